Source: an optimization exercise on an open RTL-to-GDS flow (aim: small area, a short achievable clock period and few clock cycles per item). Production flows keep margins and buffers that such runs may drop.
At most, simulation tests tie the RTL to the original design; equivalence was not proved.
Runs are listed by start time; runs that overlapped did not see each other's results, and the first one shown may already differ from the original design.
Not every run is shown, and edits may drop behaviour that the tests do not exercise.
For run 4, only the layout was checked, not whether the RTL still works.

<file path="design/flow/design.v">
module EC_TOP(
           clk, rst_n, in_valid,
           in_Px, in_Py, in_Qx, in_Qy, in_prime, in_a,
           out_valid, out_Rx, out_Ry
       );
input clk, rst_n, in_valid;
input [6-1:0] in_Px, in_Py, in_Qx, in_Qy, in_prime, in_a;
output reg out_valid;
output reg [6-1:0] out_Rx, out_Ry;
wire [6-1:0] inv_out;
reg [5:0] IP_out;
reg [1:0] count;
reg [6-1:0] IN_1,IN_Px,IN_Py,IN_Qx,IN_Qy,IN_a,IN_prime,m_out,IN_2;
reg [5:0] ox,oy;
reg [12:0] mod3_in;
reg [11:0] mod1_in;
reg [11:0] mod2_in;
reg [5:0] mod1_out,mod2_out,mod3_out;
always @(posedge clk or negedge rst_n)
begin
    if(!rst_n)
    begin
        count<=0;
    end
    else
    begin
        if(count==0)
        begin
            if(in_valid)
                count<=count+1;
            else
                count<=count;
        end
        else
        begin
            if(out_valid)
                count<=0;
            else
                count<=count+1;
        end
    end
end
always @(posedge clk  )
begin
    begin
        if(in_valid)begin
            IN_Px<=in_Px;
            IN_Py<=in_Py;
            IN_Qx<=in_Qx;
            IN_Qy<=in_Qy;
            IN_a<=in_a;
            IN_prime<=in_prime;
        end
        else begin
            IN_Px<=IN_Px;
            IN_Py<=IN_Py;
            IN_Qx<=IN_Qx;
            IN_Qy<=IN_Qy;
            IN_a<=IN_a;
            IN_prime<=IN_prime;
        end
    end
end
always @(posedge clk  )
begin
    begin
        if(count==1)
            IP_out<=inv_out;
        else
            IP_out<=IP_out;
    end
end
always @(posedge clk  )
begin
    begin
        if(in_valid)begin
            IN_2<=mod1_out;
        end
        else
            IN_2<=IN_2;
    end
end
always @(posedge clk  )begin
    begin
        if(count==1)
            m_out<=mod3_out;
        else
            m_out<=m_out;
    end
end
always @(*) begin
    if(count==0)
    begin
        if(in_Px!=in_Qx||in_Py!=in_Qy)
            mod1_in=in_prime+in_Qx-in_Px;
        else
            mod1_in=2*in_Py;
    end
    else if (count==1) begin
        mod1_in=mod2_out*IN_Px;
    end
    else if (count==2)
        mod1_in=IP_out*m_out;
    else if (count==3)
        mod1_in=IP_out*m_out;
    else
        mod1_in=0;
end
always @(*) begin
    if(count==1)
        mod2_in=3*IN_Px;
    else if (count==2)
        mod2_in=IN_prime+IN_prime-IN_Px-IN_Qx;
    else if (count==3)
        mod2_in=IN_prime+IN_Px-ox;
    else
        mod2_in=0;
end
always @(*) begin
    if(count==1)begin
        if(IN_Px!=IN_Qx||IN_Py!=IN_Qy)
            mod3_in=IN_prime+IN_Qy-IN_Py;
        else
            mod3_in=mod1_out+IN_a;
    end
    else if (count==2)
        mod3_in=mod1_out*mod1_out+mod2_out;
    else if (count==3)
        mod3_in=mod1_out*mod2_out+IN_prime-IN_Py;
    else
        mod3_in=0;
end
always @(*) begin
    if(count==0)
        mod1_out=mod1_in%in_prime;
    else
        mod1_out=mod1_in%IN_prime;
end
always @(*) begin
    mod2_out=mod2_in%IN_prime;
end
always @(*) begin
    mod3_out=mod3_in%IN_prime;
end
always @(posedge clk  )
begin
    begin
        if(count==2)
            ox<=mod3_out;
        else
            ox<=ox;
    end
end
always @(posedge clk or negedge rst_n)
begin
    if(!rst_n)
    begin
        out_Rx<=0;
        out_Ry<=0;
        out_valid<=0;
    end
    else
    begin
        if(count==3)
        begin
            out_valid<=1;
            out_Rx<=ox;
            out_Ry<=mod3_out;
        end
        else
        begin
            out_valid<=0;
            out_Rx<=0;
            out_Ry<=0;
        end
    end
end
INV_IP #(.IP_WIDTH(6)) I_INV_IP (.IN_1(IN_prime),.IN_2(IN_2),.OUT_INV(inv_out));
endmodule
module INV_IP #(parameter IP_WIDTH = 6) (
    IN_1, IN_2,
    OUT_INV
);
input  [IP_WIDTH-1:0] IN_1, IN_2;
output [IP_WIDTH-1:0] OUT_INV;
wire signed [IP_WIDTH:0] lv_out;
wire [IP_WIDTH-1:0] big_in,small_in;
assign big_in=(IN_1>IN_2)? IN_1 : IN_2;
assign small_in=(IN_1>IN_2)? IN_2 : IN_1;
wire [5:0] a1, b1;
wire [4:0] q1, r1;
wire signed [5:0] t1_1, t2_1, t3_1;
assign a1=big_in;
assign b1=small_in;
assign q1=a1/b1;
assign r1=a1%b1;
assign t1_1=0;
assign t2_1=1;
assign t3_1=t1_1-t2_1*q1;
wire [5:0] a2;
wire [4:0] b2;
wire [4:0] q2, r2;
wire signed [5:0] t1_2, t2_2, t3_2;
assign a2=b1;
assign b2=(r1==0) ? 1 : r1;
assign q2=a2/b2;
assign r2=a2%b2;
assign t1_2=t2_1;
assign t2_2=(r1==0) ? t2_1 : t3_1;
assign t3_2=t1_2-t2_2*q2;
wire [4:0] a3, b3;
wire [3:0] q3, r3;
wire signed [5:0] t1_3, t2_3, t3_3;
assign a3=b2;
assign b3=(r2==0) ? 1 : r2;
assign q3=a3/b3;
assign r3=a3%b3;
assign t1_3=t2_2;
assign t2_3=(r2==0) ? t2_2 : t3_2;
assign t3_3=t1_3-t2_3*q3;
wire [4:0] a4;
wire [3:0] b4;
wire [3:0] q4;
wire [2:0] r4;
wire signed [5:0] t1_4, t2_4, t3_4;
assign a4=b3;
assign b4=(r3==0) ? 1 : r3;
assign q4=a4/b4;
assign r4=a4%b4;
assign t1_4=t2_3;
assign t2_4=(r3==0) ? t2_3 : t3_3;
assign t3_4=t1_4-t2_4*q4;
wire [3:0] a5;
wire [2:0] b5;
wire [2:0] q5;
wire [1:0] r5;
wire signed [5:0] t1_5, t2_5, t3_5;
assign a5=b4;
assign b5=(r4==0) ? 1 : r4;
assign q5=a5/b5;
assign r5=a5%b5;
assign t1_5=t2_4;
assign t2_5=(r4==0) ? t2_4 : t3_4;
assign t3_5=t1_5-t2_5*q5;
wire [2:0] a6;
wire [1:0] b6;
wire [1:0] q6;
wire r6;
wire signed [5:0] t1_6, t2_6, t3_6;
assign a6=b5;
assign b6=(r5==0) ? 1 : r5;
assign q6=a6/b6;
assign r6=a6%b6;
assign t1_6=t2_5;
assign t2_6=(r5==0) ? t2_5 : t3_5;
assign t3_6=t1_6-t2_6*q6;
wire [1:0] a7;
wire b7;
wire q7;
wire r7;
wire signed [5:0] t1_7, t2_7, t3_7;
assign a7=b6;
assign b7=(r6==0) ? 1 : r6;
assign q7=a7/b7;
assign r7=a7%b7;
assign t1_7=t2_6;
assign t2_7=(r6==0) ? t2_6 : t3_6;
assign t3_7=t1_7-t2_7*q7;
assign lv_out=t2_7;
assign OUT_INV =(lv_out[IP_WIDTH]) ? lv_out+big_in: lv_out;
endmodule
</file>
<file path="design/flow/run.sh">
#!/bin/bash
# synth_recipe.tcl (not shown) runs the flow's synth.tcl, then flattens the netlist and writes it again
# the make line also repeats each setting of config.mk as NAME=value (left out here)
make -C /OpenROAD-flow-scripts/flow DESIGN_CONFIG=/design/flow/config.mk WORK_HOME=/design/flow/orfs CLKGATE_MAP_FILE= SYNTH_SCRIPT=/design/flow/synth_recipe.tcl finish
</file>
<file path="design/flow/config.mk">
export PLATFORM = sky130hd
export DESIGN_NAME = EC_TOP
export DESIGN_NICKNAME = EC_TOP
export VERILOG_FILES = /design/flow/design.v
export SDC_FILE = /design/flow/constraint.sdc
export NUM_CORES = 4
export LEC_CHECK = 0
export CAP_MARGIN = 20
export CORE_MARGIN = 2
export CORE_UTILIZATION = 40
export SLEW_MARGIN = 20
</file>
<file path="design/flow/constraint.sdc">
create_clock -name core_clock -period 90.0 [get_ports {clk}]
set_input_delay 18.0000 -clock core_clock [delete_from_list [all_inputs] [get_ports {clk}]]
set_output_delay 18.0000 -clock core_clock [all_outputs]
set_load 0.01 [all_outputs]
</file>
==> results of run 1 <==
-- flip-flops by register name, summed over array words and instances (netlist names) --
register,cells
out_valid,1
IN_2,6
IN_Py,6
IN_Qy,6
IN_a,6
count,2
IN_Qx,6
IN_prime,6
IN_Px,6
out_Ry,6
IP_out,6
ox,6
m_out,6
out_Rx,6
-- stage by stage --
stage,hold WS (ns),utilization,setup WS [ns],instances
final,0.532,0.433,8.32,4597
after global routing,0.556,0.433,0.842,4597
after CTS,0.517,0.433,8.84,4597
after detailed placement,0.505,0.429,9.11,4581
after global placement,0.512,0.429,11.19,4581
after floorplan,0.464,-,18.69,3620
-- cells by family (layout without fill, tap and decap cells) --
kind of cell | count (synthesis) | count (layout) | synth area share
simple gates | 1178 | 1178 | 0.206
buf+inv | 455 | 492 | 0.0623
fa+ha+maj | 612 | 612 | 0.305
mux | 127 | 127 | 0.0492
xor+xnor | 209 | 209 | 0.0647
flops | 75 | 75 | 0.0766
compound gates | 964 | 964 | 0.237
-- critical path, delay by kind of cell (launching register included) --
kind | cells | cell delay (ns)
multiplexers | 12 | 4.87
AND/OR/NAND/NOR | 102 | 20.23
flip-flops | 1 | 0.67
AO/OA/AOI/OAI | 173 | 38.12
adder cells (fa/ha/maj) | 47 | 15.52
buffers and inverters | 19 | 1.75
XOR/XNOR | 1 | 0.19
-- cells in the mapped netlist (27+ instances only) --
cell type and number:
a211oi_1 29, clkbuf_1 46, ha_1 478, o21a_1 129, edfxtp_1 60, xnor2_1 130
mux2_2 53, nor2b_1 52, inv_1 379, a21oi_1 206, a21o_1 90, o21ai_0 182
nand2_1 314, xor2_1 78, or3_1 33, nand2b_1 57, fa_1 134, nand3_1 51
nor3_1 128, and2_1 94, nor2_1 292, mux2i_1 64, a31oi_1 27, o31ai_1 28
-- worst paths after layout --
| path | to | slack, ns | cells after the start |
|---|---|---|---|
| worst max-delay path | out_Ry[3] | 8.32 | 354 |
| worst min-delay path | count[1] | 0.53 | 1 |
| worst max register to register | out_Ry[3] | 8.32 | 354 |
| worst min register to register | count[1] | 0.53 | 1 |
| max in group asynchronous | count[0] | 71.78 | 2 |
| min in group asynchronous | out_Ry[1] | 17.97 | 2 |
-- area by class of cell --
class                      count  area share
tap                          940      0.0387
clock inverter                 7     0.00255
sequential                    75      0.0717
timing repair buffer          90      0.0263
multi-input combinational   3090       0.806
inverter                     386      0.0477
clock buffer                   9     0.00741
-- routing by layer --
| metal | up-vias | wire, um | GRT usage | part of all wire |
|---|---|---|---|---|
| met5 | - | 0 | 0 | 0 |
| met1 | 12300 | 39200 | 0.308 | 0.46 |
| met4 | 0 | 2420 | 0.0707 | 0.029 |
| met3 | 121 | 3280 | 0.0138 | 0.039 |
| met2 | 595 | 39500 | 0.390 | 0.47 |
| li1 | 13100 | - | - | - |
==> impl_results.md, run 1 <==
- Core Rows: 97
- Post-route cell area: between 30000 and 40000 um^2
- ANT cells: 0
- Synth area leader: ha_1
- Outcome: no timing/DRC/antenna violations
- Most frequent cells in the layout: 477 x ha_1, 379 x inv_1, 314 x nand2_1
- First-pass GRT wire length: about 140000 um
- Max transition margin: 0.288
- Worst Max-Slew Pin Slew: 1.06 ns
- Critical path class: flip-flop to flip-flop
- CTS Buffer Depth: 2
- Nets: 4303
- Largest net degree at the start of global routing: 57
- Starting Density: 0.405
- RSZ-0062 raised after global routing: no
- Final setup viols: 0
- CP Capture Type: flip-flop
- Die height: 271 um
- Layout area overhead: 6.90%
- Reg area: 2180 um^2
- Vias in the first global route: 25300
- Crit-path most repeated cell: o21a_1
- Die Wd: ~270 um
- Final Skew: 0.0140 ns
- Minimum clock period: 81.68 ns
- Fillers: 7263
- Async SR Flop Fraction: 0.200
- Synth top area share: 0.210
- Clock transition at path regs: 0.08 ns
- Synth Net Count: 4271
- HP Start: out_valid
- Cell variety after synth: between 100 and 150
- CTS H-tree lvls: 3
- IO Count: 52
- Maximum Capacitance Violations: 0
- Total Routing Usage GR: 0.228
- Startpoint types: flip-flop
- Syn_area_per_cell: 7.85 um^2
- Initial antenna violation count: 3
- Crit path max-delay cell type: mux2i_1
- Area of the multi-input gates: 24500 um^2
- Post-synth EDFFs: 60
- Fraction of layout cells with a size suffix above 1: 0.0588
- DRT antenna net count: 0
- Worst EP arrival: 81.95 ns
- Postcts setup bufs: 0
- Top_reg_cell synth: edfxtp_1
- DP Wirelength: 68600 um
- Number of I/O port buffers: 51
- Critical Path RT: 90.27 ns
- Synth Cell Area: 28400 um^2
- Fmax: 0.0122 GHz
- Source-to-sink clock delay at the later pin of the worst-skew pair: approximately 0.4 ns
- Worst r2r src: IN_Px[1]
- Critical Path Fanout Max: 18
- Grt ovf: 0
- Register area share after synthesis: 0.0766
- Total clock sinks: 75
- DP Area: 30100 um^2
- Final-report hold violation count: 0
- Clk root buf: clkbuf_16
- Max Transition Viols Final: 0
- Largest cells by area after synthesis: ha_1 21%, fa_1 9.4%, edfxtp_1 6.3%
- Worst hold path type: flip-flop to flip-flop
- Synth Instances: 3620
- Most common cell after layout, fill and taps aside: ha_1
- Vias per cell: roughly 5.7
- Pre-Repair DR Iteration Count: 5
- Sum Neg Setup Slack: 0 ns
- Wire per inst: 18.4 um
- CTS Buf Count: 9
- TritonCTS clock tree: done
- Final WL: 84400 um
- Placer Congestion: 0.957
- Core area: around 70000 um^2
- Register bit total from synthesis: 75
- Final period utilization: 0.908
- Yosys warnings: 1
- Iter 0 DRT Violations: 1555
- Post-CTS sizing: 0
- Critical path's largest stage delay: 0.90 ns
- Via Count: 26100
- Crit path launch: IN_Px[1]
- Area of the die: 73200 um^2
- DR DRC count: 0
- Post-CTS Hold Buffers: 0
Testbench counts, summed over its fixed seeds: cycles 12,800, items 3,200.
Power of run 1 is not shown: default switching activity piles up to over one toggle a cycle in this logic, so the estimate is an artifact.
==> run 2: too many edits to list; what changed since run 1 <==
design/flow/design.v: 271 -> 18110 lines; modules unchanged: 0
  EC_TOP: edited, 179 -> 50 lines
  EC_COMB: new, 18060 lines, shown in part
  removed: INV_IP
==> module EC_TOP as of run 2 <==
module EC_TOP(
    clk, rst_n, in_valid,
    in_Px, in_Py, in_Qx, in_Qy, in_prime, in_a,
    out_valid, out_Rx, out_Ry
);
input clk, rst_n, in_valid;
input [5:0] in_Px, in_Py, in_Qx, in_Qy, in_prime, in_a;
output reg out_valid;
output reg [5:0] out_Rx, out_Ry;
reg v1, v2;
always @(posedge clk or negedge rst_n) begin
    if (!rst_n) begin
        v1 <= 1'b0;
        v2 <= 1'b0;
    end else begin
        v1 <= in_valid;
        v2 <= v1;
    end
end
reg [5:0] p, Px, Py, Qx, Qy, a;
always @(posedge clk) begin
    if (in_valid) begin
        p  <= in_prime;
        Px <= in_Px;
        Py <= in_Py;
        Qx <= in_Qx;
        Qy <= in_Qy;
        a  <= in_a;
    end
end
reg  [5:0] s;
wire [5:0] y, rx;
always @(posedge clk)
    s <= y;
EC_COMB u_comb (
    .p(p), .Px(Px), .Py(Py), .Qx(Qx), .Qy(Qy), .a(a), .s(s),
    .ph(v2), .y(y), .rx(rx)
);
always @(posedge clk or negedge rst_n) begin
    if (!rst_n) begin
        out_valid <= 1'b0;
        out_Rx    <= 6'd0;
        out_Ry    <= 6'd0;
    end else begin
        out_valid <= v2;
        out_Rx    <= v2 ? rx : 6'd0;
        out_Ry    <= v2 ? y  : 6'd0;
    end
end
endmodule
==> module EC_COMB as of run 2, first 109 of 18060 lines <==
module EC_COMB(p, Px, Py, Qx, Qy, a, s, ph, y, rx);
  input [5:0] p;
  wire [5:0] p;
  input [5:0] Px;
  wire [5:0] Px;
  input [5:0] Py;
  wire [5:0] Py;
  input [5:0] Qx;
  wire [5:0] Qx;
  input [5:0] Qy;
  wire [5:0] Qy;
  input [5:0] a;
  wire [5:0] a;
  input [5:0] s;
  wire [5:0] s;
  input ph;
  wire ph;
  output [5:0] y;
  wire [5:0] y;
  output [5:0] rx;
  wire [5:0] rx;
  wire _00000_;
  wire _00001_;
  wire _00002_;
  wire _00003_;
  wire _00004_;
  wire _00005_;
  wire _00006_;
  wire _00007_;
  wire _00008_;
  wire _00009_;
  wire _00010_;
  wire _00011_;
  wire _00012_;
  wire _00013_;
  wire _00014_;
  wire _00015_;
  wire _00016_;
  wire _00017_;
  wire _00018_;
  wire _00019_;
  wire _00020_;
  wire _00021_;
  wire _00022_;
  wire _00023_;
  wire _00024_;
  wire _00025_;
  wire _00026_;
  wire _00027_;
  wire _00028_;
  wire _00029_;
  wire _00030_;
  wire _00031_;
  wire _00032_;
  wire _00033_;
  wire _00034_;
  wire _00035_;
  wire _00036_;
  wire _00037_;
  wire _00038_;
  wire _00039_;
  wire _00040_;
  wire _00041_;
  wire _00042_;
  wire _00043_;
  wire _00044_;
  wire _00045_;
  wire _00046_;
  wire _00047_;
  wire _00048_;
  wire _00049_;
  wire _00050_;
  wire _00051_;
  wire _00052_;
  wire _00053_;
  wire _00054_;
  wire _00055_;
  wire _00056_;
  wire _00057_;
  wire _00058_;
  wire _00059_;
  wire _00060_;
  wire _00061_;
  wire _00062_;
  wire _00063_;
  wire _00064_;
  wire _00065_;
  wire _00066_;
  wire _00067_;
  wire _00068_;
  wire _00069_;
  wire _00070_;
  wire _00071_;
  wire _00072_;
  wire _00073_;
  wire _00074_;
  wire _00075_;
  wire _00076_;
  wire _00077_;
  wire _00078_;
  wire _00079_;
  wire _00080_;
  wire _00081_;
  wire _00082_;
  wire _00083_;
  wire _00084_;
  wire _00085_;
  wire _00086_;
  wire _00087_;
--- a/design/flow/config.mk
+++ b/design/flow/config.mk
@@ -5,6 +5,7 @@
 export SDC_FILE = /design/flow/constraint.sdc
 export NUM_CORES = 4
 export LEC_CHECK = 0
+export ABC_AREA = 1
 export CAP_MARGIN = 20
 export CORE_MARGIN = 2
 export CORE_UTILIZATION = 40
==> impl_results.md, run 2 <==
- Outcome: no timing/DRC/antenna violations
- Synth top area share: 0.136 (-0.0746)
- Total Routing Usage GR: 0.323 (+0.0950)
- Synth Area in Adders: 0.218 (-0.0867)
- Largest cells by area after synthesis: nand2_1 14%, ha_1 12%, inv_1 11%
- Critical path class: flip-flop to flip-flop
- Most frequent cell after synthesis: nand2_1
- Source-to-sink clock delay at the later pin of the worst-skew pair: 0.36 ns (-0.04 ns)
- Largest net degree at the start of global routing: 38 (-33%)
- Non-filler cells, final: 2990 (-35%)
- Fraction of layout cells with a size suffix above 1: 0.0678 (+0.00898)
- Core Rows: 71 (-27%)
- Max Transition Viols Final: 0 (unchanged)
- Crit path max-delay cell type: nand4_1
- Final WL: 62500 um (-26%)
- Cell variety after synth: 69 (-46%)
- CP top delay family: adder cells
- Initial antenna violation count: 0 (-3)
- Register area share after synthesis: 0.105 (+0.0281)
- Top_reg_cell synth: edfxtp_1
- Via Count: 16700 (-36%)
- Starting Density: 0.403 (-0.00246)
- Syn_area_per_cell: 6.20 um^2 (-21%)
- Clk root buf: clkbuf_16
- Async SR Flop Fraction: 0.263 (+0.0632)
- Post-CTS Hold Buffers: 0 (unchanged)
- Synth Area in Compound Gates: 0.140 (-0.0972)
- TritonCTS clock tree: done
- DR DRC count: 0 (unchanged)
- Post-synthesis xor/xnor area fraction: 0.0343 (-0.0304)
- Critical Path Fanout Max: 26 (+8)
- Die Wd: 198 um (-27%)
- Post-CTS sizing: 0 (unchanged)
- Pre-Repair DR Iteration Count: 6 (+1)
- CTS H-tree lvls: 3 (unchanged)
- DRT antenna net count: 0 (unchanged)
- Post-Synth Simple-Gate Area: 0.370 (+0.164)
- Nets: 2731 (-37%)
- Critical path's largest stage delay: 0.65 ns (-0.25 ns)
- Grt ovf: 0 (unchanged)
- RSZ-0062 raised after global routing: no
- CTS Buf Count: 9 (unchanged)
- Crit-path most repeated cell: inv_1
- First-pass GRT wire length: 96200 um (-29%)
- Iter 0 DRT Violations: 1649 (+6.0%)
- Synth Net Count: 2685 (-37%)
- Max transition margin: 0.310 (+0.0223)
- Largest family of logic cells by synthesized area: simple AND/OR/NAND/NOR gates
- Post-synth EDFFs: 36 (-40%)
- Synth cell count leaders: 545 x nand2_1, 437 x inv_1, 314 x nor2_1, 175 x nand3_1, 145 x ha_1
- Fillers: 3990 (-45%)
- Mux contribution to synthesized area: 0.000665 (-0.0485)
- Total clock sinks: 57 (-24%)
- Worst hold path type: flip-flop to flip-flop
- Vias in the first global route: 16800 (-34%)
- Minimum clock period: 27.85 ns (-53.83 ns)
- Vias per cell: 5.60 (-1.5%)
- Clock transition at path regs: 0.05 ns (-0.03 ns)
- Number of I/O port buffers: 51 (unchanged)
- Area of the die: 39200 um^2 (-46%)
- Post-placement cell count: 2974 (-35%)
- Critical Path RT: 90.21 ns (-0.06 ns)
- Startpoint types: flip-flop
- Wire per inst: 20.9 um (+14%)
- Layout area overhead: 9.10%
- Fmax: 0.0359 GHz (+190%)
- Synth area leader: nand2_1
- Final setup viols: 0 (unchanged)
- Fin Hold WS: 0.349 ns (-0.183 ns)
- Final-report hold violation count: 0 (unchanged)
- IO Count: 52 (unchanged)
- Core area: 37400 um^2 (-47%)
- Register bit total from synthesis: 57 (-24%)
- Die height: 198 um (-27%)
- CTS Buffer Depth: 2 (unchanged)
- Placer Congestion: 1.03 (+7.4%)
- Most frequent cells in the layout: 545 x nand2_1, 437 x inv_1, 313 x nor2_1
- Synth Cell Area: 15100 um^2 (-47%)
- CP Capture Type: flip-flop
- CP Buf/Inv Count: 35 (+16)
- Postcts setup bufs: 0 (unchanged)
- Yosys warnings: 1 (unchanged)
- ANT cells: 0 (unchanged)
- Final period utilization: 0.309 (-0.598)
- Most common cell after layout, fill and taps aside: nand2_1
- DP Wirelength: 49700 um (-28%)
- Worst Max-Slew Pin Slew: 1.02 ns (-0.0331 ns)
- Worst EP arrival: 28.06 ns (-53.89 ns)
- Final Skew: 0.0167 ns (+0.00271 ns)
- Synth Instances: 2428 (-33%)
- Sum Neg Setup Slack: 0 ns (unchanged)
- Maximum Capacitance Violations: 0 (unchanged)
==> run 2: cell count changes in the layout (fill, tap and decap cells not counted), moves of 92 or more <==
cell,previous run,this run
a21oi_1,206,89
o21a_1,129,4
xnor2_1,130,12
nand2_1,314,545
and2_1,94,2
ha_1,477,145
nand3_1,51,175
==> run 2: layer usage <==
| layer | wire length (um) | part of all wire | GRT usage | vias to the layer above |
|---|---|---|---|---|
| met3 | 4350 | 0.070 | 0.0455 | 269 |
| met1 | 25600 | 0.41 | 0.399 | 7787 |
| met5 | 0 | 0 | 0 | - |
| li1 | - | - | - | 7919 |
| met4 | 3990 | 0.064 | 0.188 | 0 |
| met2 | 28500 | 0.46 | 0.539 | 773 |
==> run 2: final timing paths <==
kind                             from        end  slack (ns)  depth (start not counted)
min in group asynchronous       rst_n  out_Rx[2]       18.17                          1
max in group asynchronous       rst_n  out_Ry[5]       71.23                          1
worst min register to register     v1         v2        0.35                          0
worst max register to register   p[0]  out_Ry[4]       62.15                        159
worst max-delay path             p[0]  out_Ry[4]       62.15                        159
worst min-delay path               v1         v2        0.35                          0
==> run 2: logic make-up after synthesis <==
kind of cell | count (synthesis)
compound gates | 350
xor+xnor | 56
fa+ha+maj | 219
buf+inv | 497
flops | 57
mux | 1
simple gates | 1248
==> run 2: worst reg2reg max path: cells and delay by family, from the launching register on <==
| family | cells | cell delay (ns) |
|---|---|---|
| AO/OA/AOI/OAI | 15 | 2.39 |
| adder cells (fa/ha/maj) | 41 | 12.45 |
| flip-flops | 1 | 0.37 |
| XOR/XNOR | 6 | 1.13 |
| AND/OR/NAND/NOR | 62 | 7.88 |
| buffers and inverters | 35 | 3.49 |
==> run 2: per-stage QoR <==
stage | worst slack [ns] | instance area [um^2] | util
finish | 62.15 | 16400 | 0.439
global placement | 62.99 | 16100 | 0.431
detailed placement | 62.43 | 16100 | 0.431
floorplan | 65.71 | 15100 | -
global route | 60.04 | 16400 | 0.439
CTS | 62.36 | 16400 | 0.439
==> run 2: cell type report <==
type                    instances  area [um^2]  area share
clock buffers                  11          233      0.0142
clock inverters                 5         80.1     0.00487
inverters                     453         1700       0.104
multi-input cells            1874        11500       0.699
flip-flops and latches         57         1580      0.0960
well taps                     511          639      0.0389
repair buffers                 79          716      0.0436
Testbench counts for the RTL of run 2, summed over its fixed seeds: cycles 9,600, items 3,200.
Power of run 2 is left out for the same reason.
==> run 3: changes to the inputs <==
--- a/design/flow/config.mk
+++ b/design/flow/config.mk
@@ -5,7 +5,6 @@
 export SDC_FILE = /design/flow/constraint.sdc
 export NUM_CORES = 4
 export LEC_CHECK = 0
-export ABC_AREA = 1
 export CAP_MARGIN = 20
 export CORE_MARGIN = 2
 export CORE_UTILIZATION = 40
==> impl_results.md, run 3 <==
- Die Wd: 211 um (+6.4%)
- Critical Path Fanout Max: 57 (+120%)
- Max Transition Viols Final: 0 (unchanged)
- Hold endpoint: v2
- Grt ovf: 0 (unchanged)
- Hold depth: 0 (unchanged)
- Wire per inst: 24.8 um (+19%)
- Number of I/O port buffers: 51 (unchanged)
- Yosys warnings: 1 (unchanged)
- Startpoint types: flip-flop
- Most frequent cell after synthesis: nor2_1
- Die height: 211 um (+6.4%)
- Synth Net Count: 2596 (-3.3%)
- Critical Path RT: 90.22 ns (about the same)
- Total clock sinks: 57 (unchanged)
- Worst reg2reg path endpoint: s[3]
- Syn_area_per_cell: 7.30 um^2 (+18%)
- Register area share after synthesis: 0.0923 (-0.0124)
- Iter 0 DRT Violations: 2703 (+64%)
- Met3 wire len: 7010 um (+61%)
- Clock transition at path regs: 0.05 ns (about the same)
- Synth Cell Area: 17100 um^2 (+13%)
- CP Capture Type: flip-flop
- Final WL: 70900 um (+13%)
- Final Skew: 0.0167 ns (-0.00000950 ns)
- CTS Buffer Depth: 2 (unchanged)
- Clk root buf: clkbuf_16
- Sum Neg Setup Slack: 0 ns (unchanged)
- Starting Density: 0.406 (+0.00371)
- Crit-path most repeated cell: fa_1
- Worst hold path type: flip-flop to flip-flop
- Critical path's largest stage delay: 0.74 ns (+0.09 ns)
- Final setup viols: 0 (unchanged)
- Metal-1 WL: 29000 um (+13%)
- Final period utilization: 0.383 (+0.0739)
- Minimum clock period: 34.50 ns (+6.65 ns)
- Synth area leader: ha_1
- Source-to-sink clock delay at the later pin of the worst-skew pair: 0.34 ns (-0.02 ns)
- HP Start: v1
- Crit path max-delay cell type: o311ai_0
- Worst R2R Setup Slack: 55.50 ns (-6.65 ns)
- CTS Buf Count: 9 (unchanged)
- Fillers: 4306 (+7.9%)
- Core area: 42000 um^2 (+12%)
- Most frequent cells in the layout: 240 x nor2_1, 226 x nand2_1, 173 x inv_1
- Top_reg_cell synth: edfxtp_1
- Most common cell after layout, fill and taps aside: nor2_1
- Vias per cell: 6.70 (+20%)
- Register bit total from synthesis: 57 (unchanged)
- Final-report hold violation count: 0 (unchanged)
- Maximum Capacitance Violations: 0 (unchanged)
- Worst Max-Slew Pin Slew: 1.05 ns (+0.0266 ns)
- Postcts setup bufs: 0 (unchanged)
- Synth Instances: 2339 (-3.7%)
- Via Count: 19100 (+14%)
- Core Rows: 75 (+5.6%)
- First-pass GRT wire length: 109000 um (+14%)
- Met2 WL post-DR: 31500 um (+10%)
- Synth cell count leaders: 241 x nor2_1, 226 x nand2_1, 173 x inv_1, 145 x ha_1, 116 x o21ai_0
- Fmax: 0.0290 GHz (-19%)
- Total Routing Usage GR: 0.315 (-0.00805)
- IO Count: 52 (unchanged)
- Pre-Repair DR Iteration Count: 9 (+3)
- Nets: 2568 (-6.0%)
- Synth top area share: 0.106 (-0.0297)
- RSZ-0062 raised after global routing: no
- DRT antenna net count: 0 (unchanged)
- Post-synth EDFFs: 36 (unchanged)
- Post-CTS sizing: 0 (unchanged)
- Initial antenna violation count: 0 (unchanged)
- Worst reg-to-reg path cell count: 142 (-11%)
- Post-CTS Hold Buffers: 0 (unchanged)
- Worst r2r src: p[1]
- Largest cells by area after synthesis: ha_1 11%, fa_1 8.6%, edfxtp_1 6.3%
- Async SR Flop Fraction: 0.263 (unchanged)
- Critical path class: flip-flop to flip-flop
- CTS H-tree lvls: 3 (unchanged)
- Fraction of layout cells with a size suffix above 1: 0.0708 (+0.00304)
- Placer Congestion: 1.03 (about the same)
- TritonCTS clock tree: done
- Max layer used: met4
- Worst EP arrival: 34.72 ns (+6.66 ns)
- Layout area overhead: 7.29%
- DP Wirelength: 52700 um (+6.0%)
- Largest net degree at the start of global routing: 58 (+53%)
- DR DRC count: 0 (unchanged)
- Max transition margin: 0.295 (-0.0159)
- Cell variety after synth: 117 (+70%)
- Vias in the first global route: 18600 (+11%)
- ANT cells: 0 (unchanged)
- Outcome: no timing/DRC/antenna violations
- Area of the die: 44400 um^2 (+13%)
## run 3: cell types whose count changed after synthesis, moves of 28 or more
| cell | previous run | this run |
|---|---|---|
| buf_2 | 6 | 36 |
| clkbuf_1 | 14 | 58 |
| inv_1 | 437 | 173 |
| mux2i_1 | 1 | 44 |
| nand2_1 | 545 | 226 |
| nand2b_1 | 0 | 29 |
| nand3_1 | 175 | 83 |
| nor2_1 | 314 | 241 |
| nor3_1 | 43 | 112 |
| nor4_1 | 15 | 43 |
| xnor2_1 | 12 | 78 |
## run 3: final cells by class
| class | instances | area, um^2 | share of cell area |
|---|---|---|---|
| Clock buffer | 13 | 293 | 0.0160 |
| Clock inverter | 3 | 42.5 | 0.00232 |
| Inverter | 177 | 664 | 0.0363 |
| Multi-Input combinational cell | 1969 | 14200 | 0.776 |
| Sequential cell | 57 | 1580 | 0.0860 |
| Tap cell | 539 | 674 | 0.0368 |
| Timing Repair Buffer | 97 | 851 | 0.0464 |
## run 3: worst max-delay path by stage
stage	endpoint	startpoint	slack, ns
finish	s[3]	p[1]	55.50
global route	s[3]	p[0]	53.14
CTS	s[3]	p[1]	55.85
detailed placement	s[3]	p[1]	55.90
global placement	out_Ry[1]	p[1]	56.67
floorplan	s[3]	p[1]	58.98
## run 3: cell families (layout without fill, tap and decap cells)
kind of cell | count (synthesis) | count (layout) | share of synthesized area
flip-flops | 57 | 57 | 0.0923
AO/OA/AOI/OAI | 612 | 612 | 0.256
buffers and inverters | 313 | 290 | 0.0767
adder cells (fa/ha/maj) | 239 | 239 | 0.204
multiplexers | 69 | 69 | 0.0428
XOR/XNOR | 115 | 115 | 0.0602
AND/OR/NAND/NOR | 934 | 934 | 0.267
## run 3: critical path, delay by kind of cell (launching register included)
kind                     cells  cell delay (ns)
flip-flops                   1             0.36
AO/OA/AOI/OAI               36             8.57
adder cells (fa/ha/maj)     41            13.21
XOR/XNOR                     5             1.27
multiplexers                 6             2.11
AND/OR/NAND/NOR             33             6.75
buffers and inverters       21             2.06
## run 3: per-stage QoR
| step | cell area (um^2) | setup WS, ns | hold WS, ns | cells | util |
|---|---|---|---|---|---|
| floorplan | 17100 | 58.98 | 0.331 | 2339 | - |
| global placement | 18000 | 56.67 | 0.337 | 2839 | 0.428 |
| detailed placement | 18000 | 55.90 | 0.339 | 2839 | 0.428 |
| CTS | 18300 | 55.85 | 0.351 | 2855 | 0.436 |
| global route | 18300 | 53.14 | 0.363 | 2855 | 0.436 |
| finish | 18300 | 55.50 | 0.348 | 2855 | 0.436 |
## run 3: per-layer routing
| metal | global-route usage | vias up |
|---|---|---|
| met2 | 0.505 | 1203 |
| met1 | 0.414 | 9126 |
| li1 | - | 8552 |
| met4 | 0.136 | 0 |
| met5 | 0 | - |
| met3 | 0.0590 | 247 |
Power of run 3 is left out for the same reason.
## Run 4: large edit since run 3, in outline
design/flow/design.v: 18110 -> 16511 lines; modules unchanged: 0
  EC_TOP: edited, 50 -> 54 lines
  EC_COMB: edited, 18060 -> 16457 lines, shown in part
==> module EC_TOP, changes in run 4 <==
@@ -28,13 +28,17 @@
         a  <= in_a;
     end
 end
-reg  [5:0] s;
+reg  [5:0] sv;
+reg        sflip;
 wire [5:0] y, rx;
-always @(posedge clk)
-    s <= y;
+wire       flip;
+always @(posedge clk) begin
+    sv    <= y;
+    sflip <= flip;
+end
 EC_COMB u_comb (
-    .p(p), .Px(Px), .Py(Py), .Qx(Qx), .Qy(Qy), .a(a), .s(s),
-    .ph(v2), .y(y), .rx(rx)
+    .p(p), .Px(Px), .Py(Py), .Qx(Qx), .Qy(Qy), .a(a), .sv(sv),
+    .ph(v2), .sflip(sflip), .y(y), .rx(rx), .flip(flip)
 );
 always @(posedge clk or negedge rst_n) begin
     if (!rst_n) begin
==> module EC_COMB, changes in run 4, first 99 of 21631 lines <==
@@ -1,4 +1,4 @@
-module EC_COMB(p, Px, Py, Qx, Qy, a, s, ph, y, rx);
+module EC_COMB(p, Px, Py, Qx, Qy, a, sv, ph, sflip, y, rx, flip);
   input [5:0] p;
   wire [5:0] p;
   input [5:0] Px;
@@ -11,14 +11,18 @@
   wire [5:0] Qy;
   input [5:0] a;
   wire [5:0] a;
-  input [5:0] s;
-  wire [5:0] s;
+  input [5:0] sv;
+  wire [5:0] sv;
   input ph;
   wire ph;
+  input sflip;
+  wire sflip;
   output [5:0] y;
   wire [5:0] y;
   output [5:0] rx;
   wire [5:0] rx;
+  output flip;
+  wire flip;
   wire _00000_;
   wire _00001_;
   wire _00002_;
@@ -6265,11796 +6269,10189 @@
   wire _06243_;
   wire _06244_;
   wire _06245_;
-  wire _06246_;
-  wire _06247_;
-  wire _06248_;
-  wire _06249_;
-  wire _06250_;
-  wire _06251_;
-  wire _06252_;
-  wire _06253_;
-  wire _06254_;
-  wire _06255_;
-  wire _06256_;
-  wire _06257_;
-  wire _06258_;
-  wire _06259_;
-  wire _06260_;
-  wire _06261_;
-  wire _06262_;
-  wire _06263_;
-  wire _06264_;
-  wire _06265_;
-  wire _06266_;
-  wire _06267_;
-  wire _06268_;
-  wire _06269_;
-  wire _06270_;
-  wire _06271_;
-  wire _06272_;
-  wire _06273_;
-  wire _06274_;
-  wire _06275_;
-  wire _06276_;
-  wire _06277_;
-  wire _06278_;
-  wire _06279_;
-  wire _06280_;
-  wire _06281_;
-  wire _06282_;
-  wire _06283_;
-  wire _06284_;
-  wire _06285_;
-  wire _06286_;
-  wire _06287_;
-  wire _06288_;
-  wire _06289_;
-  wire _06290_;
-  wire _06291_;
-  wire _06292_;
-  wire _06293_;
-  wire _06294_;
-  wire _06295_;
-  wire _06296_;
-  wire _06297_;
-  wire _06298_;
-  wire _06299_;
-  wire _06300_;
-  wire _06301_;
-  wire _06302_;
-  wire _06303_;
-  wire _06304_;
-  wire _06305_;
-  wire _06306_;
-  wire _06307_;
-  wire _06308_;
-  wire _06309_;
-  wire _06310_;
-  wire _06311_;
-  wire _06312_;
-  wire _06313_;
removed: design/flow/run.sh
==> design/flow/flow/run.sh (new file) <==
#!/bin/bash
# Layout flow: the standard synthesis, then the combinational logic between the
# registers is re-mapped with a stronger ABC script (every register instance, its name
# and its cell type are kept as the standard synthesis made them), then the standard
# layout steps from floorplan to finish.
set -euo pipefail
HERE=$(pwd)
RES=$HERE/orfs/results/${FLOW_PLATFORM}/EC_TOP/base
LIB=$FLOW_HOME/platforms/${FLOW_PLATFORM}/lib/sky130_fd_sc_hd__tt_025C_1v80.lib
YOSYS=$FLOW_HOME/../tools/install/yosys/bin/yosys
[ -x "$YOSYS" ] || YOSYS=yosys

# 1. standard synthesis
bash standard.sh synth > std_synth.log 2>&1
cp $RES/1_2_yosys.v std_synth.v

# 2. re-map the combinational logic
DU=""
for c in $(cat flow/dont_use.txt); do DU="$DU -dont_use $c"; done
cat > resynth.ys <<EOT
read_liberty -ignore_miss_func $LIB
read_verilog std_synth.v
hierarchy -top $FLOW_TOP
setattr -mod -set keep_hierarchy 1 sky130_fd_sc_hd__*df* sky130_fd_sc_hd__*dl*
flatten
opt_clean -purge
tee -o resynth_before.txt stat -liberty $LIB
abc -script $HERE/flow/resynth.abc -liberty $LIB $DU
opt_clean -purge
hilomap -singleton -hicell sky130_fd_sc_hd__conb_1 HI -locell sky130_fd_sc_hd__conb_1 LO
splitnets
opt_clean -purge
select $FLOW_TOP
tee -o resynth_after.txt stat -liberty $LIB
write_verilog -noattr -nohex -nodec -selected resynth.v
EOT
$YOSYS -l resynth.log -q resynth.ys > /dev/null 2>&1
cp resynth.v $RES/1_2_yosys.v
rm -f $RES/1_synth.odb $RES/1_synth.sdc

# 3. standard layout from the new netlist
bash standard.sh > std_layout.log 2>&1
==> design/flow/flow/dont_use.txt (new file) <==
sky130_fd_sc_hd__probe_p_8 sky130_fd_sc_hd__probec_p_8 sky130_fd_sc_hd__lpflow_bleeder_1 sky130_fd_sc_hd__lpflow_clkbufkapwr_1 sky130_fd_sc_hd__lpflow_clkbufkapwr_16 sky130_fd_sc_hd__lpflow_clkbufkapwr_2 sky130_fd_sc_hd__lpflow_clkbufkapwr_4 sky130_fd_sc_hd__lpflow_clkbufkapwr_8 sky130_fd_sc_hd__lpflow_clkinvkapwr_1 sky130_fd_sc_hd__lpflow_clkinvkapwr_16 sky130_fd_sc_hd__lpflow_clkinvkapwr_2 sky130_fd_sc_hd__lpflow_clkinvkapwr_4 sky130_fd_sc_hd__lpflow_clkinvkapwr_8 sky130_fd_sc_hd__lpflow_decapkapwr_12 sky130_fd_sc_hd__lpflow_decapkapwr_3 sky130_fd_sc_hd__lpflow_decapkapwr_4 sky130_fd_sc_hd__lpflow_decapkapwr_6 sky130_fd_sc_hd__lpflow_decapkapwr_8 sky130_fd_sc_hd__lpflow_inputiso0n_1 sky130_fd_sc_hd__lpflow_inputiso0p_1 sky130_fd_sc_hd__lpflow_inputiso1n_1 sky130_fd_sc_hd__lpflow_inputiso1p_1 sky130_fd_sc_hd__lpflow_inputisolatch_1 sky130_fd_sc_hd__lpflow_isobufsrc_1 sky130_fd_sc_hd__lpflow_isobufsrc_16 sky130_fd_sc_hd__lpflow_isobufsrc_2 sky130_fd_sc_hd__lpflow_isobufsrc_4 sky130_fd_sc_hd__lpflow_isobufsrc_8 sky130_fd_sc_hd__lpflow_isobufsrckapwr_16 sky130_fd_sc_hd__lpflow_lsbuf_lh_hl_isowell_tap_1 sky130_fd_sc_hd__lpflow_lsbuf_lh_hl_isowell_tap_2 sky130_fd_sc_hd__lpflow_lsbuf_lh_hl_isowell_tap_4 sky130_fd_sc_hd__lpflow_lsbuf_lh_isowell_4 sky130_fd_sc_hd__lpflow_lsbuf_lh_isowell_tap_1 sky130_fd_sc_hd__lpflow_lsbuf_lh_isowell_tap_2 sky130_fd_sc_hd__lpflow_lsbuf_lh_isowell_tap_4
==> design/flow/flow/resynth.abc (new file) <==
strash
dc2
balance; rewrite; refactor; balance; rewrite; rewrite -z; balance; refactor -z; rewrite -z; balance
dch -f
&get -n
&dch -f
&nf
&put
strash
dc2
balance; rewrite; refactor; balance; rewrite; rewrite -z; balance; refactor -z; rewrite -z; balance
&get -n
&deepsyn -T 20
&put
dch -f
map -a
map -D 14000
topo
==> design/flow/standard.sh (new file) <==
#!/bin/bash
# synth_recipe.tcl (not shown) runs the flow's synth.tcl, then flattens the netlist and writes it again
# the make line also repeats each setting of config.mk as NAME=value (left out here)
make -C /OpenROAD-flow-scripts/flow DESIGN_CONFIG=/design/flow/config.mk WORK_HOME=/design/flow/orfs CLKGATE_MAP_FILE= SYNTH_SCRIPT=/design/flow/synth_recipe.tcl "${@:-finish}"
--- a/design/flow/config.mk
+++ b/design/flow/config.mk
@@ -5,6 +5,7 @@
 export SDC_FILE = /design/flow/constraint.sdc
 export NUM_CORES = 4
 export LEC_CHECK = 0
+export ABC_AREA = 1
 export CAP_MARGIN = 20
 export CORE_MARGIN = 2
 export CORE_UTILIZATION = 40
==> impl_results.md, run 4 <==
- Outcome: no timing/DRC/antenna violations
- Non-filler cells, final: 2565 (-10%)
- Critical path class: flip-flop to flip-flop
- CTS Buffer Depth: 2 (unchanged)
- DP Worst Slack: 65.72 ns (+9.82 ns)
- Most common cell after layout, fill and taps aside: nand2_1
- Critical path's largest stage delay: 0.91 ns (+0.17 ns)
- IO Count: 52 (unchanged)
- Worst hold path type: flip-flop to flip-flop
- Vias in the first global route: 14400 (-22%)
- Worst EP arrival: 25.42 ns (-9.30 ns)
- Post-CTS Hold Buffers: 0 (unchanged)
- DRT antenna net count: 0 (unchanged)
- Clk root buf: clkbuf_16
- Total clock sinks: 58 (+1.8%)
- Minimum clock period: 25.20 ns (-9.31 ns)
- Final-report hold violation count: 0 (unchanged)
- Max transition margin: 0.232 (-0.0630)
- Syn_area_per_cell: 5.66 um^2 (-22%)
- First-pass GRT wire length: 81300 um (-26%)
- Synth Instances: 2089 (-11%)
- Synth Cell Area: 11800 um^2 (-31%)
- RSZ-0062 raised after global routing: no
- Number of I/O port buffers: 51 (unchanged)
- Post-placement cell count: 2549 (-10%)
- Yosys warnings: 1 (unchanged)
- Starting Density: 0.409 (+0.00267)
- CP Capture Type: flip-flop
- Total Routing Usage GR: 0.335 (+0.0198)
- Fraction of layout cells with a size suffix above 1: 0.0454 (-0.0254)
- Nets: 2215 (-14%)
- DR DRC count: 0 (unchanged)
- Maximum Capacitance Violations: 0 (unchanged)
- Layout area overhead: 12.3%
- Initial antenna violation count: 0 (unchanged)
- Most frequent cells in the layout: 418 x nand2_1, 372 x nor2_1, 287 x clkinv_1
- Iter 0 DRT Violations: 2454 (-9.2%)
- Vias per cell: 6.22 (-7.1%)
- Postcts setup bufs: 0 (unchanged)
- Crit-path most repeated cell: nand2_1
- Placer Congestion: 1.06 (+3.2%)
- Die Wd: 176 um (-16%)
- Largest net degree at the start of global routing: 38 (-34%)
- Wire per inst: 20.7 um (-17%)
- Final WL: 53000 um (-25%)
- CTS Buf Count: 9 (unchanged)
- Setup WS post-layout: 64.80 ns (+9.31 ns)
- Sum Neg Setup Slack: 0 ns (unchanged)
- Critical Path RT: 90.23 ns (about the same)
- Worst Max-Slew Pin Slew: 1.15 ns (+0.0996 ns)
- Grt ovf: 0 (unchanged)
- Die height: 176 um (-16%)
- Pre-Repair DR Iteration Count: 9 (unchanged)
- Synth Net Count: 2128 (-18%)
- Clock transition at path regs: 0.05 ns (about the same)
- Core Rows: 62 (-17%)
- Core area: 28900 um^2 (-31%)
- Max Transition Viols Final: 0 (unchanged)
- Source-to-sink clock delay at the later pin of the worst-skew pair: 0.34 ns (about the same)
- CTS H-tree lvls: 3 (unchanged)
- Startpoint types: flip-flop
- DP Wirelength: 41600 um (-21%)
- Final period utilization: 0.280 (-0.103)
- Via Count: 16000 (-17%)
- Post-CTS sizing: 0 (unchanged)
- ANT cells: 0 (unchanged)
- TritonCTS clock tree: done
- Fmax: 0.0397 GHz (+37%)
- Final Skew: 0.0137 ns (-0.00292 ns)
- Crit path max-delay cell type: clkinv_1
- Area of the die: 31000 um^2 (-30%)
- Critical Path Fanout Max: 26 (-54%)
- Final setup viols: 0 (unchanged)
[run 4: routing by layer]
metal	global-route usage	routed length, um	vias to the layer above
met5	0.0160	59	-
met4	0.126	2330	2
met3	0.0788	6480	207
met2	0.492	21000	1095
met1	0.473	23100	7139
li1	-	-	7517
[run 4: worst paths after layout]
check / from / endpoint / slack (ns) / cells past startpoint
max reg2reg: v2 / out_Ry[3] / 64.80 / 115
min: v1 / v2 / 0.36 / 0
min in group asynchronous: rst_n / out_Rx[0] / 18.12 / 1
min reg2reg: v1 / v2 / 0.36 / 0
max: v2 / out_Ry[3] / 64.80 / 115
max in group asynchronous: rst_n / out_Rx[5] / 71.40 / 1
[run 4: worst max-delay path: cells and delay by family (launching register included)]
family / cells / cell delay (ns)
simple gates: 56 / 10.06
fa+ha+maj: 1 / 0.40
compound gates: 49 / 11.49
xor+xnor: 5 / 1.09
buf+inv: 4 / 1.25
flops: 1 / 0.78
[run 4: cell type report]
cell class / instances / area, um^2
Inverter: 287 / 1080
Clock inverter: 5 / 27.5
Tap cell: 384 / 480
Multi-Input combinational cell: 1744 / 9170
Timing Repair Buffer: 76 / 698
Fill cell: 3091 / 15600
Clock buffer: 11 / 243
Sequential cell: 58 / 1600
[run 4: per-stage QoR]
| step | utilization | instance area, um^2 | hold WS, ns |
|---|---|---|---|
| finish | 0.459 | 13300 | 0.356 |
| CTS | 0.459 | 13300 | 0.356 |
| floorplan | - | 11800 | 0.331 |
| global route | 0.459 | 13300 | 0.367 |
| detailed placement | 0.450 | 13000 | 0.344 |
| global placement | 0.450 | 13000 | 0.334 |
Power of run 4 is left out for the same reason.
## Run 5: large edit since run 4, in outline
design/flow/design.v: 16511 -> 15843 lines; modules unchanged: 0
  EC_TOP: edited, 54 -> 50 lines
  EC_COMB: edited, 16457 -> 15793 lines, shown in part
==> module EC_TOP as of run 5 <==
module EC_TOP(
    clk, rst_n, in_valid,
    in_Px, in_Py, in_Qx, in_Qy, in_prime, in_a,
    out_valid, out_Rx, out_Ry
);
input clk, rst_n, in_valid;
input [5:0] in_Px, in_Py, in_Qx, in_Qy, in_prime, in_a;
output reg out_valid;
output reg [5:0] out_Rx, out_Ry;
reg v1, v2;
always @(posedge clk or negedge rst_n) begin
    if (!rst_n) begin
        v1 <= 1'b0;
        v2 <= 1'b0;
    end else begin
        v1 <= in_valid;
        v2 <= v1;
    end
end
reg [5:0] p, Px, Py, Qx, aq;
reg       dbl;
wire      in_dbl = (in_Px == in_Qx);
always @(posedge clk) begin
    if (in_valid) begin
        p   <= in_prime;
        Px  <= in_Px;
        Py  <= in_Py;
        Qx  <= in_Qx;
        aq  <= in_dbl ? in_a : in_Qy;
        dbl <= in_dbl;
    end
end
reg  [5:0] sv;
reg        sflip;
wire [5:0] y, rx;
wire       flip;
always @(posedge clk) begin
    sv    <= y;
    sflip <= flip;
end
EC_COMB u_comb (
    .p(p), .Px(Px), .Py(Py), .Qx(Qx), .aq(aq), .sv(sv),
    .ph(v2), .sflip(sflip), .dbl(dbl), .y(y), .rx(rx), .flip(flip)
);
always @(posedge clk) begin
    out_valid <= v2;
    out_Rx    <= v2 ? rx : 6'd0;
    out_Ry    <= v2 ? y  : 6'd0;
end
endmodule
==> module EC_COMB, changes in run 5, first 98 of 19785 lines <==
@@ -1,4 +1,4 @@
-module EC_COMB(p, Px, Py, Qx, Qy, a, sv, ph, sflip, y, rx, flip);
+module EC_COMB(p, Px, Py, Qx, aq, sv, ph, sflip, dbl, y, rx, flip);
   input [5:0] p;
   wire [5:0] p;
   input [5:0] Px;
@@ -7,16 +7,16 @@
   wire [5:0] Py;
   input [5:0] Qx;
   wire [5:0] Qx;
-  input [5:0] Qy;
-  wire [5:0] Qy;
-  input [5:0] a;
-  wire [5:0] a;
+  input [5:0] aq;
+  wire [5:0] aq;
   input [5:0] sv;
   wire [5:0] sv;
   input ph;
   wire ph;
   input sflip;
   wire sflip;
+  input dbl;
+  wire dbl;
   output [5:0] y;
   wire [5:0] y;
   output [5:0] rx;
@@ -6033,10425 +6033,9761 @@
   wire _06007_;
   wire _06008_;
   wire _06009_;
-  wire _06010_;
-  wire _06011_;
-  wire _06012_;
-  wire _06013_;
-  wire _06014_;
-  wire _06015_;
-  wire _06016_;
-  wire _06017_;
-  wire _06018_;
-  wire _06019_;
-  wire _06020_;
-  wire _06021_;
-  wire _06022_;
-  wire _06023_;
-  wire _06024_;
-  wire _06025_;
-  wire _06026_;
-  wire _06027_;
-  wire _06028_;
-  wire _06029_;
-  wire _06030_;
-  wire _06031_;
-  wire _06032_;
-  wire _06033_;
-  wire _06034_;
-  wire _06035_;
-  wire _06036_;
-  wire _06037_;
-  wire _06038_;
-  wire _06039_;
-  wire _06040_;
-  wire _06041_;
-  wire _06042_;
-  wire _06043_;
-  wire _06044_;
-  wire _06045_;
-  wire _06046_;
-  wire _06047_;
-  wire _06048_;
-  wire _06049_;
-  wire _06050_;
-  wire _06051_;
-  wire _06052_;
-  wire _06053_;
-  wire _06054_;
-  wire _06055_;
-  wire _06056_;
-  wire _06057_;
-  wire _06058_;
-  wire _06059_;
-  wire _06060_;
-  wire _06061_;
-  wire _06062_;
-  wire _06063_;
-  wire _06064_;
-  wire _06065_;
-  wire _06066_;
-  wire _06067_;
-  wire _06068_;
-  wire _06069_;
-  wire _06070_;
-  wire _06071_;
-  wire _06072_;
-  wire _06073_;
-  wire _06074_;
-  wire _06075_;
-  wire _06076_;
--- a/design/flow/flow/run.sh
+++ b/design/flow/flow/run.sh
@@ -39,4 +39,6 @@
 rm -f $RES/1_synth.odb $RES/1_synth.sdc
 
 # 3. standard layout from the new netlist
-bash standard.sh > std_layout.log 2>&1
+# the setup margin makes the resizer shorten every register-to-register path
+# whose slack is under the margin (so paths longer than 90 - margin ns)
+SETUP_SLACK_MARGIN=70 bash standard.sh > std_layout.log 2>&1
--- a/design/flow/config.mk
+++ b/design/flow/config.mk
@@ -5,7 +5,6 @@
 export SDC_FILE = /design/flow/constraint.sdc
 export NUM_CORES = 4
 export LEC_CHECK = 0
-export ABC_AREA = 1
 export CAP_MARGIN = 20
 export CORE_MARGIN = 2
 export CORE_UTILIZATION = 40
==> impl_results.md, run 5 <==
- Outcome: no timing/DRC/antenna violations
- Core Rows: 62 (unchanged)
- Syn_area_per_cell: 5.64 um^2 (-0.35%)
- CTS Buffer Depth: 2 (unchanged)
- Critical Path RT: 90.05 ns (-0.18 ns)
- Fin Hold WS: 0.377 ns (+0.0207 ns)
- Final WL: 58100 um (+9.6%)
- Vias per cell: 6.47 (+4.0%)
- Critical path's largest stage delay: 0.44 ns (-0.47 ns)
- Total Routing Usage GR: 0.348 (+0.0133)
- CTS H-tree lvls: 2 (-1)
- Minimum clock period: 19.81 ns (-5.38 ns)
- Synth Cell Area: 11600 um^2 (-1.7%)
- Grt ovf: 0 (unchanged)
- Fillers: 2747 (-11%)
- RSZ-0062 raised after global routing: no
- Nets: 2310 (+4.3%)
- Worst hold path type: flip-flop to flip-flop
- Critical path class: primary input to flip-flop
- Clk root buf: clkbuf_16
- Max transition margin: 0.290 (+0.0589)
- Critical Path Fanout Max: 7 (-73%)
- Worst r2r src: v2
- Worst Max-Slew Pin Slew: 1.04 ns (-0.112 ns)
- Placer Congestion: 1.15 (+7.9%)
- CP top delay family: simple AND/OR/NAND/NOR gates
- DP Wirelength: 40700 um (-2.1%)
- Sum Neg Setup Slack: 0 ns (unchanged)
- Most frequent cells in the layout: 344 x nand2_1, 266 x nor2_1, 229 x clkinv_1
- CTS Buf Count: 5 (-4)
- End point of the critical path: aq[4]
- Fraction of layout cells with a size suffix above 1: 0.252 (+0.206)
- Worst reg-to-reg path cell count: 122 (+6.1%)
- Cells along the critical path: clkdlybuf4s50_1 > or2_2 > nand2_1 > o221ai_1 > nor4_4 > mux2_2
- Final period utilization: 0.220 (-0.0598)
- Die height: 175 um (-0.85%)
- Synth Instances: 2060 (-1.4%)
- Pre-Repair DR Iteration Count: 10 (+1)
- WP depth: 6 (-95%)
- Worst EP arrival: 19.86 ns (-5.56 ns)
- Area of the die: 30500 um^2 (-1.7%)
- Crit path launch: in_Qx[1]
- Final Skew: 0.0129 ns (-0.000829 ns)
- Total clock sinks: 53 (-8.6%)
- Clock transition at path regs: 0.07 ns (+0.02 ns)
- Max Transition Viols Final: 0 (unchanged)
- Yosys warnings: 1 (unchanged)
- DRT antenna net count: 0 (unchanged)
- Initial antenna violation count: 0 (unchanged)
- Starting Density: 0.405 (-0.00383)
- IO Count: 52 (unchanged)
- First-pass GRT wire length: 84300 um (+3.6%)
- Fmax: 0.0505 GHz (+27%)
- Final-report hold violation count: 0 (unchanged)
- Die Wd: 175 um (-0.85%)
- Via Count: 17200 (+7.7%)
- Startpoint types: primary input
- Number of I/O port buffers: 51 (unchanged)
- Layout area overhead: 37.7%
- Iter 0 DRT Violations: 2774 (+13%)
- Wire per inst: 21.9 um (+5.9%)
- Vias in the first global route: 14900 (+3.4%)
- Largest net degree at the start of global routing: 35 (-7.9%)
- Synth Net Count: 2099 (-1.4%)
- Post-CTS Hold Buffers: 0 (unchanged)
- Most common cell after layout, fill and taps aside: nand2_1
- DR DRC count: 0 (unchanged)
- Core area: 28700 um^2 (-0.80%)
- Worst R2R Setup Slack: 70.57 ns (+5.77 ns)
- Crit path max-delay cell type: clkdlybuf4s50_1
- ANT cells: 0 (unchanged)
- Maximum Capacitance Violations: 0 (unchanged)
- Worst reg2reg path endpoint: out_Ry[1]
- TritonCTS clock tree: done
- CP Capture Type: flip-flop
- Final setup viols: 0 (unchanged)
- CP Buf/Inv Count: 1 (-3)
- Source-to-sink clock delay at the later pin of the worst-skew pair: 0.30 ns (-0.04 ns)
-- run 5: through the flow --
| step | cells | setup WS, ns | utilization | area [um^2] |
|---|---|---|---|---|
| 4_1_cts | 2561 | 69.97 | 0.480 | 13800 |
| 3_3_place_gp | 2519 | 67.00 | 0.447 | 12800 |
| 6_report | 2656 | 70.19 | 0.558 | 16000 |
| 2_1_floorplan | 2060 | 70.09 | - | 11600 |
| 3_5_place_dp | 2519 | 66.03 | 0.447 | 12800 |
| 5_1_grt | 2656 | 69.49 | 0.558 | 16000 |
-- run 5: cell type report --
type	count	area (um^2)	area share
multi-input cells	1746	11100	0.695
clock buffers	5	125	0.00781
inverters	264	1110	0.0692
repair buffers	201	1750	0.109
well taps	384	480	0.0300
clock inverters	3	43.8	0.00274
flip-flops and latches	53	1380	0.0864
-- run 5: repair_timing --
item                                    in CTS  in global routing
cloned                                       0                  4
pin swaps                                   21                131
endpoints found under the setup margin      18                 12
setup buffers                               34                 91
hold endpoints to repair                     0                  0
resized for setup                          147                365
-- run 5: how the worst min path moves through the flow --
stage,start,end,slack (ns),cells after the start
3_5_place_dp,v1,v2,0.36,0
4_1_cts,v1,v2,0.37,0
3_3_place_gp,v1,v2,0.37,0
5_1_grt,v1,v2,0.37,0
2_1_floorplan,v1,v2,0.33,0
6_report,v1,v2,0.38,0
-- run 5: metal layers --
metal  routed length [um]  track usage  part of all wire  vias up
li1                     -            -                 -     7740
met3                 6840       0.0527              0.12      303
met4                 2940        0.128             0.051        0
met2                25600        0.557              0.44     1352
met1                22700        0.474              0.39     7799
met5                    0            0                 0        -
Testbench counts for the RTL of run 5, summed over its fixed seeds: cycles 9,600, items 3,200.
Power of run 5 is left out for the same reason.
==> run 6: changes to the inputs <==
--- a/design/flow/flow/run.sh
+++ b/design/flow/flow/run.sh
@@ -41,4 +41,4 @@
 # 3. standard layout from the new netlist
 # the setup margin makes the resizer shorten every register-to-register path
 # whose slack is under the margin (so paths longer than 90 - margin ns)
-SETUP_SLACK_MARGIN=70 bash standard.sh > std_layout.log 2>&1
+SETUP_SLACK_MARGIN=68 bash standard.sh > std_layout.log 2>&1
--- a/design/flow/flow/resynth.abc
+++ b/design/flow/flow/resynth.abc
@@ -14,5 +14,5 @@
 &put
 dch -f
 map -a
-map -D 14000
+map -a
 topo
==> impl_results.md, run 6 <==
- Outcome: no timing/DRC/antenna violations
- Max transition margin: 0.375 (+0.0848)
- Most frequent cells in the layout: 306 x nand2_1, 270 x nor2_1, 215 x clkinv_1
- Critical path's largest stage delay: 0.77 ns (+0.33 ns)
- Vias in the first global route: 14000 (-6.1%)
- First-pass GRT wire length: 80300 um (-4.7%)
- Max Transition Viols Final: 0 (unchanged)
- Crit path max-delay cell type: nor2_1
- Worst R2R Setup Slack: 68.87 ns (-1.70 ns)
- DP Wirelength: 38800 um (-4.7%)
- Synth Cell Area: 10900 um^2 (-6.5%)
- Final period utilization: 0.235 (+0.0146)
- Worst hold path type: flip-flop to flip-flop
- Final-report hold violation count: 0 (unchanged)
- RSZ-0062 raised after global routing: yes
- TritonCTS clock tree: done
- Syn_area_per_cell: 5.69 um^2 (+0.79%)
- DR DRC count: 0 (unchanged)
- Number of I/O port buffers: 51 (unchanged)
- Fin Hold WS: 0.350 ns (-0.0270 ns)
- Most common cell after layout, fill and taps aside: nand2_1
- Critical path class: flip-flop to flip-flop
- Total clock sinks: 53 (unchanged)
- Die height: 169 um (-3.2%)
- Layout area overhead: 32.4%
- Maximum Capacitance Violations: 0 (unchanged)
- IO Count: 52 (unchanged)
- Iter 0 DRT Violations: 2122 (-24%)
- Synth Instances: 1912 (-7.2%)
- Grt ovf: 0 (unchanged)
- Clk root buf: clkbuf_16
- Final setup viols: 0 (unchanged)
- Worst Max-Slew Pin Slew: 0.935 ns (-0.103 ns)
- Die Wd: 169 um (-3.2%)
- Post-CTS Hold Buffers: 0 (unchanged)
- Placer Congestion: 1.03 (-10%)
- Nets: 2139 (-7.4%)
- CTS H-tree lvls: 2 (unchanged)
- Clock transition at path regs: 0.08 ns (about the same)
- Worst EP arrival: 21.33 ns (+1.47 ns)
- Pre-Repair DR Iteration Count: 6 (-4)
- CTS Buffer Depth: 2 (unchanged)
- Crit-path most repeated cell: nand2_2
- Fraction of layout cells with a size suffix above 1: 0.229 (-0.0228)
- Total Routing Usage GR: 0.360 (+0.0115)
- ANT cells: 0 (unchanged)
- Fmax: 0.0473 GHz (-6.2%)
- Startpoint types: flip-flop
- Core area: 26800 um^2 (-6.6%)
- Final WL: 53600 um (-7.7%)
- Starting Density: 0.406 (+0.000738)
- Yosys warnings: 1 (unchanged)
- Source-to-sink clock delay at the later pin of the worst-skew pair: 0.30 ns (about the same)
- Critical Path Fanout Max: 27 (+20)
- Largest net degree at the start of global routing: 35 (unchanged)
- Wire per inst: 21.9 um (+0.34%)
- CTS Buf Count: 5 (unchanged)
- Minimum clock period: 21.13 ns (+1.32 ns)
- Via Count: 15300 (-11%)
- Sum Neg Setup Slack: 0 ns (unchanged)
- Critical Path RT: 90.20 ns (+0.15 ns)
- Area of the die: 28500 um^2 (-6.3%)
- Synth Net Count: 1951 (-7.1%)
- Initial antenna violation count: 1 (+1)
- DRT antenna net count: 0 (unchanged)
- Core Rows: 60 (-3.2%)
- Final Skew: 0.0122 ns (-0.000687 ns)
- CP Capture Type: flip-flop
- Vias per cell: 6.29 (-2.9%)
[run 6: worst paths after layout]
| path | startpoint | to | depth (start not counted) |
|---|---|---|---|
| setup reg to reg | p[3] | out_Ry[1] | 147 |
| hold reg to reg | v1 | v2 | 0 |
| setup / recovery | p[3] | out_Ry[1] | 147 |
| min in group asynchronous | rst_n | v1 | 1 |
| max in group asynchronous | rst_n | v2 | 1 |
| hold / removal | v1 | v2 | 0 |
[run 6: per-layer routing]
metal	routed length, um	vias up	global-route usage
li1	-	7024	-
met1	21700	7043	0.482
met2	23800	1059	0.576
met3	5900	220	0.0706
met4	2190	2	0.127
met5	11	-	0
[run 6: cell type report]
| type | count | area (um^2) |
|---|---|---|
| multi-input cells | 1580 | 9700 |
| repair buffers | 179 | 1540 |
| inverters | 280 | 1190 |
| repair inverters | 1 | 6.26 |
| well taps | 341 | 427 |
| flip-flops and latches | 53 | 1390 |
| clock inverters | 2 | 15.0 |
| fillers | 2695 | 12400 |
| clock buffers | 6 | 139 |
[run 6: critical path: cells and delay by family, from the launching register on]
kind                     cells  cell delay [ns]
AO/OA/AOI/OAI               34             5.49
XOR/XNOR                    15             2.94
flip-flops                   1             0.35
AND/OR/NAND/NOR             77             8.92
adder cells (fa/ha/maj)      2             0.57
buffers and inverters       19             2.70
[run 6: timing repair]
item,4_1_cts,5_1_grt
pin swaps,27,81
buffers inserted,40,59
setup endpoints to repair,12,12
endpoints found under the hold margin,0,0
cloned,1,1
gates resized for setup,159,268
[run 6: metrics by stage]
step / instance area, um^2 / setup WS [ns] / util / cells
2_1_floorplan: 10900 / 68.04 / - / 1912
3_3_place_gp: 12100 / 64.39 / 0.450 / 2333
3_5_place_dp: 12100 / 63.91 / 0.450 / 2333
4_1_cts: 13000 / 68.02 / 0.486 / 2382
5_1_grt: 14400 / 67.49 / 0.537 / 2442
6_report: 14400 / 68.87 / 0.537 / 2442
Power of run 6 is left out for the same reason.
==> run 7: changes to the inputs <==
--- a/design/flow/flow/resynth.abc
+++ b/design/flow/flow/resynth.abc
@@ -14,5 +14,5 @@
 &put
 dch -f
 map -a
-map -a
+map -D 11000
 topo
==> impl_results.md, run 7 <==
- Syn_area_per_cell: 5.72 um^2 (+0.59%)
- Most frequent cells in the layout: 470 x nand2_1, 254 x nor2_1, 225 x clkinv_1
- Largest net degree at the start of global routing: 55 (+57%)
- Area of the die: 33400 um^2 (+17%)
- Critical Path Fanout Max: 38 (+41%)
- Synth Net Count: 2275 (+17%)
- Critical path's largest stage delay: 0.49 ns (-0.28 ns)
- Grt ovf: 0 (unchanged)
- Fraction of layout cells with a size suffix above 1: 0.113 (-0.116)
- Total clock sinks: 53 (unchanged)
- Final setup viols: 0 (unchanged)
- Most common cell after layout, fill and taps aside: nand2_1
- Source-to-sink clock delay at the later pin of the worst-skew pair: 0.31 ns (about the same)
- Maximum Capacitance Violations: 0 (unchanged)
- DR DRC count: 0 (unchanged)
- Worst Max-Slew Pin Slew: 0.889 ns (-0.0458 ns)
- Fillers: 3329 (+24%)
- Wire per inst: 23.6 um (+7.6%)
- CTS H-tree lvls: 2 (unchanged)
- DP Wirelength: 49200 um (+27%)
- Vias in the first global route: 16600 (+18%)
- Synth Instances: 2236 (+17%)
- Clock transition at path regs: 0.08 ns (about the same)
- Placer Congestion: 1.15 (+12%)
- Clk root buf: clkbuf_16
- Number of I/O port buffers: 51 (unchanged)
- Via Count: 18600 (+21%)
- First-pass GRT wire length: 97400 um (+21%)
- Pre-Repair DR Iteration Count: 9 (+3)
- Minimum clock period: 20.28 ns (-0.849 ns)
- Crit-path most repeated cell: nand2_1
- Sum Neg Setup Slack: 0 ns (unchanged)
- CTS Buf Count: 5 (unchanged)
- Final Skew: 0.0162 ns (+0.00398 ns)
- Worst EP arrival: 20.52 ns (-0.81 ns)
- Vias per cell: 6.78 (+7.8%)
- Max transition margin: 0.405 (+0.0293)
- Yosys warnings: 1 (unchanged)
- CTS Buffer Depth: 2 (unchanged)
- Starting Density: 0.406 (about the same)
- Core area: 31600 um^2 (+18%)
- IO Count: 52 (unchanged)
- CP Capture Type: flip-flop
- RSZ-0062 raised after global routing: no
- Final WL: 64900 um (+21%)
- Initial antenna violation count: 1 (unchanged)
- Fmax: 0.0493 GHz (+4.2%)
- DRT antenna net count: 0 (unchanged)
- Iter 0 DRT Violations: 2543 (+20%)
- Outcome: no timing/DRC/antenna violations
- Die Wd: 183 um (+8.3%)
- Worst hold path type: flip-flop to flip-flop
- Final period utilization: 0.225 (-0.00943)
- Final-report hold violation count: 0 (unchanged)
- Core Rows: 65 (+8.3%)
- Post-CTS Hold Buffers: 0 (unchanged)
- Startpoint types: flip-flop
- Total Routing Usage GR: 0.373 (+0.0132)
- Die height: 183 um (+8.3%)
- Layout area overhead: 17.3%
- Max Transition Viols Final: 0 (unchanged)
- TritonCTS clock tree: done
- Synth Cell Area: 12800 um^2 (+18%)
- ANT cells: 0 (unchanged)
- Crit path max-delay cell type: nand4_1
- Critical path class: flip-flop to flip-flop
- Critical Path RT: 90.24 ns (+0.04 ns)
- Nets: 2384 (+11%)
[run 7: final timing paths]
kind | end | cells past startpoint | slack [ns] | startpoint
worst min register to register | v2 | 0 | 0.36 | v1
worst max register to register | out_Ry[1] | 106 | 69.72 | p[3]
max in group asynchronous | v2 | 1 | 72.02 | rst_n
worst max-delay path | out_Ry[1] | 106 | 69.72 | p[3]
worst min-delay path | v2 | 0 | 0.36 | v1
min in group asynchronous | v1 | 1 | 17.86 | rst_n
[run 7: per-layer routing]
| layer | track usage | part of all wire | up-vias |
|---|---|---|---|
| met5 | 0 | 0 | - |
| met4 | 0.134 | 0.047 | 0 |
| met3 | 0.106 | 0.14 | 281 |
| met2 | 0.545 | 0.40 | 1360 |
| met1 | 0.521 | 0.41 | 8531 |
| li1 | - | - | 8451 |
[run 7: cell type report]
type                            count  area, um^2  area share
Clock inverter                      3        26.3     0.00175
Clock buffer                        5         125     0.00834
Sequential cell                    53        1380      0.0921
Multi-Input combinational cell   1953       11200       0.744
Timing Repair Buffer              102         938      0.0625
Inverter                          230         875      0.0583
Tap cell                          402         503      0.0335
[run 7: per-stage QoR]
stage	hold WS (ns)	setup slack, ns	cells	cell area [um^2]	util
5_1_grt	0.378	67.77	2748	15000	0.476
4_1_cts	0.361	68.01	2737	14300	0.455
3_3_place_gp	0.341	66.87	2722	14100	0.446
6_report	0.361	69.72	2748	15000	0.476
2_1_floorplan	0.331	69.42	2236	12800	-
3_5_place_dp	0.340	66.15	2722	14100	0.446
[run 7: worst max-delay path: cells and delay by family (launching register included)]
family	cells	cell delay (ns)
compound gates	55	11.21
buf+inv	6	1.33
flops	1	0.39
simple gates	45	7.21
[run 7: timing repair]
item,4_1_cts,5_1_grt
pin swaps,3,10
resized for setup,28,159
setup buffers,7,11
setup endpoints to repair,12,12
Power of run 7 is left out for the same reason.
==> run 8: changes to the inputs <==
--- a/design/flow/flow/resynth.abc
+++ b/design/flow/flow/resynth.abc
@@ -14,5 +14,5 @@
 &put
 dch -f
 map -a
-map -D 11000
+map -D 14000
 topo
==> impl_results.md, run 8 <==
- Final-report hold violation count: 0 (unchanged)
- Synth Instances: 2060 (-7.9%)
- Initial antenna violation count: 0 (-1)
- Max Transition Viols Final: 0 (unchanged)
- Clk root buf: clkbuf_16
- Synth Cell Area: 11600 um^2 (-9.1%)
- Worst Max-Slew Pin Slew: 1.04 ns (+0.146 ns)
- Worst hold path type: flip-flop to flip-flop
- Core area: 28700 um^2 (-9.0%)
- CTS Buffer Depth: 2 (unchanged)
- Starting Density: 0.405 (about the same)
- CTS Buf Count: 5 (unchanged)
- Final WL: 56100 um (-14%)
- First-pass GRT wire length: 83400 um (-14%)
- Total clock sinks: 53 (unchanged)
- Final period utilization: 0.228 (+0.00307)
- Crit path max-delay cell type: dfrtp_2
- Final Skew: 0.0106 ns (-0.00558 ns)
- Number of I/O port buffers: 51 (unchanged)
- Nets: 2222 (-6.8%)
- DP Wirelength: 41500 um (-16%)
- Worst EP arrival: 20.73 ns (+0.21 ns)
- DR DRC count: 0 (unchanged)
- Pre-Repair DR Iteration Count: 9 (unchanged)
- CP Capture Type: flip-flop
- Post-CTS Hold Buffers: 0 (unchanged)
- Source-to-sink clock delay at the later pin of the worst-skew pair: 0.30 ns (about the same)
- Crit-path most repeated cell: nand2_1
- Fillers: 3017 (-9.4%)
- Core Rows: 62 (-4.6%)
- Max transition margin: 0.307 (-0.0973)
- IO Count: 52 (unchanged)
- Fraction of layout cells with a size suffix above 1: 0.149 (+0.0354)
- Layout area overhead: 21.9%
- Area of the die: 30500 um^2 (-8.9%)
- Syn_area_per_cell: 5.64 um^2 (-1.4%)
- Vias in the first global route: 14600 (-12%)
- Minimum clock period: 20.56 ns (+0.276 ns)
- Outcome: no timing/DRC/antenna violations
- DRT antenna net count: 0 (unchanged)
- Final setup viols: 0 (unchanged)
- Largest net degree at the start of global routing: 43 (-22%)
- Placer Congestion: 1.11 (-3.8%)
- Critical path class: flip-flop to flip-flop
- TritonCTS clock tree: done
- Critical path's largest stage delay: 0.48 ns (about the same)
- Maximum Capacitance Violations: 0 (unchanged)
- Fin Hold WS: 0.351 ns (-0.0100 ns)
- Die Wd: 175 um (-4.6%)
- Iter 0 DRT Violations: 2142 (-16%)
- Total Routing Usage GR: 0.346 (-0.0267)
- Vias per cell: 6.36 (-6.1%)
- Clock transition at path regs: 0.08 ns (about the same)
- Synth Net Count: 2099 (-7.7%)
- CTS H-tree lvls: 2 (unchanged)
- Critical Path RT: 90.18 ns (-0.06 ns)
- Critical Path Fanout Max: 21 (-45%)
- Wire per inst: 21.8 um (-7.6%)
- Startpoint types: flip-flop
- Via Count: 16300 (-12%)
- Grt ovf: 0 (unchanged)
- Yosys warnings: 1 (unchanged)
- Most frequent cells in the layout: 377 x nand2_1, 287 x nor2_1, 244 x clkinv_1
- Sum Neg Setup Slack: 0 ns (unchanged)
- Most common cell after layout, fill and taps aside: nand2_1
- RSZ-0062 raised after global routing: no
- ANT cells: 0 (unchanged)
- Die height: 175 um (-4.6%)
- Fmax: 0.0486 GHz (-1.3%)
==> run 8: final timing paths <==
path | from | end | slack [ns] | cells after the start
min in group asynchronous | rst_n | v1 | 17.87 | 1
hold / removal | v1 | v2 | 0.35 | 0
max in group asynchronous | rst_n | v2 | 71.99 | 1
hold reg to reg | v1 | v2 | 0.35 | 0
setup reg to reg | v2 | out_Ry[1] | 69.44 | 123
setup / recovery | v2 | out_Ry[1] | 69.44 | 123
==> run 8: per-stage QoR <==
stage	area, um^2	instances	worst slack [ns]	util
floorplan	11600	2060	68.94	-
global placement	12900	2527	66.55	0.448
detailed placement	12900	2527	65.34	0.448
CTS	13200	2536	68.02	0.459
global route	14200	2568	67.69	0.494
finish	14200	2568	69.44	0.494
==> run 8: repair_timing <==
item                       4_1_cts  5_1_grt
buffers inserted                 1       29
setup endpoints to repair       12       12
cloned                           0        3
pin swaps                        1       29
resized for setup               55      200
==> run 8: critical path: cells and delay by family, from the launching register on <==
kind                      cells  cell delay, ns
AOI/OAI and AO/OA            62           11.37
and+or+nand+nor              50            6.78
buffers and inverters         9            1.29
DFF                           1            0.48
xor gates and xnor gates      2            0.47
==> run 8: final cells by class <==
| cell class | count | area (um^2) | share of cell area |
|---|---|---|---|
| well taps | 384 | 480 | 0.0339 |
| clock buffers | 5 | 125 | 0.00883 |
| clock inverters | 3 | 25.0 | 0.00177 |
| repair buffers | 115 | 1080 | 0.0765 |
| inverters | 264 | 1020 | 0.0721 |
| multi-input cells | 1744 | 10100 | 0.709 |
| flip-flops and latches | 53 | 1380 | 0.0975 |
==> run 8: layer usage <==
| metal | track usage | vias to the layer above | routed length, um |
|---|---|---|---|
| met3 | 0.0665 | 216 | 6290 |
| met1 | 0.467 | 7409 | 22800 |
| met2 | 0.548 | 1155 | 24400 |
| li1 | - | 7565 | - |
| met5 | 0 | - | 0 |
| met4 | 0.128 | 0 | 2570 |
Power of run 8 is left out for the same reason.
==> run 9: changes to the inputs <==
--- a/design/flow/config.mk
+++ b/design/flow/config.mk
@@ -5,7 +5,7 @@
 export SDC_FILE = /design/flow/constraint.sdc
 export NUM_CORES = 4
 export LEC_CHECK = 0
-export CAP_MARGIN = 20
+export CAP_MARGIN = 0
 export CORE_MARGIN = 2
 export CORE_UTILIZATION = 40
-export SLEW_MARGIN = 20
+export SLEW_MARGIN = 0
==> impl_results.md, run 9 <==
- Outcome: no timing/DRC/antenna violations
- Maximum Capacitance Violations: 0 (unchanged)
- Final period utilization: 0.228 (about the same)
- Syn_area_per_cell: 5.64 um^2 (unchanged)
- Pre-Repair DR Iteration Count: 9 (unchanged)
- IO Count: 52 (unchanged)
- Reg area: 1380 um^2 (unchanged)
- Clk root buf: clkbuf_16
- Starting Density: 0.405 (unchanged)
- Max transition margin: 0.0805 (-0.227)
- RSZ-0062 raised after global routing: no
- Vias per cell: 6.37 (about the same)
- Yosys warnings: 1 (unchanged)
- Fraction of layout cells with a size suffix above 1: 0.149 (unchanged)
- Most common cell after layout, fill and taps aside: nand2_1
- Source-to-sink clock delay at the later pin of the worst-skew pair: 0.30 ns (about the same)
- Minimum clock period: 20.56 ns (+0.000200 ns)
- CP Capture Type: flip-flop
- Final Skew: 0.0111 ns (+0.000482 ns)
- First-pass GRT wire length: 83400 um (unchanged)
- Worst EP arrival: 20.73 ns (about the same)
- CTS Buf Count: 5 (unchanged)
- Final-report hold violation count: 0 (unchanged)
- Critical Path RT: 90.18 ns (about the same)
- Via Count: 16400 (+0.098%)
- Total clock sinks: 53 (unchanged)
- Worst Max-Slew Pin Slew: 1.34 ns (+0.309 ns)
- Area of the multi-input gates: 10100 um^2 (about the same)
- Max Transition Viols Final: 0 (unchanged)
- CTS H-tree lvls: 2 (unchanged)
- Fillers: 3018 (+0.033%)
- Post-CTS Hold Buffers: 0 (unchanged)
- Clock transition at path regs: 0.08 ns (about the same)
- Synth Net Count: 2099 (unchanged)
- Grt ovf: 0 (unchanged)
- Die height: 175 um (unchanged)
- Area of the die: 30500 um^2 (unchanged)
- DP Wirelength: 41500 um (unchanged)
- Layout area overhead: 21.9% (about the same)
- Placer Congestion: 1.11 (unchanged)
- ANT cells: 0 (unchanged)
- Largest net degree at the start of global routing: 43 (unchanged)
- DRT antenna net count: 0 (unchanged)
- Critical Path Fanout Max: 18 (-14%)
- TritonCTS clock tree: done
- CTS Buffer Depth: 2 (unchanged)
- Sum Neg Setup Slack: 0 ns (unchanged)
- Iter 0 DRT Violations: 2077 (-3.0%)
- Core Rows: 62 (unchanged)
- Synth Cell Area: 11600 um^2 (unchanged)
- Final WL: 55900 um (-0.30%)
- Vias in the first global route: 14600 (unchanged)
- Worst hold path type: flip-flop to flip-flop
- Crit path max-delay cell type: edfxtp_1
- Final setup viols: 0 (unchanged)
- Synth Instances: 2060 (unchanged)
- Critical path class: flip-flop to flip-flop
- Number of I/O port buffers: 51 (unchanged)
- Startpoint types: flip-flop
- Critical path's largest stage delay: 0.41 ns (-0.07 ns)
- Fmax: 0.0486 GHz (about the same)
- Total Routing Usage GR: 0.346 (unchanged)
- Wire per inst: 21.8 um (-0.30%)
- DR DRC count: 0 (unchanged)
- Initial antenna violation count: 0 (unchanged)
- Die Wd: 175 um (unchanged)
- Most frequent cells in the layout: 377 x nand2_1, 287 x nor2_1, 244 x clkinv_1
- Crit-path most repeated cell: nand2_1
- Nets: 2222 (unchanged)
- Core area: 28700 um^2 (unchanged)
## run 9: cell type report
cell class | count | share of cell area
Sequential cell | 53 | 0.0975
Multi-Input combinational cell | 1744 | 0.709
Inverter | 264 | 0.0721
Clock buffer | 5 | 0.00883
Tap cell | 384 | 0.0339
Clock inverter | 3 | 0.00177
Timing Repair Buffer | 115 | 0.0765
## run 9: critical path, delay by kind of cell (launching register included)
| kind | cells | cell delay (ns) |
|---|---|---|
| AO/OA/AOI/OAI | 57 | 10.24 |
| AND/OR/NAND/NOR | 55 | 7.98 |
| buffers and inverters | 8 | 1.18 |
| XOR/XNOR | 2 | 0.48 |
| flip-flops | 1 | 0.41 |
## run 9: path summary, 6_finish.rpt
path / to / start / slack, ns / cells after the start
max: out_Ry[1] / p[1] / 69.44 / 122
min: v2 / v1 / 0.35 / 0
max reg2reg: out_Ry[1] / p[1] / 69.44 / 122
min reg2reg: v2 / v1 / 0.35 / 0
max in group asynchronous: v2 / rst_n / 71.99 / 1
min in group asynchronous: v1 / rst_n / 17.87 / 1
## run 9: timing repair
| item | CTS | global route |
|---|---|---|
| cloned | 0 | 3 |
| pin swaps | 1 | 29 |
| resized for setup | 55 | 200 |
| setup buffers | 1 | 29 |
| setup endpoints to repair | 12 | 12 |
## run 9: through the flow
| step | instances | hold WS [ns] | utilization | setup WS (ns) | area (um^2) |
|---|---|---|---|---|---|
| 3_5_place_dp | 2527 | 0.336 | 0.448 | 65.34 | 12900 |
| 6_report | 2568 | 0.351 | 0.494 | 69.44 | 14200 |
| 4_1_cts | 2536 | 0.353 | 0.459 | 68.02 | 13200 |
| 5_1_grt | 2568 | 0.360 | 0.494 | 67.69 | 14200 |
| 2_1_floorplan | 2060 | 0.331 | - | 68.94 | 11600 |
| 3_3_place_gp | 2527 | 0.333 | 0.448 | 66.55 | 12900 |
## run 9: metal layers
| layer | track usage | vias up | part of all wire |
|---|---|---|---|
| met5 | 0 | - | 0 |
| li1 | - | 7567 | - |
| met2 | 0.548 | 1104 | 0.44 |
| met4 | 0.128 | 0 | 0.045 |
| met3 | 0.0665 | 218 | 0.11 |
| met1 | 0.467 | 7472 | 0.41 |
Power of run 9 is left out for the same reason.
==> run 10: changes to the inputs <==
--- a/design/flow/config.mk
+++ b/design/flow/config.mk
@@ -5,7 +5,8 @@
 export SDC_FILE = /design/flow/constraint.sdc
 export NUM_CORES = 4
 export LEC_CHECK = 0
-export CAP_MARGIN = 0
+export CAP_MARGIN = 20
 export CORE_MARGIN = 2
 export CORE_UTILIZATION = 40
-export SLEW_MARGIN = 0
+export PLACE_DENSITY = 0.8
+export SLEW_MARGIN = 20
==> impl_results.md, run 10 <==
- Outcome: no timing/DRC/antenna violations
- Final setup viols: 0 (unchanged)
- Die height: 175 um (unchanged)
- DP Wirelength: 40700 um (-1.9%)
- Wire per inst: 21.5 um (-1.3%)
- Synth Cell Area: 11600 um^2 (unchanged)
- Fmax: 0.0486 GHz (-0.11%)
- First-pass GRT wire length: 83300 um (-0.17%)
- Nets: 2226 (+0.18%)
- Final WL: 55300 um (-1.1%)
- DRT antenna net count: 0 (unchanged)
- Worst reg-to-reg path cell count: 113 (-7.4%)
- Layout area overhead: 21.0%
- Clock transition at path regs: 0.07 ns (about the same)
- Worst hold path type: flip-flop to flip-flop
- Final-report hold violation count: 0 (unchanged)
- Max Transition Viols Final: 0 (unchanged)
- DP Worst Slack: 65.69 ns (+0.345 ns)
- Worst Max-Slew Pin Slew: 1.14 ns (-0.207 ns)
- Max layer used: met4
- Metal-1 WL: 22400 um (-2.3%)
- Critical Path Fanout Max: 26 (+8)
- Via Count: 16600 (+1.5%)
- Fillers: 2934 (-2.8%)
- Sum Neg Setup Slack: 0 ns (unchanged)
- Worst EP arrival: 20.74 ns (about the same)
- Final Skew: 0.00638 ns (-0.00472 ns)
- Minimum clock period: 20.58 ns (+0.0218 ns)
- Source-to-sink clock delay at the later pin of the worst-skew pair: 0.29 ns (about the same)
- Number of I/O port buffers: 51 (unchanged)
- DR DRC count: 0 (unchanged)
- CTS Buf Count: 5 (unchanged)
- Critical path's largest stage delay: 0.49 ns (+0.08 ns)
- Vias in the first global route: 15200 (+3.8%)
- Placer Congestion: 1.06 (-4.3%)
- IO Count: 52 (unchanged)
- Die Wd: 175 um (unchanged)
- Syn_area_per_cell: 5.64 um^2 (unchanged)
- Startpoint types: flip-flop
- Grt ovf: 0 (unchanged)
- Total clock sinks: 53 (unchanged)
- Core area: 28700 um^2 (unchanged)
- Most common cell after layout, fill and taps aside: nand2_1
- Largest net degree at the start of global routing: 43 (unchanged)
- Critical Path RT: 90.16 ns (-0.02 ns)
- Hold depth: 0 (unchanged)
- CP Capture Type: flip-flop
- CTS Buffer Depth: 2 (unchanged)
- Critical path class: flip-flop to flip-flop
- Fraction of layout cells with a size suffix above 1: 0.139 (-0.00987)
- Crit-path most repeated cell: nand2_1
- Clk root buf: clkbuf_16
- Synth Net Count: 2099 (unchanged)
- Core Rows: 62 (unchanged)
- Iter 0 DRT Violations: 2578 (+24%)
- Total Routing Usage GR: 0.342 (-0.00467)
- Met2 WL post-DR: 22800 um (-6.1%)
- CTS H-tree lvls: 2 (unchanged)
- Most frequent cells in the layout: 383 x nand2_1, 292 x nor2_1, 245 x clkinv_1
- Initial antenna violation count: 0 (unchanged)
- TritonCTS clock tree: done
- Yosys warnings: 1 (unchanged)
- Met3 wire len: 6720 um (+9.8%)
- RSZ-0062 raised after global routing: no
- Vias per cell: 6.45 (+1.3%)
- Maximum Capacitance Violations: 0 (unchanged)
- Synth Instances: 2060 (unchanged)
- Area of the die: 30500 um^2 (unchanged)
- Pre-Repair DR Iteration Count: 8 (-1)
- Final period utilization: 0.229 (+0.000242)
- Setup WS post-layout: 69.42 ns (-0.0218 ns)
- Crit path max-delay cell type: clkinvlp_4
- Starting Density: 0.405 (unchanged)
- Max transition margin: 0.235 (+0.154)
run 10: what timing repair did:
action / 4_1_cts / 5_1_grt
hold buffers: 0 / 0
buffers inserted: 0 / 36
endpoints found under the setup margin: 12 / 12
gates resized for setup: 47 / 175
pin swaps: 0 / 29
gates cloned: 0 / 4
hold endpoints to repair: 0 / 0
run 10: worst max-delay path: cells and delay by family, from the launching register on:
family,cells,cell delay (ns)
xor gates and xnor gates,5,1.42
AOI/OAI and AO/OA,56,10.55
and+or+nand+nor,40,6.11
DFF,1,0.32
buffers and inverters,12,1.99
run 10: stage by stage:
step	std cells	cell area [um^2]	hold slack, ns	utilization
after global placement	2524	12800	0.336	0.448
after global routing	2572	14100	0.375	0.490
after floorplan	2060	11600	0.331	-
after detailed placement	2524	12800	0.355	0.448
final	2573	14100	0.364	0.490
after CTS	2532	13100	0.371	0.458
run 10: final cells by class:
type	instances	area, um^2	area share
Multi-Input combinational cell	1745	9930	0.706
Inverter	264	1010	0.0719
Tap cell	384	480	0.0341
Timing Repair Buffer	118	1110	0.0789
Antenna cell	1	2.50	0.000178
Clock buffer	5	125	0.00889
Sequential cell	53	1380	0.0983
Clock inverter	3	26.3	0.00187
run 10: layer usage:
metal  global-route usage  vias to the layer above
li1                     -                     7556
met1                0.467                     7464
met2                0.520                     1263
met3               0.0713                      325
met4                0.146                        0
met5                    0                        -
run 10: path summary, 6_finish.rpt:
kind | startpoint | endpoint | slack (ns)
worst min register to register | v1 | v2 | 0.36
min in group asynchronous | rst_n | v1 | 17.87
max in group asynchronous | rst_n | v2 | 71.99
worst max register to register | p[0] | out_Ry[1] | 69.42
worst min-delay path | v1 | v2 | 0.36
worst max-delay path | p[0] | out_Ry[1] | 69.42
Power of run 10 is left out for the same reason.
--- run 11: outline of the changes from run 10 ---
design/flow/design.v: 15843 -> 14584 lines; modules unchanged: 0
  EC_TOP: edited, 50 -> 51 lines
  EC_COMB: edited, 15793 -> 14533 lines, shown in part
==> module EC_TOP, changes in run 11 <==
@@ -17,12 +17,13 @@
         v2 <= v1;
     end
 end
-reg [5:0] p, Px, Py, Qx, aq;
+reg [5:1] p;         
+reg [5:0] Px, Py, Qx, aq;
 reg       dbl;
 wire      in_dbl = (in_Px == in_Qx);
 always @(posedge clk) begin
     if (in_valid) begin
-        p   <= in_prime;
+        p   <= in_prime[5:1];
         Px  <= in_Px;
         Py  <= in_Py;
         Qx  <= in_Qx;
@@ -39,7 +40,7 @@
     sflip <= flip;
 end
 EC_COMB u_comb (
-    .p(p), .Px(Px), .Py(Py), .Qx(Qx), .aq(aq), .sv(sv),
+    .pu(p), .Px(Px), .Py(Py), .Qx(Qx), .aq(aq), .sv(sv),
     .ph(v2), .sflip(sflip), .dbl(dbl), .y(y), .rx(rx), .flip(flip)
 );
 always @(posedge clk) begin
==> module EC_COMB as of run 11, first 109 of 14533 lines <==
module EC_COMB(pu, Px, Py, Qx, aq, sv, ph, sflip, dbl, y, rx, flip);
  input [5:1] pu;
  wire [5:1] pu;
  input [5:0] Px;
  wire [5:0] Px;
  input [5:0] Py;
  wire [5:0] Py;
  input [5:0] Qx;
  wire [5:0] Qx;
  input [5:0] aq;
  wire [5:0] aq;
  input [5:0] sv;
  wire [5:0] sv;
  input ph;
  wire ph;
  input sflip;
  wire sflip;
  input dbl;
  wire dbl;
  output [5:0] y;
  wire [5:0] y;
  output [5:0] rx;
  wire [5:0] rx;
  output flip;
  wire flip;
  wire _00000_;
  wire _00001_;
  wire _00002_;
  wire _00003_;
  wire _00004_;
  wire _00005_;
  wire _00006_;
  wire _00007_;
  wire _00008_;
  wire _00009_;
  wire _00010_;
  wire _00011_;
  wire _00012_;
  wire _00013_;
  wire _00014_;
  wire _00015_;
  wire _00016_;
  wire _00017_;
  wire _00018_;
  wire _00019_;
  wire _00020_;
  wire _00021_;
  wire _00022_;
  wire _00023_;
  wire _00024_;
  wire _00025_;
  wire _00026_;
  wire _00027_;
  wire _00028_;
  wire _00029_;
  wire _00030_;
  wire _00031_;
  wire _00032_;
  wire _00033_;
  wire _00034_;
  wire _00035_;
  wire _00036_;
  wire _00037_;
  wire _00038_;
  wire _00039_;
  wire _00040_;
  wire _00041_;
  wire _00042_;
  wire _00043_;
  wire _00044_;
  wire _00045_;
  wire _00046_;
  wire _00047_;
  wire _00048_;
  wire _00049_;
  wire _00050_;
  wire _00051_;
  wire _00052_;
  wire _00053_;
  wire _00054_;
  wire _00055_;
  wire _00056_;
  wire _00057_;
  wire _00058_;
  wire _00059_;
  wire _00060_;
  wire _00061_;
  wire _00062_;
  wire _00063_;
  wire _00064_;
  wire _00065_;
  wire _00066_;
  wire _00067_;
  wire _00068_;
  wire _00069_;
  wire _00070_;
  wire _00071_;
  wire _00072_;
  wire _00073_;
  wire _00074_;
  wire _00075_;
  wire _00076_;
  wire _00077_;
  wire _00078_;
  wire _00079_;
  wire _00080_;
  wire _00081_;
  wire _00082_;
  wire _00083_;
--- a/design/flow/config.mk
+++ b/design/flow/config.mk
@@ -8,5 +8,4 @@
 export CAP_MARGIN = 20
 export CORE_MARGIN = 2
 export CORE_UTILIZATION = 40
-export PLACE_DENSITY = 0.8
 export SLEW_MARGIN = 20
==> impl_results.md, run 11 <==
- Worst EP arrival: 20.58 ns (-0.16 ns)
- Initial antenna violation count: 0 (unchanged)
- Most frequent cells in the layout: 399 x nand2_1, 304 x nor2_1, 229 x clkinv_1
- Synth Cell Area: 10800 um^2 (-7.4%)
- Final setup viols: 0 (unchanged)
- TritonCTS clock tree: done
- Iter 0 DRT Violations: 1856 (-28%)
- Worst Max-Slew Pin Slew: 0.914 ns (-0.224 ns)
- Final Skew: 0.0183 ns (+0.0120 ns)
- Critical Path RT: 90.22 ns (+0.06 ns)
- Clock transition at path regs: 0.09 ns (+0.02 ns)
- Area of the die: 28300 um^2 (-7.2%)
- CTS Buf Count: 5 (unchanged)
- Layout area overhead: 17.7%
- Most common cell after layout, fill and taps aside: nand2_1
- Vias per cell: 6.18 (-4.2%)
- CTS H-tree lvls: 2 (unchanged)
- Starting Density: 0.403 (-0.00210)
- Pre-Repair DR Iteration Count: 6 (-2)
- CP Capture Type: flip-flop
- Critical Path Fanout Max: 36 (+38%)
- Fmax: 0.0491 GHz (+1.1%)
- Nets: 2072 (-6.9%)
- Core Rows: 60 (-3.2%)
- IO Count: 52 (unchanged)
- Max Transition Viols Final: 0 (unchanged)
- Sum Neg Setup Slack: 0 ns (unchanged)
- Yosys warnings: 1 (unchanged)
- Final WL: 49000 um (-11%)
- Final period utilization: 0.226 (-0.00238)
- Core area: 26700 um^2 (-6.9%)
- Total Routing Usage GR: 0.331 (-0.0103)
- Outcome: no timing/DRC/antenna violations
- Synth Net Count: 1966 (-6.3%)
- Die Wd: 168 um (-3.7%)
- Crit path max-delay cell type: or4_2
- Fraction of layout cells with a size suffix above 1: 0.104 (-0.0352)
- Post-placement cell count: 2345 (-7.1%)
- Syn_area_per_cell: 5.59 um^2 (-0.98%)
- ANT cells: 0 (-1)
- Placer Congestion: 1.09 (+2.6%)
- Grt ovf: 0 (unchanged)
- Worst R2R Setup Slack: 69.64 ns (+0.21 ns)
- Wire per inst: 20.6 um (-4.0%)
- First-pass GRT wire length: 73700 um (-12%)
- Minimum clock period: 20.36 ns (-0.214 ns)
- DP Wirelength: 36100 um (-11%)
- DRT antenna net count: 0 (unchanged)
- Via Count: 14700 (-12%)
- Die height: 168 um (-3.7%)
- Clk root buf: clkbuf_16
- Source-to-sink clock delay at the later pin of the worst-skew pair: 0.32 ns (+0.03 ns)
- Number of I/O port buffers: 50 (-2.0%)
- Non-filler cells, final: 2375 (-7.7%)
- CTS Buffer Depth: 2 (unchanged)
- Final-report hold violation count: 0 (unchanged)
- Maximum Capacitance Violations: 0 (unchanged)
- DR DRC count: 0 (unchanged)
- Vias in the first global route: 13200 (-13%)
- Crit-path most repeated cell: nand2_1
- RSZ-0062 raised after global routing: no
- Startpoint types: flip-flop
- Largest net degree at the start of global routing: 43 (unchanged)
- Critical path's largest stage delay: 0.55 ns (+0.06 ns)
- Max transition margin: 0.386 (+0.151)
- Synth Instances: 1927 (-6.5%)
- Worst hold path type: flip-flop to flip-flop
- Total clock sinks: 52 (-1.9%)
- Critical path class: flip-flop to flip-flop
==> run 11: layer usage <==
metal	vias up	part of all wire	global-route usage
li1	6949	-	-
met1	6636	0.41	0.435
met2	913	0.44	0.527
met3	188	0.11	0.0712
met4	0	0.045	0.139
met5	-	0	0
==> run 11: layout make-up <==
class,instances,area [um^2]
Fill cell,2922,14000
Multi-Input combinational cell,1640,8960
Sequential cell,52,1350
Timing Repair Buffer,99,907
Inverter,235,890
Tap cell,341,427
Clock buffer,5,125
Clock inverter,3,22.5
==> run 11: repair_timing <==
item / CTS / global route
endpoints found under the hold margin: 0 / 0
hold buffers: 0 / 0
pin swaps: 0 / 24
endpoints found under the setup margin: 12 / 12
cloned: 0 / 2
buffers inserted: 0 / 20
resized for setup: 20 / 112
==> run 11: final timing paths <==
kind	from	end	cells after the start
max in group asynchronous	rst_n	v2	1
worst max register to register	p[1]	out_Ry[2]	115
worst min register to register	v1	v2	0
min in group asynchronous	rst_n	v1	1
worst max-delay path	p[1]	out_Ry[2]	115
worst min-delay path	v1	v2	0
==> run 11: stage by stage <==
stage	hold WS (ns)	worst slack (ns)	util	instance area, um^2
finish	0.369	69.64	0.474	12700
detailed placement	0.343	66.52	0.445	11900
global route	0.384	67.72	0.474	12700
CTS	0.364	68.03	0.453	12100
global placement	0.339	66.92	0.445	11900
floorplan	0.331	68.30	-	10800
==> run 11: worst max-delay path, delay by kind of cell (launching register included) <==
kind	cells	cell delay, ns
AND/OR/NAND/NOR	55	8.18
AO/OA/AOI/OAI	40	7.40
buffers and inverters	12	1.83
adder cells (fa/ha/maj)	4	1.52
XOR/XNOR	4	0.98
flip-flops	1	0.36
Testbench counts for the RTL of run 11, summed over its fixed seeds: cycles 9,600, items 3,200.
Power of run 11 is left out for the same reason.
==> run 12: changes to the inputs <==
--- a/design/flow/flow/run.sh
+++ b/design/flow/flow/run.sh
@@ -41,4 +41,4 @@
 # 3. standard layout from the new netlist
 # the setup margin makes the resizer shorten every register-to-register path
 # whose slack is under the margin (so paths longer than 90 - margin ns)
-SETUP_SLACK_MARGIN=68 bash standard.sh > std_layout.log 2>&1
+SETUP_SLACK_MARGIN=69 bash standard.sh > std_layout.log 2>&1
==> impl_results.md, run 12 <==
- Outcome: no timing/DRC/antenna violations
- DRT antenna net count: 0 (unchanged)
- Largest net degree at the start of global routing: 51 (+19%)
- Worst reg2reg path endpoint: out_Ry[3]
- Worst hold path type: flip-flop to flip-flop
- CTS Buf Count: 5 (unchanged)
- Vias in the first global route: 13400 (+1.6%)
- Syn_area_per_cell: 5.59 um^2 (unchanged)
- Post-CTS Hold Buffers: 0 (unchanged)
- Worst reg-to-reg path cell count: 118 (+2.6%)
- First-pass GRT wire length: 76100 um (+3.2%)
- CTS Buffer Depth: 2 (unchanged)
- Hold depth: 0 (unchanged)
- Synth Cell Area: 10800 um^2 (unchanged)
- HP Start: v1
- Worst R2R Setup Slack: 69.99 ns (+0.35 ns)
- Most common cell after layout, fill and taps aside: nand2_1
- DP Worst Slack: 66.15 ns (-0.370 ns)
- Nets: 2097 (+1.2%)
- Area of the die: 28300 um^2 (unchanged)
- Placer Congestion: 1.03 (-5.2%)
- Pre-Repair DR Iteration Count: 6 (unchanged)
- Fraction of layout cells with a size suffix above 1: 0.151 (+0.0473)
- Final setup viols: 0 (unchanged)
- Synth Net Count: 1966 (unchanged)
- DR DRC count: 0 (unchanged)
- Max Transition Viols Final: 0 (unchanged)
- Yosys warnings: 1 (unchanged)
- Maximum Capacitance Violations: 0 (unchanged)
- Critical path class: flip-flop to flip-flop
- TritonCTS clock tree: done
- Worst Max-Slew Pin Slew: 0.956 ns (+0.0424 ns)
- Hold endpoint: v2
- IO Count: 52 (unchanged)
- Fmax: 0.0500 GHz (+1.8%)
- Minimum clock period: 20.01 ns (-0.354 ns)
- Startpoint types: flip-flop
- Crit-path most repeated cell: nand2_1
- Total Routing Usage GR: 0.343 (+0.0119)
- Via Count: 14800 (+0.86%)
- Wire per inst: 21.2 um (+2.8%)
- Layout area overhead: 24.5%
- Fillers: 2768 (-5.3%)
- Critical Path RT: 90.22 ns (about the same)
- Final Skew: 0.00649 ns (-0.0118 ns)
- Clock transition at path regs: 0.08 ns (about the same)
- Setup WS post-layout: 69.99 ns (+0.354 ns)
- CTS H-tree lvls: 2 (unchanged)
- Core area: 26700 um^2 (unchanged)
- Worst EP arrival: 20.23 ns (-0.35 ns)
- Grt ovf: 0 (unchanged)
- Final WL: 50900 um (+3.9%)
- ANT cells: 0 (unchanged)
- Fin Hold WS: 0.354 ns (-0.0147 ns)
- Area of the multi-input gates: 9420 um^2 (+5.2%)
- Final-report hold violation count: 0 (unchanged)
- Sum Neg Setup Slack: 0 ns (unchanged)
- Worst r2r src: v2
- Core Rows: 60 (unchanged)
- Max transition margin: 0.354 (-0.0314)
- Crit path max-delay cell type: or4_2
- Final period utilization: 0.222 (-0.00393)
- Post-placement cell count: 2348 (+0.13%)
- Starting Density: 0.403 (unchanged)
- Number of I/O port buffers: 50 (unchanged)
- Critical Path Fanout Max: 29 (-19%)
- Synth Instances: 1927 (unchanged)
- Source-to-sink clock delay at the later pin of the worst-skew pair: 0.30 ns (-0.02 ns)
- Most frequent cells in the layout: 380 x nand2_1, 290 x nor2_1, 223 x clkinv_1
- CP top delay family: compound AO/OA/AOI/OAI gates
- Vias per cell: 6.17 (-0.19%)
- Clk root buf: clkbuf_16
- Die height: 168 um (unchanged)
- CP Buf/Inv Count: 10 (-2)
- RSZ-0062 raised after global routing: no
- Iter 0 DRT Violations: 1588 (-14%)
- Critical path's largest stage delay: 0.63 ns (+0.08 ns)
- Non-filler cells, final: 2400 (+1.1%)
- DP Wirelength: 36900 um (+2.1%)
- Reg area: 1350 um^2 (unchanged)
- CP Capture Type: flip-flop
- Die Wd: 168 um (unchanged)
- Total clock sinks: 52 (unchanged)
- Initial antenna violation count: 0 (unchanged)
[run 12: layer usage]
layer	part of all wire	vias to the layer above	routed length, um	global-route usage
li1	-	6994	-	-
met1	0.40	6698	20400	0.456
met2	0.43	886	22100	0.548
met3	0.11	235	5770	0.0705
met4	0.052	0	2640	0.131
met5	0	-	0	0
[run 12: worst max-delay path by stage]
stage	start	to	slack [ns]	cells past startpoint
after floorplan	v2	out_Ry[0]	69.20	116
after global placement	v2	out_Ry[3]	66.60	120
after detailed placement	v2	out_Ry[3]	66.15	119
after CTS	v2	out_Ry[3]	69.03	118
after global routing	v2	out_Ry[3]	68.62	124
final	v2	out_Ry[3]	69.99	118
[run 12: timing repair]
item / 4_1_cts / 5_1_grt
pin swaps: 1 / 36
cloned: 0 / 4
endpoints found under the hold margin: 0 / 0
setup buffers: 2 / 38
resized for setup: 72 / 182
endpoints found under the setup margin: 12 / 12
[run 12: cell type report]
type	count	share of cell area
Clock buffer	5	0.00933
Multi-Input combinational cell	1641	0.703
Timing Repair Buffer	123	0.0856
Sequential cell	52	0.101
Tap cell	341	0.0318
Clock inverter	3	0.00215
Inverter	235	0.0677
[run 12: metrics by stage]
step	instance area (um^2)	utilization
after floorplan	10800	-
after global placement	11900	0.446
after detailed placement	11900	0.446
after CTS	12300	0.461
after global routing	13400	0.502
final	13400	0.502
[run 12: worst register-to-register path, delay by kind of cell, from the launching register on]
kind                       cells  cell delay [ns]
adders and majority gates      2             0.76
and+or+nand+nor               51             7.74
DFF                            1             0.39
buffers and inverters         10             1.48
xor gates and xnor gates       6             1.19
AOI/OAI and AO/OA             49             8.41
Power of run 12 is left out for the same reason.
==> run 13: changes to the inputs <==
--- a/design/flow/flow/run.sh
+++ b/design/flow/flow/run.sh
@@ -41,4 +41,6 @@
 # 3. standard layout from the new netlist
 # the setup margin makes the resizer shorten every register-to-register path
 # whose slack is under the margin (so paths longer than 90 - margin ns)
-SETUP_SLACK_MARGIN=69 bash standard.sh > std_layout.log 2>&1
+# ports get the smallest plain buffer rather than the resizer's pick (a delay cell)
+export BUFFER_PORTS_ARGS="-buffer_cell sky130_fd_sc_hd__buf_1"
+SETUP_SLACK_MARGIN=68 bash standard.sh > std_layout.log 2>&1
==> impl_results.md, run 13 <==
- Outcome: no timing/DRC/antenna violations
- Starting Density: 0.403 (unchanged)
- Number of I/O port buffers: 50 (unchanged)
- Critical path's largest stage delay: 0.77 ns (+0.14 ns)
- Max Transition Viols Final: 0 (unchanged)
- Clock transition at path regs: 0.07 ns (about the same)
- Crit-path most repeated cell: nand2_1
- Total Routing Usage GR: 0.334 (-0.00909)
- ANT cells: 0 (unchanged)
- Source-to-sink clock delay at the later pin of the worst-skew pair: 0.31 ns (about the same)
- Initial antenna violation count: 0 (unchanged)
- DR DRC count: 0 (unchanged)
- CTS H-tree lvls: 2 (unchanged)
- Syn_area_per_cell: 5.59 um^2 (unchanged)
- CTS Buf Count: 5 (unchanged)
- Final setup viols: 0 (unchanged)
- Fraction of layout cells with a size suffix above 1: 0.108 (-0.0435)
- Fmax: 0.0486 GHz (-2.8%)
- Critical Path RT: 90.23 ns (about the same)
- Worst Max-Slew Pin Slew: 0.946 ns (-0.0103 ns)
- Fin Hold WS: 0.354 ns (-0.000529 ns)
- Layout area overhead: 15.7%
- Final Skew: 0.0119 ns (+0.00537 ns)
- Largest net degree at the start of global routing: 43 (-16%)
- Via Count: 14700 (-0.57%)
- RSZ-0062 raised after global routing: no
- DP Wirelength: 36800 um (about the same)
- Total clock sinks: 52 (unchanged)
- Die Wd: 168 um (unchanged)
- Final WL: 49400 um (-3.0%)
- DRT antenna net count: 0 (unchanged)
- Area of the multi-input gates: 9020 um^2 (-4.3%)
- Max transition margin: 0.367 (+0.0129)
- Iter 0 DRT Violations: 1656 (+4.3%)
- Vias per cell: 6.20 (+0.39%)
- Non-filler cells, final: 2377 (-0.96%)
- Most frequent cells in the layout: 396 x nand2_1, 304 x nor2_1, 231 x clkinv_1
- Fillers: 2868 (+3.6%)
- Clk root buf: clkbuf_16
- TritonCTS clock tree: done
- Minimum clock period: 20.59 ns (+0.584 ns)
- CTS Buffer Depth: 2 (unchanged)
- First-pass GRT wire length: 73900 um (-2.9%)
- Grt ovf: 0 (unchanged)
- Vias in the first global route: 13100 (-2.1%)
- Final core utilization: 0.466 (-0.0354)
- Area of the die: 28300 um^2 (unchanged)
- Pre-Repair DR Iteration Count: 6 (unchanged)
- Maximum Capacitance Violations: 0 (unchanged)
- Wire per inst: 20.8 um (-2.0%)
- Crit path max-delay cell type: clkinv_1
- Nets: 2074 (-1.1%)
- Most common cell after layout, fill and taps aside: nand2_1
- Critical Path Fanout Max: 35 (+21%)
- Worst EP arrival: 20.83 ns (+0.60 ns)
- Final period utilization: 0.229 (+0.00649)
- Critical path class: flip-flop to flip-flop
- Synth Cell Area: 10800 um^2 (unchanged)
- Final-report hold violation count: 0 (unchanged)
- Synth Net Count: 1966 (unchanged)
- Die height: 168 um (unchanged)
- Core Rows: 60 (unchanged)
- Post-placement cell count: 2347 (-0.043%)
- Sum Neg Setup Slack: 0 ns (unchanged)
- Synth Instances: 1927 (unchanged)
- IO Count: 52 (unchanged)
- Placer Congestion: 1.02 (-1.4%)
- Core area: 26700 um^2 (unchanged)
- Yosys warnings: 1 (unchanged)
- CP Capture Type: flip-flop
- Startpoint types: flip-flop
- Worst hold path type: flip-flop to flip-flop
- Reg area: 1350 um^2 (unchanged)
==> run 13: cell count changes in the layout (fill, tap and decap cells not counted), sizes merged <==
| cell | previous run | this run |
|---|---|---|
| inv | 12 | 1 |
| clkdlybuf4s15 | 1 | 0 |
| clkdlybuf4s50 | 50 | 0 |
| buf | 70 | 99 |
| nand2 | 410 | 409 |
| clkinvlp | 1 | 2 |
| clkinv | 225 | 235 |
==> run 13: path summary, 6_finish.rpt <==
| kind | startpoint | to | slack, ns | depth (start not counted) |
|---|---|---|---|---|
| worst max-delay path | p[2] | out_Ry[2] | 69.41 | 103 |
| worst min-delay path | v1 | v2 | 0.35 | 0 |
| worst max register to register | p[2] | out_Ry[2] | 69.41 | 103 |
| worst min register to register | v1 | v2 | 0.35 | 0 |
| max in group asynchronous | rst_n | v2 | 72.39 | 1 |
| min in group asynchronous | rst_n | v1 | 17.47 | 1 |
==> run 13: critical path, delay by kind of cell, from the launching register on <==
family                   cells  cell delay [ns]
AO/OA/AOI/OAI               45             8.25
AND/OR/NAND/NOR             40             7.44
buffers and inverters       10             2.34
adder cells (fa/ha/maj)      4             1.52
XOR/XNOR                     4             0.64
flip-flops                   1             0.32
==> run 13: cell type report <==
| type | instances | share of cell area |
|---|---|---|
| Clock inverter | 3 | 0.00171 |
| Clock buffer | 5 | 0.0100 |
| Tap cell | 341 | 0.0342 |
| Sequential cell | 52 | 0.108 |
| Timing Repair Buffer | 101 | 0.0505 |
| Inverter | 235 | 0.0717 |
| Multi-Input combinational cell | 1640 | 0.723 |
==> run 13: per-layer routing <==
metal / wire length (um) / global-route usage
met5: 0 / 0
met4: 2530 / 0.158
met3: 5120 / 0.0599
met2: 21300 / 0.528
met1: 20400 / 0.442
==> run 13: timing repair <==
| item | in CTS | in global routing |
|---|---|---|
| hold buffers | 0 | 0 |
| cloned | 0 | 2 |
| pin swaps | 2 | 19 |
| setup buffers | 0 | 20 |
| hold endpoints to repair | 0 | 0 |
| resized for setup | 26 | 114 |
| setup endpoints to repair | 12 | 12 |
==> run 13: through the flow <==
stage,worst slack (ns),instance area [um^2]
6_report,69.41,12500
5_1_grt,67.74,12500
4_1_cts,68.06,11800
3_5_place_dp,66.37,11600
3_3_place_gp,66.67,11600
2_1_floorplan,68.30,10800
Power of run 13 is left out for the same reason.
==> run 14: changes to the inputs <==
--- a/design/flow/flow/run.sh
+++ b/design/flow/flow/run.sh
@@ -41,6 +41,4 @@
 # 3. standard layout from the new netlist
 # the setup margin makes the resizer shorten every register-to-register path
 # whose slack is under the margin (so paths longer than 90 - margin ns)
-# ports get the smallest plain buffer rather than the resizer's pick (a delay cell)
-export BUFFER_PORTS_ARGS="-buffer_cell sky130_fd_sc_hd__buf_1"
-SETUP_SLACK_MARGIN=68 bash standard.sh > std_layout.log 2>&1
+SETUP_SLACK_MARGIN=67 bash standard.sh > std_layout.log 2>&1
==> impl_results.md, run 14 <==
- Outcome: no timing/DRC/antenna violations
- Clock transition at path regs: 0.09 ns (+0.02 ns)
- CTS H-tree lvls: 2 (unchanged)
- Sum Neg Setup Slack: 0 ns (unchanged)
- WP depth: 113 (+9.7%)
- Initial antenna violation count: 0 (unchanged)
- Grt met3 use: 0.0684 (+0.00846)
- Final period utilization: 0.235 (+0.00623)
- Vias in the first global route: 13100 (+0.31%)
- DP Wirelength: 36100 um (-2.0%)
- Clk root buf: clkbuf_16
- Maximum Capacitance Violations: 0 (unchanged)
- Hold depth: 0 (unchanged)
- Worst R2R Setup Slack: 68.85 ns (-0.56 ns)
- CP top delay family: compound AO/OA/AOI/OAI gates
- Worst reg2reg path endpoint: out_Ry[1]
- Minimum clock period: 21.15 ns (+0.561 ns)
- Met1 usage: 0.436 (-0.00569)
- Number of I/O port buffers: 50 (unchanged)
- Core Rows: 60 (unchanged)
- Critical Path RT: 90.21 ns (-0.02 ns)
- Final WL: 48700 um (-1.4%)
- Fmax: 0.0473 GHz (-2.6%)
- Most common cell after layout, fill and taps aside: nand2_1
- Die height: 168 um (unchanged)
- Pre-Repair DR Iteration Count: 8 (+2)
- ANT cells: 0 (unchanged)
- Critical Path Fanout Max: 42 (+20%)
- CTS Buf Count: 5 (unchanged)
- Synth Net Count: 1966 (unchanged)
- DRT antenna net count: 0 (unchanged)
- Most used routing layer: met2
- CP Capture Type: flip-flop
- Worst reg-to-reg path cell count: 113 (+9.7%)
- Synth Cell Area: 10800 um^2 (unchanged)
- Worst EP arrival: 21.37 ns (+0.54 ns)
- Critical path's largest stage delay: 0.55 ns (-0.22 ns)
- Synth Instances: 1927 (unchanged)
- Total Routing Usage GR: 0.331 (-0.00332)
- Largest net degree at the start of global routing: 43 (unchanged)
- Met2 usage in global routing: 0.527 (-0.00144)
- RSZ-0062 raised after global routing: no
- Hold endpoint: v2
- Worst Max-Slew Pin Slew: 0.972 ns (+0.0263 ns)
- Crit-path most repeated cell: nand2_1
- Source-to-sink clock delay at the later pin of the worst-skew pair: 0.32 ns (about the same)
- Final Skew: 0.0175 ns (+0.00563 ns)
- Grt ovf: 0 (unchanged)
- Most frequent cells in the layout: 404 x nand2_1, 311 x nor2_1, 232 x clkinv_1
- First-pass GRT wire length: 73600 um (-0.46%)
- Placer Congestion: 1.09 (+7.0%)
- Worst r2r src: v2
- Via Count: 14600 (-1.1%)
- Yosys warnings: 1 (unchanged)
- Area of the die: 28300 um^2 (unchanged)
- Layout area overhead: 15.5%
- Syn_area_per_cell: 5.59 um^2 (unchanged)
- CTS Buffer Depth: 2 (unchanged)
- Max Transition Viols Final: 0 (unchanged)
- Startpoint types: flip-flop
- Final setup viols: 0 (unchanged)
- Max transition margin: 0.346 (-0.0208)
- TritonCTS clock tree: done
- Nets: 2064 (-0.48%)
- Critical path class: flip-flop to flip-flop
- Starting Density: 0.403 (unchanged)
- Crit path max-delay cell type: or4_2
- DR DRC count: 0 (unchanged)
- Iter 0 DRT Violations: 1832 (+11%)
- Fraction of layout cells with a size suffix above 1: 0.0829 (-0.0246)
- CP Buf/Inv Count: 13 (+3)
- Die Wd: 168 um (unchanged)
- Worst hold path type: flip-flop to flip-flop
- Core area: 26700 um^2 (unchanged)
- IO Count: 52 (unchanged)
- Final-report hold violation count: 0 (unchanged)
- Wire per inst: 20.6 um (-0.95%)
- Vias per cell: 6.16 (-0.63%)
- Total clock sinks: 52 (unchanged)
- HP Start: v1
==> run 14: cell count changes in the layout (fill, tap and decap cells not counted), moves of 7 or more <==
cell,previous run,this run
a21oi_2,12,5
nand2_1,396,404
nor2_1,304,311
clkdlybuf4s50_1,0,50
a21oi_1,156,164
buf_4,45,38
buf_1,50,0
nand2_2,13,5
==> run 14: per-layer routing <==
metal	vias up	part of all wire
met2	883	0.44
met5	-	0
met3	204	0.10
li1	6926	-
met4	0	0.048
met1	6560	0.41
==> run 14: how the worst max path moves through the flow <==
stage                     end  startpoint
detailed placement  out_Ry[1]          v2
finish              out_Ry[1]          v2
global placement    out_Ry[1]          v2
floorplan           out_Ry[0]          v2
global route        out_Ry[1]          v2
CTS                 out_Ry[1]          v2
==> run 14: per-stage QoR <==
step | area (um^2) | utilization | cells | hold slack (ns) | worst slack (ns)
detailed placement | 11900 | 0.445 | 2345 | 0.343 | 66.52
global placement | 11900 | 0.445 | 2345 | 0.339 | 66.92
global route | 12400 | 0.466 | 2367 | 0.384 | 66.85
CTS | 12100 | 0.452 | 2353 | 0.364 | 67.02
floorplan | 10800 | - | 1927 | 0.331 | 68.30
finish | 12400 | 0.466 | 2367 | 0.369 | 68.85
==> run 14: cell type report <==
class	count	area, um^2
inverter	235	890
tap	341	427
multi-input combinational	1640	8810
fill	2949	14300
timing repair buffer	91	822
sequential	52	1350
clock buffer	5	125
clock inverter	3	22.5
==> run 14: worst register-to-register path, delay by kind of cell (launching register included) <==
kind	cells	cell delay, ns
adders and majority gates	4	1.52
buffers and inverters	13	2.08
xor gates and xnor gates	3	0.50
DFF	1	0.41
AOI/OAI and AO/OA	45	8.82
and+or+nand+nor	48	7.71
==> run 14: timing repair <==
item	CTS	global route
resized for setup	6	77
hold buffers	0	0
cloned	0	1
buffers inserted	0	13
pin swaps	0	10
setup endpoints to repair	12	12
Power of run 14 is left out for the same reason.
==> run 15: changes to the inputs <==
--- a/design/flow/flow/run.sh
+++ b/design/flow/flow/run.sh
@@ -41,4 +41,6 @@
 # 3. standard layout from the new netlist
 # the setup margin makes the resizer shorten every register-to-register path
 # whose slack is under the margin (so paths longer than 90 - margin ns)
-SETUP_SLACK_MARGIN=67 bash standard.sh > std_layout.log 2>&1
+# ports get the smallest plain buffer rather than the resizer's pick (a delay cell)
+export BUFFER_PORTS_ARGS="-buffer_cell sky130_fd_sc_hd__buf_1"
+SETUP_SLACK_MARGIN=68 bash standard.sh > std_layout.log 2>&1
--- a/design/flow/config.mk
+++ b/design/flow/config.mk
@@ -8,4 +8,5 @@
 export CAP_MARGIN = 20
 export CORE_MARGIN = 2
 export CORE_UTILIZATION = 40
+export PLACE_DENSITY = 0.75
 export SLEW_MARGIN = 20
==> impl_results.md, run 15 <==
- Outcome: no timing/DRC/antenna violations
- Total Routing Usage GR: 0.327 (-0.00347)
- Fraction of layout cells with a size suffix above 1: 0.103 (+0.0200)
- DRT antenna net count: 0 (unchanged)
- Final period utilization: 0.227 (-0.00759)
- Final setup viols: 0 (unchanged)
- ANT cells: 0 (unchanged)
- Critical path's largest stage delay: 0.56 ns (about the same)
- Synth Net Count: 1966 (unchanged)
- Worst R2R Setup Slack: 69.53 ns (+0.68 ns)
- Hold endpoint: v2
- Die height: 168 um (unchanged)
- Post-CTS Hold Buffers: 0 (unchanged)
- Worst Max-Slew Pin Slew: 0.960 ns (-0.0119 ns)
- Via Count: 15100 (+3.5%)
- Area of the multi-input gates: 8920 um^2 (+1.3%)
- Worst reg-to-reg path cell count: 120 (+6.2%)
- Worst hold path type: flip-flop to flip-flop
- Most used routing layer: met2
- RSZ-0062 raised after global routing: no
- Number of I/O port buffers: 50 (unchanged)
- Largest net degree at the start of global routing: 41 (-4.7%)
- Starting Density: 0.403 (unchanged)
- Worst reg2reg path endpoint: sv[3]
- IO Count: 52 (unchanged)
- Vias in the first global route: 13500 (+2.9%)
- Fillers: 2782 (-5.7%)
- Synth Cell Area: 10800 um^2 (unchanged)
- Yosys warnings: 1 (unchanged)
- Post-route cell area: 12400 um^2 (-0.66%)
- DR DRC count: 0 (unchanged)
- Crit path launch: v2
- CTS Buf Count: 5 (unchanged)
- Maximum Capacitance Violations: 0 (unchanged)
- Area of the die: 28300 um^2 (unchanged)
- CTS H-tree lvls: 2 (unchanged)
- Fmax: 0.0488 GHz (+3.3%)
- Grt met3 use: 0.0616 (-0.00682)
- CTS Buffer Depth: 2 (unchanged)
- Vias per cell: 6.33 (+2.8%)
- Initial antenna violation count: 0 (unchanged)
- TritonCTS clock tree: done
- Startpoint types: flip-flop
- Crit-path most repeated cell: nand2_1
- Synth Instances: 1927 (unchanged)
- Final-report hold violation count: 0 (unchanged)
- CP Capture Type: flip-flop
- Core area: 26700 um^2 (unchanged)
- Layout area overhead: 14.8%
- Syn_area_per_cell: 5.59 um^2 (unchanged)
- Die Wd: 168 um (unchanged)
- Most frequent cells in the layout: 396 x nand2_1, 305 x nor2_1, 229 x clkinv_1
- Max transition margin: 0.354 (+0.00800)
- Core Rows: 60 (unchanged)
- Met2 usage in global routing: 0.523 (-0.00359)
- Nets: 2079 (+0.73%)
- Final Skew: 0.00349 ns (-0.0140 ns)
- DP Area: 11600 um^2 (-2.4%)
- Minimum clock period: 20.47 ns (-0.683 ns)
- Clock transition at path regs: 0.07 ns (-0.02 ns)
- Clk root buf: clkbuf_16
- Met1 usage: 0.428 (-0.00801)
- HP Start: v1
- Source-to-sink clock delay at the later pin of the worst-skew pair: 0.31 ns (about the same)
- Sum Neg Setup Slack: 0 ns (unchanged)
- Iter 0 DRT Violations: 1716 (-6.3%)
- DP Wirelength: 35800 um (-0.82%)
- Critical Path Fanout Max: 36 (-14%)
- Critical path class: flip-flop to flip-flop
- Crit path max-delay cell type: or4_2
- Most common cell after layout, fill and taps aside: nand2_1
- Worst EP arrival: 20.65 ns (-0.72 ns)
- Hold depth: 0 (unchanged)
- Critical Path RT: 90.18 ns (-0.03 ns)
- Max Transition Viols Final: 0 (unchanged)
- Placer Congestion: 1.02 (-6.5%)
- Worst r2r src: v2
- Final WL: 49000 um (+0.53%)
- Pre-Repair DR Iteration Count: 9 (+1)
- Total clock sinks: 52 (unchanged)
- Wire per inst: 20.6 um (-0.11%)
- Grt ovf: 0 (unchanged)
- First-pass GRT wire length: 73500 um (about the same)
- Reg area: 1350 um^2 (unchanged)
-- run 15: worst max-delay path, delay by kind of cell, from the launching register on --
kind,cells,cell delay (ns)
compound gates,47,8.05
simple gates,58,9.10
fa+ha+maj,1,0.40
buf+inv,7,0.90
xor+xnor,7,1.41
flops,1,0.43
-- run 15: metal layers --
layer	wire, um	share of wire	vias up
li1	-	-	6945
met1	19000	0.39	6734
met2	20800	0.42	1131
met3	6130	0.13	271
met4	3040	0.062	0
met5	0	0	-
-- run 15: how the worst max path moves through the flow --
| stage | to | slack (ns) |
|---|---|---|
| final | sv[3] | 69.53 |
| after detailed placement | out_Ry[0] | 66.58 |
| after global placement | out_Ry[0] | 67.18 |
| after global routing | out_Ry[1] | 67.82 |
| after floorplan | out_Ry[0] | 68.30 |
| after CTS | out_Ry[1] | 68.01 |
-- run 15: stage by stage --
| stage | utilization | instances | setup slack, ns | hold WS, ns |
|---|---|---|---|---|
| after floorplan | - | 1927 | 68.30 | 0.331 |
| after global placement | 0.435 | 2348 | 67.18 | 0.344 |
| after detailed placement | 0.435 | 2348 | 66.58 | 0.343 |
| after CTS | 0.441 | 2356 | 68.01 | 0.366 |
| after global routing | 0.463 | 2382 | 67.82 | 0.378 |
| final | 0.463 | 2382 | 69.53 | 0.361 |
-- run 15: cell type report --
| class | instances | share of cell area |
|---|---|---|
| multi-input combinational | 1640 | 0.721 |
| sequential | 52 | 0.109 |
| inverter | 235 | 0.0723 |
| timing repair buffer | 106 | 0.0506 |
| tap | 341 | 0.0345 |
| clock buffer | 5 | 0.0101 |
| clock inverter | 3 | 0.00172 |
-- run 15: repair_timing --
| item | 4_1_cts | 5_1_grt |
|---|---|---|
| setup buffers | 0 | 25 |
| pin swaps | 0 | 15 |
| cloned | 0 | 1 |
| setup endpoints to repair | 12 | 12 |
| gates resized for setup | 18 | 100 |
Power of run 15 is left out for the same reason.
==> run 16: changes to the inputs <==
--- a/design/flow/design.v
+++ b/design/flow/design.v
@@ -6,7 +6,7 @@
 input clk, rst_n, in_valid;
 input [5:0] in_Px, in_Py, in_Qx, in_Qy, in_prime, in_a;
 output reg out_valid;
-output reg [5:0] out_Rx, out_Ry;
+output [5:0] out_Rx, out_Ry;
 reg v1, v2;
 always @(posedge clk or negedge rst_n) begin
     if (!rst_n) begin
@@ -21,19 +21,25 @@
 reg [5:0] Px, Py, Qx, aq;
 reg       dbl;
 wire      in_dbl = (in_Px == in_Qx);
+wire [5:0] rx;
 always @(posedge clk) begin
     if (in_valid) begin
         p   <= in_prime[5:1];
         Px  <= in_Px;
         Py  <= in_Py;
         Qx  <= in_Qx;
-        aq  <= in_dbl ? in_a : in_Qy;
         dbl <= in_dbl;
     end
 end
+always @(posedge clk) begin
+    if (in_valid)
+        aq <= in_dbl ? in_a : in_Qy;
+    else if (v2)
+        aq <= rx;
+end
 reg  [5:0] sv;
 reg        sflip;
-wire [5:0] y, rx;
+wire [5:0] y;
 wire       flip;
 always @(posedge clk) begin
     sv    <= y;
@@ -43,11 +49,10 @@
     .pu(p), .Px(Px), .Py(Py), .Qx(Qx), .aq(aq), .sv(sv),
     .ph(v2), .sflip(sflip), .dbl(dbl), .y(y), .rx(rx), .flip(flip)
 );
-always @(posedge clk) begin
+always @(posedge clk)
     out_valid <= v2;
-    out_Rx    <= v2 ? rx : 6'd0;
-    out_Ry    <= v2 ? y  : 6'd0;
-end
+assign out_Rx = out_valid ? aq : 6'd0;
+assign out_Ry = out_valid ? sv : 6'd0;
 endmodule
 module EC_COMB(pu, Px, Py, Qx, aq, sv, ph, sflip, dbl, y, rx, flip);
   input [5:1] pu;
==> impl_results.md, run 16 <==
- DP Wirelength: 35500 um (-0.89%)
- CTS Buf Count: 5 (unchanged)
- Hold depth: 0 (unchanged)
- Starting Density: 0.409 (+0.00589)
- Final setup viols: 0 (unchanged)
- Number of I/O port buffers: 50 (unchanged)
- Die height: 167 um (-0.39%)
- Critical path class: flip-flop to flip-flop
- ANT cells: 0 (unchanged)
- Via Count: 15200 (+0.79%)
- HP Start: v1
- Worst r2r src: p[2]
- Clock transition at path regs: 0.07 ns (about the same)
- Worst hold path type: flip-flop to flip-flop
- Synth Instances: 1998 (+3.7%)
- Most used routing layer: met2
- DRT antenna net count: 0 (unchanged)
- Iter 0 DRT Violations: 1785 (+4.0%)
- CTS Buffer Depth: 2 (unchanged)
- Maximum Capacitance Violations: 0 (unchanged)
- CP Capture Type: flip-flop
- RSZ-0062 raised after global routing: no
- Critical Path RT: 90.24 ns (+0.06 ns)
- DR DRC count: 0 (unchanged)
- Startpoint types: flip-flop
- CTS H-tree lvls: 2 (unchanged)
- Crit-path most repeated cell: nand2_1
- Yosys warnings: 1 (unchanged)
- Worst EP arrival: 20.29 ns (-0.36 ns)
- Die Wd: 167 um (-0.39%)
- Vias per cell: 6.27 (-0.96%)
- Final Skew: 0.0112 ns (+0.00769 ns)
- Fraction of layout cells with a size suffix above 1: 0.0661 (-0.0368)
- Source-to-sink clock delay at the later pin of the worst-skew pair: 0.29 ns (-0.02 ns)
- Met2 usage in global routing: 0.517 (-0.00667)
- Final period utilization: 0.223 (-0.00466)
- Total Routing Usage GR: 0.325 (-0.00252)
- Total clock sinks: 40 (-23%)
- Minimum clock period: 20.05 ns (-0.420 ns)
- Syn_area_per_cell: 5.35 um^2 (-4.3%)
- Worst R2R Setup Slack: 69.95 ns (+0.42 ns)
- Placer Congestion: 1.04 (+2.6%)
- Final-report hold violation count: 0 (unchanged)
- Grt ovf: 0 (unchanged)
- Largest net degree at the start of global routing: 47 (+15%)
- Worst reg2reg path endpoint: sv[2]
- Max Transition Viols Final: 0 (unchanged)
- Layout area overhead: 11.7%
- Nets: 2127 (+2.3%)
- Post-CTS Hold Buffers: 0 (unchanged)
- Fmax: 0.0499 GHz (+2.1%)
- Final WL: 47500 um (-3.0%)
- Hold endpoint: v2
- Wire per inst: 19.6 um (-4.7%)
- Sum Neg Setup Slack: 0 ns (unchanged)
- Worst Max-Slew Pin Slew: 1.16 ns (+0.202 ns)
- First-pass GRT wire length: 73200 um (-0.37%)
- Clk root buf: clkbuf_16
- Outcome: no timing/DRC/antenna violations
- Core Rows: 59 (-1.7%)
- Met1 usage: 0.413 (-0.0154)
- TritonCTS clock tree: done
- Pre-Repair DR Iteration Count: 6 (-3)
- Synth Cell Area: 10700 um^2 (-0.79%)
- Area of the die: 28000 um^2 (-0.77%)
- Core area: 26100 um^2 (-2.2%)
- Most frequent cells in the layout: 449 x nand2_1, 335 x nor2_1, 268 x clkinv_1
- Vias in the first global route: 13900 (+2.5%)
- Critical path's largest stage delay: 0.67 ns (+0.11 ns)
- Worst reg-to-reg path cell count: 124 (+3.3%)
- Grt met3 use: 0.0570 (-0.00463)
- Max transition margin: 0.222 (-0.132)
- Crit path max-delay cell type: o21ai_0
- Most common cell after layout, fill and taps aside: nand2_1
- Synth Net Count: 2037 (+3.6%)
- Initial antenna violation count: 0 (unchanged)
- Critical Path Fanout Max: 37 (+2.8%)
- IO Count: 52 (unchanged)
run 16: per-stage QoR:
step           instance area (um^2)   util  setup WS [ns]  hold slack, ns  cells
2_1_floorplan                 10700      -          70.51           0.331   1998
4_1_cts                       11700  0.446          68.21           0.360   2417
6_report                      11900  0.457          69.95           0.358   2424
5_1_grt                       11900  0.457          67.96           0.367   2424
3_5_place_dp                  11500  0.440          67.80           0.340   2409
3_3_place_gp                  11500  0.440          68.24           0.333   2409
run 16: critical path: cells and delay by family (launching register included):
kind | cells | cell delay, ns
simple gates | 62 | 7.95
xor+xnor | 2 | 0.38
compound gates | 42 | 8.52
flops | 1 | 0.38
buf+inv | 18 | 2.69
run 16: layer usage:
| layer | vias to the layer above | wire, um |
|---|---|---|
| met5 | - | 0 |
| met4 | 0 | 3280 |
| met3 | 273 | 5620 |
| met2 | 1055 | 20600 |
| met1 | 6780 | 18000 |
| li1 | 7092 | - |
run 16: final cells by class:
cell class,count,area (um^2)
Clock buffer,5,125
Multi-Input combinational cell,1681,8690
Timing Repair inverter,1,5.00
Clock inverter,3,47.5
Timing Repair Buffer,82,482
Inverter,277,1060
Tap cell,335,419
Fill cell,2871,14200
Sequential cell,40,1110
run 16: how the worst max path moves through the flow:
stage	startpoint	slack, ns	end	depth (start not counted)
after floorplan	in_Px[0]	70.51	aq[4]	9
after detailed placement	v2	67.80	sv[2]	114
after global routing	p[1]	67.96	sv[0]	130
after CTS	v2	68.21	sv[2]	120
after global placement	v2	68.24	sv[2]	114
final	p[2]	69.95	sv[2]	124
run 16: what timing repair did:
action                                  CTS  global route
gates cloned                              0             1
pin swaps                                 0             4
setup buffers                             0             6
gates resized for setup                   2            72
endpoints found under the setup margin    6             6
Testbench counts for the RTL of run 16, summed over its fixed seeds: cycles 9,600, items 3,200.
Power of run 16 is left out for the same reason.
==> run 17: changes to the inputs <==
--- a/design/flow/config.mk
+++ b/design/flow/config.mk
@@ -8,5 +8,4 @@
 export CAP_MARGIN = 20
 export CORE_MARGIN = 2
 export CORE_UTILIZATION = 40
-export PLACE_DENSITY = 0.75
 export SLEW_MARGIN = 20
==> impl_results.md, run 17 <==
- Via Count: 14800 (-2.5%)
- Core Rows: 59 (unchanged)
- Fraction of layout cells with a size suffix above 1: 0.0677 (+0.00160)
- Die Wd: 167 um (unchanged)
- RSZ-0062 raised after global routing: no
- IO Count: 52 (unchanged)
- CP Buf/Inv Count: 2 (-16)
- CP Capture Type: flip-flop
- CTS H-tree lvls: 2 (unchanged)
- Syn_area_per_cell: 5.35 um^2 (unchanged)
- Vias in the first global route: 13700 (-0.98%)
- Critical Path Fanout Max: 8 (-78%)
- CTS Buffer Depth: 2 (unchanged)
- Worst reg2reg path endpoint: sv[1]
- Outcome: no timing/DRC/antenna violations
- Fmax: 0.0506 GHz (+1.5%)
- Critical path class: primary input to flip-flop
- Nets: 2122 (-0.24%)
- Critical path's largest stage delay: 0.50 ns (-0.17 ns)
- Iter 0 DRT Violations: 1664 (-6.8%)
- Most frequent cells in the layout: 448 x nand2_1, 335 x nor2_1, 265 x clkinv_1
- First-pass GRT wire length: 75200 um (+2.7%)
- CP top delay family: simple AND/OR/NAND/NOR gates
- DP Wirelength: 36700 um (+3.5%)
- DRT antenna net count: 0 (unchanged)
- Synth Net Count: 2037 (unchanged)
- Worst r2r src: p[1]
- Most common cell after layout, fill and taps aside: nand2_1
- Minimum clock period: 19.76 ns (-0.295 ns)
- Worst hold path type: flip-flop to flip-flop
- Final period utilization: 0.220 (-0.00328)
- Area of the die: 28000 um^2 (unchanged)
- Max Transition Viols Final: 0 (unchanged)
- Core area: 26100 um^2 (unchanged)
- Die height: 167 um (unchanged)
- Worst Max-Slew Pin Slew: 1.02 ns (-0.145 ns)
- Post-placement cell count: 2408 (-0.042%)
- Total clock sinks: 40 (unchanged)
- Final Skew: 0.00816 ns (-0.00302 ns)
- TritonCTS clock tree: done
- Sum Neg Setup Slack: 0 ns (unchanged)
- CTS Buf Count: 5 (unchanged)
- Synth Instances: 1998 (unchanged)
- Final WL: 48300 um (+1.7%)
- Final setup viols: 0 (unchanged)
- Worst R2R Setup Slack: 70.30 ns (+0.35 ns)
- Final core utilization: 0.455 (-0.00144)
- Hold depth: 0 (unchanged)
- Max transition margin: 0.319 (+0.0972)
- Clock transition at path regs: 0.06 ns (about the same)
- ANT cells: 0 (unchanged)
- Vias per cell: 6.13 (-2.3%)
- Non-filler cells, final: 2419 (-0.21%)
- Pre-Repair DR Iteration Count: 8 (+2)
- Worst EP arrival: 19.79 ns (-0.50 ns)
- Worst reg-to-reg path cell count: 123 (-0.81%)
- Layout area overhead: 11.4%
- Total Routing Usage GR: 0.338 (+0.0129)
- Source-to-sink clock delay at the later pin of the worst-skew pair: 0.29 ns (about the same)
- Cells along the critical path: buf_1 > or2_2 > a21oi_1 > o21ai_0 > nor2_1 > clkinv_1 > nand2_1 > nand2_1 > nand2_1 > o21ai_0
- Grt ovf: 0 (unchanged)
- Clk root buf: clkbuf_16
- Placer Congestion: 0.994 (-4.8%)
- HP Start: v1
- Yosys warnings: 1 (unchanged)
- DP Area: 11500 um^2 (about the same)
- Largest net degree at the start of global routing: 47 (unchanged)
- Crit path max-delay cell type: nor2_1
- Critical Path RT: 90.03 ns (-0.21 ns)
- DR DRC count: 0 (unchanged)
- Maximum Capacitance Violations: 0 (unchanged)
- Initial antenna violation count: 0 (unchanged)
- Wire per inst: 20.0 um (+1.9%)
- Crit-path most repeated cell: nand2_1
- Hold endpoint: v2
- Final-report hold violation count: 0 (unchanged)
- Synth Cell Area: 10700 um^2 (unchanged)
- Starting Density: 0.409 (unchanged)
- Number of I/O port buffers: 50 (unchanged)
- Startpoint types: primary input
- Post-route cell area: 11900 um^2 (-0.31%)
-- run 17: worst max path at each step --
| stage | start | endpoint | slack [ns] | cells after the start |
|---|---|---|---|---|
| floorplan | in_Px[0] | aq[4] | 70.51 | 9 |
| global placement | v2 | sv[1] | 67.72 | 114 |
| detailed placement | v2 | sv[1] | 67.45 | 118 |
| CTS | v2 | sv[1] | 68.24 | 123 |
| global route | v2 | sv[1] | 67.97 | 130 |
| finish | in_Px[0] | aq[4] | 70.24 | 10 |
-- run 17: metal layers --
layer  part of all wire  GRT usage  up-vias  routed length, um
met3              0.096     0.0449      213               4660
met2               0.45      0.562      853              21500
met4              0.060      0.173        0               2880
met5                  0          0        -                  0
met1               0.40      0.428     6691              19200
li1                   -          -     7069                  -
-- run 17: worst register-to-register path: cells and delay by family (launching register included) --
family | cells | cell delay, ns
buffers and inverters | 11 | 1.56
flip-flops | 1 | 0.52
AND/OR/NAND/NOR | 65 | 9.04
AO/OA/AOI/OAI | 45 | 8.18
XOR/XNOR | 2 | 0.37
-- run 17: area by class of cell --
cell class	count	area, um^2
clock buffer	5	125
clock inverter	3	46.3
fill	2923	14200
inverter	277	1070
multi-input combinational	1681	8700
sequential	40	1110
tap	335	419
timing repair buffer	78	427
-- run 17: stage by stage --
step / setup WS (ns) / hold WS [ns]
after global placement: 67.72 / 0.332
after detailed placement: 67.45 / 0.340
after global routing: 67.97 / 0.369
after floorplan: 70.51 / 0.331
after CTS: 68.24 / 0.354
final: 70.24 / 0.352
-- run 17: repair_timing --
action,CTS,global route
setup buffers,0,3
pin swaps,0,2
setup endpoints to repair,6,6
gates resized for setup,3,71
hold buffers,0,0
gates cloned,0,0
Power of run 17 is left out for the same reason.
==> run 18: changes to the inputs <==
--- a/design/flow/flow/run.sh
+++ b/design/flow/flow/run.sh
@@ -43,4 +43,4 @@
 # whose slack is under the margin (so paths longer than 90 - margin ns)
 # ports get the smallest plain buffer rather than the resizer's pick (a delay cell)
 export BUFFER_PORTS_ARGS="-buffer_cell sky130_fd_sc_hd__buf_1"
-SETUP_SLACK_MARGIN=68 bash standard.sh > std_layout.log 2>&1
+SETUP_SLACK_MARGIN=69.5 bash standard.sh > std_layout.log 2>&1
--- a/design/flow/config.mk
+++ b/design/flow/config.mk
@@ -8,4 +8,5 @@
 export CAP_MARGIN = 20
 export CORE_MARGIN = 2
 export CORE_UTILIZATION = 40
+export CTS_BUF_LIST = sky130_fd_sc_hd__clkbuf_4 sky130_fd_sc_hd__clkbuf_8
 export SLEW_MARGIN = 20
==> impl_results.md, run 18 <==
- Outcome: no timing/DRC/antenna violations
- Worst reg-to-reg path cell count: 126 (+2.4%)
- Clock transition at path regs: 0.09 ns (+0.03 ns)
- Hold depth: 0 (unchanged)
- Fraction of layout cells with a size suffix above 1: 0.121 (+0.0537)
- Syn_area_per_cell: 5.46 um^2 (+2.1%)
- DRT antenna net count: 0 (unchanged)
- Worst Max-Slew Pin Slew: 0.923 ns (-0.0939 ns)
- Crit path max-delay cell type: nor2_1
- Total Routing Usage GR: 0.338 (about the same)
- Setup WS post-layout: 70.35 ns (+0.110 ns)
- Yosys warnings: 1 (unchanged)
- Post-placement cell count: 2341 (-2.8%)
- Total clock sinks: 40 (unchanged)
- Max transition margin: 0.382 (+0.0629)
- Critical Path Fanout Max: 8 (unchanged)
- Final setup viols: 0 (unchanged)
- Fin Hold WS: 0.369 ns (+0.0176 ns)
- Cells along the critical path: buf_1 > or2_2 > a21oi_1 > o221ai_1 > nor2_1 > clkinv_1 > nor2_1 > o22ai_1
- CP Capture Type: flip-flop
- Fillers: 2846 (-2.6%)
- Final WL: 50200 um (+3.9%)
- DP Wirelength: 36600 um (-0.26%)
- IO Count: 52 (unchanged)
- Crit-path most repeated cell: nor2_1
- CTS Buffer Depth: 2 (unchanged)
- Synth Cell Area: 10500 um^2 (-1.3%)
- Critical path class: primary input to flip-flop
- Final-report hold violation count: 0 (unchanged)
- Vias per cell: 6.25 (+2.0%)
- Synth Instances: 1931 (-3.4%)
- TritonCTS clock tree: done
- Worst r2r src: p[1]
- HP Start: v1
- Initial antenna violation count: 0 (unchanged)
- DP Worst Slack: 67.05 ns (-0.402 ns)
- First-pass GRT wire length: 74900 um (-0.38%)
- Starting Density: 0.406 (-0.00307)
- Core Rows: 59 (unchanged)
- Critical Path RT: 90.03 ns (about the same)
- CP Buf/Inv Count: 2 (unchanged)
- Most common cell after layout, fill and taps aside: nand2_1
- Fmax: 0.0509 GHz (+0.56%)
- Via Count: 14900 (+0.33%)
- Maximum Capacitance Violations: 0 (unchanged)
- Placer Congestion: 1.00 (+0.70%)
- DR DRC count: 0 (unchanged)
- Worst R2R Setup Slack: 70.92 ns (+0.62 ns)
- Die Wd: 166 um (-0.64%)
- Worst reg2reg path endpoint: sv[4]
- Clk root buf: clkbuf_8
- Layout area overhead: 17.5%
- Worst EP arrival: 19.68 ns (-0.11 ns)
- Max Transition Viols Final: 0 (unchanged)
- Pre-Repair DR Iteration Count: 6 (-2)
- Minimum clock period: 19.65 ns (-0.110 ns)
- Source-to-sink clock delay at the later pin of the worst-skew pair: 0.31 ns (+0.02 ns)
- RSZ-0062 raised after global routing: no
- WP depth: 8 (-2)
- CTS H-tree lvls: 2 (unchanged)
- Critical path's largest stage delay: 0.44 ns (-0.06 ns)
- Area of the die: 27700 um^2 (-1.3%)
- Hold endpoint: v2
- Vias in the first global route: 13600 (-0.87%)
- Nets: 2082 (-1.9%)
- Most frequent cells in the layout: 378 x nand2_1, 322 x nor2_1, 220 x clkinv_1
- Non-filler cells, final: 2380 (-1.6%)
- CP top delay family: simple AND/OR/NAND/NOR gates
- Number of I/O port buffers: 50 (unchanged)
- Synth Net Count: 1970 (-3.3%)
- Final Skew: 0.00890 ns (+0.000734 ns)
- Sum Neg Setup Slack: 0 ns (unchanged)
- Core area: 26000 um^2 (-0.57%)
- CTS Buf Count: 5 (unchanged)
- Worst hold path type: flip-flop to flip-flop
- Largest net degree at the start of global routing: 47 (unchanged)
- Iter 0 DRT Violations: 1495 (-10%)
- Final period utilization: 0.218 (-0.00122)
- Grt ovf: 0 (unchanged)
- Die height: 166 um (-0.64%)
- Wire per inst: 21.1 um (+5.6%)
- Startpoint types: primary input
## run 18: per-layer routing
layer  global-route usage  share of wire  vias up
met3               0.0655           0.10      253
met2                0.546           0.44      887
met4                0.191          0.068        0
met1                0.421           0.39     6737
li1                     -              -     6998
met5                    0              0        -
## run 18: layout make-up
class / instances / area, um^2 / area share
antenna: 1 / 2.50 / 0.000202
clock buffer: 5 / 68.8 / 0.00555
clock inverter: 3 / 46.3 / 0.00374
inverter: 235 / 915 / 0.0738
multi-input combinational: 1656 / 9080 / 0.733
sequential: 40 / 1110 / 0.0898
tap: 335 / 419 / 0.0338
timing repair buffer: 105 / 741 / 0.0598
## run 18: worst max-delay path by stage
| stage | start | endpoint | slack, ns |
|---|---|---|---|
| final | in_Px[3] | aq[4] | 70.35 |
| after global routing | p[1] | sv[4] | 69.34 |
| after CTS | v2 | sv[2] | 69.51 |
| after detailed placement | v2 | sv[3] | 67.05 |
| after global placement | v2 | sv[2] | 67.37 |
| after floorplan | p[1] | sv[2] | 70.02 |
## run 18: repair_timing
action | 4_1_cts | 5_1_grt
gates cloned | 0 | 4
hold buffers | 0 | 0
setup buffers | 1 | 25
resized for setup | 41 | 147
setup endpoints to repair | 6 | 6
pin swaps | 1 | 19
## run 18: metrics by stage
stage               instance area, um^2  utilization
finish                            12400        0.477
global route                      12400        0.477
CTS                               11600        0.447
detailed placement                11300        0.437
global placement                  11300        0.437
floorplan                         10500            -
Power of run 18 is left out for the same reason.
==> run 19: changes to the inputs <==
--- a/design/flow/flow/run.sh
+++ b/design/flow/flow/run.sh
@@ -43,4 +43,4 @@
 # whose slack is under the margin (so paths longer than 90 - margin ns)
 # ports get the smallest plain buffer rather than the resizer's pick (a delay cell)
 export BUFFER_PORTS_ARGS="-buffer_cell sky130_fd_sc_hd__buf_1"
-SETUP_SLACK_MARGIN=69.5 bash standard.sh > std_layout.log 2>&1
+SETUP_SLACK_MARGIN=68 bash standard.sh > std_layout.log 2>&1
--- a/design/flow/flow/resynth.abc
+++ b/design/flow/flow/resynth.abc
@@ -14,5 +14,5 @@
 &put
 dch -f
 map -a
-map -D 14000
+map -D 16000
 topo
==> impl_results.md, run 19 <==
- Clock transition at path regs: 0.09 ns (about the same)
- RSZ-0062 raised after global routing: no
- Largest net degree at the start of global routing: 48 (+2.1%)
- Final-report hold violation count: 0 (unchanged)
- Most common cell after layout, fill and taps aside: nand2_1
- HP Start: v1
- Layout area overhead: 18.2%
- Worst Max-Slew Pin Slew: 0.898 ns (-0.0250 ns)
- Synth Instances: 1905 (-1.3%)
- First-pass GRT wire length: 71700 um (-4.3%)
- DP Wirelength: 35600 um (-2.9%)
- Final setup viols: 0 (unchanged)
- Synth Cell Area: 10300 um^2 (-1.9%)
- Wire per inst: 20.5 um (-2.8%)
- Synth Net Count: 1944 (-1.3%)
- DR DRC count: 0 (unchanged)
- Source-to-sink clock delay at the later pin of the worst-skew pair: 0.32 ns (about the same)
- Vias in the first global route: 13000 (-4.7%)
- IO Count: 52 (unchanged)
- Met2 usage in global routing: 0.556 (+0.0101)
- Core Rows: 58 (-1.7%)
- Total clock sinks: 40 (unchanged)
- Fmax: 0.0494 GHz (-2.9%)
- CP Capture Type: flip-flop
- Worst r2r src: p[1]
- Minimum clock period: 20.23 ns (+0.582 ns)
- Area of the die: 27200 um^2 (-1.8%)
- Fraction of layout cells with a size suffix above 1: 0.108 (-0.0130)
- Max Transition Viols Final: 0 (unchanged)
- CTS H-tree lvls: 2 (unchanged)
- Final period utilization: 0.225 (+0.00647)
- Crit-path most repeated cell: nand2_1
- Max transition margin: 0.399 (+0.0167)
- Outcome: no timing/DRC/antenna violations
- Nets: 2069 (-0.62%)
- Critical Path Fanout Max: 16 (+8)
- Worst R2R Setup Slack: 69.77 ns (-1.15 ns)
- CTS Buf Count: 5 (unchanged)
- Die height: 165 um (-0.92%)
- Worst reg-to-reg path cell count: 141 (+12%)
- Die Wd: 165 um (-0.92%)
- Worst hold path type: flip-flop to flip-flop
- Critical path's largest stage delay: 0.41 ns (-0.03 ns)
- Maximum Capacitance Violations: 0 (unchanged)
- Placer Congestion: 0.998 (-0.32%)
- Critical path class: flip-flop to flip-flop
- Starting Density: 0.409 (+0.00274)
- Pre-Repair DR Iteration Count: 6 (unchanged)
- Clk root buf: clkbuf_8
- Total Routing Usage GR: 0.344 (+0.00598)
- Grt met3 use: 0.0477 (-0.0178)
- Critical Path RT: 90.26 ns (+0.23 ns)
- Worst EP arrival: 20.49 ns (+0.81 ns)
- Sum Neg Setup Slack: 0 ns (unchanged)
- Final Skew: 0.0136 ns (+0.00466 ns)
- Core area: 25300 um^2 (-2.5%)
- Worst reg2reg path endpoint: sv[4]
- Hold depth: 0 (unchanged)
- Number of I/O port buffers: 50 (unchanged)
- TritonCTS clock tree: done
- Yosys warnings: 1 (unchanged)
- Syn_area_per_cell: 5.43 um^2 (-0.54%)
- Final WL: 48400 um (-3.6%)
- DRT antenna net count: 0 (unchanged)
- Crit path max-delay cell type: or3_2
- CTS Buffer Depth: 2 (unchanged)
- Via Count: 14400 (-3.1%)
- Met1 usage: 0.435 (+0.0147)
- Grt ovf: 0 (unchanged)
- Hold endpoint: v2
- Startpoint types: flip-flop
- Most frequent cells in the layout: 410 x nand2_1, 311 x nor2_1, 241 x clkinv_1
- Most used routing layer: met2
- Initial antenna violation count: 1 (+1)
- Vias per cell: 6.11 (-2.3%)
- ANT cells: 0 (-1)
- Iter 0 DRT Violations: 1819 (+22%)
run 19: critical path: cells and delay by family (launching register included):
family	cells	cell delay, ns
AO/OA/AOI/OAI	39	5.95
AND/OR/NAND/NOR	74	9.10
adder cells (fa/ha/maj)	1	0.36
flip-flops	1	0.40
buffers and inverters	15	2.00
XOR/XNOR	12	2.34
run 19: worst max-delay path by stage:
stage / from / endpoint / slack [ns]
after CTS: v2 / sv[4] / 68.02
final: p[1] / sv[4] / 69.77
after floorplan: p[1] / sv[0] / 69.30
after global routing: p[1] / sv[4] / 67.78
after global placement: v2 / sv[4] / 66.48
after detailed placement: v2 / sv[4] / 66.05
run 19: routing by layer:
metal	share of wire	vias up	wire, um
met2	0.44	871	21300
met3	0.10	226	4980
met4	0.065	2	3120
met1	0.39	6533	19000
li1	-	6786	-
met5	0.00027	-	13
run 19: what timing repair did:
action,CTS,global route
hold buffers,0,0
buffers inserted,0,39
pin swaps,0,20
setup endpoints to repair,6,6
gates resized for setup,27,140
gates cloned,0,4
run 19: area by class of cell:
class / instances / area (um^2)
Clock buffer: 5 / 68.8
Sequential cell: 40 / 1110
Fill cell: 2706 / 13100
Multi-Input combinational cell: 1607 / 8690
Clock inverter: 3 / 46.3
Timing Repair Buffer: 118 / 892
Inverter: 258 / 1010
Tap cell: 330 / 413
run 19: through the flow:
stage | cell area [um^2] | util | worst slack (ns) | instances | hold WS (ns)
global route | 12200 | 0.483 | 67.78 | 2361 | 0.361
CTS | 11300 | 0.447 | 68.02 | 2318 | 0.357
detailed placement | 11100 | 0.440 | 66.05 | 2310 | 0.337
finish | 12200 | 0.483 | 69.77 | 2361 | 0.355
global placement | 11100 | 0.440 | 66.48 | 2310 | 0.333
floorplan | 10300 | - | 69.30 | 1905 | 0.331
Power of run 19 is left out for the same reason.
==> run 20: changes to the inputs <==
--- a/design/flow/flow/resynth.abc
+++ b/design/flow/flow/resynth.abc
@@ -14,5 +14,5 @@
 &put
 dch -f
 map -a
-map -D 16000
+map -D 12500
 topo
==> impl_results.md, run 20 <==
- Outcome: no timing/DRC/antenna violations
- CTS H-tree lvls: 2 (unchanged)
- Area of the die: 29500 um^2 (+8.7%)
- Number of I/O port buffers: 50 (unchanged)
- Final Skew: 0.0156 ns (+0.00200 ns)
- Fraction of layout cells with a size suffix above 1: 0.0609 (-0.0474)
- Clk root buf: clkbuf_8
- Final setup viols: 0 (unchanged)
- Core area: 27800 um^2 (+9.7%)
- CTS Buffer Depth: 2 (unchanged)
- Most common cell after layout, fill and taps aside: nand2_1
- IO Count: 52 (unchanged)
- Final period utilization: 0.221 (-0.00413)
- First-pass GRT wire length: 79900 um (+11%)
- ANT cells: 0 (unchanged)
- Syn_area_per_cell: 5.39 um^2 (-0.78%)
- Wire per inst: 20.4 um (-0.65%)
- Vias in the first global route: 14500 (+12%)
- Pre-Repair DR Iteration Count: 8 (+2)
- Worst Max-Slew Pin Slew: 0.878 ns (-0.0202 ns)
- Largest net degree at the start of global routing: 49 (+2.1%)
- Nets: 2222 (+7.4%)
- Source-to-sink clock delay at the later pin of the worst-skew pair: 0.32 ns (about the same)
- TritonCTS clock tree: done
- RSZ-0062 raised after global routing: no
- CTS Buf Count: 5 (unchanged)
- CP Capture Type: flip-flop
- Synth Instances: 2091 (+9.8%)
- Final core utilization: 0.448 (-0.0345)
- Core Rows: 61 (+5.2%)
- Placer Congestion: 1.01 (+0.89%)
- Minimum clock period: 19.86 ns (-0.372 ns)
- Max Transition Viols Final: 0 (unchanged)
- Layout area overhead: 10.5%
- Synth Net Count: 2130 (+9.6%)
- Total Routing Usage GR: 0.347 (+0.00372)
- Max transition margin: 0.412 (+0.0135)
- Iter 0 DRT Violations: 1738 (-4.5%)
- Met1 usage: 0.434 (-0.00144)
- Synth Cell Area: 11300 um^2 (+8.9%)
- Grt ovf: 0 (unchanged)
- DP Wirelength: 39600 um (+11%)
- Most used routing layer: met2
- Clock transition at path regs: 0.10 ns (about the same)
- Maximum Capacitance Violations: 0 (unchanged)
- Via Count: 15800 (+9.4%)
- Initial antenna violation count: 0 (-1)
- Critical Path Fanout Max: 8 (-8)
- Worst EP arrival: 19.92 ns (-0.57 ns)
- Sum Neg Setup Slack: 0 ns (unchanged)
- Critical path class: primary input to flip-flop
- DRT antenna net count: 0 (unchanged)
- Most frequent cells in the layout: 457 x nand2_1, 342 x nor2_1, 281 x clkinv_1
- Final-report hold violation count: 0 (unchanged)
- Yosys warnings: 1 (unchanged)
- Grt met3 use: 0.0513 (+0.00356)
- Fmax: 0.0504 GHz (+1.9%)
- Total clock sinks: 40 (unchanged)
- Startpoint types: primary input
- Final WL: 52100 um (+7.8%)
- Vias per cell: 6.15 (+0.78%)
- Worst hold path type: flip-flop to flip-flop
- Starting Density: 0.406 (-0.00291)
- DR DRC count: 0 (unchanged)
- Die Wd: 172 um (+4.3%)
- Post-CTS Hold Buffers: 0 (unchanged)
- Critical Path RT: 90.07 ns (-0.19 ns)
- Die height: 172 um (+4.3%)
- Met2 usage in global routing: 0.572 (+0.0167)
## run 20: final timing paths
path | from | endpoint | slack [ns] | cells past startpoint
max | in_Qx[0] | aq[4] | 70.14 | 10
min reg2reg | v1 | v2 | 0.36 | 0
max in group asynchronous | rst_n | v1 | 72.40 | 1
max reg2reg | v2 | sv[2] | 70.27 | 111
min in group asynchronous | rst_n | v2 | 17.47 | 1
min | v1 | v2 | 0.36 | 0
## run 20: worst max-delay path, stage by stage
cell and delay (ns):
buf_1 0.11, or2_2 0.28, a21oi_1 0.14, o21ai_0 0.17, nor2_1 0.60, clkinv_1 0.33
nand2_1 0.12, nand2_1 0.06, nand2_1 0.05, o21ai_0 0.07
## run 20: layer usage
| layer | wire length, um | share of wire | vias up |
|---|---|---|---|
| met2 | 23100 | 0.44 | 860 |
| met1 | 20700 | 0.40 | 7198 |
| met4 | 3330 | 0.064 | 0 |
| met5 | 0 | 0 | - |
| li1 | - | - | 7483 |
| met3 | 4940 | 0.095 | 226 |
## run 20: repair_timing
item,CTS,global route
buffers inserted,0,7
endpoints found under the setup margin,6,6
pin swaps,0,0
resized for setup,1,51
cloned,0,1
## run 20: metrics by stage
stage	setup WS, ns	cell area, um^2	hold WS (ns)	instances
after CTS	68.10	12200	0.363	2554
final	70.14	12500	0.360	2562
after global routing	67.95	12500	0.369	2562
after detailed placement	67.83	12100	0.343	2546
after global placement	68.28	12100	0.333	2546
after floorplan	70.51	11300	0.331	2091
## run 20: area by class of cell
cell class              count  area [um^2]
clock buffers               6         76.3
clock inverters             2         16.3
fillers                  3150        15300
inverters                 288         1100
multi-input cells        1763         9200
flip-flops and latches     40         1110
well taps                 378          473
repair buffers             84          475
repair inverters            1         5.00
Power of run 20 is left out for the same reason.
==> run 21: changes to the inputs <==
--- a/design/flow/flow/resynth.abc
+++ b/design/flow/flow/resynth.abc
@@ -14,5 +14,5 @@
 &put
 dch -f
 map -a
-map -D 12500
+map -D 14000
 topo
--- a/design/flow/config.mk
+++ b/design/flow/config.mk
@@ -7,6 +7,6 @@
 export LEC_CHECK = 0
 export CAP_MARGIN = 20
 export CORE_MARGIN = 2
-export CORE_UTILIZATION = 40
+export CORE_UTILIZATION = 50
 export CTS_BUF_LIST = sky130_fd_sc_hd__clkbuf_4 sky130_fd_sc_hd__clkbuf_8
 export SLEW_MARGIN = 20
==> impl_results.md, run 21 <==
- TritonCTS clock tree: done
- Max layer used: met4
- Fillers: 2119 (-33%)
- Minimum clock period: 20.24 ns (+0.386 ns)
- Max transition margin: 0.285 (-0.128)
- Initial antenna violation count: 0 (unchanged)
- Metal-1 WL: 17300 um (-17%)
- Die height: 150 um (-13%)
- Starting Density: 0.508 (+0.103)
- Iter 0 DRT Violations: 2230 (+28%)
- Startpoint types: flip-flop
- DP Wirelength: 35400 um (-11%)
- Total clock sinks: 40 (unchanged)
- RSZ-0062 raised after global routing: no
- Final Skew: 0.0134 ns (-0.00220 ns)
- Worst EP arrival: 20.46 ns (+0.54 ns)
- Largest net degree at the start of global routing: 46 (-6.1%)
- Met2 WL post-DR: 20400 um (-12%)
- Die Wd: 150 um (-13%)
- Fmax: 0.0494 GHz (-1.9%)
- ANT cells: 0 (unchanged)
- CTS Buf Count: 5 (unchanged)
- Final period utilization: 0.225 (+0.00429)
- Total Routing Usage GR: 0.410 (+0.0625)
- Fraction of layout cells with a size suffix above 1: 0.0675 (+0.00663)
- Vias in the first global route: 13900 (-4.0%)
- Sum Neg Setup Slack: 0 ns (unchanged)
- Core Rows: 53 (-13%)
- Grt ovf: 0 (unchanged)
- CP top delay family: simple AND/OR/NAND/NOR gates
- Synth Instances: 1998 (-4.4%)
- DRT antenna net count: 0 (unchanged)
- Critical Path Fanout Max: 37 (+29)
- Placer Congestion: 1.07 (+6.3%)
- DR DRC count: 0 (unchanged)
- Synth Cell Area: 10700 um^2 (-5.2%)
- First-pass GRT wire length: 72700 um (-8.9%)
- Syn_area_per_cell: 5.35 um^2 (-0.77%)
- CP Buf/Inv Count: 11 (+9)
- CTS Buffer Depth: 2 (unchanged)
- Pre-Repair DR Iteration Count: 6 (-2)
- Most frequent cells in the layout: 451 x nand2_1, 333 x nor2_1, 267 x clkinv_1
- Final setup viols: 0 (unchanged)
- CP Capture Type: flip-flop
- Wire per inst: 20.0 um (-1.8%)
- Critical path's largest stage delay: 0.38 ns (-0.22 ns)
- Most common cell after layout, fill and taps aside: nand2_1
- Area of the die: 22600 um^2 (-24%)
- Via Count: 15200 (-3.5%)
- Critical Path RT: 90.22 ns (+0.15 ns)
- Crit-path most repeated cell: nand2_1
- Clk root buf: clkbuf_8
- Source-to-sink clock delay at the later pin of the worst-skew pair: 0.32 ns (about the same)
- Final-report hold violation count: 0 (unchanged)
- Synth Net Count: 2037 (-4.4%)
- Max Transition Viols Final: 0 (unchanged)
- Nets: 2126 (-4.3%)
- Outcome: no timing/DRC/antenna violations
- Critical path class: flip-flop to flip-flop
- Yosys warnings: 1 (unchanged)
- Vias per cell: 6.44 (+4.7%)
- CTS H-tree lvls: 2 (unchanged)
- Maximum Capacitance Violations: 0 (unchanged)
- Worst Max-Slew Pin Slew: 1.07 ns (+0.191 ns)
- Met3 wire len: 5760 um (+17%)
- IO Count: 52 (unchanged)
- Core area: 21000 um^2 (-24%)
- Crit path max-delay cell type: edfxtp_1
- Final WL: 47200 um (-9.4%)
- Clock transition at path regs: 0.09 ns (about the same)
- Number of I/O port buffers: 50 (unchanged)
- Layout area overhead: 10.4%
- Worst hold path type: flip-flop to flip-flop
-- run 21: what timing repair did --
item,4_1_cts,5_1_grt
gates resized for setup,2,71
hold buffers,0,0
setup buffers,0,6
endpoints found under the setup margin,6,6
pin swaps,0,2
-- run 21: stage by stage --
| stage | instances | instance area (um^2) | hold WS [ns] | worst slack (ns) | util |
|---|---|---|---|---|---|
| 2_1_floorplan | 1998 | 10700 | 0.331 | 70.51 | - |
| 3_3_place_gp | 2349 | 11400 | 0.341 | 68.54 | 0.543 |
| 3_5_place_dp | 2349 | 11400 | 0.348 | 67.89 | 0.543 |
| 4_1_cts | 2357 | 11500 | 0.373 | 68.12 | 0.548 |
| 5_1_grt | 2363 | 11800 | 0.379 | 67.82 | 0.561 |
| 6_report | 2363 | 11800 | 0.374 | 69.76 | 0.561 |
-- run 21: per-layer routing --
metal | global-route usage | up-vias
li1 | - | 7084
met1 | 0.505 | 6735
met2 | 0.652 | 1083
met3 | 0.0827 | 321
met4 | 0.260 | 0
met5 | 0 | -
-- run 21: cell type report --
type / instances / area (um^2) / area share
timing repair buffer: 82 / 467 / 0.0396
clock buffer: 6 / 76.3 / 0.00647
clock inverter: 2 / 16.3 / 0.00138
tap: 275 / 344 / 0.0292
multi-input combinational: 1681 / 8710 / 0.739
sequential: 40 / 1110 / 0.0942
inverter: 277 / 1070 / 0.0906
-- run 21: final timing paths --
check                            from     to  slack, ns  cells after the start
worst max register to register   p[2]  sv[5]      69.76                    122
worst max-delay path             p[2]  sv[5]      69.76                    122
worst min register to register     v1     v2       0.37                      0
max in group asynchronous       rst_n     v1      72.42                      1
worst min-delay path               v1     v2       0.37                      0
min in group asynchronous       rst_n     v2      17.46                      1
Power of run 21 is left out for the same reason.
==> run 22: changes to the inputs <==
--- a/design/flow/config.mk
+++ b/design/flow/config.mk
@@ -7,6 +7,7 @@
 export LEC_CHECK = 0
 export CAP_MARGIN = 20
 export CORE_MARGIN = 2
-export CORE_UTILIZATION = 50
+export CORE_UTILIZATION = 40
 export CTS_BUF_LIST = sky130_fd_sc_hd__clkbuf_4 sky130_fd_sc_hd__clkbuf_8
+export GPL_ROUTABILITY_DRIVEN = 0
 export SLEW_MARGIN = 20
==> impl_results.md, run 22 <==
- Outcome: no timing/DRC/antenna violations
- Synth Net Count: 2037 (unchanged)
- Critical path's largest stage delay: 0.52 ns (+0.14 ns)
- CTS H-tree lvls: 2 (unchanged)
- Largest net degree at the start of global routing: 48 (+4.3%)
- Critical Path RT: 90.06 ns (-0.16 ns)
- Yosys warnings: 1 (unchanged)
- Area of the die: 28000 um^2 (+24%)
- Die Wd: 167 um (+11%)
- CP Capture Type: flip-flop
- Crit-path most repeated cell: nand2_1
- Critical path class: primary input to flip-flop
- Max Transition Viols Final: 0 (unchanged)
- Worst hold path type: flip-flop to flip-flop
- Fillers: 2865 (+35%)
- Critical Path Fanout Max: 8 (-78%)
- Clock transition at path regs: 0.09 ns (about the same)
- First-pass GRT wire length: 68700 um (-5.5%)
- Core Rows: 59 (+11%)
- Vias per cell: 6.16 (-4.4%)
- Synth Cell Area: 10700 um^2 (unchanged)
- CTS Buffer Depth: 2 (unchanged)
- Fmax: 0.0506 GHz (+2.3%)
- Fin Hold WS: 0.361 ns (-0.0123 ns)
- Pre-Repair DR Iteration Count: 16 (+10)
- Iter 0 DRT Violations: 2030 (-9.0%)
- Cells along the critical path: buf_1 > or2_2 > a21oi_1 > o21ai_0 > nor2_1 > clkinv_1 > nand2_1 > nand2_1 > nand2_1 > o21ai_0
- Vias in the first global route: 13500 (-2.9%)
- DRT antenna net count: 0 (unchanged)
- TritonCTS clock tree: done
- Total clock sinks: 40 (unchanged)
- DP Wirelength: 32300 um (-8.7%)
- Most frequent cells in the layout: 451 x nand2_1, 337 x nor2_1, 270 x clkinv_1
- Maximum Capacitance Violations: 0 (unchanged)
- Fraction of layout cells with a size suffix above 1: 0.0623 (-0.00527)
- Worst EP arrival: 19.84 ns (-0.62 ns)
- Final period utilization: 0.220 (-0.00515)
- Sum Neg Setup Slack: 0 ns (unchanged)
- Wire per inst: 18.0 um (-10%)
- Crit path max-delay cell type: nor2_1
- Final setup viols: 0 (unchanged)
- Core area: 26100 um^2 (+24%)
- ANT cells: 0 (unchanged)
- Final-report hold violation count: 0 (unchanged)
- Grt ovf: 0 (unchanged)
- Via Count: 14900 (-2.0%)
- Source-to-sink clock delay at the later pin of the worst-skew pair: 0.32 ns (about the same)
- CP top delay family: simple AND/OR/NAND/NOR gates
- Starting Density: 0.409 (-0.0994)
- Final WL: 43500 um (-7.9%)
- Final Skew: 0.0140 ns (+0.000673 ns)
- RSZ-0062 raised after global routing: no
- Layout area overhead: 10.7%
- Max transition margin: 0.313 (+0.0283)
- Post-route cell area: 11800 um^2 (+0.29%)
- Number of I/O port buffers: 50 (unchanged)
- DR DRC count: 0 (unchanged)
- CP Buf/Inv Count: 2 (-9)
- Post-CTS Hold Buffers: 0 (unchanged)
- CTS Buf Count: 5 (unchanged)
- Total Routing Usage GR: 0.302 (-0.108)
- Clk root buf: clkbuf_8
- Syn_area_per_cell: 5.35 um^2 (unchanged)
- Nets: 2126 (unchanged)
- Most common cell after layout, fill and taps aside: nand2_1
- IO Count: 52 (unchanged)
- Minimum clock period: 19.78 ns (-0.463 ns)
- Synth Instances: 1998 (unchanged)
- Worst Max-Slew Pin Slew: 1.03 ns (-0.0422 ns)
- Startpoint types: primary input
- DP Area: 11500 um^2 (+0.53%)
- Die height: 167 um (+11%)
- Initial antenna violation count: 0 (unchanged)
[run 22: final timing paths]
check	startpoint	to	slack [ns]	cells after the start
max reg2reg	p[1]	sv[1]	70.26	121
max	in_Px[0]	aq[4]	70.22	10
min in group asynchronous	rst_n	v1	17.46	1
min reg2reg	v1	v2	0.36	0
min	v1	v2	0.36	0
max in group asynchronous	rst_n	v1	72.42	1
[run 22: routing by layer]
metal	wire [um]	vias to the layer above	global-route usage	part of all wire
li1	-	7071	-	-
met1	17000	6500	0.380	0.39
met2	18100	1020	0.473	0.42
met3	5470	325	0.0872	0.13
met4	2920	0	0.146	0.067
met5	0	-	0	0
[run 22: through the flow]
step / worst slack, ns / cells / util
floorplan: 70.51 / 1998 / -
global placement: 67.91 / 2407 / 0.439
detailed placement: 67.66 / 2407 / 0.439
CTS: 68.12 / 2415 / 0.443
global route: 68.03 / 2423 / 0.453
finish: 70.22 / 2423 / 0.453
[run 22: area by class of cell]
cell class | instances | area, um^2 | share of cell area
multi-input combinational | 1681 | 8680 | 0.734
sequential | 40 | 1110 | 0.0939
inverter | 277 | 1060 | 0.0897
timing repair buffer | 81 | 462 | 0.0390
tap | 335 | 419 | 0.0354
clock buffer | 5 | 68.8 | 0.00582
clock inverter | 3 | 23.8 | 0.00201
timing repair inverter | 1 | 5.00 | 0.000423
[run 22: what timing repair did]
action	in CTS	in global routing
resized for setup	2	63
setup buffers	0	7
cloned	0	1
pin swaps	0	3
hold endpoints to repair	0	0
setup endpoints to repair	6	6
[run 22: worst reg2reg max path, delay by kind of cell, from the launching register on]
| kind | cells | cell delay [ns] |
|---|---|---|
| compound gates | 48 | 8.70 |
| simple gates | 56 | 7.61 |
| buf+inv | 11 | 1.77 |
| xor+xnor | 6 | 1.23 |
| flops | 1 | 0.38 |
Power of run 22 is left out for the same reason.
==> run 23: changes to the inputs <==
--- a/design/flow/config.mk
+++ b/design/flow/config.mk
@@ -9,5 +9,4 @@
 export CORE_MARGIN = 2
 export CORE_UTILIZATION = 40
 export CTS_BUF_LIST = sky130_fd_sc_hd__clkbuf_4 sky130_fd_sc_hd__clkbuf_8
-export GPL_ROUTABILITY_DRIVEN = 0
 export SLEW_MARGIN = 20
==> impl_results.md, run 23 <==
- Outcome: no timing/DRC/antenna violations
- Startpoint types: flip-flop
- Worst r2r src: p[1]
- Most frequent cells in the layout: 448 x nand2_1, 335 x nor2_1, 265 x clkinv_1
- Core Rows: 59 (unchanged)
- Source-to-sink clock delay at the later pin of the worst-skew pair: 0.31 ns (about the same)
- Maximum Capacitance Violations: 0 (unchanged)
- Crit path max-delay cell type: edfxtp_1
- Starting Density: 0.409 (unchanged)
- RSZ-0062 raised after global routing: no
- DR DRC count: 0 (unchanged)
- Fillers: 2936 (+2.5%)
- Placer Congestion: ~1
- Largest net degree at the start of global routing: 47 (-2.1%)
- Via Count: 14800 (-1.1%)
- Critical Path RT: 90.26 ns (+0.20 ns)
- Met1 usage: 0.427 (+0.0465)
- Worst R2R Setup Slack: 70.26 ns (about the same)
- Iter 0 DRT Violations: 1601 (-21%)
- Wire per inst: 19.9 um (+11%)
- Post-placement cell count: 2408 (+0.042%)
- Core area: 26100 um^2 (unchanged)
- Synth Cell Area: 10700 um^2 (unchanged)
- Final-report hold violation count: 0 (unchanged)
- Clock transition at path regs: 0.10 ns (about the same)
- TritonCTS clock tree: done
- Max Transition Viols Final: 0 (unchanged)
- Clk root buf: clkbuf_8
- Hold endpoint: v2
- Post-route cell area: 11800 um^2 (+0.16%)
- HP Start: v1
- Area of the multi-input gates: 8700 um^2 (+0.26%)
- Total clock sinks: 40 (unchanged)
- Number of I/O port buffers: 50 (unchanged)
- Sum Neg Setup Slack: 0 ns (unchanged)
- Most common cell after layout, fill and taps aside: nand2_1
- Fmax: 0.0506 GHz (+0.18%)
- ANT cells: 0 (unchanged)
- Die height: 167 um (unchanged)
- Non-filler cells, final: 2419 (-0.17%)
- Worst hold path type: flip-flop to flip-flop
- Die Wd: 167 um (unchanged)
- Yosys warnings: 1 (unchanged)
- Final Skew: 0.0129 ns (-0.00116 ns)
- First-pass GRT wire length: 75100 um (+9.3%)
- Worst reg2reg path endpoint: sv[1]
- Total Routing Usage GR: 0.337 (+0.0356)
- Pre-Repair DR Iteration Count: 8 (-8)
- Vias per cell: 6.10 (-0.90%)
- Crit-path most repeated cell: nand2_1
- Post-CTS Hold Buffers: 0 (unchanged)
- IO Count: 52 (unchanged)
- Vias in the first global route: 13700 (+1.6%)
- CTS Buffer Depth: 2 (unchanged)
- DP Area: 11500 um^2 (about the same)
- Synth Net Count: 2037 (unchanged)
- Area of the die: 28000 um^2 (unchanged)
- Critical Path Fanout Max: 46 (+38)
- Critical path's largest stage delay: 0.53 ns (about the same)
- Minimum clock period: 19.74 ns (-0.0363 ns)
- Critical path class: flip-flop to flip-flop
- Final period utilization: 0.219 (-0.000403)
- Layout area overhead: 10.9%
- DP Wirelength: 36700 um (+14%)
- Most used routing layer: met2
- Max transition margin: 0.332 (+0.0189)
- Hold depth: 0 (unchanged)
- CP Capture Type: flip-flop
- Met2 usage in global routing: 0.559 (+0.0853)
- Grt met3 use: 0.0456 (-0.0416)
- Final WL: 48200 um (+11%)
- Final setup viols: 0 (unchanged)
- Nets: 2122 (-0.19%)
- Worst EP arrival: 20.01 ns (+0.17 ns)
- Reg area: 1110 um^2 (unchanged)
- Worst reg-to-reg path cell count: 123 (+1.7%)
- Synth Instances: 1998 (unchanged)
- Worst Max-Slew Pin Slew: 0.999 ns (-0.0282 ns)
- Initial antenna violation count: 0 (unchanged)
- Grt ovf: 0 (unchanged)
- CTS Buf Count: 5 (unchanged)
- Fraction of layout cells with a size suffix above 1: 0.0677 (+0.00540)
- DRT antenna net count: 0 (unchanged)
- CTS H-tree lvls: 2 (unchanged)
- Syn_area_per_cell: 5.35 um^2 (unchanged)
-- run 23: worst max-delay path: cells and delay by family (launching register included) --
kind,cells,cell delay [ns]
compound gates,46,8.49
simple gates,62,8.37
buf+inv,12,1.77
flops,1,0.53
xor+xnor,3,0.49
-- run 23: layout make-up --
class | count | share of cell area
Inverter | 277 | 0.0907
Sequential cell | 40 | 0.0938
Clock buffer | 5 | 0.00581
Tap cell | 335 | 0.0354
Clock inverter | 3 | 0.00391
Multi-Input combinational cell | 1681 | 0.734
Timing Repair Buffer | 78 | 0.0360
-- run 23: layer usage --
| layer | routed length, um | up-vias |
|---|---|---|
| met5 | 0 | - |
| met4 | 3060 | 0 |
| met3 | 4600 | 228 |
| met2 | 21300 | 806 |
| met1 | 19200 | 6652 |
| li1 | - | 7072 |
-- run 23: repair_timing --
item / CTS / global route
buffers inserted: 0 / 3
setup endpoints to repair: 6 / 6
resized for setup: 3 / 71
endpoints found under the hold margin: 0 / 0
pin swaps: 0 / 2
-- run 23: stage by stage --
step | util | hold slack, ns | setup slack (ns)
6_report | 0.453 | 0.357 | 70.26
5_1_grt | 0.453 | 0.375 | 67.96
4_1_cts | 0.444 | 0.360 | 68.23
3_5_place_dp | 0.439 | 0.340 | 67.45
3_3_place_gp | 0.439 | 0.332 | 67.72
2_1_floorplan | - | 0.331 | 70.51
-- run 23: worst max path at each step --
stage | slack (ns) | startpoint | cells past startpoint | end
6_report | 70.26 | p[1] | 123 | sv[1]
5_1_grt | 67.96 | v2 | 130 | sv[1]
4_1_cts | 68.23 | v2 | 123 | sv[1]
3_5_place_dp | 67.45 | v2 | 118 | sv[1]
3_3_place_gp | 67.72 | v2 | 114 | sv[1]
2_1_floorplan | 70.51 | in_Px[0] | 9 | aq[4]
Power of run 23 is left out for the same reason.

-- static timing again, ports no longer ideal --
In the flow no input, the clock included, has a driving cell. The finished layouts below were timed again as built, in two steps. Step 1, drivers: a clkbuf_16 drives clk and a buf_2 each remaining input, both assumed. Step 2 adds t to the input delays and takes it off the output delays; t is the mean of the earliest and latest rising clock arrival at the registers after step 1. Input paths then give back, and output paths get back, about the clock's delay inside the block. Three values: ideal, step 1, step 2; two values: the first two.
| run | t (ns) | setup WS [ns] | worst register clock-pin slew, ns | worst data-port slew with drivers (ns) | pins driven straight from the clock port |
|---|---|---|---|---|---|
| run 1 | 0.440 | 8.319 / 8.319 / 8.319 | 0.08 / 0.08 | 0.04 | 1 |
| run 2 | 0.391 | 62.150 / 62.150 / 62.150 | 0.06 / 0.06 | 0.05 | 1 |
| run 3 | 0.384 | 55.497 / 55.497 / 55.497 | 0.06 / 0.06 | 0.06 | 1 |
| run 4 | 0.368 | 64.804 / 64.804 / 64.804 | 0.06 / 0.06 | 0.05 | 1 |
| run 5 | 0.330 | 70.188 / 70.189 / 69.860 | 0.08 / 0.08 | 0.05 | 1 |
| run 6 | 0.332 | 68.872 / 68.872 / 68.872 | 0.08 / 0.08 | 0.04 | 1 |
| run 7 | 0.337 | 69.721 / 69.721 / 69.721 | 0.08 / 0.08 | 0.05 | 1 |
| run 8 | 0.339 | 69.444 / 69.444 / 69.444 | 0.08 / 0.08 | 0.05 | 1 |
| run 9 | 0.339 | 69.444 / 69.444 / 69.444 | 0.08 / 0.08 | 0.05 | 1 |
| run 10 | 0.324 | 69.422 / 69.422 / 69.422 | 0.07 / 0.07 | 0.05 | 1 |
| run 11 | 0.349 | 69.636 / 69.636 / 69.636 | 0.09 / 0.09 | 0.04 | 1 |
| run 12 | 0.337 | 69.990 / 69.990 / 69.854 | 0.08 / 0.08 | 0.04 | 1 |
| run 13 | 0.343 | 69.406 / 69.406 / 69.406 | 0.08 / 0.08 | 0.04 | 1 |
| run 14 | 0.352 | 68.845 / 68.845 / 68.845 | 0.09 / 0.09 | 0.04 | 1 |
| run 15 | 0.345 | 69.529 / 69.529 / 69.529 | 0.07 / 0.07 | 0.05 | 1 |
| run 16 | 0.327 | 69.948 / 69.948 / 69.883 | 0.07 / 0.07 | 0.04 | 1 |
| run 17 | 0.331 | 70.243 / 70.265 / 69.934 | 0.07 / 0.07 | 0.05 | 1 |
| run 18 | 0.341 | 70.353 / 70.365 / 70.024 | 0.09 / 0.09 | 0.04 | 1 |
| run 19 | 0.338 | 69.771 / 69.771 / 69.771 | 0.09 / 0.09 | 0.03 | 1 |
| run 20 | 0.345 | 70.143 / 70.160 / 69.815 | 0.10 / 0.10 | 0.04 | 1 |
| run 21 | 0.350 | 69.756 / 69.756 / 69.756 | 0.09 / 0.09 | 0.04 | 1 |
| run 22 | 0.349 | 70.219 / 70.237 / 69.888 | 0.10 / 0.10 | 0.03 | 1 |
| run 23 | 0.344 | 70.256 / 70.256 / 69.932 | 0.10 / 0.10 | 0.05 | 1 |
After both steps setup and hold are still met in every run listed. For run 22, which loses most, drivers alone change the setup slack by +0.018 ns; drivers and shift together by -0.331 ns.
